What follows belongs to an exercise in optimizing a design on an open flow for small area, a short achievable clock period and few clock cycles per item; a production flow would make more cautious choices.
RTL that was checked went through simulation tests only; none was proved equivalent to the original.
Order is by start time. A run may have started before the one above it ended, and the first run may already hold edits.
Some runs may be left out. An edit can pass the tests and still lose a function that they never use.
No functional check of the RTL was part of runs 1, 3 to 14, 16 to 18, 21 to 23 and 25.
Power is estimated from default activity; no workload was simulated.

--- design/flow/config.mk ---
export PLATFORM = sky130hd
export DESIGN_NAME = convert_to_10
export DESIGN_NICKNAME = convert_to_10
export VERILOG_FILES = /design/flow/design.v
export SDC_FILE = /design/flow/constraint.sdc
export NUM_CORES = 4
export LEC_CHECK = 0
export CAP_MARGIN = 20
export CORE_MARGIN = 2
export CORE_UTILIZATION = 40
export SLEW_MARGIN = 20
--- design/flow/constraint.sdc ---
create_clock -name core_clock -period 10.0 [get_ports {clk}]
set_input_delay 2.0000 -clock core_clock [delete_from_list [all_inputs] [get_ports {clk}]]
set_output_delay 2.0000 -clock core_clock [all_outputs]
set_load 0.01 [all_outputs]
--- design/flow/design.v ---
`timescale 1ns / 1ps
module convert_to_10 (
    input wire clk,
    input wire rst,
    input wire start,
    input wire [399:0] binary,
    output reg [3:0] decimal,   
    output reg valid,           
    output reg done
);
    reg [399:0] shift_reg;
    reg [7:0] count;   
    reg active;
    always @(posedge clk) begin
        if (rst) begin
            shift_reg <= 0;
            decimal <= 0;
            count <= 0;
            done <= 0;
            valid <= 0;
            active <= 0;
        end else if (start) begin
            shift_reg <= binary;
            decimal <= 0;
            count <= 0;
            done <= 0;
            valid <= 0;
            active <= 1;
        end else if (active) begin
            if (count < 150) begin
                decimal <= shift_reg[395:392];
                shift_reg[399:392] = 8'h00;
                shift_reg <= (shift_reg << 3) + (shift_reg << 1);
                count <= count + 1;
                valid <= 1;   
                done <= 0;    
            end else begin
                valid <= 0;   
                done <= 1;
                active <= 0;
            end
        end else begin
            valid <= 0;   
            done <= 0;
        end
    end
endmodule
--- design/flow/run.sh ---
#!/bin/bash
# synth_recipe.tcl (not shown) runs the flow's synth.tcl, then flattens the netlist and writes it again
# the make line also repeats each setting of config.mk as NAME=value (left out here)
make -C /OpenROAD-flow-scripts/flow DESIGN_CONFIG=/design/flow/config.mk WORK_HOME=/design/flow/orfs CLKGATE_MAP_FILE= SYNTH_SCRIPT=/design/flow/synth_recipe.tcl finish
==> results of run 1 <==
[kinds of logic after synthesis]
kind of cell / share of synthesized area
XOR/XNOR: 0.0630
adder cells (fa/ha/maj): 0.0973
multiplexers: 0.00240
AO/OA/AOI/OAI: 0.370
AND/OR/NAND/NOR: 0.256
flip-flops: 0.163
buffers and inverters: 0.0481
[synth_stat cells (118+ instances only)]
| cell | instances | area (µm²) |
|---|---|---|
| a21oi_1 | 1260 | 6310 |
| nand2_1 | 1114 | 4180 |
| nor2_1 | 830 | 3120 |
| o21ai_0 | 696 | 3480 |
| dfxtp_1 | 411 | 8230 |
| ha_1 | 391 | 4890 |
| clkbuf_1 | 367 | 1380 |
| nand4_1 | 275 | 1720 |
| xnor2_1 | 226 | 1980 |
| a21o_1 | 196 | 1470 |
| nor3_1 | 165 | 826 |
| o21bai_1 | 147 | 1100 |
| xor2_1 | 137 | 1200 |
| inv_1 | 126 | 473 |
| nand3_1 | 118 | 591 |
[routing by layer]
layer | up-vias | global-route usage
met4 | 10 | 0.145
met3 | 426 | 0.0651
met5 | - | 0
met1 | 28800 | 0.530
met2 | 2618 | 0.579
li1 | 28400 | -
[power groups by stage]
| stage | clock, mW | combinational (mW) | sequential, mW |
|---|---|---|---|
| CTS | 2.11 | 2.37 | 1.90 |
| finish | 2.08 | 2.43 | 1.90 |
| detailed placement | 0 | 2.36 | 1.94 |
| global placement | 0 | 2.35 | 1.93 |
| floorplan | 0 | 1.59 | 1.88 |
| global route | 2.16 | 2.62 | 1.92 |
[path summary, 6_finish.rpt]
path | endpoint | cells past startpoint
setup / recovery | shift_reg[355] | 16
hold / removal | decimal[1] | 2
setup reg to reg | shift_reg[355] | 16
hold reg to reg | decimal[1] | 2
[final cells by class]
cell class                      instances  area [µm²]  share of cell area
Inverter                              128         490             0.00862
Timing Repair Buffer                  454        4450              0.0782
Multi-Input combinational cell       6678       39800               0.700
Antenna cell                            8        20.0            0.000352
Sequential cell                       411        8230               0.145
Clock inverter                         25         302             0.00530
Clock buffer                           72        1520              0.0267
Tap cell                             1650        2060              0.0363
[worst max-delay path, cell delays in order, from the launching register on]
cell      delay [ps]
dfxtp_1          340
ha_1             420
a21o_1           170
a21oi_1           60
nor4_1           450
a21oi_1          270
o41ai_2          710
nand4_1          480
a21oi_1          430
a21oi_1          110
buf_4            200
o41ai_4          760
a41oi_1          630
o21ai_1          580
xor2_1           130
a221oi_1         280
nor2_1            60
==> results by group, run 1 <==
Global route
  • Number of global-route vias before repair: 56,100
  • Largest net degree at the start of global routing: 184
  • Antenna violations before repair: 16
  • Remaining Overflow, GRT: 0
  • Total GRT Usage: 0.380
  • First-pass GRT wire length: around 370,000 µm

Finish
  • Area Growth Syn to Fin: 12.8%
  • Fraction of layout cells with a size suffix above 1: 0.0337
  • Non-filler instance count after layout: around 9,400
  • Commonest non-fill, non-tap cell in the layout: a21oi_1
  • Most frequent cells in the layout: a21oi_1 (1,260), nand2_1 (1,113), nor2_1 (826), o21ai_0 (696), dfxtp_1 (411)
  • Filler instances: 13,300
  • Post-Route Utilization: 0.454
  • Max reg flops: between 300 and 400
  • Post-route cell area: roughly 57,000 µm²
  • Post-layout net count: 8,522

Setup path
  • Type of element capturing the critical path: flip-flop
  • Worst EP required: roughly 11,000 ps
  • Crit path arrival time: 6790 ps
  • Reg2Reg Setup Slack: 3760 ps
  • Critical setup path kind: reg -> reg
  • RR Startpoint: shift_reg[11]
  • Worst Path Max Fanout: 8
  • Startpoint types: flip-flop
  • Crit path from: shift_reg[11]

Clock tree
  • Sink Count: 411
  • Post-CTS Setup Repair Bufs: 0
  • Worst-case clock buffer depth: 3
  • Hold buffer count at CTS: 0
  • Root Driver: clkbuf_16
  • Post-CTS Resized: 0
  • CTS tree: built
  • H-tree Lvls: 2
  • Clock slew at reported path FFs: 60 ps
  • Clk latency of the worst-skew pair: 710 ps
  • Total CTS buffers: 54

Floorplanning
  • Die Ht: 359 µm
  • Die width: 359 µm
  • Top-Level Pins: 409
  • Placeable core area: roughly 130,000 µm²
  • Site row count: 130
  • Initial Util: 0.402
  • Die area: 129,000 µm²

Yosys
  • Sequential-to-total area share from yosys stat: 0.163
  • Top_reg_cell synth: dfxtp_1
  • Ys Warns: 1
  • Cells after Synth: between 7,000 and 8,000
  • Ys async rst share: 0
  • Syn nets: approximately 8,500
  • Synth Area per Inst: 6.55 µm²
  • Post-synth cell types: about 110
  • EDFF count, synth: 0
  • #FFs+latches synth: 411
  • Mapped Area: between 50,000 and 60,000 µm²

Detailed routing
  • Highest Signal Layer: met5
  • DR pass1 iterations: 6
  • Vias per cell: around 6.4
  • DRC: 0
  • Drt total wl: 258,000 µm
  • Met1 Routed Length: 116,000 µm
  • Vias: 60,300
  • Met2 WL: 109,000 µm
  • WL per Instance: 27.4 µm
  • Starting DRC count in detailed routing: 6,689
  • Met3 Routed Length: 22,100 µm
  • Antenna-violating nets left: 0

STA
  • Setup TNS: 0 ps
  • Worst setup margin: 3760 ps
  • RSZ-0062 raised after global routing: false
  • Hold_ws: 460 ps
  • Worst Max-Slew Pin Slew: 1230 ps
  • Final Skew: 38.0 ps
  • Crit share post-route: 0.624
  • Min cycle time layout: about 6200 ps
  • FMAX: 0.160 GHz
  • Final Hold Viols: 0
  • Final setup viols: 0
  • Slew Limit Fails: 0
  • Max_slew headroom: 0.173

Place
  • Worst slack at placement: 4100 ps
  • Final HPWL DP: 213,000 µm
  • RD Place Congestion: around 1.1
  • Dpl cell area: 55,100 µm²
  • DP Cell Count: 9,320
  • Port-buffer cells: approximately 400

Outcome
  • Status: no timing/DRC/antenna violations

Power
  • Net Sw Frac: 0.404
  • Switch Pwr: 2.59 mW
  • Pwr Total: 6.41 mW
  • Peak supply drop: 0.000179 V
  • Power share of the clock group: 0.325
  • Sequential group share of total power: 0.297
  • Power per cell area: 113 nW/µm²
  • Leak pwr: 21.5 nW
  • Power share of the combinational group: 0.378
  • P_int: 3.82 mW

Worst hold path
  • Hold Path Class: reg -> reg
  • HP Start: decimal[1]

Job
  • Max-cap violations: 0
==> run 2: changes to the inputs <==
==> design/flow/design.v (replaced) <==
`timescale 1ns / 1ps
module convert_to_10 (
    input wire clk,
    input wire rst,
    input wire start,
    input wire [399:0] binary,
    output reg [3:0] decimal,
    output reg valid,
    output reg done
);
    localparam integer W  = 16;                
    localparam integer NB = (392 + W - 1) / W;  
    localparam integer WT = 392 - (NB - 1) * W;  
    reg  [391:0] v;                  
    reg  [2*NB-1:0] p;               
    reg  [3:0] jreg;                 
    reg        ereg;                 
    reg        run;
    reg  [7:0] cnt;
    wire [395:0] a = {1'b0, v, 3'b000};
    wire [395:0] b = {3'b000, v, 1'b0};
    wire [391:0] v_nx;
    wire [2*NB-1:0] p_nx;
    wire [3:0]   j_nx;
    genvar gi;
    generate
        for (gi = 0; gi < NB; gi = gi + 1) begin : blk
            localparam integer LO = gi * W;
            if (gi < NB - 1) begin : mid
                wire [1:0] pp = (gi == 0) ? 2'b00 : p[2*gi +: 2];
                wire [W+1:0] q = {{(W-3){1'b0}}, pp[1], pp[0], pp[1], pp[0], 1'b0};
                wire [W+1:0] s = {2'b00, a[LO +: W]} + {2'b00, b[LO +: W]} + q;
                assign v_nx[LO +: W] = s[W-1:0];
                assign p_nx[2*(gi+1) +: 2] = s[W+1:W];
            end else begin : top
                wire [1:0] pp = p[2*gi +: 2];
                wire [WT+3:0] q = {{(WT-1){1'b0}}, pp[1], pp[0], pp[1], pp[0], 1'b0};
                wire [WT+3:0] s = a[395:LO] + b[395:LO] + q;
                assign v_nx[391:LO] = s[WT-1:0];
                assign j_nx = s[WT+3:WT];
            end
        end
    endgenerate
    assign p_nx[1:0] = 2'b00;
    wire [NB-1:0] g0, pr0;
    generate
        for (gi = 0; gi < NB; gi = gi + 1) begin : gp
            localparam integer LO = gi * W;
            localparam integer HI = (gi < NB - 1) ? LO + W - 1 : 391;
            wire hi1 = &v[HI:LO+2];
            wire v1 = v[LO + 1];
            wire v0 = v[LO];
            wire p1 = (gi == 0) ? 1'b0 : p[2*gi + 1];
            wire p0 = (gi == 0) ? 1'b0 : p[2*gi];
            assign g0[gi]  = hi1 & v1 & (p1 | (p0 & v0));
            assign pr0[gi] = hi1 & ((~p1 & ~p0 & v1 & v0) | (p0 & v1 & ~v0) | (p1 & ~v1 & v0));
        end
    endgenerate
    localparam integer LV = 5;    
    wire [NB-1:0] gl [0:LV];
    wire [NB-1:0] pl [0:LV];
    assign gl[0] = g0;
    assign pl[0] = pr0;
    genvar gl_i, gl_l;
    generate
        for (gl_l = 0; gl_l < LV; gl_l = gl_l + 1) begin : lv
            for (gl_i = 0; gl_i < NB; gl_i = gl_i + 1) begin : el
                if ((gl_i % (2 << gl_l)) == 0 && gl_i + (1 << gl_l) < NB) begin : cmb
                    assign gl[gl_l+1][gl_i] = gl[gl_l][gl_i + (1 << gl_l)] |
                                              (pl[gl_l][gl_i + (1 << gl_l)] & gl[gl_l][gl_i]);
                    assign pl[gl_l+1][gl_i] = pl[gl_l][gl_i + (1 << gl_l)] & pl[gl_l][gl_i];
                end else begin : pass
                    assign gl[gl_l+1][gl_i] = gl[gl_l][gl_i];
                    assign pl[gl_l+1][gl_i] = pl[gl_l][gl_i];
                end
            end
        end
    endgenerate
    wire e = gl[LV][0];
    wire [3:0] digit = jreg + {3'b000, e} + {1'b0, ereg, ereg, 1'b0};
    always @(posedge clk) begin
        if (run) begin
            v <= v_nx;
            p <= p_nx;
        end else begin
            v <= binary[391:0];
            p <= 0;
        end
        jreg <= j_nx;
        ereg <= e;
        decimal <= run ? digit : binary[395:392];
    end
    always @(posedge clk) begin
        if (rst) begin
            run   <= 1'b0;
            cnt   <= 8'd0;
            valid <= 1'b0;
            done  <= 1'b0;
        end else begin
            valid <= start | (run & (cnt >= 8'd2));
            done  <= run & (cnt == 8'd150);
            if (run) begin
                cnt <= cnt + 8'd1;
                if (cnt == 8'd150) run <= 1'b0;
            end else if (start) begin
                run <= 1'b1;
                cnt <= 8'd1;
            end
        end
    end
endmodule
==> run 2 against run 1 <==
- still clean on timing, DRC and antenna
- final cell count down 39%
- wire length down 62%
- register-to-register slack better by 1600 ps
- die area down 24%
- non-clock buffer count down 43
- clock skew down 20 ps
- largest cell class unchanged
- fmax up 34%
==> results by group, run 2 <==
Outcome
  • Status: no timing/DRC/antenna violations

STA
  • Worst Max-Slew Pin Slew: a little over 1000 ps
  • Worst setup margin: 5360 ps
  • Max_slew headroom: 0.311
  • FMAX: 0.215 GHz
  • Crit share post-route: 0.464
  • Min cycle time layout: 4640 ps
  • Slew Limit Fails: 0
  • Final Hold Viols: 0
  • Final setup viols: 0
  • RSZ-0062 raised after global routing: false
  • Setup TNS: 0 ps
  • Final Skew: roughly 18 ps

Floorplanning
  • Die width: 314 µm
  • Site row count: 113
  • Die Ht: ~310 µm
  • Initial Util: 0.404
  • Placeable core area: around 95,000 µm²
  • Die area: 98,500 µm²
  • Top-Level Pins: 409

Yosys
  • Top cells by area, synth: dfxtp_1 (24%), ha_1 (21%), mux2_2 (8.8%)
  • Ys async rst share: 0
  • Area share of the largest cell type after synthesis: 0.239
  • Syn nets: 5,202
  • EDFF count, synth: 0
  • Cells after Synth: 4,024
  • Post-synth top cells: ha_1 (655), dfxtp_1 (459), nor2_1 (375)
  • Post-synth cell types: 68
  • Most frequent cell after synthesis: ha_1
  • #FFs+latches synth: 459
  • Top_reg_cell synth: dfxtp_1
  • Sequential-to-total area share from yosys stat: 0.239
  • Mapped Area: roughly 38,000 µm²
  • Ys Warns: 1
  • Leading area contributor after synthesis: dfxtp_1
  • Synth Area per Inst: 9.54 µm²

Setup path
  • CP most frequent cell: a21oi_1
  • Critical setup path kind: reg -> reg
  • Slowest-stage cell, CP: nor4_1
  • Worst Path Max Fanout: 5
  • CP max stage delay: 860 ps
  • Type of element capturing the critical path: flip-flop
  • Crit path arrival time: 5180 ps
  • Startpoint types: flip-flop
  • Worst EP required: 10,540 ps
  • CP cell instances: a21oi_1, or3_1, a2111o_1, o41ai_2, nor2_1, nor4_1, a21oi_1, o32ai_1, ha_1, inv_1, fa_1, xnor2_1, mux2_2

Clock tree
  • Clk latency of the worst-skew pair: 650 ps
  • H-tree Lvls: 2
  • Total CTS buffers: 60
  • Sink Count: approximately 460
  • Worst-case clock buffer depth: 3
  • Clock slew at reported path FFs: roughly 60 ps
  • Post-CTS Setup Repair Bufs: 0
  • Post-CTS Resized: 0
  • CTS tree: built
  • Hold buffer count at CTS: 0
  • Root Driver: clkbuf_16

Detailed routing
  • Vias per cell: 5.33
  • Antenna-violating nets left: 0
  • Met1 Routed Length: 46,000 µm
  • Starting DRC count in detailed routing: 1,406
  • Vias: 30,600
  • Highest Signal Layer: met5
  • Met3 Routed Length: 3850 µm
  • DR pass1 iterations: 7
  • DRC: 0
  • Drt total wl: 99,100 µm
  • WL per Instance: 17.3 µm
  • Met2 WL: 47,400 µm

Finish
  • Fraction of layout cells with a size suffix above 1: 0.108
  • Area Growth Syn to Fin: 19.8%
  • Max reg flops: 392
  • Non-filler instance count after layout: 5,746
  • Post-layout net count: 5,606
  • Most frequent cells in the layout: ha_1 (655), dfxtp_1 (458), clkdlybuf4s50_1 (404), nor2_1 (375), mux2_2 (300)
  • Commonest non-fill, non-tap cell in the layout: ha_1

Global route
  • Number of global-route vias before repair: 30,600
  • Total GRT Usage: 0.200
  • Largest net degree at the start of global routing: 169
  • First-pass GRT wire length: around 160,000 µm
  • Antenna violations before repair: 17
  • Remaining Overflow, GRT: 0

Place
  • DP Cell Count: 5,631
  • Port-buffer cells: 404
  • Final HPWL DP: a little under 80,000 µm
  • Worst slack at placement: 5330 ps
  • RD Place Congestion: 0.875

Job
  • Max-cap violations: 0

Worst hold path
  • Hold Path Class: reg -> reg
run 2: cell count changes after synthesis, sizes merged, moves of 116 or more:
cell,previous run,this run
o21ai,738,190
nor2,832,375
fa,1,120
a21oi,1265,127
mux2,1,301
nand4,275,110
nand2,1118,222
a21o,196,80
clkbuf,367,64
ha,391,655
run 2: through the flow:
step / instance area [µm²] / hold slack, ps / util
final: 46000 / 504 / 0.484
after global routing: 46000 / 527 / 0.484
after CTS: 46000 / 503 / 0.484
after detailed placement: 43800 / 493 / 0.461
after global placement: 43800 / 487 / 0.461
after floorplan: 38400 / 461 / -
run 2: worst max-delay path, delay by kind of cell (launching register included):
family	cells	cell delay [ps]
simple gates	3	1450
compound gates	5	1430
fa+ha+maj	2	640
flops	1	450
mux	1	290
xor+xnor	1	190
buf+inv	1	60
run 2: cell type report:
type / instances / area [µm²]
clock buffers: 79 / 1670
repair buffers: 411 / 4110
clock inverters: 32 / 467
diodes: 4 / 10.0
flip-flops and latches: 459 / 9190
well taps: 1265 / 1580
inverters: 157 / 597
multi-input cells: 3339 / 28300
fillers: 8971 / 49000
run 2: logic make-up after synthesis:
| kind of cell | count (synthesis) | synth area share |
|---|---|---|
| xor+xnor | 253 | 0.0577 |
| mux | 327 | 0.0952 |
| compound gates | 770 | 0.146 |
| flops | 459 | 0.239 |
| simple gates | 1213 | 0.163 |
| buf+inv | 226 | 0.0221 |
| fa+ha+maj | 776 | 0.276 |
run 2: final timing paths:
check,start,to,slack [ps],cells past startpoint
setup / recovery,v[208],decimal[2],5360,13
hold / removal,cnt[3],cnt[3],500,2
setup reg to reg,v[208],decimal[2],5360,13
hold reg to reg,cnt[3],cnt[3],500,2
run 2: per-layer routing:
metal / vias up / GRT usage
met4: 24 / 0.0461
met1: 14300 / 0.262
met5: - / 0
met2: 463 / 0.345
li1: 15800 / -
met3: 111 / 0.0321
Testbench counts for the RTL of run 2, summed over its fixed seeds: cycles 19,328, items 128.
Power of run 2 is not shown: the default activity estimate is doubtful for this run.
==> run 3: changes to the inputs <==
--- a/design/flow/design.v
+++ b/design/flow/design.v
@@ -15,4 +15,4 @@
     reg  [2*NB-1:0] p;               
-    reg  [3:0] jreg;                 
-    reg        ereg;                 
+    reg  [3:0] jreg, jreg2;          
+    reg        ereg, ereg2;          
     reg        run;
@@ -58,3 +58,3 @@
     endgenerate
-    localparam integer LV = 5;    
+    localparam integer LV = (NB > 32) ? 6 : (NB > 16) ? 5 : (NB > 8) ? 4 : 3;   
     wire [NB-1:0] gl [0:LV];
@@ -79,3 +79,3 @@
     wire e = gl[LV][0];
-    wire [3:0] digit = jreg + {3'b000, e} + {1'b0, ereg, ereg, 1'b0};
+    wire [3:0] digit = jreg2 + {3'b000, ereg} + {1'b0, ereg2, ereg2, 1'b0};
     always @(posedge clk) begin
@@ -88,4 +88,6 @@
         end
-        jreg <= j_nx;
-        ereg <= e;
+        jreg  <= j_nx;
+        jreg2 <= jreg;
+        ereg  <= e;
+        ereg2 <= ereg;
         decimal <= run ? digit : binary[395:392];
@@ -99,7 +101,7 @@
         end else begin
-            valid <= start | (run & (cnt >= 8'd2));
-            done  <= run & (cnt == 8'd150);
+            valid <= start | (run & (cnt >= 8'd3));
+            done  <= run & (cnt == 8'd151);
             if (run) begin
                 cnt <= cnt + 8'd1;
-                if (cnt == 8'd150) run <= 1'b0;
+                if (cnt == 8'd151) run <= 1'b0;
             end else if (start) begin
==> run 3 against run 2 <==
- still clean on timing, DRC and antenna
- worst setup slack improved by 1100 ps
- core utilization about the same
- register-to-register slack improved by 1100 ps
- clock skew decreased by 7.6 ps
- die area decreased by 2.4%
- via count decreased by 0.39%
- critical path depth unchanged
- sequential cell count increased by 5
- first-iteration DRC count increased by 4.3%
- final area decreased by 2.1%
- critical endpoint is now v[335]
==> results by group, run 3 <==
Clock tree
  • Total CTS buffers: 59
  • Hold buffer count at CTS: 0
  • Root Driver: clkbuf_16
  • Worst-case clock buffer depth: 3
  • H-tree Lvls: 2
  • Clock slew at reported path FFs: 60 ps
  • CTS tree: built
  • Post-CTS Setup Repair Bufs: 0
  • Post-CTS Resized: 0
  • Sink Count: 464
  • Clk latency of the worst-skew pair: between 600 and 700 ps

Yosys
  • Ys Warns: 1
  • #FFs+latches synth: between 400 and 500
  • Ys async rst share: 0
  • Top cells by area, synth: dfxtp_1 (25%), ha_1 (22%), mux2_2 (7.7%)
  • Cells after Synth: 4,005
  • Top_reg_cell synth: dfxtp_1
  • Mapped Area: 37,500 µm²
  • Area share of the largest cell type after synthesis: 0.248
  • Syn nets: ~5,200
  • Sequential-to-total area share from yosys stat: 0.248
  • Post-synth top cells: ha_1 (654), dfxtp_1 (464), nand2_1 (294)
  • EDFF count, synth: 0
  • Synth Area per Inst: slightly above 9 µm²
  • Most frequent cell after synthesis: ha_1
  • Post-synth cell types: 75
  • Leading area contributor after synthesis: dfxtp_1

Setup path
  • Type of element capturing the critical path: flip-flop
  • Crit path arrival time: 4080 ps
  • CP delay by family, top: adder cells
  • CP max stage delay: 530 ps
  • Slowest-stage cell, CP: fa_1
  • Buf/Inv on CP: 2
  • Worst EP required: 10,560 ps
  • Startpoint types: flip-flop
  • Reg2Reg Setup Slack: between 6000 and 7000 ps
  • Worst Path Max Fanout: 6
  • Critical setup path kind: reg -> reg
  • Cell count of the worst reg-to-reg path: 13
  • CP cell instances: fa_1, ha_1, inv_1, fa_1, inv_1, a21o_1, a21oi_1, o211a_1, or3_4, a311oi_2, o21ai_1, and3_1, o31ai_2
  • RR Endpoint: v[335]
  • RR Startpoint: v[320]

Floorplanning
  • Initial Util: 0.403
  • Site row count: 112
  • Die area: 96,100 µm²
  • Die width: around 310 µm
  • Die Ht: 310 µm
  • Placeable core area: 93,000 µm²
  • Top-Level Pins: between 400 and 500

STA
  • Final Hold Viols: 0
  • RSZ-0062 raised after global routing: false
  • Crit share post-route: 0.352
  • Final Skew: 10.0 ps
  • FMAX: between 0.2 and 0.3 GHz
  • Setup TNS: 0 ps
  • Max_slew headroom: 0.339
  • Worst Max-Slew Pin Slew: 992 ps
  • Min cycle time layout: about 3500 ps
  • Slew Limit Fails: 0
  • Final setup viols: 0
  • Hold_ws: 326 ps

Place
  • RD Place Congestion: 0.876
  • Final HPWL DP: 76,200 µm
  • DP Cell Count: 5,599
  • Port-buffer cells: roughly 400

Global route
  • Total GRT Usage: 0.200
  • First-pass GRT wire length: 156,000 µm
  • Number of global-route vias before repair: 30,400
  • Remaining Overflow, GRT: 0
  • Largest net degree at the start of global routing: approximately 150
  • Antenna violations before repair: 22

Finish
  • Commonest non-fill, non-tap cell in the layout: ha_1
  • Fraction of layout cells with a size suffix above 1: 0.101
  • Most frequent cells in the layout: ha_1 (654), dfxtp_1 (463), clkdlybuf4s50_1 (404), nand2_1 (294), mux2_2 (257)
  • Area Growth Syn to Fin: 20.1%
  • Non-filler instance count after layout: 5,718
  • Post-layout net count: ~5,600
  • Max reg flops: slightly below 400

Detailed routing
  • DRC: 0
  • Vias: 30,500
  • Antenna-violating nets left: 0
  • Drt total wl: 97,300 µm
  • Starting DRC count in detailed routing: 1,467
  • WL per Instance: 17.0 µm
  • Vias per cell: between 5 and 6
  • DR pass1 iterations: 6

Worst hold path
  • Worst Hold End: jreg2[0]
  • Worst Hold Depth: 0
  • Hold Path Class: reg -> reg
  • HP Start: jreg[0]

Outcome
  • Status: no timing/DRC/antenna violations

Job
  • Max-cap violations: 0
## run 3: cell count changes after synthesis, sizes merged, moves of 53 or more
cell / change
a21oi: +103
nand3: +62
nor2: -173
nand2: +72
a211oi: -72
xnor2: -53
## run 3: routing by layer
metal | routed length (µm) | part of all wire | up-vias | global-route usage
met1 | 44600 | 0.46 | 14300 | 0.256
met4 | 2060 | 0.021 | 26 | 0.0554
met2 | 45200 | 0.46 | 437 | 0.336
met3 | 5240 | 0.054 | 133 | 0.0452
met5 | 172 | 0.0018 | - | 0
li1 | - | - | 15700 | -
## run 3: worst max path at each step
stage / cells after the start / slack [ps] / to / start
after CTS: 1 / 6420 / done / done
after global routing: 13 / 6210 / v[287] / v[272]
final: 13 / 6480 / v[335] / v[320]
after global placement: 13 / 6510 / v[287] / v[272]
after detailed placement: 13 / 6500 / v[271] / v[254]
after floorplan: 13 / 6820 / v[367] / v[352]
## run 3: area by class of cell
type	count	area (µm²)
Sequential cell	464	9290
Clock inverter	22	273
Timing Repair Buffer	411	4110
Clock buffer	89	1820
Antenna cell	8	20.0
Multi-Input combinational cell	3280	27200
Inverter	190	721
Tap cell	1254	1570
Fill cell	8951	48000
## run 3: cells by family after synthesis
family                   synth area share
AO/OA/AOI/OAI                       0.166
XOR/XNOR                           0.0493
adder cells (fa/ha/maj)             0.283
buffers and inverters              0.0261
flip-flops                          0.248
multiplexers                       0.0804
AND/OR/NAND/NOR                     0.148
## run 3: per-stage QoR
| step | util | area, µm² | setup WS [ps] |
|---|---|---|---|
| finish | 0.484 | 45000 | 6480 |
| global route | 0.484 | 45000 | 6210 |
| CTS | 0.483 | 45000 | 6420 |
| detailed placement | 0.461 | 42900 | 6500 |
| global placement | 0.461 | 42900 | 6510 |
| floorplan | - | 37500 | 6820 |
Power of run 3 is not shown: the default activity estimate is doubtful for this run.
==> run 4: changes to the inputs <==
--- a/design/flow/design.v
+++ b/design/flow/design.v
@@ -10,3 +10,3 @@
 );
-    localparam integer W  = 16;                
+    localparam integer W  = 8;                
     localparam integer NB = (392 + W - 1) / W;  
==> run 4 against run 3 <==
- still clean
- global-route usage shrank 1.6 points
- synthesized cell count fell by 8.3%
- hold slack lost 1.9 ps
- register-to-register slack got worse by 60 ps
- wire length decreased by 9.7%
- via count is 12% lower
- first-iteration DRC count down 31%
- core utilization grew 0.50 points
- clock skew increased by 8.0 ps
- non-clock buffer count shrank 2
- synthesized area up 0.91%
==> results by group, run 4 <==
Outcome
  • Status: no timing/DRC/antenna violations

Clock tree
  • Worst-case clock buffer depth: 3
  • H-tree Lvls: 3
  • Hold buffer count at CTS: 0
  • Clock slew at reported path FFs: 50 ps
  • Clk latency of the worst-skew pair: 630 ps
  • Root Driver: clkbuf_16
  • Post-CTS Resized: 0
  • Sink Count: 512
  • Post-CTS Setup Repair Bufs: 0
  • Total CTS buffers: 69
  • CTS tree: built

Yosys
  • Post-synth top cells: ha_1 (542), dfxtp_1 (512), a21oi_1 (384)
  • #FFs+latches synth: 512
  • Syn nets: 4,857
  • Ys Warns: 1
  • Cells after Synth: 3,672
  • Most frequent cell after synthesis: ha_1
  • Simple-gate portion of the synthesized area: 0.0719
  • Area share of the largest cell type after synthesis: 0.271
  • Post-synth cell types: 61
  • Mux share of post-synthesis cell area: 0.122
  • Largest family of logic cells by synthesized area: adder cells
  • Ys async rst share: 0
  • EDFF count, synth: 0
  • Leading area contributor after synthesis: dfxtp_1
  • Top cells by area, synth: dfxtp_1 (27%), ha_1 (18%), fa_1 (13%)
  • Top_reg_cell synth: dfxtp_1
  • Synth Area per Inst: 10.3 µm²
  • Mapped Area: 37,800 µm²
  • Synth Area in Adders: 0.306
  • Sequential-to-total area share from yosys stat: 0.271
  • Synth Area in XOR/XNOR: 0.0683
  • Complex-gate fraction of the synthesized area: 0.119

Global route
  • Total GRT Usage: 0.184
  • First-pass GRT wire length: approximately 140,000 µm
  • Number of global-route vias before repair: about 28,000
  • Remaining Overflow, GRT: 0
  • Antenna violations before repair: 31
  • Largest net degree at the start of global routing: 176

Worst hold path
  • Hold Path Class: reg -> reg

Place
  • Final HPWL DP: 69,900 µm
  • Port-buffer cells: 404
  • DP Cell Count: 5,278
  • Worst slack at placement: 6320 ps
  • RD Place Congestion: between 0.8 and 0.9

Floorplanning
  • Die Ht: slightly above 300 µm
  • Top-Level Pins: 409
  • Initial Util: 0.405
  • Die width: 311 µm
  • Die area: 97,000 µm²
  • Site row count: 112
  • Placeable core area: 93,500 µm²

Setup path
  • Worst Path Max Fanout: 6
  • Startpoint types: flip-flop
  • Setup crit end: ereg
  • Type of element capturing the critical path: flip-flop
  • RR Endpoint: ereg
  • Reg2Reg Setup Slack: 6420 ps
  • Crit path from: v[216]
  • Cell count of the worst reg-to-reg path: 9
  • Worst EP required: 10,560 ps
  • Crit path arrival time: 4140 ps
  • Critical setup path kind: reg -> reg
  • RR Startpoint: v[216]

STA
  • FMAX: 0.279 GHz
  • Final setup viols: 0
  • Setup TNS: 0 ps
  • Final Skew: 18.0 ps
  • Worst setup margin: 6420 ps
  • Min cycle time layout: 3580 ps
  • Worst Max-Slew Pin Slew: 1110 ps
  • Final Hold Viols: 0
  • RSZ-0062 raised after global routing: false
  • Crit share post-route: 0.358
  • Max_slew headroom: 0.258
  • Slew Limit Fails: 0

Detailed routing
  • Starting DRC count in detailed routing: ~1,000
  • DR pass1 iterations: 5
  • WL per Instance: ~16 µm
  • Antenna-violating nets left: 0
  • Drt total wl: 87,900 µm
  • Vias per cell: 4.96
  • Vias: 26,900
  • DRC: 0

Finish
  • Post-layout net count: 5,280
  • Max reg flops: between 300 and 400
  • Non-filler instance count after layout: 5,422
  • Most frequent cells in the layout: ha_1 (542), dfxtp_1 (511), clkdlybuf4s50_1 (404), a21oi_1 (384), inv_1 (359)
  • Area Growth Syn to Fin: 20.8%
  • Fraction of layout cells with a size suffix above 1: 0.115
  • Commonest non-fill, non-tap cell in the layout: ha_1

Job
  • Max-cap violations: 0
-- run 4: cell count changes after synthesis, moves of 57 or more --
cell	delta
a21oi_1	+158
fa_1	+120
ha_1	-112
inv_1	+170
mux2_2	+98
mux2i_1	+57
nand2_1	-163
nand3_1	-95
nor2_1	-96
nor3_1	-99
o21ai_0	-173
o21bai_1	+157
xor2_1	+61
-- run 4: worst min-delay path by stage --
stage	end	slack, ps	from	depth (start not counted)
after floorplan	jreg2[0]	310	jreg[0]	0
after global placement	jreg2[2]	310	jreg[2]	0
after detailed placement	jreg2[2]	310	jreg[2]	0
after CTS	jreg2[2]	330	jreg[2]	0
after global routing	jreg2[0]	340	jreg[0]	0
final	jreg2[2]	320	jreg[2]	0
-- run 4: worst max-delay path: stages, from the launching register on --
cell,delay (ps)
dfxtp_1,460
or3b_1,390
a311oi_2,330
nand4_1,170
nor4_1,510
nand4_1,390
a221oi_2,510
nor3_1,190
o211ai_1,370
a22o_1,190
-- run 4: logic make-up after synthesis --
family                   after synthesis
AO/OA/AOI/OAI                        728
XOR/XNOR                             295
adder cells (fa/ha/maj)              782
buffers and inverters                416
flip-flops                           512
multiplexers                         418
AND/OR/NAND/NOR                      521
-- run 4: per-stage QoR --
| stage | instance area, µm² | utilization | hold slack [ps] |
|---|---|---|---|
| after global placement | 43300 | 0.463 | 311 |
| after global routing | 45700 | 0.489 | 341 |
| after floorplan | 37800 | - | 310 |
| final | 45700 | 0.489 | 324 |
| after detailed placement | 43300 | 0.463 | 312 |
| after CTS | 45600 | 0.488 | 325 |
-- run 4: final cells by class --
| class | instances | area, µm² |
|---|---|---|
| Tap cell | 1254 | 1570 |
| Antenna cell | 18 | 45.0 |
| Sequential cell | 512 | 10300 |
| Inverter | 359 | 1350 |
| Fill cell | 8732 | 47800 |
| Clock buffer | 105 | 2110 |
| Multi-Input combinational cell | 2744 | 26000 |
| Clock inverter | 21 | 259 |
| Timing Repair Buffer | 409 | 4090 |
-- run 4: layer usage --
layer  vias to the layer above  GRT usage  part of all wire  routed length [µm]
met1                     12600      0.236              0.46               40200
met3                       150     0.0422             0.048                4180
li1                      13800          -                 -                   -
met4                        26     0.0606             0.027                2390
met2                       392      0.304              0.47               41000
met5                         -          0            0.0018                 156
Power of run 4 is not shown: the default activity estimate is doubtful for this run.
==> run 5: changes to the inputs <==
--- a/design/flow/design.v
+++ b/design/flow/design.v
@@ -10,3 +10,3 @@
 );
-    localparam integer W  = 8;                
+    localparam integer W  = 32;                
     localparam integer NB = (392 + W - 1) / W;  
==> run 5 against run 4 <==
- critical endpoint is now v[283]
- via count grew 19%
- non-clock buffer count grew 2
- still clean
- count of clock-buffer cells in the layout shrank 21
==> results by group, run 5 <==
Setup path
  • Slowest-stage cell, CP: o41ai_2
  • CP cell instances: inv_1, fa_1, inv_1, ha_1, fa_1, a21o_1, a21oi_1, nor2b_1, o211a_1, o21ai_0, a21oi_1, o41ai_2, o21ai_0, xor2_1, mux2_2
  • Startpoint types: flip-flop
  • Cell count of the worst reg-to-reg path: 15
  • Buf/Inv on CP: 2
  • Reg2Reg Setup Slack: ~5600 ps
  • CP max stage delay: between 600 and 700 ps
  • Crit path from: v[254]
  • Worst Path Max Fanout: 6
  • CP delay by family, top: compound AO/OA/AOI/OAI gates
  • Type of element capturing the critical path: flip-flop
  • RR Endpoint: v[283]
  • RR Startpoint: v[254]
  • Critical setup path kind: reg -> reg
  • Worst EP required: 10,540 ps
  • CP Depth: 15
  • Crit path arrival time: 4930 ps

Yosys
  • Post-synth cell types: 85
  • Ys async rst share: 0
  • Cells after Synth: 4,183
  • Area share of the largest cell type after synthesis: 0.231
  • Mapped Area: 38,200 µm²
  • Top cells by area, synth: dfxtp_1 (23%), ha_1 (23%), mux2_2 (8.7%)
  • Sequential-to-total area share from yosys stat: 0.231
  • Synth Area per Inst: 9.13 µm²
  • Post-synth top cells: ha_1 (698), dfxtp_1 (440), a21oi_1 (375)
  • Leading area contributor after synthesis: dfxtp_1
  • Ys Warns: 1
  • Syn nets: 5,344
  • Top_reg_cell synth: dfxtp_1
  • Most frequent cell after synthesis: ha_1
  • #FFs+latches synth: 440
  • EDFF count, synth: 0

Detailed routing
  • Antenna-violating nets left: 0
  • Starting DRC count in detailed routing: 1,468
  • DRC: 0
  • WL per Instance: 17.5 µm
  • Drt total wl: 103,000 µm
  • Vias per cell: approximately 5.4
  • DR pass1 iterations: 5
  • Vias: 32,000

Worst hold path
  • HP Start: jreg[1]
  • Worst Hold Depth: 0
  • Hold Path Class: reg -> reg
  • Worst Hold End: jreg2[1]

Outcome
  • Status: no timing/DRC/antenna violations

Global route
  • Total GRT Usage: 0.205
  • Remaining Overflow, GRT: 0
  • Number of global-route vias before repair: 31,600
  • Largest net degree at the start of global routing: 76
  • First-pass GRT wire length: around 160,000 µm
  • Antenna violations before repair: 18

STA
  • RSZ-0062 raised after global routing: false
  • Min cycle time layout: 4390 ps
  • Final setup viols: 0
  • Setup TNS: 0 ps
  • Final Hold Viols: 0
  • Max_slew headroom: 0.225
  • Worst Max-Slew Pin Slew: 1150 ps
  • Hold_ws: 323 ps
  • Slew Limit Fails: 0
  • Worst setup margin: roughly 5600 ps
  • Crit share post-route: 0.439
  • Final Skew: around 14 ps
  • FMAX: 0.228 GHz

Finish
  • Commonest non-fill, non-tap cell in the layout: ha_1
  • Post-layout net count: around 5,700
  • Area Growth Syn to Fin: 19.6%
  • Filler instances: 9,142
  • Most frequent cells in the layout: ha_1 (698), dfxtp_1 (439), clkdlybuf4s50_1 (404), a21oi_1 (375), mux2_2 (296)
  • Max reg flops: 392
  • Fraction of layout cells with a size suffix above 1: 0.0988
  • Post-route cell area: 45,700 µm²

Clock tree
  • Total CTS buffers: 59
  • H-tree Lvls: 2
  • CTS tree: built
  • Post-CTS Resized: 0
  • Post-CTS Setup Repair Bufs: 0
  • Clk latency of the worst-skew pair: 660 ps
  • Root Driver: clkbuf_16
  • Sink Count: 440
  • Hold buffer count at CTS: 0
  • Clock slew at reported path FFs: 60 ps
  • Worst-case clock buffer depth: 3

Place
  • Worst slack at placement: around 5600 ps
  • Dpl cell area: 43,600 µm²
  • Final HPWL DP: approximately 80,000 µm
  • RD Place Congestion: ~0.9
  • Port-buffer cells: 404

Floorplanning
  • Die Ht: 313 µm
  • Placeable core area: 94,900 µm²
  • Die area: 98,000 µm²
  • Die width: 313 µm
  • Site row count: 113
  • Top-Level Pins: 409
  • Initial Util: 0.403

Job
  • Max-cap violations: 0
==> run 5: cell count changes in the layout (fill, tap and decap cells not counted), moves of 133 or more <==
cell	before	now
inv_1	359	178
fa_1	240	60
ha_1	542	698
o21ai_0	20	175
a21o_1	59	201
o21bai_1	192	59
==> run 5: routing by layer <==
metal,part of all wire,routed length (µm),global-route usage
met1,0.47,48300,0.273
met2,0.46,47300,0.342
met3,0.047,4850,0.0325
met4,0.022,2270,0.0598
met5,0.0011,108,0
==> run 5: cell type report <==
| type | instances | area [µm²] | share of cell area |
|---|---|---|---|
| Multi-Input combinational cell | 3474 | 28400 | 0.621 |
| Tap cell | 1265 | 1580 | 0.0346 |
| Inverter | 179 | 677 | 0.0148 |
| Timing Repair Buffer | 411 | 4100 | 0.0896 |
| Clock buffer | 84 | 1760 | 0.0385 |
| Clock inverter | 28 | 367 | 0.00802 |
| Antenna cell | 9 | 22.5 | 0.000493 |
| Sequential cell | 440 | 8810 | 0.193 |
==> run 5: logic make-up after synthesis <==
kind of cell / share of synthesized area
flops: 0.231
simple gates: 0.126
mux: 0.0899
compound gates: 0.197
buf+inv: 0.0264
xor+xnor: 0.0708
fa+ha+maj: 0.260
==> run 5: worst max path at each step <==
stage | to | slack, ps
5_1_grt | v[223] | 5230
2_1_floorplan | v[381] | 6290
4_1_cts | v[223] | 5600
3_3_place_gp | v[281] | 5580
3_5_place_dp | v[281] | 5630
6_report | v[283] | 5610
==> run 5: stage by stage <==
stage,utilization,cells
final,0.482,5890
after floorplan,-,4183
after global routing,0.482,5887
after detailed placement,0.459,5769
after global placement,0.459,5769
after CTS,0.482,5881
Power of run 5 is left out: the tool's default activity adds up to more than one toggle a clock period on the data nets, which glitch-free logic cannot reach.
==> run 6: changes to the inputs <==
--- a/design/flow/design.v
+++ b/design/flow/design.v
@@ -10,3 +10,3 @@
 );
-    localparam integer W  = 32;                
+    localparam integer W  = 16;                
     localparam integer NB = (392 + W - 1) / W;  
==> design/flow/flow/run.sh (new file) <==
#!/bin/bash
# Standard layout, with the port buffers made of the smallest buffer cell.
set -euo pipefail
export BUFFER_PORTS_ARGS="-buffer_cell sky130_fd_sc_hd__buf_1"
bash standard.sh > standard_flow.log 2>&1
==> design/flow/standard.sh (new file) <==
#!/bin/bash
# synth_recipe.tcl (not shown) runs the flow's synth.tcl, then flattens the netlist and writes it again
# the make line also repeats each setting of config.mk as NAME=value (left out here)
make -C /OpenROAD-flow-scripts/flow DESIGN_CONFIG=/design/flow/config.mk WORK_HOME=/design/flow/orfs CLKGATE_MAP_FILE= SYNTH_SCRIPT=/design/flow/synth_recipe.tcl "${@:-finish}"
removed: design/flow/run.sh
==> run 6 against run 5 <==
- clock skew grew 21 ps
- count of clock-buffer cells in the layout grew 3
- synthesized cell count shrank 4.3%
- worst setup slack gained 850 ps
==> results by group, run 6 <==
Yosys
  • Area share of the largest cell type after synthesis: 0.248
  • EDFF count, synth: 0
  • Cells after Synth: 4,005
  • Top cells by area, synth: dfxtp_1 (25%), ha_1 (22%), mux2_2 (7.7%)
  • Mapped Area: 37,500 µm²
  • Synth Area per Inst: 9.36 µm²
  • Post-synth cell types: between 70 and 80
  • Top_reg_cell synth: dfxtp_1
  • Sequential-to-total area share from yosys stat: 0.248
  • Ys Warns: 1
  • Leading area contributor after synthesis: dfxtp_1
  • Post-synth top cells: ha_1 (654), dfxtp_1 (464), nand2_1 (294)
  • Most frequent cell after synthesis: ha_1
  • Syn nets: 5,182
  • #FFs+latches synth: 464
  • Ys async rst share: 0

Worst hold path
  • HP Start: jreg[1]
  • Worst Hold End: jreg2[1]
  • Hold Path Class: reg -> reg
  • Worst Hold Depth: 0

Outcome
  • Status: no timing/DRC/antenna violations

Finish
  • Max reg flops: 392
  • Commonest non-fill, non-tap cell in the layout: ha_1
  • Post-layout net count: 5,579
  • Post-route cell area: 42,400 µm²
  • Most frequent cells in the layout: ha_1 (654), dfxtp_1 (463), buf_1 (404), nand2_1 (294), mux2_2 (257)
  • Fraction of layout cells with a size suffix above 1: 0.0984
  • Area Growth Syn to Fin: 13.2%

Clock tree
  • Post-CTS Resized: 0
  • CTS tree: built
  • Clock slew at reported path FFs: 60 ps
  • Post-CTS Setup Repair Bufs: 0
  • Total CTS buffers: 58
  • Clk latency of the worst-skew pair: 660 ps
  • H-tree Lvls: 2
  • Hold buffer count at CTS: 0
  • Sink Count: 464
  • Worst-case clock buffer depth: 3
  • Root Driver: clkbuf_16

Floorplanning
  • Die width: 310 µm
  • Site row count: 112
  • Die area: ~96,000 µm²
  • Top-Level Pins: 409
  • Initial Util: 0.403
  • Placeable core area: 93,000 µm²
  • Die Ht: 310 µm

Global route
  • Antenna violations before repair: 27
  • Total GRT Usage: 0.196
  • Number of global-route vias before repair: 30,400
  • First-pass GRT wire length: 154,000 µm
  • Largest net degree at the start of global routing: approximately 180
  • Remaining Overflow, GRT: 0

Setup path
  • RR Startpoint: v[80]
  • Critical setup path kind: reg -> reg
  • Crit path arrival time: 4070 ps
  • Reg2Reg Setup Slack: 6460 ps
  • RR Endpoint: v[95]
  • Worst Path Max Fanout: 6
  • Type of element capturing the critical path: flip-flop
  • Startpoint types: flip-flop
  • Cell count of the worst reg-to-reg path: 13
  • Worst EP required: 10,530 ps

Detailed routing
  • Starting DRC count in detailed routing: 1,430
  • Vias per cell: around 5.4
  • Drt total wl: 95,400 µm
  • DR pass1 iterations: 5
  • WL per Instance: 16.7 µm
  • Vias: ~30,000
  • DRC: 0
  • Antenna-violating nets left: 0

STA
  • Final Hold Viols: 0
  • Setup TNS: 0 ps
  • Min cycle time layout: 3540 ps
  • Hold_ws: 337 ps
  • Slew Limit Fails: 0
  • Worst setup margin: 6460 ps
  • Crit share post-route: 0.354
  • Worst Max-Slew Pin Slew: 999 ps
  • FMAX: around 0.28 GHz
  • Final Skew: between 30 and 40 ps
  • RSZ-0062 raised after global routing: false
  • Max_slew headroom: 0.334
  • Final setup viols: 0

Place
  • Port-buffer cells: 404
  • Worst slack at placement: 6500 ps
  • Dpl cell area: around 40,000 µm²
  • Final HPWL DP: 74,900 µm
  • RD Place Congestion: 0.875

Job
  • Max-cap violations: 0
==> run 6: cell count changes after synthesis, moves of 28 or more <==
cell      before  now
xor2_1        81   36
fa_1          60  120
nand3_1       88  130
and2_1        12   48
a21oi_1      375  226
ha_1         698  654
nand2_1      205  294
a41oi_1       12   41
xnor2_1      228  175
nor3_1        54  116
a21o_1       201   61
nand2b_1      41   13
mux2_2       296  257
==> run 6: kinds of logic (layout without fill, tap and decap cells) <==
kind of cell,Yosys count,in the layout,share of synthesized area
AOI/OAI and AO/OA,912,912,0.166
xor gates and xnor gates,211,211,0.0493
adders and majority gates,775,775,0.283
buffers and inverters,261,705,0.0261
DFF,464,464,0.248
muxes,267,267,0.0804
other,0,10,0
and+or+nand+nor,1115,1115,0.148
==> run 6: area by class of cell <==
class                   count  area, µm²
diodes                     10       25.0
inverters                 190        721
clock inverters            20        328
multi-input cells        3280      27200
fillers                  9211      50600
clock buffers              87       1710
flip-flops and latches    464       9290
well taps                1254       1570
repair buffers            408       1570
==> run 6: worst max-delay path, cell delays in order (launching register included) <==
cell and delay, ps:
dfxtp_1 380, fa_1 530, ha_1 180, inv_1 80, fa_1 470, inv_1 80
a21o_1 100, a21oi_1 100, o211a_1 270, or3_4 410, a311oi_2 270, o21ai_1 120
and3_1 200, o31ai_2 250
==> run 6: worst max path at each step <==
stage | startpoint | endpoint | slack [ps]
floorplan | v[352] | v[367] | 6820
global placement | v[352] | v[367] | 6540
detailed placement | v[80] | v[95] | 6500
CTS | v[334] | v[351] | 6480
global route | v[254] | v[271] | 6200
finish | v[80] | v[95] | 6460
==> run 6: routing by layer <==
metal  track usage  routed length (µm)  up-vias
met5             0                 192        -
met3        0.0382                4490      149
li1              -                   -    15700
met2         0.330               44000      459
met1         0.252               44300    14400
met4        0.0615                2440       28
==> run 6: stage by stage <==
stage	util	instances
2_1_floorplan	-	4005
3_3_place_gp	0.434	5596
3_5_place_dp	0.434	5596
4_1_cts	0.456	5703
5_1_grt	0.456	5712
6_report	0.456	5713
Power of run 6 is left out for the same reason.
==> run 7: changes to the inputs <==
==> design/flow/run.sh (new file) <==
#!/bin/bash
# synth_recipe.tcl (not shown) runs the flow's synth.tcl, then flattens the netlist and writes it again
# the make line also repeats each setting of config.mk as NAME=value (left out here)
make -C /OpenROAD-flow-scripts/flow DESIGN_CONFIG=/design/flow/config.mk WORK_HOME=/design/flow/orfs CLKGATE_MAP_FILE= SYNTH_SCRIPT=/design/flow/synth_recipe.tcl finish
--- a/design/flow/config.mk
+++ b/design/flow/config.mk
@@ -7,2 +7,3 @@
 export LEC_CHECK = 0
+export ABC_AREA = 1
 export CAP_MARGIN = 20
removed: design/flow/flow/run.sh
removed: design/flow/standard.sh
==> run 7 against run 6 <==
- clock skew decreased by 13 ps
- final cell count up 25%
- sequential cell count unchanged
- first-iteration DRC count is 2.2% higher
==> results by group, run 7 <==
Setup path
  • Worst Path Max Fanout: 1
  • Buf/Inv on CP: 1
  • Worst EP required: 8000 ps
  • CP cell instances: clkdlybuf4s50_1
  • Critical setup path kind: reg -> out
  • CP max stage delay: 620 ps
  • Type of element capturing the critical path: primary output
  • CP delay by family, top: buffers and inverters
  • Crit path arrival time: 1580 ps
  • Startpoint types: flip-flop
  • Slowest-stage cell, CP: clkdlybuf4s50_1

Yosys
  • Top cells by area, synth: dfxtp_1 (23%), ha_1 (20%), nand2_1 (14%)
  • Top_reg_cell synth: dfxtp_1
  • EDFF count, synth: 0
  • Syn nets: roughly 6,600
  • Area share of the largest cell type after synthesis: 0.230
  • Most frequent cell after synthesis: nand2_1
  • Leading area contributor after synthesis: dfxtp_1
  • Synth Area per Inst: about 7.4 µm²
  • Post-synth top cells: nand2_1 (1,491), ha_1 (654), inv_1 (559)
  • Sequential-to-total area share from yosys stat: 0.230
  • #FFs+latches synth: 464
  • Ys Warns: 1
  • Post-synth cell types: around 50
  • Cells after Synth: around 5,400
  • Mapped Area: 40,400 µm²
  • Ys async rst share: 0

Floorplanning
  • Die width: 322 µm
  • Die area: approximately 100,000 µm²
  • Initial Util: 0.404
  • Placeable core area: 100,000 µm²
  • Die Ht: 322 µm
  • Site row count: 116
  • Top-Level Pins: between 400 and 500

STA
  • FMAX: 0.279 GHz
  • Slew Limit Fails: 0
  • Worst Max-Slew Pin Slew: slightly below 1000 ps
  • Setup TNS: 0 ps
  • RSZ-0062 raised after global routing: false
  • Max_slew headroom: 0.346
  • Final Hold Viols: 0
  • Final setup viols: 0
  • Final Skew: 21.6 ps
  • Hold_ws: 327 ps
  • Crit share post-route: 0.358
  • Min cycle time layout: between 3000 and 4000 ps

Global route
  • Total GRT Usage: 0.205
  • Antenna violations before repair: 8
  • Largest net degree at the start of global routing: 125
  • Number of global-route vias before repair: between 30,000 and 40,000
  • First-pass GRT wire length: roughly 170,000 µm
  • Remaining Overflow, GRT: 0

Detailed routing
  • DRC: 0
  • Vias per cell: 4.98
  • Vias: 35,700
  • Drt total wl: 107,000 µm
  • WL per Instance: between 10 and 15 µm
  • DR pass1 iterations: 5
  • Starting DRC count in detailed routing: 1,462
  • Antenna-violating nets left: 0

Clock tree
  • Clock slew at reported path FFs: 60 ps
  • Sink Count: roughly 460
  • Post-CTS Resized: 0
  • Post-CTS Setup Repair Bufs: 0
  • Root Driver: clkbuf_16
  • Worst-case clock buffer depth: 3
  • CTS tree: built
  • Hold buffer count at CTS: 0
  • H-tree Lvls: 2
  • Total CTS buffers: 59
  • Clk latency of the worst-skew pair: 660 ps

Worst hold path
  • Hold Path Class: reg -> reg

Finish
  • Non-filler instance count after layout: 7,165
  • Filler instances: 9,959
  • Area Growth Syn to Fin: 18.5%
  • Fraction of layout cells with a size suffix above 1: 0.0691
  • Post-layout net count: 6,992
  • Commonest non-fill, non-tap cell in the layout: nand2_1
  • Max reg flops: 392
  • Post-route cell area: 47,800 µm²
  • Most frequent cells in the layout: nand2_1 (1,491), ha_1 (654), inv_1 (559), dfxtp_1 (463), clkdlybuf4s50_1 (404)

Outcome
  • Status: no timing/DRC/antenna violations

Place
  • Dpl cell area: around 46,000 µm²
  • Final HPWL DP: slightly below 90,000 µm
  • DP Cell Count: 7,052
  • Port-buffer cells: 404
  • RD Place Congestion: 0.889

Job
  • Max-cap violations: 0
-- run 7: changes by cell type after synthesis, sizes merged, moves of 61 or more --
| cell | previous run | this run |
|---|---|---|
| a21oi | 230 | 318 |
| inv | 190 | 601 |
| mux2 | 261 | 0 |
| nand2 | 294 | 1520 |
| nand3 | 130 | 262 |
| nor2 | 202 | 364 |
| nor3 | 116 | 37 |
| o21ai | 215 | 508 |
| o31ai | 66 | 0 |
| or3 | 61 | 0 |
-- run 7: cell families after synthesis --
group                      count (synthesis)  share of synthesized area
buffers and inverters                    696                     0.0676
AOI/OAI and AO/OA                       1057                      0.165
adders and majority gates                774                      0.262
and+or+nand+nor                         2261                      0.235
xor gates and xnor gates                 183                     0.0397
DFF                                      464                      0.230
-- run 7: cell type report --
cell class	count	area [µm²]	share of cell area
multi-input combinational	4275	28300	0.593
sequential	464	9290	0.194
timing repair buffer	414	4120	0.0861
inverter	601	2260	0.0473
clock buffer	84	1770	0.0371
tap	1298	1620	0.0340
clock inverter	26	398	0.00832
antenna	3	7.51	0.000157
-- run 7: worst register-to-register path, delay by kind of cell (launching register included) --
family | cells | cell delay, ps
AOI/OAI and AO/OA | 1 | 120
buffers and inverters | 3 | 1950
and+or+nand+nor | 1 | 270
DFF | 1 | 400
-- run 7: through the flow --
stage	worst slack [ps]	utilization
6_report	6420	0.478
5_1_grt	6340	0.478
4_1_cts	6350	0.478
3_5_place_dp	6710	0.456
3_3_place_gp	6750	0.456
2_1_floorplan	7330	-
-- run 7: path summary, 6_finish.rpt --
path / cells past startpoint / endpoint / slack (ps) / from
worst min register to register: 0 / jreg2[1] / 330 / jreg[1]
worst max-delay path: 1 / valid / 6420 / valid
worst min-delay path: 0 / jreg2[1] / 330 / jreg[1]
worst max register to register: 5 / v[228] / 7190 / run
-- run 7: routing by layer --
layer,vias up,global-route usage,share of wire
met3,135,0.0325,0.039
met2,467,0.361,0.47
met4,8,0.0507,0.023
met5,-,0,0.00038
li1,18900,-,-
met1,16200,0.261,0.47
Power of run 7 is not shown: the default activity estimate is doubtful for this run.
==> run 8: changes to the inputs <==
==> design/flow/flow/run.sh (new file) <==
#!/bin/bash
# Standard layout, repair_timing aiming at 6.5 ns of setup slack, with the port buffers made of the smallest buffer cell.
set -euo pipefail
export BUFFER_PORTS_ARGS="-buffer_cell sky130_fd_sc_hd__buf_1"
export SETUP_SLACK_MARGIN=6.5
bash standard.sh > standard_flow.log 2>&1
==> design/flow/standard.sh (new file) <==
#!/bin/bash
# synth_recipe.tcl (not shown) runs the flow's synth.tcl, then flattens the netlist and writes it again
# the make line also repeats each setting of config.mk as NAME=value (left out here)
make -C /OpenROAD-flow-scripts/flow DESIGN_CONFIG=/design/flow/config.mk WORK_HOME=/design/flow/orfs CLKGATE_MAP_FILE= SYNTH_SCRIPT=/design/flow/synth_recipe.tcl "${@:-finish}"
--- a/design/flow/config.mk
+++ b/design/flow/config.mk
@@ -7,3 +7,2 @@
 export LEC_CHECK = 0
-export ABC_AREA = 1
 export CAP_MARGIN = 20
removed: design/flow/run.sh
==> run 8 against run 7 <==
- core utilization is 1.6 points lower
- sequential cell count unchanged
- non-clock buffer count up 19
- first-iteration DRC count shrank 5.2%
- clock skew rose by 12 ps
- final area is 10% lower
- critical path type is now reg -> reg
- largest cell class unchanged
==> results by group, run 8 <==
Detailed routing
  • Met3 Routed Length: 4470 µm
  • Highest Signal Layer: met5
  • Met1 Routed Length: 44,500 µm
  • WL per Instance: between 15 and 20 µm
  • Vias: slightly above 30,000
  • Drt total wl: 96,400 µm
  • Starting DRC count in detailed routing: between 1,000 and 1,500
  • DRC: 0
  • Vias per cell: 5.36
  • Met2 WL: approximately 45,000 µm
  • DR pass1 iterations: 7
  • Antenna-violating nets left: 0

Yosys
  • #FFs+latches synth: 464
  • Syn nets: 5,182
  • Most frequent cell after synthesis: ha_1
  • Top cells by area, synth: dfxtp_1 (25%), ha_1 (22%), mux2_2 (7.7%)
  • Ys Warns: 1
  • Mapped Area: 37,500 µm²
  • Area share of the largest cell type after synthesis: 0.248
  • Post-synth cell types: 75
  • Ys async rst share: 0
  • Post-synth top cells: ha_1 (654), dfxtp_1 (464), nand2_1 (294)
  • Leading area contributor after synthesis: dfxtp_1
  • Cells after Synth: 4,005
  • Synth Area per Inst: 9.36 µm²
  • Top_reg_cell synth: dfxtp_1
  • Sequential-to-total area share from yosys stat: 0.248
  • EDFF count, synth: 0

STA
  • Final Skew: 33.6 ps
  • Crit share post-route: 0.342
  • Min cycle time layout: 3420 ps
  • FMAX: 0.292 GHz
  • Setup TNS: 0 ps
  • Max_slew headroom: 0.329
  • Final Hold Viols: 0
  • RSZ-0062 raised after global routing: true
  • Worst setup margin: 6580 ps
  • Worst Max-Slew Pin Slew: 1010 ps
  • Final setup viols: 0
  • Slew Limit Fails: 0

Place
  • Final HPWL DP: 74,900 µm
  • Worst slack at placement: 6500 ps
  • Port-buffer cells: 404
  • RD Place Congestion: between 0.8 and 0.9
  • Dpl cell area: 40,400 µm²

Setup path
  • Crit path arrival time: 3950 ps
  • Worst Path Max Fanout: 3
  • Cell count of the worst reg-to-reg path: 13
  • RR Startpoint: v[78]
  • Critical setup path kind: reg -> reg
  • Startpoint types: flip-flop
  • Type of element capturing the critical path: flip-flop
  • Worst EP required: ~11,000 ps
  • Reg2Reg Setup Slack: about 6600 ps
  • RR Endpoint: v[95]

Global route
  • Largest net degree at the start of global routing: ~180
  • Antenna violations before repair: 28
  • First-pass GRT wire length: 154,000 µm
  • Remaining Overflow, GRT: 0
  • Total GRT Usage: 0.196
  • Number of global-route vias before repair: 30,500

Job
  • Max-cap violations: 0

Floorplanning
  • Top-Level Pins: between 400 and 500
  • Placeable core area: 93,000 µm²
  • Die Ht: between 300 and 400 µm
  • Die width: 310 µm
  • Site row count: 112
  • Die area: just under 100,000 µm²
  • Initial Util: 0.403

Clock tree
  • Worst-case clock buffer depth: 3
  • CTS tree: built
  • Root Driver: clkbuf_16
  • Total CTS buffers: 58
  • Sink Count: 464
  • Hold buffer count at CTS: 0
  • Clk latency of the worst-skew pair: 660 ps
  • Clock slew at reported path FFs: 60 ps
  • H-tree Lvls: 2

Finish
  • Area Growth Syn to Fin: 14.7%
  • Max reg flops: 392
  • Post-route cell area: between 40,000 and 50,000 µm²
  • Commonest non-fill, non-tap cell in the layout: ha_1
  • Most frequent cells in the layout: ha_1 (643), dfxtp_1 (432), buf_1 (404), nand2_1 (294), mux2_2 (257)
  • Fraction of layout cells with a size suffix above 1: 0.122
  • Post-layout net count: between 5,000 and 6,000

Worst hold path
  • Worst Hold Depth: 0
  • HP Start: jreg[1]
  • Worst Hold End: jreg2[1]
  • Hold Path Class: reg -> reg

Outcome
  • Status: no timing/DRC/antenna violations
[run 8: repair_timing]
action,CTS,global route
setup endpoints to repair,6,42
gates resized for setup,6,92
gates cloned,0,0
buffers inserted,2,23
pin swaps,3,46
[run 8: cells by family (layout without fill, tap and decap cells)]
| kind of cell | Yosys count | in the layout | synth area share |
|---|---|---|---|
| simple gates | 1115 | 1115 | 0.148 |
| xor+xnor | 211 | 211 | 0.0493 |
| other cells | 0 | 11 | 0 |
| buf+inv | 261 | 730 | 0.0261 |
| compound gates | 912 | 912 | 0.166 |
| flops | 464 | 464 | 0.248 |
| fa+ha+maj | 775 | 775 | 0.283 |
| mux | 267 | 267 | 0.0804 |
[run 8: critical path: stages, from the launching register on]
cell      delay (ps)
dfxtp_1          340
fa_1             550
ha_2             190
inv_1             70
fa_2             410
inv_1             70
a21o_1           100
a21oi_1          100
o211a_1          260
or3_4            430
a311oi_4         240
o21ai_1          120
and3_1           200
o31ai_2          250
[run 8: how the worst max path moves through the flow]
stage	startpoint	endpoint
2_1_floorplan	v[352]	v[367]
5_1_grt	v[272]	v[287]
6_report	v[78]	v[95]
4_1_cts	v[126]	p[19]
3_3_place_gp	v[352]	v[367]
3_5_place_dp	v[80]	v[95]
[run 8: metrics by stage]
step / instances / util / hold WS (ps)
2_1_floorplan: 4005 / - / 310
3_3_place_gp: 5596 / 0.434 / 316
3_5_place_dp: 5596 / 0.434 / 312
4_1_cts: 5705 / 0.456 / 339
5_1_grt: 5738 / 0.462 / 344
6_report: 5739 / 0.462 / 337
[run 8: area by class of cell]
class                      instances  area, µm²
tap                             1254       1570
timing repair buffer             433       1760
fill                            9177      50100
antenna                           11       27.5
clock buffer                      87       1710
clock inverter                    20        328
multi-input combinational       3280      27500
inverter                         190        721
sequential                       464       9340
[run 8: per-layer routing]
| layer | GRT usage | vias to the layer above |
|---|---|---|
| li1 | - | 15700 |
| met1 | 0.253 | 14400 |
| met2 | 0.330 | 445 |
| met3 | 0.0381 | 148 |
| met4 | 0.0621 | 28 |
| met5 | 0 | - |
Power of run 8 is left out: the tool's default activity adds up to more than one toggle a clock period on the data nets, which glitch-free logic cannot reach.
==> run 9: changes to the inputs <==
--- a/design/flow/design.v
+++ b/design/flow/design.v
@@ -24,3 +24,3 @@
     wire [3:0]   j_nx;
-    genvar gi;
+    genvar gi, gj, gk;
     generate
@@ -28,6 +28,27 @@
             localparam integer LO = gi * W;
+            localparam integer N  = (gi < NB - 1) ? W : WT + 4;    
+            wire [1:0]   pp = (gi == 0) ? 2'b00 : p[2*gi +: 2];
+            wire [N-1:0] ab = a[LO +: N];
+            wire [N-1:0] bb = b[LO +: N];
+            wire [N-1:0] qb = {{(N-5){1'b0}}, pp[1], pp[0], pp[1], pp[0], 1'b0};
+            wire [N:0]   x  = {1'b0, ab ^ bb ^ qb};
+            wire [N:0]   y  = {(ab & bb) | (ab & qb) | (bb & qb), 1'b0};
+            wire [N:0]   G [0:5];
+            wire [N:0]   P [0:5];
+            assign G[0] = x & y;
+            assign P[0] = x ^ y;
+            for (gj = 0; gj < 5; gj = gj + 1) begin : lv
+                for (gk = 0; gk <= N; gk = gk + 1) begin : el
+                    if ((gk >> gj) & 1) begin : c
+                        localparam integer J = ((gk >> gj) << gj) - 1;
+                        assign G[gj+1][gk] = G[gj][gk] | (P[gj][gk] & G[gj][J]);
+                        assign P[gj+1][gk] = P[gj][gk] & P[gj][J];
+                    end else begin : n
+                        assign G[gj+1][gk] = G[gj][gk];
+                        assign P[gj+1][gk] = P[gj][gk];
+                    end
+                end
+            end
+            wire [N+1:0] s = {G[5][N], P[0] ^ {G[5][N-1:0], 1'b0}};
             if (gi < NB - 1) begin : mid
-                wire [1:0] pp = (gi == 0) ? 2'b00 : p[2*gi +: 2];
-                wire [W+1:0] q = {{(W-3){1'b0}}, pp[1], pp[0], pp[1], pp[0], 1'b0};
-                wire [W+1:0] s = {2'b00, a[LO +: W]} + {2'b00, b[LO +: W]} + q;
                 assign v_nx[LO +: W] = s[W-1:0];
@@ -35,5 +56,2 @@
             end else begin : top
-                wire [1:0] pp = p[2*gi +: 2];
-                wire [WT+3:0] q = {{(WT-1){1'b0}}, pp[1], pp[0], pp[1], pp[0], 1'b0};
-                wire [WT+3:0] s = a[395:LO] + b[395:LO] + q;
                 assign v_nx[391:LO] = s[WT-1:0];
==> design/flow/flow/run.sh (replaced) <==
#!/bin/bash
# Standard layout, with the port buffers made of the smallest buffer cell.
set -euo pipefail
export BUFFER_PORTS_ARGS="-buffer_cell sky130_fd_sc_hd__buf_1"
bash standard.sh > standard_flow.log 2>&1
==> run 9 against run 8 <==
- critical path depth decreased by 1
- global-route usage decreased by 0.65 points
- worst setup slack got worse by 96 ps
- sequential share of layout area increased by 1.2 points
- non-clock buffer count decreased by 22
- die area decreased by 4.3%
- synthesized cell count decreased by 10%
- critical path type unchanged
- core utilization decreased by 0.41 points
- count of clock-buffer cells in the layout increased by 2
- final cell count decreased by 8.8%
- clock skew decreased by 7.1 ps
==> results by group, run 9 <==
Job
  • Max-cap violations: 0

Finish
  • Area of the multi-input gates: roughly 25,000 µm²
  • Post-route cell area: 40,600 µm²
  • Commonest non-fill, non-tap cell in the layout: ha_1
  • Fraction of layout cells with a size suffix above 1: 0.0999
  • Area Growth Syn to Fin: 13.2%
  • Filler instances: 8,656
  • Post-layout net count: ~5,300
  • Most frequent cells in the layout: ha_1 (687), dfxtp_1 (464), buf_1 (404), inv_1 (293), mux2_2 (269)
  • Max reg flops: 392
  • Register area: 9310 µm²

Floorplanning
  • Die width: between 300 and 400 µm
  • Placeable core area: 88,600 µm²
  • Die area: approximately 92,000 µm²
  • Top-Level Pins: 409
  • Site row count: 109
  • Die Ht: 303 µm
  • Initial Util: 0.404

Setup path
  • Setup crit end: p[8]
  • Critical setup path kind: reg -> reg
  • RR Endpoint: p[8]
  • Startpoint types: flip-flop
  • Crit path arrival time: about 4100 ps
  • Cell count of the worst reg-to-reg path: 12
  • Reg2Reg Setup Slack: 6480 ps
  • Crit path from: v[49]
  • Worst EP required: 10,530 ps
  • Worst Path Max Fanout: 5
  • RR Startpoint: v[49]
  • Type of element capturing the critical path: flip-flop

Place
  • Dpl cell area: 38,600 µm²
  • RD Place Congestion: slightly below 0.9
  • Final HPWL DP: 70,400 µm
  • Port-buffer cells: 404

Yosys
  • Syn nets: 4,867
  • Sequential-to-total area share from yosys stat: 0.260
  • Cells after Synth: around 3,600
  • Ys async rst share: 0
  • Area share of the largest cell type after synthesis: 0.260
  • Post-synth top cells: ha_1 (687), dfxtp_1 (465), inv_1 (294)
  • Post-synth cell types: 70
  • EDFF count, synth: 0
  • Ys Warns: 1
  • Leading area contributor after synthesis: dfxtp_1
  • Top_reg_cell synth: dfxtp_1
  • Top cells by area, synth: dfxtp_1 (26%), ha_1 (24%), fa_1 (9.6%)
  • Synth Area per Inst: 9.94 µm²
  • #FFs+latches synth: 465
  • Mapped Area: 35,800 µm²
  • Most frequent cell after synthesis: ha_1

Outcome
  • Status: no timing/DRC/antenna violations

STA
  • Slew Limit Fails: 0
  • Setup TNS: 0 ps
  • Min cycle time layout: 3520 ps
  • Crit share post-route: 0.352
  • RSZ-0062 raised after global routing: false
  • Final Skew: 26.5 ps
  • Worst Max-Slew Pin Slew: between 1000 and 1500 ps
  • Final Hold Viols: 0
  • Max_slew headroom: 0.234
  • FMAX: ~0.28 GHz
  • Final setup viols: 0

Clock tree
  • Worst-case clock buffer depth: 3
  • Post-CTS Resized: 0
  • H-tree Lvls: 2
  • Post-CTS Setup Repair Bufs: 0
  • Total CTS buffers: 58
  • CTS tree: built
  • Clk latency of the worst-skew pair: between 600 and 700 ps
  • Root Driver: clkbuf_16
  • Sink Count: about 470
  • Hold buffer count at CTS: 0
  • Clock slew at reported path FFs: 60 ps

Detailed routing
  • Vias per cell: 5.17
  • Vias: ~27,000
  • Starting DRC count in detailed routing: 959
  • Drt total wl: 87,400 µm
  • DR pass1 iterations: 4
  • WL per Instance: 16.7 µm
  • Antenna-violating nets left: 0
  • DRC: 0

Global route
  • Antenna violations before repair: 30
  • Total GRT Usage: 0.190
  • Remaining Overflow, GRT: 0
  • Largest net degree at the start of global routing: 92
  • First-pass GRT wire length: 140,000 µm
  • Number of global-route vias before repair: about 28,000

Worst hold path
  • Hold Path Class: reg -> reg
  • Worst Hold Depth: 0
-- run 9: worst min-delay path by stage --
stage / startpoint / endpoint / slack, ps
6_report: jreg[3] / jreg2[3] / 320
5_1_grt: jreg[3] / jreg2[3] / 330
4_1_cts: jreg[2] / jreg2[2] / 330
3_5_place_dp: jreg[2] / jreg2[2] / 310
3_3_place_gp: jreg[3] / jreg2[3] / 310
2_1_floorplan: jreg[0] / jreg2[0] / 310
-- run 9: worst max-delay path, stage by stage, from the launching register on --
cell and delay, ps:
dfxtp_1 450, fa_1 490, ha_1 330, a211oi_1 340
o21ai_0 220, a31o_2 270, o41a_1 370, nand4_1 110
nand3_1 110, o21ai_0 230, nand2b_1 90, ha_1 260
and2_1 150
-- run 9: logic make-up (layout without fill, tap and decap cells) --
group	Yosys count	after routing	synth area share
xor+xnor	221	221	0.0540
simple gates	823	823	0.115
compound gates	598	598	0.110
other cells	0	15	0
mux	278	278	0.0872
flops	465	465	0.260
fa+ha+maj	860	860	0.336
buf+inv	360	810	0.0377
-- run 9: stage by stage --
| step | hold slack (ps) | worst slack (ps) | std cells | utilization |
|---|---|---|---|---|
| 2_1_floorplan | 310 | 6780 | 3605 | - |
| 3_3_place_gp | 313 | 6510 | 5115 | 0.436 |
| 3_5_place_dp | 312 | 6500 | 5115 | 0.436 |
| 4_1_cts | 325 | 6460 | 5220 | 0.457 |
| 5_1_grt | 331 | 6170 | 5228 | 0.458 |
| 6_report | 324 | 6480 | 5235 | 0.458 |
-- run 9: layout make-up --
type                    instances  area share
multi-input cells            2780       0.620
diodes                         15    0.000925
clock buffers                  89      0.0423
inverters                     294      0.0273
well taps                    1165      0.0359
flip-flops and latches        465       0.230
repair buffers                411      0.0387
clock inverters                16     0.00500
-- run 9: per-layer routing --
layer	vias to the layer above	wire (µm)	global-route usage	part of all wire
met2	411	41100	0.324	0.47
met1	12700	39500	0.241	0.45
li1	13800	-	-	-
met5	-	177	0	0.0020
met3	137	4490	0.0393	0.051
met4	28	2130	0.0573	0.024
Power of run 9 is not shown: the default activity estimate is doubtful for this run.
==> run 10: changes to the inputs <==
==> design/flow/flow/run.sh (replaced) <==
#!/bin/bash
# Standard layout, repair_timing aiming at 7.5 ns of setup slack, with the port buffers made of the smallest buffer cell.
set -euo pipefail
export BUFFER_PORTS_ARGS="-buffer_cell sky130_fd_sc_hd__buf_1"
export SETUP_SLACK_MARGIN=7.5
bash standard.sh > standard_flow.log 2>&1
==> run 10 against run 9 <==
- clock skew increased by 2.4 ps
- hold slack got worse by 6.5 ps
- first-iteration DRC count increased by 0.63%
- critical path type is now reg -> out
- highest routed layer unchanged
==> results by group, run 10 <==
Yosys
  • #FFs+latches synth: 465
  • Top cells by area, synth: dfxtp_1 (26%), ha_1 (24%), fa_1 (9.6%)
  • Mapped Area: 35,800 µm²
  • Area share of the largest cell type after synthesis: 0.260
  • Cells after Synth: 3,605
  • Leading area contributor after synthesis: dfxtp_1
  • Post-synth top cells: ha_1 (687), dfxtp_1 (465), inv_1 (294)
  • Ys Warns: 1
  • Ys async rst share: 0
  • Sequential-to-total area share from yosys stat: 0.260
  • Syn nets: a little under 5,000
  • Synth Area per Inst: 9.94 µm²
  • Most frequent cell after synthesis: ha_1
  • EDFF count, synth: 0
  • Post-synth cell types: 70
  • Top_reg_cell synth: dfxtp_1

Finish
  • Area Growth Syn to Fin: 31.9%
  • Max reg flops: 392
  • Commonest non-fill, non-tap cell in the layout: ha_1
  • Post-layout net count: between 5,000 and 6,000
  • Most frequent cells in the layout: ha_1 (613), buf_1 (398), dfxtp_1 (301), buf_4 (234), inv_1 (218)
  • Fraction of layout cells with a size suffix above 1: 0.321

Place
  • Final HPWL DP: 70,800 µm
  • RD Place Congestion: a little under 0.9
  • Port-buffer cells: 404

STA
  • Final Skew: roughly 29 ps
  • Crit share post-route: 0.310
  • Worst Max-Slew Pin Slew: about 1000 ps
  • Setup TNS: 0 ps
  • Slew Limit Fails: 0
  • FMAX: 0.322 GHz
  • Min cycle time layout: 3100 ps
  • Final setup viols: 0
  • Max_slew headroom: 0.309
  • Final Hold Viols: 0
  • RSZ-0062 raised after global routing: true

Setup path
  • Startpoint types: flip-flop
  • Crit path arrival time: 1100 ps
  • CP delay by family, top: flip-flops
  • CP Depth: 1
  • Buf/Inv on CP: 1
  • Type of element capturing the critical path: primary output
  • RR Startpoint: p[47]
  • Slowest-stage cell, CP: dfxtp_2
  • Cell count of the worst reg-to-reg path: 11
  • RR Endpoint: p[48]
  • CP max stage delay: approximately 350 ps
  • CP cell instances: buf_6
  • Reg2Reg Setup Slack: about 6900 ps
  • Worst Path Max Fanout: 1
  • Critical setup path kind: reg -> out
  • Worst EP required: roughly 8000 ps

Global route
  • Largest net degree at the start of global routing: 85
  • Total GRT Usage: 0.207
  • First-pass GRT wire length: 153,000 µm
  • Antenna violations before repair: 38
  • Number of global-route vias before repair: 30,000
  • Remaining Overflow, GRT: 0

Worst hold path
  • Worst Hold End: jreg2[2]
  • Hold Path Class: reg -> reg
  • HP Start: jreg[2]
  • Worst Hold Depth: 0

Floorplanning
  • Top-Level Pins: 409
  • Die Ht: 303 µm
  • Die width: 303 µm
  • Site row count: 109
  • Die area: 92,000 µm²
  • Initial Util: 0.404
  • Placeable core area: 88,600 µm²

Detailed routing
  • Starting DRC count in detailed routing: 965
  • Vias: 29,100
  • Vias per cell: ~5.2
  • Drt total wl: 98,600 µm
  • Antenna-violating nets left: 0
  • DR pass1 iterations: 5
  • DRC: 0
  • WL per Instance: between 15 and 20 µm

Clock tree
  • CTS tree: built
  • Hold buffer count at CTS: 0
  • H-tree Lvls: 2
  • Sink Count: 465
  • Root Driver: clkbuf_16
  • Worst-case clock buffer depth: 3
  • Clk latency of the worst-skew pair: roughly 700 ps
  • Clock slew at reported path FFs: around 60 ps
  • Total CTS buffers: 58

Job
  • Max-cap violations: 0

Outcome
  • Status: no timing/DRC/antenna violations
-- run 10: worst register-to-register path, cell delays in order, from the launching register on --
cell,delay [ps]
dfxtp_4,360
fa_1,610
ha_4,230
a211oi_4,270
o21a_1,220
o31ai_4,80
o41a_1,360
a41o_1,220
o21ai_2,140
nand2b_1,80
ha_2,240
and2_1,150
-- run 10: what timing repair did --
item / 4_1_cts / 5_1_grt
pin swaps: 265 / 205
resized for setup: 471 / 377
buffers inserted: 209 / 103
setup endpoints to repair: 311 / 254
hold endpoints to repair: 0 / 0
-- run 10: through the flow --
stage	hold slack [ps]	cells	instance area, µm²	worst slack, ps	util
after global routing	335	5547	47200	6750	0.533
after floorplan	310	3605	36300	7040	-
after detailed placement	317	5117	39100	6560	0.441
final	318	5548	47200	6900	0.533
after CTS	326	5432	44700	6840	0.504
after global placement	314	5117	39100	6560	0.441
-- run 10: kinds of logic (layout without fill, tap and decap cells) --
group	count (synthesis)	in the layout	synth area share
mux	278	278	0.0872
compound gates	598	598	0.110
buf+inv	360	1125	0.0377
flops	465	465	0.260
other cells	0	13	0
fa+ha+maj	860	860	0.336
simple gates	823	823	0.115
xor+xnor	221	221	0.0540
-- run 10: how the worst max path moves through the flow --
stage           start  endpoint  slack, ps
6_report         done      done       6900
5_1_grt         p[27]     p[28]       6750
4_1_cts          done      done       6840
3_5_place_dp      run    v[383]       6560
3_3_place_gp      run    v[383]       6560
2_1_floorplan  v[207]     p[28]       7040
-- run 10: metal layers --
| metal | vias up | global-route usage | wire (µm) |
|---|---|---|---|
| met5 | - | 0 | 275 |
| met4 | 48 | 0.0740 | 3140 |
| met3 | 206 | 0.0456 | 5030 |
| met2 | 481 | 0.355 | 47800 |
| met1 | 13900 | 0.254 | 42400 |
| li1 | 14400 | - | - |
-- run 10: cell type report --
type / instances / area, µm²
Antenna cell: 13 / 32.5
Clock buffer: 76 / 1620
Clock inverter: 30 / 458
Fill cell: 7905 / 41400
Inverter: 294 / 1120
Multi-Input combinational cell: 2780 / 28600
Sequential cell: 465 / 9650
Tap cell: 1165 / 1460
Timing Repair Buffer: 725 / 4310
Power of run 10 is left out: the tool's default activity adds up to more than one toggle a clock period on the data nets, which glitch-free logic cannot reach.
==> run 11: changes to the inputs <==
==> design/flow/flow/run.sh (replaced) <==
#!/bin/bash
# Standard layout, repair_timing aiming at 6.5 ns of setup slack, with the port buffers made of the smallest buffer cell.
set -euo pipefail
export BUFFER_PORTS_ARGS="-buffer_cell sky130_fd_sc_hd__buf_1"
export SETUP_SLACK_MARGIN=6.5
bash standard.sh > standard_flow.log 2>&1
--- a/design/flow/config.mk
+++ b/design/flow/config.mk
@@ -9,3 +9,5 @@
 export CORE_MARGIN = 2
-export CORE_UTILIZATION = 40
+export CORE_UTILIZATION = 55
+export CTS_BUF_LIST = sky130_fd_sc_hd__clkbuf_4 sky130_fd_sc_hd__clkbuf_8
+export PLACE_DENSITY = 0.7
 export SLEW_MARGIN = 20
==> run 11 against run 10 <==
- still clean
- critical path depth up 13
- count of clock-buffer cells in the layout up 79
- hold slack worse by 10 ps
- sequential cell count unchanged
- first-iteration DRC count up 23%
- non-clock buffer count down 312
- fmax down 8.7%
- final cell count down 10%
- clock skew up 8.7 ps
- synthesized area unchanged
- die area down 27%
- highest routed layer unchanged
==> results by group, run 11 <==
Outcome
  • Status: no timing/DRC/antenna violations

Setup path
  • Critical setup path kind: reg -> reg
  • Type of element capturing the critical path: flip-flop
  • CP delay by family, top: adder cells
  • Buf/Inv on CP: 4
  • CP cell instances: inv_1, fa_1, inv_1, ha_1, o21a_1, a2111oi_4, nor4_2, nor3_2, buf_4, buf_4, o31ai_1, a21oi_1, xnor2_1, mux2_2
  • CP max stage delay: ~590 ps
  • Slowest-stage cell, CP: fa_1
  • Worst Path Max Fanout: 3
  • Crit path arrival time: 3970 ps
  • Worst EP required: 10,570 ps
  • Startpoint types: flip-flop

STA
  • RSZ-0062 raised after global routing: true
  • Max_slew headroom: 0.258
  • Final Hold Viols: 0
  • Slew Limit Fails: 0
  • Final Skew: about 38 ps
  • FMAX: 0.294 GHz
  • Setup TNS: 0 ps
  • Worst Max-Slew Pin Slew: between 1000 and 1500 ps
  • Min cycle time layout: 3400 ps
  • Crit share post-route: 0.340
  • Hold_ws: 308 ps
  • Final setup viols: 0

Floorplanning
  • Top-Level Pins: 409
  • Die width: ~260 µm
  • Die area: 67,200 µm²
  • Die Ht: 259 µm
  • Site row count: 93
  • Placeable core area: 64,500 µm²
  • Initial Util: 0.556

Finish
  • Max reg flops: 392
  • Commonest non-fill, non-tap cell in the layout: ha_1
  • Most frequent cells in the layout: ha_1 (687), dfxtp_1 (458), buf_1 (404), inv_1 (293), mux2_2 (269)
  • Non-filler instance count after layout: 4,986
  • Post-Route Utilization: 0.627
  • Post-layout net count: between 5,000 and 6,000
  • Area Growth Syn to Fin: 12.8%
  • Fraction of layout cells with a size suffix above 1: 0.121

Yosys
  • #FFs+latches synth: about 470
  • Ys Warns: 1
  • Top_reg_cell synth: dfxtp_1
  • Post-synth top cells: ha_1 (687), dfxtp_1 (465), inv_1 (294)
  • Post-synth cell types: 70
  • Mapped Area: 35,800 µm²
  • Ys async rst share: 0
  • Sequential-to-total area share from yosys stat: 0.260
  • Syn nets: 4,867
  • EDFF count, synth: 0
  • Cells after Synth: 3,605
  • Top cells by area, synth: dfxtp_1 (26%), ha_1 (24%), fa_1 (9.6%)
  • Area share of the largest cell type after synthesis: 0.260
  • Leading area contributor after synthesis: dfxtp_1
  • Synth Area per Inst: 9.94 µm²
  • Most frequent cell after synthesis: ha_1

Clock tree
  • CTS tree: built
  • Sink Count: 465
  • Clk latency of the worst-skew pair: approximately 700 ps
  • Clock slew at reported path FFs: about 60 ps
  • Root Driver: clkbuf_8
  • Total CTS buffers: 90
  • H-tree Lvls: 3
  • Worst-case clock buffer depth: 3

Detailed routing
  • Vias per cell: 5.51
  • Drt total wl: 83,100 µm
  • WL per Instance: 16.7 µm
  • Starting DRC count in detailed routing: 1,188
  • DR pass1 iterations: 5
  • Vias: 27,500
  • DRC: 0
  • Antenna-violating nets left: 0

Global route
  • Antenna violations before repair: 37
  • First-pass GRT wire length: between 100,000 and 150,000 µm
  • Total GRT Usage: 0.248
  • Remaining Overflow, GRT: 0
  • Largest net degree at the start of global routing: between 200 and 250
  • Number of global-route vias before repair: around 28,000

Place
  • RD Place Congestion: ~0.87
  • Port-buffer cells: around 400
  • DP Cell Count: 4,803
  • Final HPWL DP: ~65,000 µm

Job
  • Max-cap violations: 0

Worst hold path
  • Hold Path Class: reg -> reg
## run 11: cell counts after synthesis
No cell type changed its count.
## run 11: path summary, 6_finish.rpt
kind	from	end	slack, ps	cells after the start
worst max register to register	v[83]	v[94]	6600	14
worst min-delay path	jreg[2]	jreg2[2]	310	0
worst max-delay path	v[83]	v[94]	6600	14
worst min register to register	jreg[2]	jreg2[2]	310	0
## run 11: metal layers
layer  vias to the layer above  GRT usage  wire [µm]
met5                         -          0        267
met4                        42     0.0781       2330
met3                       186     0.0682       4980
met2                       474      0.416      38700
met1                     12900      0.308      36800
li1                      13900          -          -
## run 11: kinds of logic (layout without fill, tap and decap cells)
kind of cell,Yosys count,after routing,synth area share
adders and majority gates,860,860,0.336
and+or+nand+nor,823,823,0.115
AOI/OAI and AO/OA,598,598,0.110
DFF,465,465,0.260
buffers and inverters,360,872,0.0377
muxes,278,278,0.0872
xor gates and xnor gates,221,221,0.0540
other,0,14,0
## run 11: repair_timing
item	CTS	global route
gates cloned	0	0
resized for setup	4	34
setup buffers	0	4
pin swaps	1	5
hold buffers	0	0
endpoints found under the setup margin	54	81
## run 11: stage by stage
stage,instance area [µm²],setup WS [ps]
after floorplan,35800,6780
after global placement,38200,6380
after detailed placement,38200,6340
after CTS,40300,6500
after global routing,40400,6420
final,40400,6600
## run 11: area by class of cell
cell class / instances / area, µm²
flip-flops and latches: 465 / 9320
clock buffers: 155 / 1960
well taps: 855 / 1070
clock inverters: 10 / 92.6
diodes: 14 / 35.0
fillers: 5463 / 24000
repair buffers: 413 / 1600
inverters: 294 / 1110
multi-input cells: 2780 / 25200
Power of run 11 is not shown: the default activity estimate is doubtful for this run.
==> run 12: changes to the inputs <==
--- a/design/flow/design.v
+++ b/design/flow/design.v
@@ -18,2 +18,3 @@
     reg        run;
+    reg        first;                
     reg  [7:0] cnt;
@@ -29,3 +30,3 @@
             localparam integer N  = (gi < NB - 1) ? W : WT + 4;    
-            wire [1:0]   pp = (gi == 0) ? 2'b00 : p[2*gi +: 2];
+            wire [1:0]   pp = (gi == 0) ? 2'b00 : p[2*gi +: 2] & {2{~first}};
             wire [N-1:0] ab = a[LO +: N];
@@ -70,4 +71,4 @@
             wire v0 = v[LO];
-            wire p1 = (gi == 0) ? 1'b0 : p[2*gi + 1];
-            wire p0 = (gi == 0) ? 1'b0 : p[2*gi];
+            wire p1 = (gi == 0) ? 1'b0 : p[2*gi + 1] & ~first;
+            wire p0 = (gi == 0) ? 1'b0 : p[2*gi] & ~first;
             assign g0[gi]  = hi1 & v1 & (p1 | (p0 & v0));
@@ -99,9 +100,4 @@
     always @(posedge clk) begin
-        if (run) begin
-            v <= v_nx;
-            p <= p_nx;
-        end else begin
-            v <= binary[391:0];
-            p <= 0;
-        end
+        v <= run ? v_nx : binary[391:0];
+        p <= p_nx;
         jreg  <= j_nx;
@@ -111,2 +107,4 @@
         decimal <= run ? digit : binary[395:392];
+        first <= ~run;
+        cnt <= run ? cnt + 8'd1 : 8'd1;
     end
@@ -115,3 +113,2 @@
             run   <= 1'b0;
-            cnt   <= 8'd0;
             valid <= 1'b0;
@@ -121,9 +118,3 @@
             done  <= run & (cnt == 8'd151);
-            if (run) begin
-                cnt <= cnt + 8'd1;
-                if (cnt == 8'd151) run <= 1'b0;
-            end else if (start) begin
-                run <= 1'b1;
-                cnt <= 8'd1;
-            end
+            run   <= start | (run & (cnt != 8'd151));
         end
--- a/design/flow/config.mk
+++ b/design/flow/config.mk
@@ -9,5 +9,3 @@
 export CORE_MARGIN = 2
-export CORE_UTILIZATION = 55
-export CTS_BUF_LIST = sky130_fd_sc_hd__clkbuf_4 sky130_fd_sc_hd__clkbuf_8
-export PLACE_DENSITY = 0.7
+export CORE_UTILIZATION = 40
 export SLEW_MARGIN = 20
==> run 12 against run 11 <==
- via count increased by 5.2%
- final cell count up 12%
- sequential cell count increased by 1
- non-clock buffer count grew 175
- synthesized cell count is 4.6% higher
- wire length is 16% higher
- hold slack gained 18 ps
- first-iteration DRC count down 5.9%
- critical path type unchanged
- critical path depth grew 2
- clock skew down 19 ps
- still clean
- die area is 40% higher
==> results by group, run 12 <==
STA
  • Worst Max-Slew Pin Slew: 1050 ps
  • Slew Limit Fails: 0
  • Final Skew: 18.8 ps
  • Final setup viols: 0
  • Crit share post-route: 0.370
  • Min cycle time layout: 3700 ps
  • RSZ-0062 raised after global routing: true
  • Max_slew headroom: 0.291
  • Final Hold Viols: 0
  • Setup TNS: 0 ps
  • FMAX: 0.270 GHz
  • Hold_ws: between 300 and 400 ps

Detailed routing
  • Vias per cell: 5.17
  • Starting DRC count in detailed routing: 1,118
  • Drt total wl: 96,200 µm
  • Vias: 28,900
  • DR pass1 iterations: 7
  • WL per Instance: 17.2 µm
  • DRC: 0
  • Antenna-violating nets left: 0

Setup path
  • Crit path arrival time: 4170 ps
  • Reg2Reg Setup Slack: 6300 ps
  • Worst Path Max Fanout: 5
  • CP cell instances: buf_12, buf_8, nor2b_4, inv_2, fa_1, inv_1, ha_1, a21o_1, a21o_1, a2111oi_4, o21ai_2, o41ai_4, buf_4, o21bai_4, a2111oi_4, a211oi_2
  • Slowest-stage cell, CP: fa_1
  • Crit path from: first
  • Cell count of the worst reg-to-reg path: 16
  • RR Startpoint: first
  • Buf/Inv on CP: 5
  • Startpoint types: flip-flop
  • CP max stage delay: 550 ps
  • Type of element capturing the critical path: flip-flop
  • Worst EP required: approximately 10,000 ps
  • Critical setup path kind: reg -> reg
  • CP Depth: 16
  • RR Endpoint: v[382]
  • CP delay by family, top: compound AO/OA/AOI/OAI gates

Yosys
  • Post-synth top cells: ha_1 (729), dfxtp_1 (466), inv_1 (329)
  • Most frequent cell after synthesis: ha_1
  • Syn nets: slightly above 5,000
  • Leading area contributor after synthesis: dfxtp_1
  • Largest family of logic cells by synthesized area: adder cells
  • EDFF count, synth: 0
  • Complex-gate fraction of the synthesized area: 0.126
  • Mapped Area: 36,800 µm²
  • Area share of the largest cell type after synthesis: 0.254
  • Top_reg_cell synth: dfxtp_1
  • Top cells by area, synth: dfxtp_1 (25%), ha_1 (25%), mux2_2 (8.5%)
  • Ys async rst share: 0
  • Sequential-to-total area share from yosys stat: 0.254
  • Ys Warns: 1
  • Simple-gate portion of the synthesized area: 0.110
  • Post-synth cell types: 79
  • Mux share of post-synthesis cell area: 0.0848
  • Cells after Synth: between 3,000 and 4,000
  • Synth Area per Inst: about 10 µm²
  • Synth Area in Adders: 0.319
  • #FFs+latches synth: about 470
  • Synth Area in XOR/XNOR: 0.0655

Floorplanning
  • Site row count: 111
  • Initial Util: 0.402
  • Die area: 94,400 µm²
  • Die Ht: slightly above 300 µm
  • Placeable core area: 91,400 µm²
  • Die width: 307 µm
  • Top-Level Pins: 409

Finish
  • Area Growth Syn to Fin: 22.0%
  • Non-filler instance count after layout: 5,588
  • Fraction of layout cells with a size suffix above 1: 0.186
  • Commonest non-fill, non-tap cell in the layout: ha_1
  • Post-layout net count: 5,608
  • Max reg flops: 392
  • Most frequent cells in the layout: ha_1 (711), dfxtp_1 (464), buf_1 (404), inv_1 (314), mux2_2 (272)

Worst hold path
  • Hold Path Class: reg -> reg
  • Worst Hold Depth: 0
  • HP Start: jreg[2]
  • Worst Hold End: jreg2[2]

Global route
  • Largest net degree at the start of global routing: 152
  • Number of global-route vias before repair: 28,700
  • Remaining Overflow, GRT: 0
  • Antenna violations before repair: 36
  • First-pass GRT wire length: 148,000 µm
  • Total GRT Usage: 0.196

Clock tree
  • Sink Count: roughly 470
  • Clock slew at reported path FFs: 60 ps
  • H-tree Lvls: 2
  • Root Driver: clkbuf_16
  • CTS tree: built
  • Total CTS buffers: 58
  • Clk latency of the worst-skew pair: 650 ps
  • Worst-case clock buffer depth: 3

Job
  • Max-cap violations: 0

Place
  • Port-buffer cells: 404
  • DP Cell Count: about 5,300
  • RD Place Congestion: 0.865
  • Final HPWL DP: approximately 71,000 µm

Outcome
  • Status: no timing/DRC/antenna violations
-- run 12: changes by cell type in the layout (fill, tap and decap cells not counted), moves of 34 or more --
cell / change
nand3_1: -52
a21o_1: +42
clkbuf_8: -112
buf_4: +138
nand2_1: +50
fa_1: -52
and2_1: -34
xnor2_1: +47
clkbuf_16: +63
-- run 12: stage by stage --
step | utilization | setup slack [ps] | area (µm²)
after floorplan | - | 6330 | 37000
after CTS | 0.466 | 6290 | 42600
after global placement | 0.434 | 5200 | 39700
after detailed placement | 0.434 | 5160 | 39700
final | 0.491 | 6300 | 44900
after global routing | 0.491 | 6200 | 44800
-- run 12: cell families (layout without fill, tap and decap cells) --
kind of cell,Yosys count,in the layout
other,0,11
AND/OR/NAND/NOR,810,810
adder cells (fa/ha/maj),860,860
AO/OA/AOI/OAI,679,679
multiplexers,277,277
flip-flops,466,466
XOR/XNOR,275,275
buffers and inverters,403,1024
-- run 12: final cells by class --
class	count	area, µm²
well taps	1186	1480
diodes	11	27.5
fillers	8558	46500
clock buffers	87	1770
inverters	329	1270
clock inverters	18	293
flip-flops and latches	466	9340
multi-input cells	2901	27400
repair inverters	2	60.1
repair buffers	588	3250
-- run 12: routing by layer --
metal	up-vias	track usage	part of all wire
li1	14600	-	-
met1	13600	0.243	0.44
met2	435	0.336	0.47
met3	169	0.0489	0.055
met4	48	0.0546	0.023
met5	-	0	0.0034
-- run 12: repair_timing --
item / CTS / global route
setup buffers: 41 / 134
cloned: 0 / 4
hold buffers: 0 / 0
resized for setup: 93 / 236
pin swaps: 41 / 154
setup endpoints to repair: 312 / 186
-- run 12: how the worst max path moves through the flow --
stage,end,slack [ps]
2_1_floorplan,p[4],6330
5_1_grt,p[48],6200
3_3_place_gp,p[6],5200
6_report,v[382],6300
3_5_place_dp,p[10],5160
4_1_cts,v[222],6290
Power of run 12 is left out: the tool's default activity adds up to more than one toggle a clock period on the data nets, which glitch-free logic cannot reach.
==> run 13: changes to the inputs <==
--- a/design/flow/design.v
+++ b/design/flow/design.v
@@ -18,3 +18,2 @@
     reg        run;
-    reg        first;                
     reg  [7:0] cnt;
@@ -30,3 +29,3 @@
             localparam integer N  = (gi < NB - 1) ? W : WT + 4;    
-            wire [1:0]   pp = (gi == 0) ? 2'b00 : p[2*gi +: 2] & {2{~first}};
+            wire [1:0]   pp = (gi == 0) ? 2'b00 : p[2*gi +: 2];
             wire [N-1:0] ab = a[LO +: N];
@@ -71,4 +70,4 @@
             wire v0 = v[LO];
-            wire p1 = (gi == 0) ? 1'b0 : p[2*gi + 1] & ~first;
-            wire p0 = (gi == 0) ? 1'b0 : p[2*gi] & ~first;
+            wire p1 = (gi == 0) ? 1'b0 : p[2*gi + 1];
+            wire p0 = (gi == 0) ? 1'b0 : p[2*gi];
             assign g0[gi]  = hi1 & v1 & (p1 | (p0 & v0));
@@ -100,4 +99,9 @@
     always @(posedge clk) begin
-        v <= run ? v_nx : binary[391:0];
-        p <= p_nx;
+        if (run) begin
+            v <= v_nx;
+            p <= p_nx;
+        end else begin
+            v <= binary[391:0];
+            p <= 0;
+        end
         jreg  <= j_nx;
@@ -107,4 +111,2 @@
         decimal <= run ? digit : binary[395:392];
-        first <= ~run;
-        cnt <= run ? cnt + 8'd1 : 8'd1;
     end
@@ -113,2 +115,3 @@
             run   <= 1'b0;
+            cnt   <= 8'd0;
             valid <= 1'b0;
@@ -118,3 +121,9 @@
             done  <= run & (cnt == 8'd151);
-            run   <= start | (run & (cnt != 8'd151));
+            if (run) begin
+                cnt <= cnt + 8'd1;
+                if (cnt == 8'd151) run <= 1'b0;
+            end else if (start) begin
+                run <= 1'b1;
+                cnt <= 8'd1;
+            end
         end
==> design/flow/flow/run.sh (replaced) <==
#!/bin/bash
# Standard layout, repair_timing aiming at 6.8 ns of setup slack, with the port buffers made of the smallest buffer cell.
set -euo pipefail
export BUFFER_PORTS_ARGS="-buffer_cell sky130_fd_sc_hd__buf_1"
export SETUP_SLACK_MARGIN=6.8
bash standard.sh > standard_flow.log 2>&1
--- a/design/flow/config.mk
+++ b/design/flow/config.mk
@@ -9,3 +9,5 @@
 export CORE_MARGIN = 2
-export CORE_UTILIZATION = 40
+export CORE_UTILIZATION = 55
+export CTS_BUF_LIST = sky130_fd_sc_hd__clkbuf_4 sky130_fd_sc_hd__clkbuf_8
+export PLACE_DENSITY = 0.7
 export SLEW_MARGIN = 20
==> run 13 against run 12 <==
- still clean on timing, DRC and antenna
- sequential cell count shrank 1
- die area shrank 29%
- via count fell by 4.0%
- synthesized area down 2.6%
- fmax is 17% higher
- global-route usage is 5.4 points higher
==> results by group, run 13 <==
Floorplanning
  • Die Ht: 259 µm
  • Top-Level Pins: 409
  • Site row count: 93
  • Die width: about 260 µm
  • Initial Util: 0.556
  • Die area: 67,200 µm²
  • Placeable core area: 64,500 µm²

Setup path
  • CP cell instances: inv_1, fa_1, inv_1, ha_1, nor3_2, o21ai_2, a31o_2, o41a_1, nand4_1, nand3_1, o21ai_2, nand2b_1, ha_1, and2_1
  • Crit path arrival time: 3730 ps
  • CP max stage delay: a little under 600 ps
  • Startpoint types: flip-flop
  • Buf/Inv on CP: 2
  • Worst Path Max Fanout: 3
  • Critical setup path kind: reg -> reg
  • Type of element capturing the critical path: flip-flop
  • CP delay by family, top: adder cells
  • Slowest-stage cell, CP: fa_1
  • Worst EP required: 10,550 ps

Finish
  • Post-route cell area: 41,200 µm²
  • Post-layout net count: 5,354
  • Most frequent cells in the layout: ha_1 (680), buf_1 (400), dfxtp_1 (398), inv_1 (291), mux2_2 (269)
  • Area Growth Syn to Fin: 15.0%
  • Commonest non-fill, non-tap cell in the layout: ha_1
  • Max reg flops: approximately 390
  • Post-Route Utilization: 0.639
  • Fraction of layout cells with a size suffix above 1: 0.163

Yosys
  • Area share of the largest cell type after synthesis: 0.260
  • Sequential-to-total area share from yosys stat: 0.260
  • Mapped Area: 35,800 µm²
  • EDFF count, synth: 0
  • Ys Warns: 1
  • Ys async rst share: 0
  • Synth Area per Inst: 9.94 µm²
  • Post-synth cell types: 70
  • Cells after Synth: 3,605
  • Top cells by area, synth: dfxtp_1 (26%), ha_1 (24%), fa_1 (9.6%)
  • Syn nets: 4,867
  • Top_reg_cell synth: dfxtp_1
  • #FFs+latches synth: 465
  • Leading area contributor after synthesis: dfxtp_1
  • Most frequent cell after synthesis: ha_1
  • Post-synth top cells: ha_1 (687), dfxtp_1 (465), inv_1 (294)

Clock tree
  • Worst-case clock buffer depth: 3
  • Root Driver: clkbuf_8
  • Total CTS buffers: 90
  • Clk latency of the worst-skew pair: ~690 ps
  • CTS tree: built
  • Clock slew at reported path FFs: 60 ps
  • Sink Count: 465
  • H-tree Lvls: 3
  • Hold buffer count at CTS: 0

Place
  • Worst slack at placement: ~6500 ps
  • Port-buffer cells: 404
  • Dpl cell area: between 30,000 and 40,000 µm²
  • Final HPWL DP: about 66,000 µm
  • RD Place Congestion: about 0.88

STA
  • Final Hold Viols: 0
  • Worst Max-Slew Pin Slew: 1140 ps
  • Worst setup margin: 6820 ps
  • Setup TNS: 0 ps
  • Min cycle time layout: 3180 ps
  • Final setup viols: 0
  • Final Skew: 31.4 ps
  • Max_slew headroom: 0.239
  • FMAX: roughly 0.31 GHz
  • Slew Limit Fails: 0
  • RSZ-0062 raised after global routing: true
  • Crit share post-route: 0.318

Worst hold path
  • Hold Path Class: reg -> reg

Detailed routing
  • Drt total wl: roughly 84,000 µm
  • DRC: 0
  • Vias per cell: 5.52
  • WL per Instance: about 17 µm
  • DR pass1 iterations: 5
  • Vias: between 20,000 and 30,000
  • Starting DRC count in detailed routing: 1,278
  • Antenna-violating nets left: 0

Global route
  • Total GRT Usage: 0.250
  • First-pass GRT wire length: between 100,000 and 150,000 µm
  • Antenna violations before repair: 36
  • Number of global-route vias before repair: 28,000
  • Largest net degree at the start of global routing: 207
  • Remaining Overflow, GRT: 0

Outcome
  • Status: no timing/DRC/antenna violations

Job
  • Max-cap violations: 0
==> run 13: changes by cell type in the layout (fill, tap and decap cells not counted), moves of 31 or more <==
cell / before / now
a21o_1: 98 / 56
and2_1: 18 / 51
buf_4: 144 / 56
clkbuf_16: 63 / 0
clkbuf_8: 15 / 113
dfxtp_1: 464 / 398
dfxtp_2: 0 / 58
fa_1: 120 / 167
ha_1: 711 / 680
nand2_1: 231 / 181
nand3_1: 31 / 78
xnor2_1: 223 / 176
==> run 13: path summary, 6_finish.rpt <==
path              end  startpoint  slack [ps]  depth (start not counted)
max              p[8]        p[7]        6820                         14
min reg2reg  jreg2[0]     jreg[0]         330                          0
max reg2reg      p[8]        p[7]        6820                         14
min          jreg2[0]     jreg[0]         330                          0
==> run 13: kinds of logic (layout without fill, tap and decap cells) <==
logic type,Yosys count,count (layout),synth area share
XOR/XNOR,221,221,0.0540
buffers and inverters,360,911,0.0377
multiplexers,278,278,0.0872
other,0,18,0
AO/OA/AOI/OAI,598,598,0.110
flip-flops,465,465,0.260
adder cells (fa/ha/maj),860,860,0.336
AND/OR/NAND/NOR,823,823,0.115
==> run 13: routing by layer <==
metal  GRT usage  wire length, µm
met1       0.315            37300
met2       0.423            40300
met3      0.0594             4610
met4      0.0785             2030
met5           0              222
==> run 13: cell type report <==
class | count | area [µm²]
Fill cell | 5458 | 23300
Clock inverter | 14 | 136
Timing Repair Buffer | 461 | 1960
Antenna cell | 18 | 45.0
Clock buffer | 142 | 1770
Sequential cell | 465 | 9420
Tap cell | 855 | 1070
Multi-Input combinational cell | 2780 | 25700
Inverter | 294 | 1110
==> run 13: repair_timing <==
item | CTS | global route
gates cloned | 0 | 0
setup buffers | 8 | 44
setup endpoints to repair | 49 | 87
resized for setup | 67 | 150
pin swaps | 20 | 84
==> run 13: worst reg2reg max path: cells and delay by family (launching register included) <==
kind	cells	cell delay, ps
compound gates	4	840
fa+ha+maj	3	1060
buf+inv	2	130
flops	1	370
simple gates	5	660
==> run 13: per-stage QoR <==
| step | std cells | hold WS, ps |
|---|---|---|
| global route | 5021 | 334 |
| floorplan | 3605 | 310 |
| CTS | 4967 | 327 |
| finish | 5029 | 326 |
| detailed placement | 4803 | 312 |
| global placement | 4803 | 312 |
Power of run 13 is left out for the same reason.
==> run 14: changes to the inputs <==
==> design/flow/flow/run.sh (replaced) <==
#!/bin/bash
# Standard layout, repair_timing aiming at 7.0 ns of setup slack, with the port buffers made of the smallest buffer cell.
set -euo pipefail
export BUFFER_PORTS_ARGS="-buffer_cell sky130_fd_sc_hd__buf_1"
export SETUP_SLACK_MARGIN=7.0
bash standard.sh > standard_flow.log 2>&1
==> run 14 against run 13 <==
- register-to-register slack about the same
- sequential cell count is the same
- non-clock buffer count increased by 111
- core utilization rose by 2.7 points
- die area did not move
- synthesized cell count is the same
- sequential share of layout area decreased by 0.64 points
- largest cell class unchanged
- global-route usage increased by 0.57 points
- critical path depth down 1
- still clean on timing, DRC and antenna
- final cell count up 2.2%
==> results by group, run 14 <==
Outcome
  • Status: no timing/DRC/antenna violations

STA
  • Worst Max-Slew Pin Slew: about 1100 ps
  • Final Hold Viols: 0
  • Crit share post-route: 0.317
  • Setup TNS: 0 ps
  • RSZ-0062 raised after global routing: true
  • Max_slew headroom: 0.280
  • Slew Limit Fails: 0
  • Final Skew: ~35 ps
  • Final setup viols: 0
  • FMAX: 0.316 GHz
  • Min cycle time layout: ~3200 ps

Detailed routing
  • Antenna-violating nets left: 0
  • Drt total wl: 88,900 µm
  • Starting DRC count in detailed routing: 1,236
  • Vias per cell: 5.53
  • DRC: 0
  • DR pass1 iterations: 7
  • WL per Instance: 17.3 µm
  • Vias: 28,500

Setup path
  • Startpoint types: flip-flop
  • Crit path arrival time: 3730 ps
  • Worst Path Max Fanout: 3
  • Worst EP required: 10,570 ps
  • Critical setup path kind: reg -> reg
  • Type of element capturing the critical path: flip-flop
  • Cell count of the worst reg-to-reg path: 13

Place
  • Port-buffer cells: about 400
  • DP Cell Count: 4,803
  • Final HPWL DP: roughly 66,000 µm
  • RD Place Congestion: around 0.9

Finish
  • Post-layout net count: 5,463
  • Filler instances: 5,129
  • Commonest non-fill, non-tap cell in the layout: ha_1
  • Max reg flops: 392
  • Most frequent cells in the layout: ha_1 (658), buf_1 (398), dfxtp_1 (351), inv_1 (264), mux2_2 (262)
  • Fraction of layout cells with a size suffix above 1: 0.226
  • Register area: 9540 µm²
  • Non-filler instance count after layout: 5,141
  • Area of the multi-input gates: about 26,000 µm²
  • Area Growth Syn to Fin: 19.9%

Yosys
  • Most frequent cell after synthesis: ha_1
  • Top cells by area, synth: dfxtp_1 (26%), ha_1 (24%), fa_1 (9.6%)
  • Post-synth top cells: ha_1 (687), dfxtp_1 (465), inv_1 (294)
  • Ys Warns: 1
  • Top_reg_cell synth: dfxtp_1
  • Mapped Area: around 36,000 µm²
  • Syn nets: 4,867
  • Ys async rst share: 0
  • EDFF count, synth: 0
  • Synth Area per Inst: 9.94 µm²
  • Area share of the largest cell type after synthesis: 0.260
  • Post-synth cell types: 70
  • Sequential-to-total area share from yosys stat: 0.260
  • Leading area contributor after synthesis: dfxtp_1
  • #FFs+latches synth: 465
  • Cells after Synth: 3,605

Floorplanning
  • Top-Level Pins: approximately 400
  • Site row count: 93
  • Die area: 67,200 µm²
  • Die Ht: 259 µm
  • Placeable core area: 64,500 µm²
  • Die width: approximately 260 µm
  • Initial Util: 0.556

Global route
  • Largest net degree at the start of global routing: around 190
  • Antenna violations before repair: 34
  • Total GRT Usage: 0.256
  • Remaining Overflow, GRT: 0
  • First-pass GRT wire length: 141,000 µm
  • Number of global-route vias before repair: ~29,000

Worst hold path
  • Hold Path Class: reg -> reg
  • Worst Hold Depth: 0

Clock tree
  • Root Driver: clkbuf_8
  • Clk latency of the worst-skew pair: 690 ps
  • Sink Count: about 470
  • CTS tree: built
  • Clock slew at reported path FFs: 60 ps
  • Worst-case clock buffer depth: 3
  • H-tree Lvls: 3
  • Total CTS buffers: 88

Job
  • Max-cap violations: 0
==> run 14: area by class of cell <==
| type | instances | area share |
|---|---|---|
| inverters | 294 | 0.0259 |
| clock inverters | 21 | 0.00344 |
| flip-flops and latches | 465 | 0.222 |
| clock buffers | 138 | 0.0406 |
| repair buffers | 572 | 0.0673 |
| diodes | 16 | 0.000932 |
| multi-input cells | 2780 | 0.615 |
| well taps | 855 | 0.0249 |
==> run 14: path summary, 6_finish.rpt <==
path | startpoint | endpoint | slack, ps
worst max-delay path | v[209] | v[217] | 6830
worst min-delay path | jreg[2] | jreg2[2] | 330
worst max register to register | v[209] | v[217] | 6830
worst min register to register | jreg[2] | jreg2[2] | 330
==> run 14: what timing repair did <==
item                       in CTS  in global routing
gates resized for setup       223                243
setup endpoints to repair     171                183
hold buffers                    0                  0
buffers inserted               90                 72
pin swaps                     113                165
cloned                          0                  1
==> run 14: worst max-delay path, stage by stage (launching register included) <==
cell       delay [ps]
dfxtp_4           360
inv_2              60
fa_1              580
inv_1              60
ha_1              270
o21a_1            170
a2111oi_4         100
buf_4             150
or3_4             380
inv_2              90
a21oi_4            60
fa_2              380
xnor2_1           140
mux2_2            260
==> run 14: metrics by stage <==
stage | utilization | setup slack, ps | instance area, µm² | hold slack [ps]
after detailed placement | 0.593 | 6220 | 38300 | 312
after global placement | 0.593 | 6200 | 38300 | 313
after floorplan | - | 6980 | 35900 | 310
after CTS | 0.645 | 6760 | 41600 | 325
final | 0.666 | 6830 | 42900 | 325
after global routing | 0.666 | 6730 | 42900 | 331
==> run 14: cells by family after synthesis <==
logic type               after synthesis  synth area share
AND/OR/NAND/NOR                      823             0.115
multiplexers                         278            0.0872
buffers and inverters                360            0.0377
XOR/XNOR                             221            0.0540
flip-flops                           465             0.260
AO/OA/AOI/OAI                        598             0.110
adder cells (fa/ha/maj)              860             0.336
==> run 14: per-layer routing <==
metal,routed length (µm),track usage,share of wire,vias to the layer above
met5,243,0,0.0027,-
met4,2610,0.0910,0.029,38
met3,5080,0.0582,0.057,196
met2,42500,0.433,0.48,558
met1,38400,0.320,0.43,13500
li1,-,-,-,14200
Power of run 14 is left out for the same reason.
==> run 15: changes to the inputs <==
--- a/design/flow/design.v
+++ b/design/flow/design.v
@@ -10,3 +10,3 @@
 );
-    localparam integer W  = 16;                
+    localparam integer W  = 12;                
     localparam integer NB = (392 + W - 1) / W;  
==> design/flow/flow/run.sh (replaced) <==
#!/bin/bash
# Standard layout, repair_timing aiming at 6.8 ns of setup slack, with the port buffers made of the smallest buffer cell.
set -euo pipefail
export BUFFER_PORTS_ARGS="-buffer_cell sky130_fd_sc_hd__buf_1"
export SETUP_SLACK_MARGIN=6.8
bash standard.sh > standard_flow.log 2>&1
==> run 15 against run 14 <==
- wire length is 9.6% lower
- highest routed layer unchanged
- core utilization fell by 3.5 points
- final cell count shrank 6.8%
- critical path depth down 12
- non-clock buffer count fell by 157
- hold slack gained 0.85 ps
- sequential share of layout area increased by 1.8 points
- largest cell class unchanged
- via count fell by 8.5%
==> results by group, run 15 <==
Setup path
  • Buf/Inv on CP: 1
  • Cell count of the worst reg-to-reg path: 11
  • CP max stage delay: 310 ps
  • RR Endpoint: v[35]
  • Startpoint types: flip-flop
  • CP cell instances: buf_2
  • CP delay by family, top: flip-flops
  • Critical setup path kind: reg -> out
  • Type of element capturing the critical path: primary output
  • Crit path arrival time: 1130 ps
  • Slowest-stage cell, CP: dfxtp_1
  • RR Startpoint: p[5]
  • Worst Path Max Fanout: 1
  • Reg2Reg Setup Slack: 6880 ps
  • Worst EP required: 8000 ps

Clock tree
  • Total CTS buffers: 90
  • Clock slew at reported path FFs: approximately 60 ps
  • Root Driver: clkbuf_8
  • Clk latency of the worst-skew pair: a little under 700 ps
  • CTS tree: built
  • Worst-case clock buffer depth: 3
  • H-tree Lvls: 3
  • Sink Count: around 480

Global route
  • Total GRT Usage: 0.245
  • Largest net degree at the start of global routing: 180
  • First-pass GRT wire length: 133,000 µm
  • Remaining Overflow, GRT: 0
  • Antenna violations before repair: 29
  • Number of global-route vias before repair: 26,900

Finish
  • Area Growth Syn to Fin: 14.3%
  • Post-layout net count: 5,106
  • Max reg flops: 392
  • Commonest non-fill, non-tap cell in the layout: ha_1
  • Fraction of layout cells with a size suffix above 1: 0.164
  • Most frequent cells in the layout: ha_1 (623), dfxtp_1 (419), buf_1 (398), mux2_2 (268), inv_1 (245)
  • Non-filler instance count after layout: about 4,800
  • Filler instances: ~5,400

Yosys
  • Mapped Area: 35,400 µm²
  • EDFF count, synth: 0
  • Post-synth cell types: 70
  • #FFs+latches synth: 481
  • Post-synth top cells: ha_1 (623), dfxtp_1 (481), mux2_2 (268)
  • Area share of the largest cell type after synthesis: 0.272
  • Leading area contributor after synthesis: dfxtp_1
  • Sequential-to-total area share from yosys stat: 0.272
  • Cells after Synth: 3,414
  • Top_reg_cell synth: dfxtp_1
  • Most frequent cell after synthesis: ha_1
  • Synth Area per Inst: approximately 10 µm²
  • Syn nets: 4,668
  • Ys Warns: 1
  • Ys async rst share: 0
  • Top cells by area, synth: dfxtp_1 (27%), ha_1 (22%), fa_1 (13%)

Detailed routing
  • WL per Instance: 16.8 µm
  • Vias per cell: 5.44
  • Drt total wl: 80,400 µm
  • DR pass1 iterations: 5
  • Antenna-violating nets left: 0
  • Vias: 26,000
  • DRC: 0
  • Starting DRC count in detailed routing: 966

Place
  • Port-buffer cells: 404
  • Final HPWL DP: 62,100 µm
  • RD Place Congestion: ~0.85
  • DP Cell Count: 4,610

Floorplanning
  • Site row count: just over 90
  • Placeable core area: about 64,000 µm²
  • Top-Level Pins: just over 400
  • Die area: 66,400 µm²
  • Initial Util: 0.552
  • Die width: 258 µm
  • Die Ht: between 200 and 300 µm

STA
  • Crit share post-route: 0.313
  • Worst Max-Slew Pin Slew: 967 ps
  • Final setup viols: 0
  • Final Hold Viols: 0
  • FMAX: 0.319 GHz
  • Min cycle time layout: about 3100 ps
  • RSZ-0062 raised after global routing: true
  • Hold_ws: 326 ps
  • Max_slew headroom: 0.355
  • Final Skew: 27.4 ps
  • Slew Limit Fails: 0
  • Setup TNS: 0 ps

Worst hold path
  • Worst Hold End: jreg2[0]
  • Hold Path Class: reg -> reg
  • Worst Hold Depth: 0
  • HP Start: jreg[0]

Job
  • Max-cap violations: 0

Outcome
  • Status: no timing/DRC/antenna violations
run 15: cell types whose count changed in the layout (fill, tap and decap cells not counted), sizes merged, moves of 27 or more:
cell    before  now
a31oi       36    4
o21bai      33   62
inv        299  250
nand2      181  208
and3        34    3
nor3        93   38
o21ai      139  112
and2        52    9
buf        571  415
nor2       164  124
ha         687  623
fa         172  228
a21oi      142  236
run 15: metal layers:
layer | up-vias | share of wire | global-route usage | routed length [µm]
li1 | 13000 | - | - | -
met1 | 12300 | 0.44 | 0.310 | 35700
met2 | 487 | 0.47 | 0.405 | 37700
met3 | 182 | 0.053 | 0.0580 | 4270
met4 | 30 | 0.031 | 0.0925 | 2520
met5 | - | 0.0024 | 0 | 189
run 15: worst max path at each step:
stage               depth (start not counted)  startpoint  endpoint  slack (ps)
floorplan                                  11      v[325]    v[335]        6960
global placement                            9      v[349]      ereg        6250
detailed placement                          9      v[349]      ereg        6250
CTS                                        11       p[61]    v[371]        6800
global route                               11        p[5]     v[35]        6760
finish                                      1        done      done        6870
run 15: what timing repair did:
item	in CTS	in global routing
setup buffers	1	4
hold endpoints to repair	0	0
resized for setup	57	142
hold buffers	0	0
setup endpoints to repair	132	171
pin swaps	2	22
run 15: final cells by class:
class / count / area (µm²) / share of cell area
Antenna cell: 16 / 40.0 / 0.000989
Clock buffer: 136 / 1740 / 0.0430
Clock inverter: 23 / 206 / 0.00510
Inverter: 246 / 926 / 0.0229
Multi-Input combinational cell: 2618 / 25100 / 0.621
Sequential cell: 481 / 9720 / 0.240
Tap cell: 855 / 1070 / 0.0264
Timing Repair Buffer: 415 / 1650 / 0.0407
run 15: through the flow:
step | area (µm²) | util | worst slack [ps]
floorplan | 35400 | - | 6960
global placement | 37800 | 0.590 | 6250
detailed placement | 37800 | 0.590 | 6250
CTS | 39900 | 0.623 | 6800
global route | 40500 | 0.631 | 6760
finish | 40500 | 0.632 | 6870
run 15: cells by family after synthesis:
family	count (synthesis)	synth area share
AOI/OAI and AO/OA	582	0.104
xor gates and xnor gates	225	0.0556
adders and majority gates	852	0.349
buffers and inverters	315	0.0334
DFF	481	0.272
muxes	298	0.0937
and+or+nand+nor	661	0.0926
Testbench counts for the RTL of run 15, summed over its fixed seeds: cycles 19,456, items 128.
Power of run 15 is not shown: the default activity estimate is doubtful for this run.
==> run 16: changes to the inputs <==
--- a/design/flow/design.v
+++ b/design/flow/design.v
@@ -10,3 +10,3 @@
 );
-    localparam integer W  = 12;                
+    localparam integer W  = 8;                
     localparam integer NB = (392 + W - 1) / W;  
==> run 16 against run 15 <==
- register-to-register slack better by 120 ps
- sequential cell count rose by 32
- count of clock-buffer cells in the layout increased by 16
- final cell count fell by 0.94%
- synthesized area is 3.6% higher
- final area grew 1.7%
- global-route usage is 1.4 points lower
- fmax is 0.32% higher
- critical path depth unchanged
==> results by group, run 16 <==
Floorplanning
  • Die width: 262 µm
  • Top-Level Pins: 409
  • Initial Util: 0.557
  • Site row count: 94
  • Placeable core area: about 66,000 µm²
  • Die area: around 70,000 µm²
  • Die Ht: roughly 260 µm

Setup path
  • Worst Path Max Fanout: 1
  • CP delay by family, top: flip-flops
  • Type of element capturing the critical path: primary output
  • Slowest-stage cell, CP: dfxtp_2
  • CP max stage delay: 340 ps
  • Startpoint types: flip-flop
  • Crit path arrival time: 1120 ps
  • Worst EP required: ~8000 ps
  • Buf/Inv on CP: 1
  • CP cell instances: buf_2
  • Critical setup path kind: reg -> out

Clock tree
  • Total CTS buffers: 95
  • Sink Count: 513
  • Hold buffer count at CTS: 0
  • Clock slew at reported path FFs: 60 ps
  • CTS tree: built
  • Root Driver: clkbuf_8
  • H-tree Lvls: 3
  • Clk latency of the worst-skew pair: between 600 and 700 ps
  • Worst-case clock buffer depth: 3

Yosys
  • Post-synth cell types: 73
  • Synth Area per Inst: approximately 11 µm²
  • Most frequent cell after synthesis: ha_1
  • Leading area contributor after synthesis: dfxtp_1
  • Post-synth top cells: ha_1 (591), dfxtp_1 (513), fa_1 (292)
  • Sequential-to-total area share from yosys stat: 0.280
  • Mapped Area: 36,700 µm²
  • Top_reg_cell synth: dfxtp_1
  • Cells after Synth: 3,365
  • Ys async rst share: 0
  • Area share of the largest cell type after synthesis: 0.280
  • #FFs+latches synth: 513
  • EDFF count, synth: 0
  • Syn nets: 4,651
  • Ys Warns: 1
  • Top cells by area, synth: dfxtp_1 (28%), ha_1 (20%), fa_1 (16%)

Finish
  • Commonest non-fill, non-tap cell in the layout: ha_1
  • Most frequent cells in the layout: ha_1 (591), dfxtp_1 (491), buf_1 (399), fa_1 (292), mux2_2 (251)
  • Post-layout net count: 5,084
  • Fraction of layout cells with a size suffix above 1: 0.133
  • Area Growth Syn to Fin: 12.3%
  • Post-Route Utilization: 0.625
  • Non-filler instance count after layout: 4,745
  • Max reg flops: 392

STA
  • FMAX: 0.320 GHz
  • Setup TNS: 0 ps
  • Crit share post-route: 0.312
  • Final setup viols: 0
  • RSZ-0062 raised after global routing: true
  • Final Hold Viols: 0
  • Max_slew headroom: 0.240
  • Worst Max-Slew Pin Slew: 1140 ps
  • Min cycle time layout: approximately 3100 ps
  • Slew Limit Fails: 0
  • Final Skew: 31.9 ps

Detailed routing
  • Starting DRC count in detailed routing: 889
  • DR pass1 iterations: 5
  • Drt total wl: 77,700 µm
  • DRC: 0
  • Vias: 25,600
  • Antenna-violating nets left: 0
  • Vias per cell: 5.39
  • WL per Instance: 16.4 µm

Worst hold path
  • Hold Path Class: reg -> reg

Place
  • Final HPWL DP: approximately 62,000 µm
  • RD Place Congestion: 0.843
  • DP Cell Count: 4,565
  • Port-buffer cells: about 400

Global route
  • Number of global-route vias before repair: 26,600
  • First-pass GRT wire length: 131,000 µm
  • Total GRT Usage: 0.231
  • Remaining Overflow, GRT: 0
  • Largest net degree at the start of global routing: 215
  • Antenna violations before repair: 30

Job
  • Max-cap violations: 0

Outcome
  • Status: no timing/DRC/antenna violations
[run 16: cell count changes after synthesis, moves of 50 or more]
cell and change:
and2_1 +88, o21bai_1 -58, nand3_1 -50, inv_1 -69, xor2_1 -61, a21o_1 +93, nor2b_1 +91, nand2_1 -124
fa_1 +64
[run 16: timing repair]
item,in CTS,in global routing
resized for setup,8,31
buffers inserted,0,0
gates cloned,0,0
pin swaps,0,0
setup endpoints to repair,6,106
[run 16: per-stage QoR]
stage | area (µm²) | hold WS, ps | worst slack [ps]
floorplan | 36700 | 310 | 7190
global placement | 39100 | 311 | 6790
detailed placement | 39100 | 313 | 6750
CTS | 41100 | 332 | 6800
global route | 41200 | 337 | 6780
finish | 41200 | 330 | 6880
[run 16: area by class of cell]
| type | instances | area, µm² |
|---|---|---|
| sequential | 513 | 10300 |
| timing repair buffer | 408 | 1590 |
| multi-input combinational | 2603 | 25500 |
| inverter | 177 | 664 |
| clock buffer | 152 | 1940 |
| clock inverter | 15 | 85.1 |
| fill | 5474 | 24700 |
| antenna | 13 | 32.5 |
| tap | 864 | 1080 |
[run 16: worst paths after layout]
kind | cells past startpoint | end | slack [ps] | from
hold / removal | 0 | jreg2[1] | 330 | jreg[1]
setup / recovery | 1 | done | 6880 | done
setup reg to reg | 11 | p[72] | 7000 | v[281]
hold reg to reg | 0 | jreg2[1] | 330 | jreg[1]
[run 16: logic make-up after synthesis]
family | count (synthesis) | share of synthesized area
XOR/XNOR | 151 | 0.0361
AND/OR/NAND/NOR | 719 | 0.114
multiplexers | 269 | 0.0820
buffers and inverters | 249 | 0.0255
flip-flops | 513 | 0.280
AO/OA/AOI/OAI | 579 | 0.101
adder cells (fa/ha/maj) | 885 | 0.362
[run 16: metal layers]
layer | GRT usage | share of wire | routed length, µm | vias to the layer above
li1 | - | - | - | 12800
met1 | 0.295 | 0.44 | 34200 | 12200
met2 | 0.390 | 0.48 | 37500 | 401
met3 | 0.0469 | 0.049 | 3820 | 149
met4 | 0.0762 | 0.026 | 2030 | 26
met5 | 0 | 0.0020 | 154 | -
Power of run 16 is not shown: the default activity estimate is doubtful for this run.
==> run 17: changes to the inputs <==
--- a/design/flow/config.mk
+++ b/design/flow/config.mk
@@ -10,3 +10,5 @@
 export CORE_UTILIZATION = 55
-export CTS_BUF_LIST = sky130_fd_sc_hd__clkbuf_4 sky130_fd_sc_hd__clkbuf_8
+export CTS_BUF_LIST = sky130_fd_sc_hd__clkbuf_8 sky130_fd_sc_hd__clkbuf_16
+export CTS_CLUSTER_DIAMETER = 100
+export CTS_CLUSTER_SIZE = 30
 export PLACE_DENSITY = 0.7
==> run 17 against run 16 <==
- still clean
- sequential cell count is the same
- final cell count shrank 2.6%
- hold slack got worse by 7.3 ps
- final area is 2.5% lower
- register-to-register slack worse by 30 ps
- critical path type unchanged
- critical endpoint unchanged
- highest routed layer unchanged
==> results by group, run 17 <==
Global route
  • First-pass GRT wire length: 129,000 µm
  • Number of global-route vias before repair: about 26,000
  • Largest net degree at the start of global routing: 215
  • Remaining Overflow, GRT: 0
  • Antenna violations before repair: 29
  • Total GRT Usage: 0.226

Worst hold path
  • Worst Hold End: jreg2[3]
  • HP Start: jreg[3]
  • Hold Path Class: reg -> reg
  • Worst Hold Depth: 0

STA
  • Final Skew: 25.5 ps
  • Final setup viols: 0
  • Final Hold Viols: 0
  • Max_slew headroom: 0.348
  • Hold_ws: roughly 320 ps
  • Slew Limit Fails: 0
  • RSZ-0062 raised after global routing: false
  • Worst setup margin: 6860 ps
  • Crit share post-route: 0.314
  • Setup TNS: 0 ps
  • Worst Max-Slew Pin Slew: roughly 980 ps
  • Min cycle time layout: between 3000 and 4000 ps
  • FMAX: between 0.3 and 0.4 GHz

Setup path
  • CP delay by family, top: flip-flops
  • RR Startpoint: v[281]
  • CP cell instances: buf_1
  • Worst EP required: 8000 ps
  • Cell count of the worst reg-to-reg path: 11
  • Worst Path Max Fanout: 1
  • Type of element capturing the critical path: primary output
  • Reg2Reg Setup Slack: 6970 ps
  • RR Endpoint: p[72]
  • Slowest-stage cell, CP: dfxtp_1
  • Critical setup path kind: reg -> out
  • Startpoint types: flip-flop
  • Buf/Inv on CP: 1
  • CP max stage delay: between 300 and 400 ps
  • Crit path arrival time: 1140 ps

Finish
  • Commonest non-fill, non-tap cell in the layout: ha_1
  • Most frequent cells in the layout: ha_1 (591), dfxtp_1 (486), buf_1 (403), fa_1 (292), mux2_2 (251)
  • Max reg flops: 392
  • Area Growth Syn to Fin: 9.44%
  • Post-layout net count: about 5,000
  • Fraction of layout cells with a size suffix above 1: 0.106

Yosys
  • Cells after Synth: 3,365
  • Sequential-to-total area share from yosys stat: 0.280
  • EDFF count, synth: 0
  • Top cells by area, synth: dfxtp_1 (28%), ha_1 (20%), fa_1 (16%)
  • Ys Warns: 1
  • Post-synth cell types: 73
  • #FFs+latches synth: slightly above 500
  • Synth Area per Inst: 10.9 µm²
  • Top_reg_cell synth: dfxtp_1
  • Post-synth top cells: ha_1 (591), dfxtp_1 (513), fa_1 (292)
  • Mapped Area: ~37,000 µm²
  • Ys async rst share: 0
  • Leading area contributor after synthesis: dfxtp_1
  • Area share of the largest cell type after synthesis: 0.280
  • Most frequent cell after synthesis: ha_1
  • Syn nets: 4,651

Floorplanning
  • Site row count: 94
  • Placeable core area: 65,900 µm²
  • Die area: 68,800 µm²
  • Initial Util: 0.557
  • Die width: approximately 260 µm
  • Die Ht: 262 µm
  • Top-Level Pins: 409

Place
  • RD Place Congestion: 0.843
  • Final HPWL DP: roughly 62,000 µm
  • Worst slack at placement: 6750 ps
  • Port-buffer cells: 404

Detailed routing
  • Antenna-violating nets left: 0
  • WL per Instance: around 17 µm
  • Starting DRC count in detailed routing: 922
  • Vias per cell: 5.43
  • DR pass1 iterations: 7
  • Drt total wl: 76,600 µm
  • Vias: roughly 25,000
  • DRC: 0

Clock tree
  • Clk latency of the worst-skew pair: 630 ps
  • Total CTS buffers: 27
  • Clock slew at reported path FFs: 110 ps
  • Worst-case clock buffer depth: 3
  • Root Driver: clkbuf_16
  • Post-CTS Setup Repair Bufs: 0
  • Post-CTS Resized: 2
  • Hold buffer count at CTS: 0
  • H-tree Lvls: 1
  • Sink Count: 513
  • CTS tree: built

Job
  • Max-cap violations: 0

Outcome
  • Status: no timing/DRC/antenna violations
[run 17: cell families (layout without fill, tap and decap cells)]
family	Yosys count	count (layout)	synth area share
fa+ha+maj	885	885	0.362
simple gates	719	719	0.114
compound gates	579	579	0.101
flops	513	513	0.280
mux	269	269	0.0820
buf+inv	249	632	0.0255
xor+xnor	151	151	0.0361
other cells	0	11	0
[run 17: layout make-up]
type,count,area (µm²)
Timing Repair Buffer,408,1590
Inverter,177,664
Fill cell,5581,25700
Antenna cell,11,27.5
Multi-Input combinational cell,2603,25500
Sequential cell,513,10300
Clock buffer,28,689
Clock inverter,19,279
Tap cell,864,1080
[run 17: per-layer routing]
metal / share of wire / routed length [µm] / global-route usage
met1: 0.44 / 33900 / 0.294
met2: 0.48 / 37100 / 0.390
met3: 0.049 / 3750 / 0.0413
met4: 0.022 / 1670 / 0.0485
met5: 0.0025 / 191 / 0
[run 17: worst max-delay path by stage]
stage | slack (ps) | to | startpoint | cells after the start
finish | 6860 | done | done | 1
global route | 6800 | p[72] | v[281] | 11
CTS | 6790 | ereg | v[136] | 9
detailed placement | 6750 | ereg | v[121] | 9
global placement | 6790 | ereg | v[121] | 9
floorplan | 7190 | jreg[1] | v[385] | 10
[run 17: through the flow]
| stage | util | instances | instance area [µm²] |
|---|---|---|---|
| final | 0.609 | 4623 | 40100 |
| after global routing | 0.609 | 4620 | 40100 |
| after CTS | 0.608 | 4612 | 40000 |
| after detailed placement | 0.593 | 4565 | 39100 |
| after global placement | 0.593 | 4565 | 39100 |
| after floorplan | - | 3365 | 36700 |
Power of run 17 is not shown: the default activity estimate is doubtful for this run.
==> run 18: changes to the inputs <==
==> design/flow/flow/run.sh (replaced) <==
#!/bin/bash
# Standard layout with: repair_timing aiming at 6.8 ns of setup slack, port buffers made of
# the smallest buffer cell, and clock tree synthesis without dummy loads.
set -euo pipefail
export BUFFER_PORTS_ARGS="-buffer_cell sky130_fd_sc_hd__buf_1"
export SETUP_SLACK_MARGIN=6.8
export CTS_ARGS="-sink_clustering_enable -repair_clock_nets -dont_use_dummy_load -buf_list {sky130_fd_sc_hd__clkbuf_8 sky130_fd_sc_hd__clkbuf_16}"
bash standard.sh > standard_flow.log 2>&1
--- a/design/flow/config.mk
+++ b/design/flow/config.mk
@@ -10,5 +10,2 @@
 export CORE_UTILIZATION = 55
-export CTS_BUF_LIST = sky130_fd_sc_hd__clkbuf_8 sky130_fd_sc_hd__clkbuf_16
-export CTS_CLUSTER_DIAMETER = 100
-export CTS_CLUSTER_SIZE = 30
 export PLACE_DENSITY = 0.7
==> run 18 against run 17 <==
- still clean on timing, DRC and antenna
- die area unchanged
- final area up 1.4%
- hold slack lost 4.6 ps
- sequential share of layout area fell by 0.38 points
- via count is 0.66% higher
- global-route usage is 0.49 points higher
- register-to-register slack hardly changed
- largest cell class unchanged
==> results by group, run 18 <==
Outcome
  • Status: no timing/DRC/antenna violations

Clock tree
  • Hold buffer count at CTS: 0
  • CTS tree: built
  • Post-CTS Resized: 2
  • H-tree Lvls: 2
  • Root Driver: clkbuf_16
  • Sink Count: 513
  • Total CTS buffers: 61
  • Clk latency of the worst-skew pair: 620 ps
  • Worst-case clock buffer depth: 3
  • Post-CTS Setup Repair Bufs: 0
  • Clock slew at reported path FFs: ~60 ps

Finish
  • Area Growth Syn to Fin: 11.0%
  • Register area: between 10,000 and 15,000 µm²
  • Fraction of layout cells with a size suffix above 1: 0.107
  • Filler instances: roughly 5,500
  • Post-layout net count: 5,050
  • Max reg flops: 392
  • Commonest non-fill, non-tap cell in the layout: ha_1
  • Most frequent cells in the layout: ha_1 (591), dfxtp_1 (495), buf_1 (403), fa_1 (292), mux2_2 (251)
  • Post-route cell area: around 41,000 µm²
  • Area of the multi-input gates: 25,500 µm²

Setup path
  • Type of element capturing the critical path: primary output
  • Critical setup path kind: reg -> out
  • Startpoint types: flip-flop
  • Crit path arrival time: 1110 ps
  • Slowest-stage cell, CP: dfxtp_1
  • Buf/Inv on CP: 1
  • CP delay by family, top: flip-flops
  • Worst EP required: 8000 ps
  • Worst Path Max Fanout: 1
  • CP cell instances: buf_1
  • CP max stage delay: 340 ps

Floorplanning
  • Die width: 262 µm
  • Die area: 68,800 µm²
  • Die Ht: 262 µm
  • Placeable core area: roughly 66,000 µm²
  • Top-Level Pins: 409
  • Initial Util: 0.557
  • Site row count: 94

Detailed routing
  • Drt total wl: 77,700 µm
  • Vias: 25,300
  • Antenna-violating nets left: 0
  • DRC: 0
  • DR pass1 iterations: 5
  • Vias per cell: approximately 5.4
  • WL per Instance: between 15 and 20 µm
  • Starting DRC count in detailed routing: a little under 1,000

Yosys
  • Sequential-to-total area share from yosys stat: 0.280
  • Ys Warns: 1
  • Synth Area per Inst: 10.9 µm²
  • Largest family of logic cells by synthesized area: adder cells
  • Mux share of post-synthesis cell area: 0.0820
  • Simple-gate portion of the synthesized area: 0.114
  • Top_reg_cell synth: dfxtp_1
  • Syn nets: 4,651
  • EDFF count, synth: 0
  • Most frequent cell after synthesis: ha_1
  • #FFs+latches synth: about 510
  • Ys async rst share: 0
  • Leading area contributor after synthesis: dfxtp_1
  • Synth Area in Adders: 0.362
  • Top cells by area, synth: dfxtp_1 (28%), ha_1 (20%), fa_1 (16%)
  • Mapped Area: 36,700 µm²
  • Post-synth cell types: 73
  • Cells after Synth: about 3,400
  • Complex-gate fraction of the synthesized area: 0.101
  • Synth Area in XOR/XNOR: 0.0361
  • Post-synth top cells: ha_1 (591), dfxtp_1 (513), fa_1 (292)
  • Area share of the largest cell type after synthesis: 0.280

STA
  • Worst Max-Slew Pin Slew: 1020 ps
  • FMAX: about 0.32 GHz
  • Final Skew: 27.5 ps
  • Max_slew headroom: 0.323
  • Crit share post-route: 0.311
  • Setup TNS: 0 ps
  • Min cycle time layout: 3110 ps
  • Worst setup margin: 6890 ps
  • Final setup viols: 0
  • Hold_ws: ~320 ps
  • RSZ-0062 raised after global routing: false
  • Slew Limit Fails: 0
  • Final Hold Viols: 0

Global route
  • Number of global-route vias before repair: ~26,000
  • Largest net degree at the start of global routing: 215
  • First-pass GRT wire length: 131,000 µm
  • Remaining Overflow, GRT: 0
  • Antenna violations before repair: 31
  • Total GRT Usage: 0.231

Place
  • Dpl cell area: 39,100 µm²
  • Port-buffer cells: 404
  • Final HPWL DP: around 60,000 µm
  • Worst slack at placement: 6750 ps
  • RD Place Congestion: 0.843

Job
  • Max-cap violations: 0

Worst hold path
  • Hold Path Class: reg -> reg
-- run 18: cell counts after synthesis --
No cell type changed its count.
-- run 18: logic make-up (layout without fill, tap and decap cells) --
| logic type | count (synthesis) | after routing |
|---|---|---|
| mux | 269 | 269 |
| flops | 513 | 513 |
| other cells | 0 | 17 |
| compound gates | 579 | 579 |
| xor+xnor | 151 | 151 |
| simple gates | 719 | 719 |
| fa+ha+maj | 885 | 885 |
| buf+inv | 249 | 646 |
-- run 18: metrics by stage --
stage / utilization / cells
6_report: 0.618 / 4643
5_1_grt: 0.618 / 4637
4_1_cts: 0.616 / 4626
3_5_place_dp: 0.593 / 4565
3_3_place_gp: 0.593 / 4565
2_1_floorplan: - / 3365
-- run 18: metal layers --
metal	track usage	vias up	part of all wire
met5	0	-	0.0021
met4	0.0637	26	0.024
met3	0.0459	126	0.051
met2	0.394	372	0.48
met1	0.297	12000	0.44
li1	-	12700	-
-- run 18: path summary, 6_finish.rpt --
| path | endpoint | start | cells past startpoint | slack [ps] |
|---|---|---|---|---|
| min | jreg2[3] | jreg[3] | 0 | 320 |
| max reg2reg | p[46] | v[177] | 11 | 6970 |
| max | done | done | 1 | 6890 |
| min reg2reg | jreg2[3] | jreg[3] | 0 | 320 |
-- run 18: layout make-up --
| class | instances | area share |
|---|---|---|
| multi-input cells | 2603 | 0.627 |
| flip-flops and latches | 513 | 0.253 |
| repair buffers | 408 | 0.0390 |
| clock buffers | 61 | 0.0375 |
| diodes | 17 | 0.00105 |
| inverters | 177 | 0.0163 |
| well taps | 864 | 0.0266 |
Power of run 18 is not shown: the default activity estimate is doubtful for this run.
==> run 19: changes to the inputs <==
--- a/design/flow/design.v
+++ b/design/flow/design.v
@@ -10,3 +10,3 @@
 );
-    localparam integer W  = 8;                
+    localparam integer W  = 12;                
     localparam integer NB = (392 + W - 1) / W;  
==> run 19 against run 18 <==
- sequential cell count down 32
- highest routed layer unchanged
- sequential share of layout area down 0.97 points
- wire length up 2.9%
- global-route usage up 1.2 points
- count of clock-buffer cells in the layout is 5 lower
- final area shrank 1.8%
- fmax about the same
- non-clock buffer count grew 10
- synthesized area shrank 3.4%
==> results by group, run 19 <==
STA
  • Worst Max-Slew Pin Slew: roughly 990 ps
  • Final Hold Viols: 0
  • RSZ-0062 raised after global routing: true
  • Setup TNS: 0 ps
  • Min cycle time layout: 3110 ps
  • Slew Limit Fails: 0
  • Final setup viols: 0
  • Max_slew headroom: 0.341
  • Final Skew: 18.4 ps
  • FMAX: ~0.32 GHz
  • Crit share post-route: 0.311

Yosys
  • Syn nets: ~4,700
  • Mapped Area: 35,400 µm²
  • Area share of the largest cell type after synthesis: 0.272
  • Ys async rst share: 0
  • #FFs+latches synth: 481
  • Post-synth cell types: 70
  • Ys Warns: 1
  • Top cells by area, synth: dfxtp_1 (27%), ha_1 (22%), fa_1 (13%)
  • Synth Area per Inst: 10.4 µm²
  • Leading area contributor after synthesis: dfxtp_1
  • Sequential-to-total area share from yosys stat: 0.272
  • Cells after Synth: 3,414
  • Top_reg_cell synth: dfxtp_1
  • Most frequent cell after synthesis: ha_1
  • Post-synth top cells: ha_1 (623), dfxtp_1 (481), mux2_2 (268)
  • EDFF count, synth: 0

Setup path
  • Slowest-stage cell, CP: dfxtp_1
  • Crit path arrival time: 1110 ps
  • CP delay by family, top: flip-flops
  • CP max stage delay: between 300 and 400 ps
  • Worst Path Max Fanout: 1
  • Critical setup path kind: reg -> out
  • Worst EP required: 8000 ps
  • CP cell instances: buf_1
  • Type of element capturing the critical path: primary output
  • Startpoint types: flip-flop
  • Buf/Inv on CP: 1

Detailed routing
  • Antenna-violating nets left: 0
  • Vias per cell: 5.49
  • WL per Instance: 17.0 µm
  • DR pass1 iterations: 6
  • Drt total wl: about 80,000 µm
  • Vias: 25,800
  • Starting DRC count in detailed routing: about 1,200
  • DRC: 0

Global route
  • First-pass GRT wire length: 133,000 µm
  • Largest net degree at the start of global routing: 180
  • Antenna violations before repair: 24
  • Remaining Overflow, GRT: 0
  • Number of global-route vias before repair: 26,700
  • Total GRT Usage: 0.243

Floorplanning
  • Top-Level Pins: 409
  • Initial Util: 0.552
  • Die Ht: 258 µm
  • Die width: 258 µm
  • Die area: between 60,000 and 70,000 µm²
  • Placeable core area: ~64,000 µm²
  • Site row count: 93

Finish
  • Register area: 9720 µm²
  • Most frequent cells in the layout: ha_1 (623), dfxtp_1 (420), buf_1 (404), mux2_2 (268), inv_1 (245)
  • Commonest non-fill, non-tap cell in the layout: ha_1
  • Filler instances: 5,397
  • Max reg flops: 392
  • Non-filler instance count after layout: 4,693
  • Area Growth Syn to Fin: 12.8%
  • Post-layout net count: 5,075
  • Area of the multi-input gates: 25,100 µm²
  • Fraction of layout cells with a size suffix above 1: 0.140

Clock tree
  • H-tree Lvls: 2
  • Sink Count: 481
  • Hold buffer count at CTS: 0
  • Worst-case clock buffer depth: 3
  • Clock slew at reported path FFs: 60 ps
  • Total CTS buffers: 56
  • CTS tree: built
  • Clk latency of the worst-skew pair: 600 ps
  • Root Driver: clkbuf_16

Place
  • Final HPWL DP: ~62,000 µm
  • Port-buffer cells: 404
  • DP Cell Count: between 4,000 and 5,000
  • RD Place Congestion: around 0.85

Job
  • Max-cap violations: 0

Worst hold path
  • Hold Path Class: reg -> reg

Outcome
  • Status: no timing/DRC/antenna violations
## run 19: layout make-up
cell class	instances	area share
multi-input cells	2618	0.629
inverters	246	0.0232
well taps	855	0.0268
repair buffers	418	0.0416
diodes	19	0.00119
clock buffers	56	0.0351
flip-flops and latches	481	0.243
## run 19: cell families (layout without fill, tap and decap cells)
group	after synthesis	after routing	synth area share
adder cells (fa/ha/maj)	852	852	0.349
AND/OR/NAND/NOR	661	661	0.0926
AO/OA/AOI/OAI	582	582	0.104
flip-flops	481	481	0.272
buffers and inverters	315	720	0.0334
multiplexers	298	298	0.0937
XOR/XNOR	225	225	0.0556
other	0	19	0
## run 19: repair_timing
item                       in CTS  in global routing
resized for setup              46                144
pin swaps                       3                 27
setup endpoints to repair     155                181
setup buffers                   1                  7
hold endpoints to repair        0                  0
## run 19: path summary, 6_finish.rpt
check	slack, ps	depth (start not counted)	from	end
setup / recovery	6890	1	done	done
hold / removal	330	0	jreg[2]	jreg2[2]
setup reg to reg	6910	11	p[5]	v[35]
hold reg to reg	330	0	jreg[2]	jreg2[2]
## run 19: per-layer routing
metal,wire length (µm),global-route usage
met1,35900,0.316
met4,2020,0.0740
met3,3920,0.0442
met2,38000,0.412
met5,126,0
## run 19: through the flow
step / area [µm²] / utilization / hold WS (ps) / setup slack (ps)
6_report: 39900 / 0.623 / 326 / 6890
5_1_grt: 39900 / 0.623 / 331 / 6740
4_1_cts: 39400 / 0.614 / 327 / 6800
3_5_place_dp: 37800 / 0.590 / 312 / 6250
3_3_place_gp: 37800 / 0.590 / 311 / 6250
2_1_floorplan: 35400 / - / 310 / 6960
Testbench counts for the RTL of run 19, summed over its fixed seeds: cycles 19,456, items 128.
Power of run 19 is not shown: the default activity estimate is doubtful for this run.
==> run 20: changes to the inputs <==
==> design/flow/flow/run.sh (replaced) <==
#!/bin/bash
# Standard layout with: repair_timing aiming at 6.9 ns of setup slack, port buffers made of
# the smallest buffer cell, and clock tree synthesis without dummy loads.
set -euo pipefail
export BUFFER_PORTS_ARGS="-buffer_cell sky130_fd_sc_hd__buf_1"
export SETUP_SLACK_MARGIN=6.9
export CTS_ARGS="-sink_clustering_enable -repair_clock_nets -dont_use_dummy_load -buf_list {sky130_fd_sc_hd__clkbuf_8 sky130_fd_sc_hd__clkbuf_16}"
bash standard.sh > standard_flow.log 2>&1
--- a/design/flow/config.mk
+++ b/design/flow/config.mk
@@ -9,4 +9,4 @@
 export CORE_MARGIN = 2
-export CORE_UTILIZATION = 55
-export PLACE_DENSITY = 0.7
+export CORE_UTILIZATION = 70
+export PLACE_DENSITY = 0.8
 export SLEW_MARGIN = 20
==> run 20 against run 19 <==
- first-iteration DRC count increased by 4.9%
- critical endpoint is now v[334]
- critical path type is now reg -> reg
- worst setup slack improved by 43 ps
- wire length increased by 8.4%
==> results by group, run 20 <==
Outcome
  • Status: no timing/DRC/antenna violations

Setup path
  • Reg2Reg Setup Slack: 6930 ps
  • Type of element capturing the critical path: flip-flop
  • CP max stage delay: 560 ps
  • Critical setup path kind: reg -> reg
  • Crit path from: v[325]
  • Startpoint types: flip-flop
  • CP cell instances: fa_1, ha_1, a21o_1, a21o_1, a21o_1, a21o_1, a21oi_2, o21bai_2, a311oi_2, buf_4, xnor2_1, mux2_4
  • Cell count of the worst reg-to-reg path: 12
  • RR Endpoint: v[334]
  • CP most frequent cell: a21o_1
  • Worst Path Max Fanout: 3
  • CP Depth: 12
  • RR Startpoint: v[325]
  • CP delay by family, top: compound AO/OA/AOI/OAI gates
  • Slowest-stage cell, CP: fa_1
  • Buf/Inv on CP: 1
  • Worst EP required: between 10,000 and 15,000 ps
  • Setup crit end: v[334]
  • Crit path arrival time: 3570 ps

Finish
  • Area of the multi-input gates: 25,300 µm²
  • Register area: 9790 µm²
  • Filler instances: 3,213
  • Post-route cell area: between 40,000 and 50,000 µm²
  • Fraction of layout cells with a size suffix above 1: 0.164
  • Area Growth Syn to Fin: 13.3%
  • Max reg flops: around 390
  • Commonest non-fill, non-tap cell in the layout: ha_1
  • Most frequent cells in the layout: ha_1 (623), buf_1 (399), dfxtp_1 (397), mux2_2 (267), inv_1 (245)
  • Post-layout net count: 5,103

Yosys
  • Cells after Synth: 3,414
  • Top_reg_cell synth: dfxtp_1
  • Ys Warns: 1
  • EDFF count, synth: 0
  • Synth Area in Adders: 0.349
  • Largest family of logic cells by synthesized area: adder cells
  • Ys async rst share: 0
  • Post-synth top cells: ha_1 (623), dfxtp_1 (481), mux2_2 (268)
  • Synth Area per Inst: about 10 µm²
  • Leading area contributor after synthesis: dfxtp_1
  • Post-synth cell types: 70
  • Sequential-to-total area share from yosys stat: 0.272
  • Most frequent cell after synthesis: ha_1
  • #FFs+latches synth: 481
  • Mapped Area: 35,400 µm²
  • Top cells by area, synth: dfxtp_1 (27%), ha_1 (22%), fa_1 (13%)
  • Synth Area in XOR/XNOR: 0.0556
  • Simple-gate portion of the synthesized area: 0.0926
  • Mux share of post-synthesis cell area: 0.0937
  • Area share of the largest cell type after synthesis: 0.272
  • Syn nets: 4,668
  • Complex-gate fraction of the synthesized area: 0.104

Detailed routing
  • Vias per cell: between 5 and 6
  • WL per Instance: 19.0 µm
  • DR pass1 iterations: 7
  • Antenna-violating nets left: 0
  • Vias: 27,000
  • Starting DRC count in detailed routing: 1,244
  • Drt total wl: around 87,000 µm
  • DRC: 0

STA
  • Worst Max-Slew Pin Slew: 1030 ps
  • Final Skew: 37.6 ps
  • RSZ-0062 raised after global routing: true
  • Slew Limit Fails: 0
  • Max_slew headroom: 0.310
  • Final Hold Viols: 0
  • FMAX: 0.326 GHz
  • Setup TNS: 0 ps
  • Crit share post-route: 0.307
  • Final setup viols: 0
  • Min cycle time layout: 3070 ps

Clock tree
  • Hold buffer count at CTS: 0
  • H-tree Lvls: 2
  • Clk latency of the worst-skew pair: 610 ps
  • Clock slew at reported path FFs: 60 ps
  • Total CTS buffers: 54
  • Worst-case clock buffer depth: 3
  • Sink Count: 481
  • CTS tree: built
  • Root Driver: clkbuf_16

Floorplanning
  • Die area: 52,400 µm²
  • Die Ht: 229 µm
  • Site row count: slightly above 80
  • Die width: 229 µm
  • Placeable core area: 50,100 µm²
  • Initial Util: 0.707
  • Top-Level Pins: 409

Worst hold path
  • Hold Path Class: reg -> reg
  • Worst Hold Depth: 0

Global route
  • Number of global-route vias before repair: 29,200
  • First-pass GRT wire length: 141,000 µm
  • Remaining Overflow, GRT: 0
  • Total GRT Usage: 0.328
  • Largest net degree at the start of global routing: between 80 and 90
  • Antenna violations before repair: 43

Place
  • RD Place Congestion: 0.899
  • Port-buffer cells: 404
  • Dpl cell area: 37,600 µm²
  • Final HPWL DP: 65,600 µm

Job
  • Max-cap violations: 0
[run 20: cell counts after synthesis]
Identical to the previous run, type by type.
[run 20: area by class of cell]
cell class,count,share of cell area
Tap cell,672,0.0210
Clock buffer,54,0.0337
Inverter,246,0.0231
Timing Repair Buffer,448,0.0464
Antenna cell,29,0.00181
Sequential cell,481,0.244
Multi-Input combinational cell,2618,0.630
[run 20: how the worst min path moves through the flow]
stage / startpoint / to / slack [ps]
after floorplan: jreg[0] / jreg2[0] / 310
after global placement: jreg[0] / jreg2[0] / 320
after detailed placement: jreg[2] / jreg2[2] / 310
after CTS: jreg[2] / jreg2[2] / 330
after global routing: jreg[3] / jreg2[3] / 350
final: jreg[2] / jreg2[2] / 330
[run 20: metal layers]
metal  share of wire  vias up  global-route usage  wire (µm)
met3           0.057      269              0.0686       4960
li1                -    13000                   -          -
met1            0.39    13100               0.378      33800
met4           0.049       30               0.156       4220
met5          0.0023        -                   0        195
met2            0.50      671               0.580      43500
[run 20: worst register-to-register path, cell delays in order, from the launching register on]
cell and delay (ps):
dfxtp_4 350, fa_1 560, ha_1 240, a21o_1 150, a21o_1 160, a21o_1 150
a21o_1 170, a21oi_2 190, o21bai_2 120, a311oi_2 360, buf_4 180, xnor2_1 60
mux2_4 260
[run 20: per-stage QoR]
stage | setup slack [ps] | hold WS (ps) | cells | utilization
final | 6930 | 329 | 4548 | 0.801
after global routing | 6830 | 347 | 4544 | 0.801
after detailed placement | 6610 | 315 | 4428 | 0.750
after global placement | 6610 | 315 | 4428 | 0.750
after floorplan | 6960 | 310 | 3414 | -
after CTS | 6900 | 329 | 4485 | 0.785
[run 20: cell families after synthesis]
group                    count (synthesis)
adder cells (fa/ha/maj)                852
flip-flops                             481
AO/OA/AOI/OAI                          582
AND/OR/NAND/NOR                        661
XOR/XNOR                               225
buffers and inverters                  315
multiplexers                           298
[run 20: what timing repair did]
item	in CTS	in global routing
hold endpoints to repair	0	0
pin swaps	9	94
endpoints found under the setup margin	176	171
resized for setup	129	147
setup buffers	3	34
Power of run 20 is not shown: default switching activity piles up to over one toggle a cycle in this logic, so the estimate is an artifact.
==> run 21: changes to the inputs <==
--- a/design/flow/design.v
+++ b/design/flow/design.v
@@ -10,3 +10,3 @@
 );
-    localparam integer W  = 12;                
+    localparam integer W  = 8;                
     localparam integer NB = (392 + W - 1) / W;  
==> run 21 against run 20 <==
- still clean
- final cell count is 1.9% lower
- wire length is 4.9% lower
- count of clock-buffer cells in the layout is 3 higher
- first-iteration DRC count is 20% lower
- fmax hardly changed
- highest routed layer unchanged
==> results by group, run 21 <==
STA
  • Worst Max-Slew Pin Slew: 1100 ps
  • Final Hold Viols: 0
  • Final Skew: 30.6 ps
  • FMAX: between 0.3 and 0.4 GHz
  • Max_slew headroom: 0.267
  • Final setup viols: 0
  • Crit share post-route: 0.307
  • Setup TNS: 0 ps
  • Slew Limit Fails: 0
  • Min cycle time layout: 3070 ps
  • RSZ-0062 raised after global routing: false

Finish
  • Fraction of layout cells with a size suffix above 1: 0.123
  • Commonest non-fill, non-tap cell in the layout: ha_1
  • Max reg flops: 392
  • Filler instances: 3,374
  • Register area: 10,400 µm²
  • Area Growth Syn to Fin: 10.3%
  • Post-layout net count: 5,047
  • Area of the multi-input gates: 25,500 µm²
  • Most frequent cells in the layout: ha_1 (591), dfxtp_1 (439), buf_1 (398), fa_1 (292), mux2_2 (251)

Yosys
  • Synth Area per Inst: 10.9 µm²
  • Sequential-to-total area share from yosys stat: 0.280
  • Post-synth cell types: 73
  • #FFs+latches synth: 513
  • Top cells by area, synth: dfxtp_1 (28%), ha_1 (20%), fa_1 (16%)
  • Post-synth top cells: ha_1 (591), dfxtp_1 (513), fa_1 (292)
  • Top_reg_cell synth: dfxtp_1
  • Mapped Area: 36,700 µm²
  • Ys Warns: 1
  • Most frequent cell after synthesis: ha_1
  • Ys async rst share: 0
  • Leading area contributor after synthesis: dfxtp_1
  • Area share of the largest cell type after synthesis: 0.280
  • Cells after Synth: 3,365
  • EDFF count, synth: 0
  • Syn nets: 4,651

Detailed routing
  • Drt total wl: 82,400 µm
  • Starting DRC count in detailed routing: about 990
  • DR pass1 iterations: 5
  • Vias per cell: 5.90
  • Vias: approximately 26,000
  • Antenna-violating nets left: 0
  • DRC: 0
  • WL per Instance: 18.5 µm

Floorplanning
  • Placeable core area: about 52,000 µm²
  • Top-Level Pins: 409
  • Die width: 233 µm
  • Die area: around 54,000 µm²
  • Die Ht: approximately 230 µm
  • Site row count: between 80 and 90
  • Initial Util: 0.712

Clock tree
  • CTS tree: built
  • Clock slew at reported path FFs: 60 ps
  • Clk latency of the worst-skew pair: 620 ps
  • Total CTS buffers: 57
  • Hold buffer count at CTS: 0
  • Worst-case clock buffer depth: 3
  • H-tree Lvls: 2
  • Sink Count: 513
  • Root Driver: clkbuf_16
  • Post-CTS Setup Repair Bufs: 0

Setup path
  • CP cell instances: buf_6
  • Startpoint types: flip-flop
  • Worst EP required: approximately 8000 ps
  • Slowest-stage cell, CP: dfxtp_2
  • CP delay by family, top: flip-flops
  • CP max stage delay: between 300 and 400 ps
  • Crit path arrival time: 1070 ps
  • Critical setup path kind: reg -> out
  • Buf/Inv on CP: 1
  • Type of element capturing the critical path: primary output
  • Worst Path Max Fanout: 1

Global route
  • First-pass GRT wire length: ~140,000 µm
  • Largest net degree at the start of global routing: 205
  • Antenna violations before repair: 25
  • Number of global-route vias before repair: 28,400
  • Total GRT Usage: 0.309
  • Remaining Overflow, GRT: 0

Job
  • Max-cap violations: 0

Place
  • RD Place Congestion: 0.899
  • Port-buffer cells: 404
  • Final HPWL DP: 65,700 µm

Outcome
  • Status: no timing/DRC/antenna violations

Worst hold path
  • Hold Path Class: reg -> reg
## run 21: stage by stage
| step | hold slack, ps | cells | cell area (µm²) | util | worst slack [ps] |
|---|---|---|---|---|---|
| finish | 317 | 4460 | 40500 | 0.786 | 6930 |
| global route | 312 | 4452 | 40400 | 0.785 | 6900 |
| CTS | 313 | 4439 | 40300 | 0.782 | 6830 |
| detailed placement | 317 | 4382 | 38800 | 0.754 | 6770 |
| global placement | 313 | 4382 | 38800 | 0.754 | 6820 |
| floorplan | 310 | 3365 | 36700 | - | 7190 |
## run 21: area by class of cell
cell class / count / area share
multi-input cells: 2603 / 0.630
flip-flops and latches: 513 / 0.256
repair buffers: 409 / 0.0395
clock buffers: 57 / 0.0352
well taps: 680 / 0.0210
inverters: 177 / 0.0164
diodes: 21 / 0.00130
## run 21: final timing paths
kind	cells after the start	slack [ps]	end	start
worst max register to register	10	7000	jreg[1]	v[385]
worst min register to register	0	320	jreg2[2]	jreg[2]
worst min-delay path	0	320	jreg2[2]	jreg[2]
worst max-delay path	1	6930	valid	valid
## run 21: what timing repair did
action                                  in CTS  in global routing
endpoints found under the hold margin        0                  0
endpoints found under the setup margin      47                 74
gates resized for setup                     17                104
## run 21: logic make-up after synthesis
logic type      Yosys count  synth area share
buf+inv                 249            0.0255
mux                     269            0.0820
compound gates          579             0.101
flops                   513             0.280
xor+xnor                151            0.0361
simple gates            719             0.114
fa+ha+maj               885             0.362
## run 21: per-layer routing
metal | track usage | wire length (µm) | vias up
li1 | - | - | 12700
met1 | 0.365 | 33300 | 12800
met3 | 0.0558 | 4260 | 199
met4 | 0.133 | 3240 | 16
met5 | 0 | 95 | -
met2 | 0.549 | 41600 | 553
Power of run 21 is not shown: the default activity estimate is doubtful for this run.
==> run 22: changes to the inputs <==
--- a/design/flow/design.v
+++ b/design/flow/design.v
@@ -15,4 +15,4 @@
     reg  [2*NB-1:0] p;               
-    reg  [3:0] jreg, jreg2;          
-    reg        ereg, ereg2;          
+    reg  [3:0] jreg;                 
+    reg        ereg;                 
     reg        run;
@@ -97,3 +97,5 @@
     wire e = gl[LV][0];
-    wire [3:0] digit = jreg2 + {3'b000, ereg} + {1'b0, ereg2, ereg2, 1'b0};
+    wire [3:0] dig0 = jreg + {1'b0, ereg, ereg, 1'b0};
+    wire [3:0] dig1 = dig0 + 4'd1;
+    wire [3:0] digit = e ? dig1 : dig0;
     always @(posedge clk) begin
@@ -107,5 +109,3 @@
         jreg  <= j_nx;
-        jreg2 <= jreg;
         ereg  <= e;
-        ereg2 <= ereg;
         decimal <= run ? digit : binary[395:392];
@@ -119,7 +119,7 @@
         end else begin
-            valid <= start | (run & (cnt >= 8'd3));
-            done  <= run & (cnt == 8'd151);
+            valid <= start | (run & (cnt >= 8'd2));
+            done  <= run & (cnt == 8'd150);
             if (run) begin
                 cnt <= cnt + 8'd1;
-                if (cnt == 8'd151) run <= 1'b0;
+                if (cnt == 8'd150) run <= 1'b0;
             end else if (start) begin
==> run 22 against run 21 <==
- count of clock-buffer cells in the layout is the same
- wire length shrank 0.31%
- die area is essentially flat
- synthesized area is essentially flat
- highest routed layer unchanged
- synthesized cell count grew 0.53%
- critical path depth grew 11
- register-to-register slack lost 130 ps
- final cell count grew 0.96%
==> results by group, run 22 <==
Setup path
  • CP Depth: 12
  • CP cell instances: nand2_1, or4_4, a221o_1, buf_4, a311o_1, o221ai_4, a2111oi_4, o41ai_4, buf_4, nor2_2, xnor2_1, mux2_2
  • RR Startpoint: v[214]
  • Reg2Reg Setup Slack: around 6900 ps
  • RR Endpoint: decimal[0]
  • Slowest-stage cell, CP: or4_4
  • Type of element capturing the critical path: flip-flop
  • Worst Path Max Fanout: 3
  • Crit path from: v[214]
  • CP max stage delay: 530 ps
  • CP most frequent cell: buf_4
  • Critical setup path kind: reg -> reg
  • Buf/Inv on CP: 2
  • Startpoint types: flip-flop
  • Crit path arrival time: ~3600 ps
  • Cell count of the worst reg-to-reg path: 12
  • CP delay by family, top: compound AO/OA/AOI/OAI gates
  • Setup crit end: decimal[0]
  • Worst EP required: around 10,000 ps

STA
  • Worst Max-Slew Pin Slew: 1440 ps
  • Slew Limit Fails: 0
  • Final setup viols: 0
  • Final Hold Viols: 0
  • RSZ-0062 raised after global routing: true
  • Min cycle time layout: 3130 ps
  • Crit share post-route: 0.313
  • Max_slew headroom: 0.0429
  • Setup TNS: 0 ps
  • FMAX: 0.319 GHz
  • Final Skew: approximately 19 ps

Finish
  • Max reg flops: just under 400
  • Filler instances: between 3,000 and 4,000
  • Fraction of layout cells with a size suffix above 1: 0.133
  • Post-layout net count: roughly 5,100
  • Area Growth Syn to Fin: 11.2%
  • Post-Route Utilization: 0.790
  • Commonest non-fill, non-tap cell in the layout: ha_1
  • Most frequent cells in the layout: ha_1 (591), dfxtp_1 (418), buf_1 (401), fa_1 (292), mux2_2 (250)
  • Post-route cell area: 40,800 µm²

Global route
  • Total GRT Usage: 0.305
  • Number of global-route vias before repair: 28,400
  • Largest net degree at the start of global routing: 235
  • First-pass GRT wire length: 134,000 µm
  • Antenna violations before repair: 43
  • Remaining Overflow, GRT: 0

Yosys
  • Mux share of post-synthesis cell area: 0.0808
  • Synth Area per Inst: 10.8 µm²
  • Leading area contributor after synthesis: dfxtp_1
  • Area share of the largest cell type after synthesis: 0.277
  • Ys Warns: 1
  • EDFF count, synth: 0
  • Largest family of logic cells by synthesized area: adder cells
  • Top_reg_cell synth: dfxtp_1
  • Cells after Synth: 3,383
  • Post-synth cell types: just under 70
  • Ys async rst share: 0
  • Top cells by area, synth: dfxtp_1 (28%), ha_1 (20%), fa_1 (16%)
  • Sequential-to-total area share from yosys stat: 0.277
  • Simple-gate portion of the synthesized area: 0.117
  • Synth Area in XOR/XNOR: 0.0365
  • Syn nets: 4,669
  • Synth Area in Adders: 0.361
  • Post-synth top cells: ha_1 (591), dfxtp_1 (508), fa_1 (292)
  • Complex-gate fraction of the synthesized area: 0.102
  • #FFs+latches synth: between 500 and 600
  • Most frequent cell after synthesis: ha_1
  • Mapped Area: 36,700 µm²

Floorplanning
  • Die width: 233 µm
  • Site row count: 83
  • Placeable core area: about 52,000 µm²
  • Initial Util: 0.711
  • Top-Level Pins: about 400
  • Die area: between 50,000 and 60,000 µm²
  • Die Ht: 233 µm

Clock tree
  • H-tree Lvls: 2
  • Clock slew at reported path FFs: 60 ps
  • Hold buffer count at CTS: 0
  • Sink Count: around 510
  • Worst-case clock buffer depth: 3
  • Root Driver: clkbuf_16
  • Clk latency of the worst-skew pair: 610 ps
  • Total CTS buffers: between 50 and 60
  • CTS tree: built

Outcome
  • Status: no timing/DRC/antenna violations

Place
  • RD Place Congestion: 0.906
  • Dpl cell area: slightly below 40,000 µm²
  • Port-buffer cells: 404
  • Final HPWL DP: around 65,000 µm

Worst hold path
  • Hold Path Class: reg -> reg

Detailed routing
  • DR pass1 iterations: 5
  • WL per Instance: between 15 and 20 µm
  • Starting DRC count in detailed routing: 1,049
  • DRC: 0
  • Vias per cell: 5.88
  • Antenna-violating nets left: 0
  • Vias: 26,500
  • Drt total wl: about 82,000 µm

Job
  • Max-cap violations: 0
-- run 22: layout make-up --
cell class | count | area [µm²] | area share
Inverter | 181 | 679 | 0.0167
Clock buffer | 57 | 1430 | 0.0350
Antenna cell | 32 | 80.1 | 0.00196
Multi-Input combinational cell | 2622 | 25800 | 0.631
Sequential cell | 508 | 10300 | 0.252
Tap cell | 680 | 851 | 0.0209
Timing Repair Buffer | 423 | 1700 | 0.0417
-- run 22: cell families after synthesis --
family          Yosys count
flops                   508
xor+xnor                153
compound gates          579
mux                     265
buf+inv                 253
fa+ha+maj               884
simple gates            741
-- run 22: stage by stage --
stage | hold WS (ps) | std cells | worst slack, ps
after global placement | 478 | 4398 | 6510
after CTS | 503 | 4459 | 6900
final | 509 | 4503 | 6870
after floorplan | 461 | 3383 | 7210
after detailed placement | 482 | 4398 | 6330
after global routing | 534 | 4499 | 6780
-- run 22: worst register-to-register path: stages, from the launching register on --
cell and delay [ps]:
dfxtp_4 360, nand2_1 80, or4_4 530, a221o_1 330, buf_4 150, a311o_1 330
o221ai_4 310, a2111oi_4 140, o41ai_4 80, buf_4 200, nor2_2 70, xnor2_1 160
mux2_2 270
-- run 22: timing repair --
item,in CTS,in global routing
setup buffers,4,11
endpoints found under the setup margin,11,79
resized for setup,28,133
pin swaps,6,15
-- run 22: worst min-delay path by stage --
stage                start       to  cells after the start
floorplan             v[0]     v[1]                      1
detailed placement    v[1]     v[2]                      1
global placement      v[1]     v[2]                      1
CTS                   v[1]     v[2]                      1
global route        v[391]  jreg[2]                      1
finish                v[1]     v[2]                      1
-- run 22: layer usage --
layer | GRT usage | up-vias | routed length [µm]
li1 | - | 12800 | -
met5 | 0 | - | 161
met4 | 0.148 | 26 | 3580
met1 | 0.359 | 12900 | 33200
met3 | 0.0585 | 222 | 4360
met2 | 0.533 | 551 | 40800
Power of run 22 is not shown: the default activity estimate is doubtful for this run.
==> run 23: changes to the inputs <==
--- a/design/flow/design.v
+++ b/design/flow/design.v
@@ -15,4 +15,4 @@
     reg  [2*NB-1:0] p;               
-    reg  [3:0] jreg;                 
-    reg        ereg;                 
+    reg  [3:0] jreg, jreg2;          
+    reg        ereg, ereg2;          
     reg        run;
@@ -97,5 +97,3 @@
     wire e = gl[LV][0];
-    wire [3:0] dig0 = jreg + {1'b0, ereg, ereg, 1'b0};
-    wire [3:0] dig1 = dig0 + 4'd1;
-    wire [3:0] digit = e ? dig1 : dig0;
+    wire [3:0] digit = jreg2 + {3'b000, ereg} + {1'b0, ereg2, ereg2, 1'b0};
     always @(posedge clk) begin
@@ -109,3 +107,5 @@
         jreg  <= j_nx;
+        jreg2 <= jreg;
         ereg  <= e;
+        ereg2 <= ereg;
         decimal <= run ? digit : binary[395:392];
@@ -119,7 +119,7 @@
         end else begin
-            valid <= start | (run & (cnt >= 8'd2));
-            done  <= run & (cnt == 8'd150);
+            valid <= start | (run & (cnt >= 8'd3));
+            done  <= run & (cnt == 8'd151);
             if (run) begin
                 cnt <= cnt + 8'd1;
-                if (cnt == 8'd150) run <= 1'b0;
+                if (cnt == 8'd151) run <= 1'b0;
             end else if (start) begin
--- a/design/flow/flow/run.sh
+++ b/design/flow/flow/run.sh
@@ -6,3 +6,3 @@
 export SETUP_SLACK_MARGIN=6.9
-export CTS_ARGS="-sink_clustering_enable -repair_clock_nets -dont_use_dummy_load -buf_list {sky130_fd_sc_hd__clkbuf_8 sky130_fd_sc_hd__clkbuf_16}"
+export CTS_ARGS="-sink_clustering_enable -repair_clock_nets -dont_use_dummy_load -buf_list {sky130_fd_sc_hd__clkbuf_16} -sink_clustering_size 24 -sink_clustering_max_diameter 70"
 bash standard.sh > standard_flow.log 2>&1
==> run 23 against run 22 <==
- via count decreased by 1.3%
- wire length shrank 0.99%
- final area shrank 2.1%
- critical endpoint is now done
- count of clock-buffer cells in the layout down 20
- critical path depth fell by 11
- sequential cell count grew 5
==> results by group, run 23 <==
Finish
  • Area Growth Syn to Fin: 8.90%
  • Max reg flops: a little under 400
  • Most frequent cells in the layout: ha_1 (591), dfxtp_1 (440), buf_1 (400), fa_1 (292), mux2_2 (251)
  • Post-layout net count: 5,027
  • Post-route cell area: 39,900 µm²
  • Filler instances: around 3,500
  • Commonest non-fill, non-tap cell in the layout: ha_1
  • Post-Route Utilization: 0.775
  • Fraction of layout cells with a size suffix above 1: 0.117

Yosys
  • Most frequent cell after synthesis: ha_1
  • Leading area contributor after synthesis: dfxtp_1
  • Post-synth top cells: ha_1 (591), dfxtp_1 (513), fa_1 (292)
  • Cells after Synth: approximately 3,400
  • Ys async rst share: 0
  • Top_reg_cell synth: dfxtp_1
  • Mapped Area: 36,700 µm²
  • Ys Warns: 1
  • #FFs+latches synth: 513
  • EDFF count, synth: 0
  • Post-synth cell types: 73
  • Area share of the largest cell type after synthesis: 0.280
  • Top cells by area, synth: dfxtp_1 (28%), ha_1 (20%), fa_1 (16%)
  • Synth Area per Inst: 10.9 µm²
  • Sequential-to-total area share from yosys stat: 0.280
  • Syn nets: 4,651

Detailed routing
  • Drt total wl: 81,300 µm
  • DR pass1 iterations: 7
  • Vias per cell: 5.88
  • Antenna-violating nets left: 0
  • Starting DRC count in detailed routing: 1,006
  • DRC: 0
  • WL per Instance: 18.3 µm
  • Vias: around 26,000

STA
  • Final setup viols: 0
  • Max_slew headroom: 0.260
  • Final Hold Viols: 0
  • Setup TNS: 0 ps
  • Crit share post-route: 0.306
  • RSZ-0062 raised after global routing: true
  • Hold_ws: 330 ps
  • Min cycle time layout: between 3000 and 4000 ps
  • Final Skew: 34.7 ps
  • FMAX: approximately 0.33 GHz
  • Worst Max-Slew Pin Slew: 1110 ps
  • Slew Limit Fails: 0

Clock tree
  • Clock slew at reported path FFs: 80 ps
  • H-tree Lvls: 2
  • Sink Count: 513
  • Worst-case clock buffer depth: 3
  • Root Driver: clkbuf_16
  • Total CTS buffers: 37
  • Clk latency of the worst-skew pair: about 570 ps
  • Post-CTS Setup Repair Bufs: 0
  • CTS tree: built

Floorplanning
  • Placeable core area: 51,500 µm²
  • Die width: between 200 and 250 µm
  • Die Ht: between 200 and 250 µm
  • Die area: 54,200 µm²
  • Initial Util: 0.712
  • Site row count: 83
  • Top-Level Pins: 409

Setup path
  • Buf/Inv on CP: 1
  • Crit path from: done
  • Crit path arrival time: 1060 ps
  • CP cell instances: buf_2
  • RR Startpoint: v[207]
  • Slowest-stage cell, CP: dfxtp_2
  • Worst EP required: 8000 ps
  • Worst Path Max Fanout: 1
  • CP delay by family, top: flip-flops
  • Startpoint types: flip-flop
  • Type of element capturing the critical path: primary output
  • Critical setup path kind: reg -> out
  • CP max stage delay: 350 ps

Global route
  • Remaining Overflow, GRT: 0
  • Largest net degree at the start of global routing: between 200 and 250
  • Total GRT Usage: 0.304
  • First-pass GRT wire length: 134,000 µm
  • Number of global-route vias before repair: 28,100
  • Antenna violations before repair: 23

Job
  • Max-cap violations: 0

Place
  • RD Place Congestion: ~0.9
  • Port-buffer cells: 404
  • Final HPWL DP: 65,700 µm
  • Dpl cell area: 38,800 µm²

Worst hold path
  • HP Start: jreg[0]
  • Hold Path Class: reg -> reg

Outcome
  • Status: no timing/DRC/antenna violations
[run 23: timing repair]
action,in CTS,in global routing
gates resized for setup,13,101
hold buffers,0,0
setup endpoints to repair,33,74
hold endpoints to repair,0,0
[run 23: worst paths after layout]
check	slack (ps)	to	cells past startpoint
worst max-delay path	6940	done	1
worst min-delay path	330	jreg2[0]	0
worst max register to register	7020	p[54]	11
worst min register to register	330	jreg2[0]	0
[run 23: logic make-up (layout without fill, tap and decap cells)]
group,count (synthesis),count (layout),synth area share
xor+xnor,151,151,0.0361
fa+ha+maj,885,885,0.362
simple gates,719,719,0.114
buf+inv,249,623,0.0255
flops,513,513,0.280
compound gates,579,579,0.101
other cells,0,23,0
mux,269,269,0.0820
[run 23: stage by stage]
step | cells | setup slack, ps
3_3_place_gp | 4382 | 6820
4_1_cts | 4419 | 6860
3_5_place_dp | 4382 | 6770
2_1_floorplan | 3365 | 7190
6_report | 4442 | 6940
5_1_grt | 4431 | 6870
[run 23: area by class of cell]
type	instances	area (µm²)	area share
multi-input cells	2603	25500	0.639
flip-flops and latches	513	10400	0.259
diodes	23	57.6	0.00144
repair buffers	409	1580	0.0394
clock buffers	37	926	0.0232
well taps	680	851	0.0213
inverters	177	664	0.0166
[run 23: metal layers]
| metal | up-vias | routed length [µm] | part of all wire | GRT usage |
|---|---|---|---|---|
| met2 | 511 | 41100 | 0.50 | 0.543 |
| met5 | - | 77 | 0.00095 | 0 |
| met1 | 12700 | 33200 | 0.41 | 0.364 |
| met3 | 182 | 4080 | 0.050 | 0.0490 |
| met4 | 14 | 2930 | 0.036 | 0.125 |
| li1 | 12700 | - | - | - |
Power of run 23 is not shown: the default activity estimate is doubtful for this run.
==> run 24: changes to the inputs <==
--- a/design/flow/design.v
+++ b/design/flow/design.v
@@ -10,3 +10,3 @@
 );
-    localparam integer W  = 8;                
+    localparam integer W  = 12;                
     localparam integer NB = (392 + W - 1) / W;  
==> run 24 against run 23 <==
- sequential cell count is 32 lower
- hold slack gained 4.3 ps
- global-route usage is 1.7 points higher
- wire length is 4.9% higher
- core utilization up 1.8 points
- final cell count rose by 2.2%
- first-iteration DRC count grew 23%
- die area down 3.4%
- count of clock-buffer cells in the layout is the same
- via count grew 3.2%
- critical path type is now reg -> reg
- critical endpoint is now v[297]
==> results by group, run 24 <==
Outcome
  • Status: no timing/DRC/antenna violations

Yosys
  • Area share of the largest cell type after synthesis: 0.272
  • Sequential-to-total area share from yosys stat: 0.272
  • Syn nets: 4,668
  • Synth Area per Inst: 10.4 µm²
  • Leading area contributor after synthesis: dfxtp_1
  • Top cells by area, synth: dfxtp_1 (27%), ha_1 (22%), fa_1 (13%)
  • #FFs+latches synth: a little under 500
  • Ys async rst share: 0
  • Top_reg_cell synth: dfxtp_1
  • Most frequent cell after synthesis: ha_1
  • EDFF count, synth: 0
  • Cells after Synth: 3,414
  • Ys Warns: 1
  • Post-synth cell types: 70
  • Mapped Area: around 35,000 µm²
  • Post-synth top cells: ha_1 (623), dfxtp_1 (481), mux2_2 (268)

Setup path
  • Startpoint types: flip-flop
  • CP cell instances: fa_1, ha_1, a21o_1, a21oi_2, o21bai_1, a21o_1, a21oi_2, o21bai_2, inv_2, fa_2, xnor2_2, mux2_2
  • Crit path from: v[289]
  • Buf/Inv on CP: 1
  • Worst Path Max Fanout: 6
  • Worst EP required: around 10,000 ps
  • Crit path arrival time: 3590 ps
  • RR Startpoint: v[289]
  • CP max stage delay: around 530 ps
  • Critical setup path kind: reg -> reg
  • CP delay by family, top: adder cells
  • Type of element capturing the critical path: flip-flop
  • Slowest-stage cell, CP: fa_1

Clock tree
  • Total CTS buffers: 37
  • Root Driver: clkbuf_16
  • Sink Count: 481
  • H-tree Lvls: 2
  • Worst-case clock buffer depth: 3
  • CTS tree: built
  • Clk latency of the worst-skew pair: about 600 ps
  • Clock slew at reported path FFs: around 80 ps
  • Hold buffer count at CTS: 0

STA
  • Slew Limit Fails: 0
  • Final setup viols: 0
  • Final Skew: 45.3 ps
  • RSZ-0062 raised after global routing: true
  • Final Hold Viols: 0
  • Max_slew headroom: 0.316
  • Hold_ws: roughly 330 ps
  • Worst Max-Slew Pin Slew: 1030 ps
  • Setup TNS: 0 ps
  • Min cycle time layout: approximately 3100 ps
  • Crit share post-route: 0.313
  • FMAX: 0.320 GHz

Detailed routing
  • Starting DRC count in detailed routing: 1,239
  • Drt total wl: 85,300 µm
  • WL per Instance: 18.8 µm
  • Vias: 26,900
  • DRC: 0
  • DR pass1 iterations: 8
  • Vias per cell: around 5.9
  • Met3 Routed Length: 4560 µm
  • Met1 Routed Length: between 30,000 and 40,000 µm
  • Highest Signal Layer: met5
  • Met2 WL: about 43,000 µm
  • Antenna-violating nets left: 0

Place
  • DP Cell Count: 4,428
  • RD Place Congestion: 0.899
  • Port-buffer cells: just over 400
  • Final HPWL DP: 65,600 µm

Floorplanning
  • Placeable core area: 50,100 µm²
  • Top-Level Pins: 409
  • Die Ht: roughly 230 µm
  • Site row count: 82
  • Die area: 52,400 µm²
  • Initial Util: 0.707
  • Die width: 229 µm

Global route
  • Total GRT Usage: 0.321
  • Number of global-route vias before repair: 28,900
  • Antenna violations before repair: 42
  • First-pass GRT wire length: around 140,000 µm
  • Largest net degree at the start of global routing: 88
  • Remaining Overflow, GRT: 0

Finish
  • Most frequent cells in the layout: ha_1 (623), buf_1 (401), dfxtp_1 (399), mux2_2 (267), inv_1 (244)
  • Area Growth Syn to Fin: 12.2%
  • Non-filler instance count after layout: roughly 4,500
  • Max reg flops: slightly below 400
  • Commonest non-fill, non-tap cell in the layout: ha_1
  • Post-layout net count: 5,095
  • Fraction of layout cells with a size suffix above 1: 0.160
  • Post-Route Utilization: 0.793
  • Filler instances: about 3,300

Job
  • Max-cap violations: 0

Worst hold path
  • Hold Path Class: reg -> reg
  • HP Start: jreg[2]
-- run 24: changes by cell type after synthesis, sizes merged, moves of 64 or more --
cell   delta
nor2b    -91
inv      +69
nand2   +122
and2     -88
a21o     -93
fa       -64
-- run 24: stage by stage --
step | area, µm² | setup WS (ps)
global placement | 37600 | 6610
global route | 39700 | 6810
detailed placement | 37600 | 6610
CTS | 38800 | 6900
finish | 39700 | 6870
floorplan | 35400 | 6960
-- run 24: cell type report --
| type | instances | area (µm²) | area share |
|---|---|---|---|
| timing repair buffer | 457 | 1920 | 0.0484 |
| clock buffer | 37 | 926 | 0.0233 |
| tap | 672 | 841 | 0.0212 |
| sequential | 481 | 9800 | 0.247 |
| antenna | 27 | 67.6 | 0.00170 |
| inverter | 246 | 926 | 0.0233 |
| multi-input combinational | 2618 | 25200 | 0.636 |
-- run 24: metal layers --
layer | GRT usage | vias to the layer above
met4 | 0.144 | 28
li1 | - | 13000
met1 | 0.375 | 13100
met3 | 0.0603 | 250
met5 | 0 | -
met2 | 0.571 | 641
-- run 24: cells by family after synthesis --
family / after synthesis / synth area share
simple gates: 661 / 0.0926
flops: 481 / 0.272
fa+ha+maj: 852 / 0.349
xor+xnor: 225 / 0.0556
buf+inv: 315 / 0.0334
compound gates: 582 / 0.104
mux: 298 / 0.0937
-- run 24: worst paths after layout --
kind / depth (start not counted) / end / slack, ps
worst max-delay path: 12 / v[297] / 6870
worst min-delay path: 0 / jreg2[2] / 330
worst max register to register: 12 / v[297] / 6870
worst min register to register: 0 / jreg2[2] / 330
-- run 24: timing repair --
action | CTS | global route
resized for setup | 113 | 156
gates cloned | 0 | 0
buffers inserted | 3 | 43
setup endpoints to repair | 171 | 171
pin swaps | 9 | 111
Testbench counts for the RTL of run 24, summed over its fixed seeds: cycles 19,456, items 128.
Power of run 24 is left out: the tool's default activity adds up to more than one toggle a clock period on the data nets, which glitch-free logic cannot reach.
==> run 25: changes to the inputs <==
--- a/design/flow/design.v
+++ b/design/flow/design.v
@@ -10,3 +10,3 @@
 );
-    localparam integer W  = 12;                
+    localparam integer W  = 8;                
     localparam integer NB = (392 + W - 1) / W;  
--- a/design/flow/config.mk
+++ b/design/flow/config.mk
@@ -7,2 +7,3 @@
 export LEC_CHECK = 0
+export ABC_AREA = 1
 export CAP_MARGIN = 20
==> run 25 against run 24 <==
- global-route usage is 1.4 points lower
- synthesized area increased by 4.3%
- final cell count rose by 18%
- wire length shrank 4.1%
- critical path type is now reg -> out
==> results by group, run 25 <==
Place
  • DP Cell Count: between 5,000 and 6,000
  • RD Place Congestion: between 0.8 and 0.9
  • Final HPWL DP: 64,000 µm
  • Port-buffer cells: just over 400

STA
  • Final Hold Viols: 0
  • Crit share post-route: 0.304
  • RSZ-0062 raised after global routing: false
  • Final setup viols: 0
  • Max_slew headroom: 0.311
  • Worst Max-Slew Pin Slew: 1030 ps
  • Slew Limit Fails: 0
  • FMAX: around 0.33 GHz
  • Setup TNS: 0 ps
  • Min cycle time layout: slightly above 3000 ps
  • Final Skew: 41.1 ps

Yosys
  • Mapped Area: 36,900 µm²
  • Area share of the largest cell type after synthesis: 0.278
  • Top_reg_cell synth: dfxtp_1
  • EDFF count, synth: 0
  • #FFs+latches synth: 513
  • Syn nets: 5,587
  • Synth Area per Inst: 8.59 µm²
  • Ys async rst share: 0
  • Post-synth top cells: nand2_1 (1,307), ha_1 (591), dfxtp_1 (513)
  • Top cells by area, synth: dfxtp_1 (28%), ha_1 (20%), fa_1 (16%)
  • Sequential-to-total area share from yosys stat: 0.278
  • Most frequent cell after synthesis: nand2_1
  • Post-synth cell types: 37
  • Ys Warns: 1
  • Leading area contributor after synthesis: dfxtp_1
  • Cells after Synth: roughly 4,300

Global route
  • First-pass GRT wire length: 136,000 µm
  • Largest net degree at the start of global routing: 184
  • Remaining Overflow, GRT: 0
  • Total GRT Usage: 0.307
  • Number of global-route vias before repair: 29,000
  • Antenna violations before repair: 20

Detailed routing
  • Starting DRC count in detailed routing: 1,273
  • DRC: 0
  • DR pass1 iterations: 5
  • WL per Instance: 15.3 µm
  • Drt total wl: 81,800 µm
  • Vias per cell: 5.42
  • Vias: around 29,000
  • Antenna-violating nets left: 0

Floorplanning
  • Placeable core area: roughly 52,000 µm²
  • Initial Util: 0.706
  • Site row count: 84
  • Die area: ~55,000 µm²
  • Top-Level Pins: 409
  • Die width: 234 µm
  • Die Ht: about 230 µm

Finish
  • Commonest non-fill, non-tap cell in the layout: nand2_1
  • Max reg flops: just under 400
  • Most frequent cells in the layout: nand2_1 (1,307), ha_1 (591), dfxtp_1 (511), buf_1 (402), inv_1 (335)
  • Post-layout net count: 5,937
  • Filler instances: 3,949
  • Non-filler instance count after layout: 5,360
  • Fraction of layout cells with a size suffix above 1: 0.0118
  • Area Growth Syn to Fin: 8.21%

Setup path
  • CP cell instances: buf_2
  • Startpoint types: flip-flop
  • Critical setup path kind: reg -> out
  • Worst Path Max Fanout: 1
  • Buf/Inv on CP: 1
  • CP max stage delay: 350 ps
  • Type of element capturing the critical path: primary output
  • Crit path arrival time: 1040 ps
  • CP delay by family, top: flip-flops
  • Slowest-stage cell, CP: dfxtp_2
  • Worst EP required: 8000 ps

Clock tree
  • Clock slew at reported path FFs: 80 ps
  • CTS tree: built
  • Sink Count: 513
  • Total CTS buffers: 38
  • H-tree Lvls: 2
  • Hold buffer count at CTS: 0
  • Worst-case clock buffer depth: 3
  • Clk latency of the worst-skew pair: roughly 600 ps
  • Post-CTS Setup Repair Bufs: 0
  • Root Driver: clkbuf_16

Outcome
  • Status: no timing/DRC/antenna violations

Job
  • Max-cap violations: 0

Worst hold path
  • Hold Path Class: reg -> reg
-- run 25: changes by cell type after synthesis, moves of 36 or more --
cell / before / now
nand2_1: 208 / 1307
buf_2: 0 / 56
a21o_1: 65 / 103
mux2_2: 268 / 0
nor2b_1: 36 / 0
a21oi_1: 234 / 148
nand4_1: 72 / 32
inv_1: 246 / 335
nand3_1: 65 / 210
fa_1: 228 / 292
o21bai_1: 60 / 1
o21ai_0: 108 / 258
-- run 25: worst paths after layout --
check             slack, ps    start        to  cells past startpoint
setup / recovery       6960    valid     valid                      1
hold / removal          330  jreg[1]  jreg2[1]                      0
hold reg to reg         330  jreg[1]  jreg2[1]                      0
setup reg to reg       7320      run    v[135]                      5
-- run 25: layout make-up --
class | count | area (µm²) | area share
Timing Repair Buffer | 410 | 1590 | 0.0397
Multi-Input combinational cell | 3352 | 25000 | 0.625
Tap cell | 688 | 861 | 0.0215
Antenna cell | 23 | 57.6 | 0.00144
Clock buffer | 38 | 951 | 0.0238
Sequential cell | 513 | 10300 | 0.257
Inverter | 336 | 1280 | 0.0320
-- run 25: cells by family after synthesis --
| family | after synthesis | synth area share |
|---|---|---|
| flops | 513 | 0.278 |
| simple gates | 1722 | 0.187 |
| fa+ha+maj | 883 | 0.358 |
| xor+xnor | 203 | 0.0481 |
| buf+inv | 436 | 0.0462 |
| compound gates | 544 | 0.0829 |
-- run 25: per-stage QoR --
stage	hold slack, ps	setup WS (ps)	util	area [µm²]
6_report	328	6960	0.764	40000
5_1_grt	338	6920	0.764	40000
4_1_cts	327	6900	0.763	39900
3_5_place_dp	312	6650	0.744	38900
3_3_place_gp	311	6690	0.744	38900
2_1_floorplan	310	7330	-	36900
-- run 25: timing repair --
item                                    in CTS  in global routing
endpoints found under the setup margin      45                 29
resized for setup                            4                  3
endpoints found under the hold margin        0                  0
-- run 25: routing by layer --
metal  share of wire  vias to the layer above  global-route usage  routed length (µm)
met5         0.00056                        -                   0                  46
met1            0.43                    13500               0.390               35400
met2            0.48                      586               0.529               39200
met4           0.040                        8               0.125                3260
met3           0.048                      172              0.0389                3920
li1                -                    14800                   -                   -
Power of run 25 is not shown: the default activity estimate is doubtful for this run.
==> run 26: changes to the inputs <==
--- a/design/flow/design.v
+++ b/design/flow/design.v
@@ -10,3 +10,3 @@
 );
-    localparam integer W  = 8;                
+    localparam integer W  = 12;                
     localparam integer NB = (392 + W - 1) / W;  
==> run 26 against run 25 <==
- synthesized cell count up 7.9%
- first-iteration DRC count is 15% higher
- synthesized area rose by 0.45%
- non-clock buffer count increased by 2
- highest routed layer unchanged
==> results by group, run 26 <==
Outcome
  • Status: no timing/DRC/antenna violations

Place
  • Worst slack at placement: 6520 ps
  • Final HPWL DP: ~66,000 µm
  • RD Place Congestion: roughly 0.90
  • Port-buffer cells: 404

Finish
  • Commonest non-fill, non-tap cell in the layout: nand2_1
  • Max reg flops: 392
  • Filler instances: between 4,000 and 5,000
  • Area Growth Syn to Fin: 8.24%
  • Post-layout net count: 6,249
  • Fraction of layout cells with a size suffix above 1: 0.0367
  • Most frequent cells in the layout: nand2_1 (1,452), ha_1 (623), dfxtp_1 (478), buf_1 (402), inv_1 (374)

Yosys
  • Area share of the largest cell type after synthesis: 0.259
  • Post-synth top cells: nand2_1 (1,452), ha_1 (623), dfxtp_1 (481)
  • Synth Area in Adders: 0.333
  • Mux share of post-synthesis cell area: 0
  • Syn nets: 5,893
  • Cells after Synth: 4,639
  • Ys async rst share: 0
  • Most frequent cell after synthesis: nand2_1
  • Synth Area in XOR/XNOR: 0.0345
  • Top cells by area, synth: dfxtp_1 (26%), ha_1 (21%), nand2_1 (15%)
  • EDFF count, synth: 0
  • Leading area contributor after synthesis: dfxtp_1
  • Mapped Area: 37,100 µm²
  • Post-synth cell types: 48
  • Top_reg_cell synth: dfxtp_1
  • #FFs+latches synth: 481
  • Ys Warns: 1
  • Largest family of logic cells by synthesized area: adder cells
  • Sequential-to-total area share from yosys stat: 0.259
  • Synth Area per Inst: 8.00 µm²
  • Complex-gate fraction of the synthesized area: 0.0841
  • Simple-gate portion of the synthesized area: 0.236

Detailed routing
  • Vias: 30,700
  • DR pass1 iterations: 6
  • Vias per cell: approximately 5.4
  • Drt total wl: ~83,000 µm
  • DRC: 0
  • Antenna-violating nets left: 0
  • Starting DRC count in detailed routing: 1,459
  • WL per Instance: 14.6 µm

STA
  • Slew Limit Fails: 0
  • Final Hold Viols: 0
  • Setup TNS: 0 ps
  • Final Skew: between 30 and 40 ps
  • RSZ-0062 raised after global routing: false
  • Final setup viols: 0
  • Max_slew headroom: 0.342
  • Crit share post-route: 0.305
  • Worst setup margin: 6950 ps
  • Worst Max-Slew Pin Slew: 986 ps
  • Min cycle time layout: slightly above 3000 ps
  • FMAX: 0.328 GHz

Job
  • Max-cap violations: 0

Clock tree
  • CTS tree: built
  • H-tree Lvls: 2
  • Root Driver: clkbuf_16
  • Worst-case clock buffer depth: 3
  • Clk latency of the worst-skew pair: 590 ps
  • Clock slew at reported path FFs: 80 ps
  • Post-CTS Setup Repair Bufs: 0
  • Sink Count: 481
  • Total CTS buffers: 37
  • Hold buffer count at CTS: 0

Floorplanning
  • Die Ht: 234 µm
  • Placeable core area: 52,400 µm²
  • Die width: 234 µm
  • Site row count: 84
  • Die area: between 50,000 and 60,000 µm²
  • Initial Util: 0.708
  • Top-Level Pins: 409

Setup path
  • Critical setup path kind: reg -> out
  • Slowest-stage cell, CP: dfxtp_2
  • Worst Path Max Fanout: 1
  • CP max stage delay: 340 ps
  • CP delay by family, top: flip-flops
  • Cell count of the worst reg-to-reg path: 5
  • CP cell instances: buf_2
  • Buf/Inv on CP: 1
  • Type of element capturing the critical path: primary output
  • CP Depth: 1
  • Worst EP required: 8000 ps
  • Crit path arrival time: 1050 ps
  • Startpoint types: flip-flop

Global route
  • Remaining Overflow, GRT: 0
  • Antenna violations before repair: 29
  • Number of global-route vias before repair: approximately 30,000
  • Met2 Track Usage GR: 0.516
  • Largest net degree at the start of global routing: ~220
  • Met3 GRT Util: 0.0591
  • Total GRT Usage: 0.308
  • Top Usage Layer GRT: met2
  • Routing usage on met1: 0.388
  • First-pass GRT wire length: about 140,000 µm

Worst hold path
  • Worst Hold Depth: 0
  • Hold Path Class: reg -> reg
==> run 26: kinds of logic (layout without fill, tap and decap cells) <==
logic type      count (synthesis)  count (layout)
other cells                     0              17
buf+inv                       509             863
compound gates                524             524
fa+ha+maj                     851             851
simple gates                 2128            2128
flops                         481             481
xor+xnor                      146             146
==> run 26: what timing repair did <==
item,in CTS,in global routing
hold endpoints to repair,0,0
setup endpoints to repair,59,1
pin swaps,0,0
resized for setup,5,1
==> run 26: path summary, 6_finish.rpt <==
path / from / slack [ps] / endpoint
hold reg to reg: jreg[2] / 330 / jreg2[2]
setup reg to reg: run / 7050 / decimal[0]
hold / removal: jreg[2] / 330 / jreg2[2]
setup / recovery: done / 6950 / done
==> run 26: metal layers <==
metal | routed length [µm] | vias up
li1 | - | 15800
met1 | 36300 | 14000
met2 | 38700 | 614
met3 | 4940 | 200
met4 | 3270 | 28
met5 | 181 | -
==> run 26: layout make-up <==
cell class / count / area, µm² / area share
inverters: 414 / 1560 / 0.0389
repair buffers: 412 / 1610 / 0.0400
multi-input cells: 3649 / 25500 / 0.636
clock buffers: 37 / 926 / 0.0230
diodes: 17 / 42.5 / 0.00106
flip-flops and latches: 481 / 9640 / 0.240
well taps: 688 / 861 / 0.0214
==> run 26: metrics by stage <==
step | std cells | util | cell area (µm²) | hold slack (ps)
after global placement | 5643 | 0.747 | 39200 | 312
after detailed placement | 5643 | 0.747 | 39200 | 314
final | 5698 | 0.766 | 40200 | 332
after global routing | 5693 | 0.766 | 40200 | 339
after CTS | 5680 | 0.765 | 40100 | 334
after floorplan | 4639 | - | 37100 | 310
Testbench counts for the RTL of run 26, summed over its fixed seeds: cycles 19,456, items 128.
Power of run 26 is not shown: the default activity estimate is doubtful for this run.
==> run 27: changes to the inputs <==
--- a/design/flow/design.v
+++ b/design/flow/design.v
@@ -10,4 +10,4 @@
 );
-    localparam integer W  = 12;                
-    localparam integer NB = (392 + W - 1) / W;  
+    localparam integer W  = 10;                
+    localparam integer NB = 392 / W;              
     localparam integer WT = 392 - (NB - 1) * W;  
--- a/design/flow/config.mk
+++ b/design/flow/config.mk
@@ -7,3 +7,2 @@
 export LEC_CHECK = 0
-export ABC_AREA = 1
 export CAP_MARGIN = 20
==> run 27 against run 26 <==
- clock skew fell by 7.0 ps
- still clean
- critical path depth rose by 10
- global-route usage rose by 0.96 points
- critical endpoint is now v[88]
==> results by group, run 27 <==
Yosys
  • #FFs+latches synth: 493
  • Mux share of post-synthesis cell area: 0.0985
  • Synth Area in Adders: 0.361
  • Largest family of logic cells by synthesized area: adder cells
  • EDFF count, synth: 0
  • Syn nets: 4,511
  • Mapped Area: 35,500 µm²
  • Synth Area in XOR/XNOR: 0.0454
  • Simple-gate portion of the synthesized area: 0.112
  • Top cells by area, synth: dfxtp_1 (28%), ha_1 (21%), fa_1 (15%)
  • Area share of the largest cell type after synthesis: 0.278
  • Leading area contributor after synthesis: dfxtp_1
  • Post-synth top cells: ha_1 (593), dfxtp_1 (493), fa_1 (270)
  • Ys Warns: 1
  • Synth Area per Inst: 10.9 µm²
  • Top_reg_cell synth: dfxtp_1
  • Post-synth cell types: 63
  • Sequential-to-total area share from yosys stat: 0.278
  • Cells after Synth: around 3,200
  • Most frequent cell after synthesis: ha_1
  • Ys async rst share: 0
  • Complex-gate fraction of the synthesized area: 0.0912

STA
  • Setup TNS: 0 ps
  • Max_slew headroom: 0.209
  • Slew Limit Fails: 0
  • RSZ-0062 raised after global routing: true
  • Crit share post-route: 0.312
  • Min cycle time layout: approximately 3100 ps
  • Final setup viols: 0
  • Worst Max-Slew Pin Slew: between 1000 and 1500 ps
  • FMAX: 0.321 GHz
  • Final Hold Viols: 0
  • Final Skew: 28.3 ps

Finish
  • Filler instances: 3,062
  • Area of the multi-input gates: 25,800 µm²
  • Most frequent cells in the layout: ha_1 (589), buf_1 (402), dfxtp_1 (328), mux2_2 (259), fa_1 (221)
  • Max reg flops: 392
  • Non-filler instance count after layout: 4,517
  • Register area: just over 10,000 µm²
  • Fraction of layout cells with a size suffix above 1: 0.226
  • Commonest non-fill, non-tap cell in the layout: ha_1
  • Post-layout net count: 5,084
  • Area Growth Syn to Fin: 16.0%

Setup path
  • Worst EP required: around 10,000 ps
  • RR Startpoint: v[79]
  • Crit path arrival time: 3570 ps
  • Type of element capturing the critical path: flip-flop
  • Crit path from: v[79]
  • Critical setup path kind: reg -> reg
  • Startpoint types: flip-flop
  • Reg2Reg Setup Slack: 6880 ps
  • Worst Path Max Fanout: 2

Detailed routing
  • Drt total wl: 87,300 µm
  • DR pass1 iterations: 5
  • WL per Instance: 19.3 µm
  • Starting DRC count in detailed routing: 1,463
  • Antenna-violating nets left: 0
  • DRC: 0
  • Vias: approximately 27,000
  • Vias per cell: 5.99

Outcome
  • Status: no timing/DRC/antenna violations

Clock tree
  • Total CTS buffers: 37
  • Worst-case clock buffer depth: 3
  • Clock slew at reported path FFs: 80 ps
  • CTS tree: built
  • Root Driver: clkbuf_16
  • Sink Count: 493
  • Clk latency of the worst-skew pair: 570 ps
  • H-tree Lvls: 2

Global route
  • Largest net degree at the start of global routing: 218
  • Remaining Overflow, GRT: 0
  • Antenna violations before repair: 34
  • Number of global-route vias before repair: 28,400
  • Total GRT Usage: 0.317
  • First-pass GRT wire length: about 140,000 µm

Floorplanning
  • Die Ht: 229 µm
  • Initial Util: 0.709
  • Site row count: 82
  • Placeable core area: 50,100 µm²
  • Die area: 52,500 µm²
  • Top-Level Pins: 409
  • Die width: between 200 and 250 µm

Place
  • Port-buffer cells: 404
  • Final HPWL DP: approximately 64,000 µm
  • DP Cell Count: 4,257
  • RD Place Congestion: a little under 0.9

Worst hold path
  • Hold Path Class: reg -> reg
  • HP Start: jreg[1]

Job
  • Max-cap violations: 0
## run 27: cell types whose count changed after synthesis, sizes merged, moves of 125 or more
cell	delta
a21o	+125
inv	-352
mux2	+266
nand2	-1396
nand3	-197
nor2	-147
o21ai	-185
## run 27: area by class of cell
| type | count | area share |
|---|---|---|
| flip-flops and latches | 493 | 0.248 |
| repair buffers | 602 | 0.0741 |
| multi-input cells | 2623 | 0.627 |
| well taps | 672 | 0.0204 |
| clock buffers | 37 | 0.0225 |
| diodes | 29 | 0.00176 |
| inverters | 61 | 0.00556 |
## run 27: metal layers
metal  up-vias  share of wire  GRT usage
met1     13200           0.40      0.382
met4        28          0.040      0.130
met5         -         0.0019          0
li1      12900              -          -
met3       244          0.057     0.0631
met2       697           0.51      0.555
## run 27: final timing paths
| kind | to | depth (start not counted) |
|---|---|---|
| max | v[88] | 11 |
| min | jreg2[1] | 0 |
| min reg2reg | jreg2[1] | 0 |
| max reg2reg | v[88] | 11 |
## run 27: logic make-up after synthesis
logic type | Yosys count
buf+inv | 129
fa+ha+maj | 863
flops | 493
compound gates | 539
mux | 316
simple gates | 721
xor+xnor | 184
## run 27: through the flow
step                hold slack [ps]  setup WS [ps]   util  cell area (µm²)
floorplan                       310           6900      -            35500
global placement                315           6680  0.752            37700
detailed placement              315           6550  0.752            37700
CTS                             333           6850  0.788            39500
global route                    339           6780  0.822            41100
finish                          333           6880  0.822            41200
## run 27: timing repair
action / 4_1_cts / 5_1_grt
setup endpoints to repair: 77 / 187
cloned: 0 / 0
hold buffers: 0 / 0
pin swaps: 61 / 200
buffers inserted: 62 / 132
gates resized for setup: 184 / 243
## run 27: worst max-delay path, stage by stage (launching register included)
cell and delay [ps]:
dfxtp_4 360, fa_2 600, ha_4 210, a21o_1 160
a21o_1 160, a21o_1 170, a21oi_2 200, nor2b_2 90
o21ai_2 190, nand2b_1 130, fa_2 460, mux2_4 260
Testbench counts for the RTL of run 27, summed over its fixed seeds: cycles 19,456, items 128.
Power of run 27 is not shown: the default activity estimate is doubtful for this run.
==> run 28: changes to the inputs <==
--- a/design/flow/config.mk
+++ b/design/flow/config.mk
@@ -7,2 +7,3 @@
 export LEC_CHECK = 0
+export ABC_AREA = 1
 export CAP_MARGIN = 20
==> run 28 against run 27 <==
- non-clock buffer count decreased by 191
- sequential share of layout area rose by 0.81 points
- hold slack lost 5.5 ps
==> results by group, run 28 <==
Outcome
  • Status: no timing/DRC/antenna violations

Floorplanning
  • Placeable core area: 50,200 µm²
  • Die area: 52,700 µm²
  • Die Ht: 229 µm
  • Top-Level Pins: 409
  • Initial Util: 0.709
  • Site row count: 82
  • Die width: 229 µm

Place
  • DP Cell Count: 5,109
  • Port-buffer cells: 404
  • Final HPWL DP: 61,700 µm
  • RD Place Congestion: 0.886

Detailed routing
  • DR pass1 iterations: 6
  • Vias: 28,200
  • Drt total wl: 78,700 µm
  • DRC: 0
  • Vias per cell: roughly 5.5
  • Starting DRC count in detailed routing: approximately 1,600
  • WL per Instance: 15.3 µm
  • Antenna-violating nets left: 0

Yosys
  • #FFs+latches synth: 493
  • Area share of the largest cell type after synthesis: 0.277
  • Leading area contributor after synthesis: dfxtp_1
  • Largest family of logic cells by synthesized area: adder cells
  • Syn nets: 5,390
  • Top cells by area, synth: dfxtp_1 (28%), ha_1 (21%), fa_1 (15%)
  • Top_reg_cell synth: dfxtp_1
  • Mapped Area: between 30,000 and 40,000 µm²
  • Simple-gate portion of the synthesized area: 0.203
  • Synth Area in Adders: 0.360
  • Most frequent cell after synthesis: nand2_1
  • Ys async rst share: 0
  • Synth Area in XOR/XNOR: 0.0497
  • Mux share of post-synthesis cell area: 0
  • Post-synth cell types: 47
  • Sequential-to-total area share from yosys stat: 0.277
  • EDFF count, synth: 0
  • Synth Area per Inst: about 8.6 µm²
  • Ys Warns: 1
  • Cells after Synth: roughly 4,100
  • Complex-gate fraction of the synthesized area: 0.0841
  • Post-synth top cells: nand2_1 (1,347), ha_1 (593), dfxtp_1 (493)

Clock tree
  • Hold buffer count at CTS: 0
  • Clock slew at reported path FFs: 90 ps
  • Sink Count: 493
  • Clk latency of the worst-skew pair: 580 ps
  • H-tree Lvls: 2
  • Root Driver: clkbuf_16
  • Total CTS buffers: 37
  • CTS tree: built
  • Worst-case clock buffer depth: 3

Setup path
  • Reg2Reg Setup Slack: 7070 ps
  • Type of element capturing the critical path: primary output
  • CP cell instances: buf_1
  • Startpoint types: flip-flop
  • Critical setup path kind: reg -> out
  • Worst EP required: around 8000 ps
  • Worst Path Max Fanout: 1
  • CP max stage delay: about 320 ps
  • Slowest-stage cell, CP: dfxtp_1
  • Crit path arrival time: 1030 ps
  • Buf/Inv on CP: 1
  • CP delay by family, top: flip-flops

STA
  • Final setup viols: 0
  • Final Skew: 31.3 ps
  • Final Hold Viols: 0
  • Crit share post-route: 0.303
  • Slew Limit Fails: 0
  • Worst Max-Slew Pin Slew: 1030 ps
  • Min cycle time layout: between 3000 and 4000 ps
  • Max_slew headroom: 0.316
  • Setup TNS: 0 ps
  • RSZ-0062 raised after global routing: false
  • FMAX: between 0.3 and 0.4 GHz

Finish
  • Fraction of layout cells with a size suffix above 1: 0.0315
  • Most frequent cells in the layout: nand2_1 (1,347), ha_1 (592), dfxtp_1 (468), buf_1 (402), fa_1 (270)
  • Area Growth Syn to Fin: 8.47%
  • Non-filler instance count after layout: 5,151
  • Post-layout net count: 5,743
  • Post-Route Utilization: 0.769
  • Max reg flops: between 300 and 400
  • Commonest non-fill, non-tap cell in the layout: nand2_1

Global route
  • Met2 Track Usage GR: 0.512
  • Routing usage on met1: 0.407
  • Remaining Overflow, GRT: 0
  • Antenna violations before repair: 10
  • Total GRT Usage: 0.307
  • Top Usage Layer GRT: met2
  • First-pass GRT wire length: 133,000 µm
  • Largest net degree at the start of global routing: 270
  • Number of global-route vias before repair: about 28,000
  • Met3 GRT Util: 0.0479

Worst hold path
  • Hold Path Class: reg -> reg

Job
  • Max-cap violations: 0
run 28: cell types whose count changed after synthesis, sizes merged, moves of 50 or more:
| cell | change |
|---|---|
| nor3 | -52 |
| nand3 | +136 |
| nor2b | -99 |
| nand2 | +1276 |
| inv | +73 |
| mux2i | -50 |
| mux2 | -266 |
| o21ai | +159 |
| a21o | -88 |
| nor2 | +73 |
| a21oi | -51 |
| nand2b | -78 |
run 28: cell families after synthesis:
logic type,after synthesis
adders and majority gates,863
and+or+nand+nor,1811
buffers and inverters,231
DFF,493
xor gates and xnor gates,202
AOI/OAI and AO/OA,524
run 28: final cells by class:
cell class,count,area [µm²]
Tap cell,672,841
Sequential cell,493,9900
Fill cell,3833,11600
Clock buffer,37,926
Multi-Input combinational cell,3400,24800
Timing Repair Buffer,411,1590
Inverter,134,515
Antenna cell,4,10.0
run 28: worst paths after layout:
check                                start    endpoint  cells past startpoint
worst max register to register      v[291]      v[299]                     12
worst min-delay path               jreg[1]    jreg2[1]                      0
worst max-delay path            decimal[2]  decimal[2]                      1
worst min register to register     jreg[1]    jreg2[1]                      0
run 28: metrics by stage:
stage               area (µm²)  hold slack (ps)  worst slack, ps
finish                   38600              327             6970
global route             38600              338             6870
CTS                      38500              330             6900
detailed placement       37600              314             6630
global placement         37600              310             6610
floorplan                35600              310             7330
run 28: repair_timing:
item | 4_1_cts | 5_1_grt
setup endpoints to repair | 74 | 88
buffers inserted | 0 | 1
pin swaps | 0 | 1
resized for setup | 1 | 30
run 28: per-layer routing:
layer	vias to the layer above	share of wire	routed length, µm
met2	595	0.46	36600
met3	158	0.051	4030
met4	14	0.036	2840
met5	-	0.00094	74
li1	14400	-	-
met1	13100	0.45	35200
Power of run 28 is not shown: the default activity estimate is doubtful for this run.
==> run 29: changes to the inputs <==
--- a/design/flow/config.mk
+++ b/design/flow/config.mk
@@ -10,4 +10,4 @@
 export CORE_MARGIN = 2
-export CORE_UTILIZATION = 70
-export PLACE_DENSITY = 0.8
+export CORE_UTILIZATION = 80
+export PLACE_DENSITY = 0.85
 export SLEW_MARGIN = 20
==> run 29 against run 28 <==
- die area fell by 12%
- final cell count fell by 1.3%
- global-route usage rose by 6.3 points
- highest routed layer unchanged
- synthesized cell count did not move
- via count rose by 4.2%
- wire length rose by 6.5%
- hold slack improved by 1.0 ps
==> results by group, run 29 <==
Clock tree
  • H-tree Lvls: 2
  • Hold buffer count at CTS: 0
  • Clk latency of the worst-skew pair: roughly 570 ps
  • Post-CTS Setup Repair Bufs: 0
  • Total CTS buffers: 37
  • Sink Count: 493
  • Worst-case clock buffer depth: 3
  • CTS tree: built
  • Root Driver: clkbuf_16
  • Post-CTS Resized: 4
  • Clock slew at reported path FFs: 70 ps

Setup path
  • CP delay by family, top: flip-flops
  • Crit path from: decimal[1]
  • CP max stage delay: about 360 ps
  • Crit path arrival time: around 1100 ps
  • Slowest-stage cell, CP: dfxtp_1
  • Type of element capturing the critical path: primary output
  • RR Startpoint: v[161]
  • Buf/Inv on CP: 1
  • Worst EP required: about 8000 ps
  • Startpoint types: flip-flop
  • CP cell instances: buf_2
  • Critical setup path kind: reg -> out
  • Worst Path Max Fanout: 1

Finish
  • Post-layout net count: 5,741
  • Max reg flops: 392
  • Area of the multi-input gates: 24,800 µm²
  • Filler instances: 2,429
  • Post-Route Utilization: 0.875
  • Fraction of layout cells with a size suffix above 1: 0.0340
  • Commonest non-fill, non-tap cell in the layout: nand2_1
  • Post-route cell area: between 30,000 and 40,000 µm²
  • Area Growth Syn to Fin: 8.30%
  • Most frequent cells in the layout: nand2_1 (1,347), ha_1 (592), dfxtp_1 (456), buf_1 (401), fa_1 (270)
  • Register area: a little under 10,000 µm²

STA
  • Worst Max-Slew Pin Slew: 1010 ps
  • Slew Limit Fails: 0
  • Final setup viols: 0
  • FMAX: about 0.33 GHz
  • Min cycle time layout: 3060 ps
  • Final Skew: 22.7 ps
  • Setup TNS: 0 ps
  • Max_slew headroom: 0.328
  • RSZ-0062 raised after global routing: true
  • Final Hold Viols: 0
  • Crit share post-route: 0.306

Job
  • Max-cap violations: 0

Global route
  • Met2 Track Usage GR: 0.618
  • Total GRT Usage: 0.370
  • First-pass GRT wire length: 140,000 µm
  • Met3 GRT Util: 0.0651
  • Number of global-route vias before repair: between 20,000 and 30,000
  • Antenna violations before repair: 24
  • Largest net degree at the start of global routing: 193
  • Routing usage on met1: 0.457
  • Top Usage Layer GRT: met2
  • Remaining Overflow, GRT: 0

Floorplanning
  • Placeable core area: 44,000 µm²
  • Die width: approximately 210 µm
  • Initial Util: 0.808
  • Top-Level Pins: slightly above 400
  • Die Ht: between 200 and 250 µm
  • Die area: 46,200 µm²
  • Site row count: between 70 and 80

Place
  • Dpl cell area: 37,500 µm²
  • Final HPWL DP: 63,100 µm
  • Port-buffer cells: 404
  • RD Place Congestion: 0.932

Yosys
  • Most frequent cell after synthesis: nand2_1
  • Mapped Area: around 36,000 µm²
  • Syn nets: 5,390
  • #FFs+latches synth: 493
  • EDFF count, synth: 0
  • Area share of the largest cell type after synthesis: 0.277
  • Post-synth cell types: 47
  • Sequential-to-total area share from yosys stat: 0.277
  • Synth Area per Inst: 8.63 µm²
  • Top_reg_cell synth: dfxtp_1
  • Leading area contributor after synthesis: dfxtp_1
  • Cells after Synth: between 4,000 and 5,000
  • Post-synth top cells: nand2_1 (1,347), ha_1 (593), dfxtp_1 (493)
  • Ys async rst share: 0
  • Top cells by area, synth: dfxtp_1 (28%), ha_1 (21%), fa_1 (15%)
  • Ys Warns: 1

Detailed routing
  • DRC: 0
  • Starting DRC count in detailed routing: 1,945
  • Vias per cell: 5.79
  • WL per Instance: 16.5 µm
  • Antenna-violating nets left: 0
  • DR pass1 iterations: 5
  • Drt total wl: 83,800 µm
  • Vias: 29,400

Worst hold path
  • Hold Path Class: reg -> reg
  • HP Start: jreg[1]

Outcome
  • Status: no timing/DRC/antenna violations
==> run 29: cell counts after synthesis <==
No cell type changed its count.
==> run 29: layout make-up <==
class	count	share of cell area
Tap cell	592	0.0192
Timing Repair Buffer	409	0.0409
Clock buffer	37	0.0240
Multi-Input combinational cell	3400	0.644
Sequential cell	493	0.257
Antenna cell	19	0.00123
Inverter	134	0.0134
==> run 29: path summary, 6_finish.rpt <==
check / to / slack (ps) / cells after the start
setup / recovery: decimal[1] / 6940 / 1
hold / removal: jreg2[1] / 330 / 0
setup reg to reg: v[169] / 7020 / 12
hold reg to reg: jreg2[1] / 330 / 0
==> run 29: cell families after synthesis <==
group	after synthesis	synth area share
AOI/OAI and AO/OA	524	0.0841
xor gates and xnor gates	202	0.0497
adders and majority gates	863	0.360
buffers and inverters	231	0.0260
DFF	493	0.277
and+or+nand+nor	1811	0.203
==> run 29: routing by layer <==
metal	vias to the layer above	share of wire	wire (µm)
met1	13800	0.40	33700
li1	14400	-	-
met3	291	0.068	5720
met5	-	0.00095	80
met2	984	0.47	39700
met4	12	0.055	4600
==> run 29: metrics by stage <==
stage	instances	hold WS [ps]	setup WS, ps
after detailed placement	5028	315	6860
after global placement	5028	311	6900
final	5084	328	6940
after global routing	5079	335	6890
after floorplan	4124	310	7330
after CTS	5065	331	6920
Power of run 29 is not shown: the default activity estimate is doubtful for this run.
==> run 30: changes to the inputs <==
==> design/flow/flow/run.sh (replaced) <==
#!/bin/bash
# Standard layout with: repair_timing aiming at 6.9 ns of setup slack, port buffers made of
# the smallest buffer cell, and clock tree synthesis without dummy loads.
set -euo pipefail
export BUFFER_PORTS_ARGS="-buffer_cell sky130_fd_sc_hd__buf_1"
export SETUP_SLACK_MARGIN=6.9
export CTS_ARGS="-sink_clustering_enable -repair_clock_nets -dont_use_dummy_load -buf_list {sky130_fd_sc_hd__clkbuf_16} -sink_clustering_size 30 -sink_clustering_max_diameter 90"
bash standard.sh > standard_flow.log 2>&1
--- a/design/flow/config.mk
+++ b/design/flow/config.mk
@@ -10,4 +10,4 @@
 export CORE_MARGIN = 2
-export CORE_UTILIZATION = 80
-export PLACE_DENSITY = 0.85
+export CORE_UTILIZATION = 70
+export PLACE_DENSITY = 0.8
 export SLEW_MARGIN = 20
==> run 30 against run 29 <==
- synthesized cell count is the same
- register-to-register slack improved by 20 ps
- synthesized area is the same
- highest routed layer unchanged
- still clean
- final cell count rose by 1.1%
- global-route usage decreased by 6.7 points
==> results by group, run 30 <==
Outcome
  • Status: no timing/DRC/antenna violations

Floorplanning
  • Initial Util: 0.709
  • Die area: 52,700 µm²
  • Die Ht: 229 µm
  • Placeable core area: 50,200 µm²
  • Site row count: approximately 80
  • Die width: 229 µm
  • Top-Level Pins: 409

STA
  • Final Hold Viols: 0
  • Min cycle time layout: 3070 ps
  • Slew Limit Fails: 0
  • Crit share post-route: 0.307
  • Final Skew: between 70 and 80 ps
  • FMAX: about 0.33 GHz
  • RSZ-0062 raised after global routing: true
  • Worst Max-Slew Pin Slew: 1030 ps
  • Max_slew headroom: 0.310
  • Setup TNS: 0 ps
  • Final setup viols: 0

Finish
  • Area Growth Syn to Fin: 7.78%
  • Filler instances: slightly below 4,000
  • Fraction of layout cells with a size suffix above 1: 0.0300
  • Most frequent cells in the layout: nand2_1 (1,347), ha_1 (592), dfxtp_1 (467), buf_1 (400), fa_1 (270)
  • Commonest non-fill, non-tap cell in the layout: nand2_1
  • Max reg flops: 392
  • Post-route cell area: around 38,000 µm²
  • Post-layout net count: 5,733

Global route
  • Largest net degree at the start of global routing: 270
  • Antenna violations before repair: 11
  • Remaining Overflow, GRT: 0
  • First-pass GRT wire length: 132,000 µm
  • Total GRT Usage: 0.303
  • Number of global-route vias before repair: roughly 28,000

Clock tree
  • Clk latency of the worst-skew pair: approximately 620 ps
  • Worst-case clock buffer depth: 3
  • CTS tree: built
  • Sink Count: slightly below 500
  • Clock slew at reported path FFs: 110 ps
  • Hold buffer count at CTS: 0
  • Root Driver: clkbuf_16
  • Total CTS buffers: 27
  • H-tree Lvls: 1

Setup path
  • CP delay by family, top: flip-flops
  • Crit path arrival time: around 1100 ps
  • Worst EP required: 8000 ps
  • CP max stage delay: 320 ps
  • Type of element capturing the critical path: primary output
  • Worst Path Max Fanout: 1
  • Critical setup path kind: reg -> out
  • CP cell instances: buf_2
  • Buf/Inv on CP: 1
  • Slowest-stage cell, CP: dfxtp_1
  • Startpoint types: flip-flop

Yosys
  • Mapped Area: 35,600 µm²
  • Synth Area in XOR/XNOR: 0.0497
  • Synth Area per Inst: 8.63 µm²
  • Top cells by area, synth: dfxtp_1 (28%), ha_1 (21%), fa_1 (15%)
  • Syn nets: 5,390
  • Synth Area in Adders: 0.360
  • EDFF count, synth: 0
  • Complex-gate fraction of the synthesized area: 0.0841
  • #FFs+latches synth: 493
  • Leading area contributor after synthesis: dfxtp_1
  • Simple-gate portion of the synthesized area: 0.203
  • Post-synth top cells: nand2_1 (1,347), ha_1 (593), dfxtp_1 (493)
  • Area share of the largest cell type after synthesis: 0.277
  • Cells after Synth: slightly above 4,000
  • Largest family of logic cells by synthesized area: adder cells
  • Ys Warns: 1
  • Sequential-to-total area share from yosys stat: 0.277
  • Post-synth cell types: 47
  • Top_reg_cell synth: dfxtp_1
  • Most frequent cell after synthesis: nand2_1
  • Ys async rst share: 0
  • Mux share of post-synthesis cell area: 0

Detailed routing
  • Vias per cell: ~5.5
  • Starting DRC count in detailed routing: 1,506
  • Vias: around 28,000
  • DR pass1 iterations: 5
  • Drt total wl: 78,100 µm
  • WL per Instance: 15.2 µm
  • Antenna-violating nets left: 0
  • DRC: 0

Job
  • Max-cap violations: 0

Worst hold path
  • Hold Path Class: reg -> reg

Place
  • RD Place Congestion: 0.886
  • Dpl cell area: 37,600 µm²
  • Port-buffer cells: 404
  • Final HPWL DP: 61,700 µm
[run 30: cell counts after synthesis]
Identical to the previous run, type by type.
[run 30: final timing paths]
kind / from / to / slack, ps / cells after the start
max: decimal[3] / decimal[3] / 6930 / 1
min: ereg / ereg2 / 310 / 0
max reg2reg: v[80] / v[89] / 7040 / 12
min reg2reg: ereg / ereg2 / 310 / 0
[run 30: logic make-up after synthesis]
group / count (synthesis)
AO/OA/AOI/OAI: 524
XOR/XNOR: 202
buffers and inverters: 231
AND/OR/NAND/NOR: 1811
adder cells (fa/ha/maj): 863
flip-flops: 493
[run 30: metal layers]
| metal | up-vias | global-route usage | share of wire | wire length (µm) |
|---|---|---|---|---|
| li1 | 14300 | - | - | - |
| met1 | 13100 | 0.404 | 0.44 | 34700 |
| met4 | 14 | 0.0935 | 0.032 | 2490 |
| met3 | 139 | 0.0423 | 0.053 | 4160 |
| met5 | - | 0 | 0.0010 | 80 |
| met2 | 574 | 0.511 | 0.47 | 36700 |
[run 30: final cells by class]
| type | count | area [µm²] | area share |
|---|---|---|---|
| antenna | 4 | 10.0 | 0.000261 |
| timing repair buffer | 411 | 1590 | 0.0416 |
| sequential | 493 | 9900 | 0.258 |
| multi-input combinational | 3400 | 24800 | 0.647 |
| clock buffer | 27 | 676 | 0.0176 |
| tap | 672 | 841 | 0.0219 |
| inverter | 134 | 515 | 0.0134 |
[run 30: timing repair]
| action | in CTS | in global routing |
|---|---|---|
| resized for setup | 5 | 29 |
| buffers inserted | 0 | 1 |
| endpoints found under the setup margin | 78 | 92 |
| pin swaps | 0 | 1 |
[run 30: through the flow]
step / hold slack (ps) / util / cells / worst slack (ps)
CTS: 312 / 0.763 / 5136 / 6900
detailed placement: 314 / 0.749 / 5109 / 6630
global placement: 310 / 0.749 / 5109 / 6610
global route: 322 / 0.765 / 5141 / 6880
finish: 311 / 0.765 / 5141 / 6930
floorplan: 310 / - / 4124 / 7330
Power of run 30 is not shown: the default activity estimate is doubtful for this run.
==> run 31: changes to the inputs <==
==> design/flow/flow/run.sh (replaced) <==
#!/bin/bash
# Standard layout with: repair_timing aiming at 7.0 ns of setup slack, port buffers made of
# the smallest buffer cell, and clock tree synthesis without dummy loads.
set -euo pipefail
export BUFFER_PORTS_ARGS="-buffer_cell sky130_fd_sc_hd__buf_1"
export SETUP_SLACK_MARGIN=7.0
export CTS_ARGS="-sink_clustering_enable -repair_clock_nets -dont_use_dummy_load -buf_list {sky130_fd_sc_hd__clkbuf_16} -sink_clustering_size 24 -sink_clustering_max_diameter 70"
bash standard.sh > standard_flow.log 2>&1
==> run 31 against run 30 <==
- still clean on timing, DRC and antenna
- critical path depth unchanged
- sequential cell count did not move
- count of clock-buffer cells in the layout is 10 higher
- clock skew is 42 ps lower
- hold slack gained 17 ps
- via count increased by 0.63%
- core utilization grew 0.96 points
- non-clock buffer count grew 1
- first-iteration DRC count down 1.4%
- critical path type unchanged
- final cell count rose by 0.21%
- final area up 1.3%
- global-route usage rose by 0.42 points
==> results by group, run 31 <==
Yosys
  • Post-synth cell types: 47
  • Mux share of post-synthesis cell area: 0
  • Sequential-to-total area share from yosys stat: 0.277
  • Simple-gate portion of the synthesized area: 0.203
  • EDFF count, synth: 0
  • Most frequent cell after synthesis: nand2_1
  • Leading area contributor after synthesis: dfxtp_1
  • Post-synth top cells: nand2_1 (1,347), ha_1 (593), dfxtp_1 (493)
  • Mapped Area: 35,600 µm²
  • Area share of the largest cell type after synthesis: 0.277
  • Largest family of logic cells by synthesized area: adder cells
  • Top cells by area, synth: dfxtp_1 (28%), ha_1 (21%), fa_1 (15%)
  • #FFs+latches synth: 493
  • Cells after Synth: 4,124
  • Ys async rst share: 0
  • Synth Area in Adders: 0.360
  • Syn nets: 5,390
  • Synth Area in XOR/XNOR: 0.0497
  • Complex-gate fraction of the synthesized area: 0.0841
  • Synth Area per Inst: between 8 and 9 µm²
  • Ys Warns: 1
  • Top_reg_cell synth: dfxtp_1

Finish
  • Commonest non-fill, non-tap cell in the layout: nand2_1
  • Most frequent cells in the layout: nand2_1 (1,347), ha_1 (585), dfxtp_1 (401), buf_1 (398), fa_1 (270)
  • Fraction of layout cells with a size suffix above 1: 0.0494
  • Post-layout net count: 5,744
  • Area Growth Syn to Fin: 9.14%
  • Max reg flops: 392

STA
  • RSZ-0062 raised after global routing: true
  • Setup TNS: 0 ps
  • FMAX: roughly 0.33 GHz
  • Slew Limit Fails: 0
  • Final setup viols: 0
  • Hold_ws: 328 ps
  • Min cycle time layout: 3010 ps
  • Final Skew: 32.8 ps
  • Worst Max-Slew Pin Slew: 1020 ps
  • Crit share post-route: 0.301
  • Max_slew headroom: 0.317
  • Final Hold Viols: 0

Clock tree
  • CTS tree: built
  • Clock slew at reported path FFs: 90 ps
  • Sink Count: 493
  • Clk latency of the worst-skew pair: 580 ps
  • Worst-case clock buffer depth: 3
  • Hold buffer count at CTS: 0
  • Total CTS buffers: 37
  • Root Driver: clkbuf_16
  • H-tree Lvls: 2

Global route
  • Total GRT Usage: 0.307
  • First-pass GRT wire length: 133,000 µm
  • Remaining Overflow, GRT: 0
  • Antenna violations before repair: 10
  • Largest net degree at the start of global routing: 270
  • Number of global-route vias before repair: 28,500

Detailed routing
  • Vias: 28,300
  • Vias per cell: 5.49
  • WL per Instance: 15.3 µm
  • DR pass1 iterations: 5
  • Starting DRC count in detailed routing: ~1,500
  • Antenna-violating nets left: 0
  • Drt total wl: 79,000 µm
  • DRC: 0

Setup path
  • Startpoint types: flip-flop
  • Critical setup path kind: reg -> out
  • CP cell instances: buf_2
  • Slowest-stage cell, CP: dfxtp_1
  • Worst EP required: roughly 8000 ps
  • Worst Path Max Fanout: 1
  • CP delay by family, top: flip-flops
  • Crit path arrival time: 1010 ps
  • Type of element capturing the critical path: primary output
  • CP max stage delay: 320 ps
  • Buf/Inv on CP: 1

Place
  • Port-buffer cells: 404
  • Final HPWL DP: 61,700 µm
  • RD Place Congestion: 0.886

Floorplanning
  • Initial Util: 0.709
  • Placeable core area: 50,200 µm²
  • Die Ht: 229 µm
  • Site row count: 82
  • Die area: 52,700 µm²
  • Die width: 229 µm
  • Top-Level Pins: 409

Job
  • Max-cap violations: 0

Outcome
  • Status: no timing/DRC/antenna violations

Worst hold path
  • Hold Path Class: reg -> reg
run 31: cell counts after synthesis:
Identical to the previous run, type by type.
run 31: layer usage:
metal / track usage / share of wire / up-vias
met5: 0 / 0.00094 / -
met4: 0.111 / 0.036 / 14
met1: 0.407 / 0.45 / 13100
met3: 0.0479 / 0.052 / 156
li1: - / - / 14400
met2: 0.511 / 0.47 / 611
run 31: cell type report:
class                           count  area [µm²]
Antenna cell                        4        10.0
Clock buffer                       37         926
Tap cell                          672         841
Fill cell                        3786       11300
Inverter                          134         515
Sequential cell                   493       10000
Multi-Input combinational cell   3400       24900
Timing Repair Buffer              412        1620
run 31: path summary, 6_finish.rpt:
check                                 from  slack [ps]  cells after the start         end
worst min-delay path               jreg[1]         330                      0    jreg2[1]
worst min register to register     jreg[1]         330                      0    jreg2[1]
worst max register to register       v[80]        7140                     12       v[89]
worst max-delay path            decimal[3]        6990                      1  decimal[3]
run 31: logic make-up after synthesis:
logic type | Yosys count
and+or+nand+nor | 1811
adders and majority gates | 863
AOI/OAI and AO/OA | 524
DFF | 493
buffers and inverters | 231
xor gates and xnor gates | 202
run 31: timing repair:
item	in CTS	in global routing
setup buffers	0	2
resized for setup	8	116
pin swaps	0	5
setup endpoints to repair	80	69
run 31: stage by stage:
step | util | worst slack, ps | instance area (µm²) | cells
after CTS | 0.768 | 6950 | 38500 | 5146
after global placement | 0.749 | 6610 | 37600 | 5109
after detailed placement | 0.749 | 6630 | 37600 | 5109
after global routing | 0.774 | 6910 | 38800 | 5152
final | 0.774 | 6990 | 38800 | 5152
after floorplan | - | 7330 | 35600 | 4124
Power of run 31 is not shown: the default activity estimate is doubtful for this run.
==> run 32: changes to the inputs <==
==> design/flow/flow/run.sh (replaced) <==
#!/bin/bash
# Standard layout with: repair_timing aiming at 7.1 ns of setup slack, port buffers made of
# the smallest buffer cell, and clock tree synthesis without dummy loads.
set -euo pipefail
export BUFFER_PORTS_ARGS="-buffer_cell sky130_fd_sc_hd__buf_1"
export SETUP_SLACK_MARGIN=7.1
export CTS_ARGS="-sink_clustering_enable -repair_clock_nets -dont_use_dummy_load -buf_list {sky130_fd_sc_hd__clkbuf_16} -sink_clustering_size 24 -sink_clustering_max_diameter 70"
bash standard.sh > standard_flow.log 2>&1
==> run 32 against run 31 <==
- fmax hardly changed
- critical path depth stayed put
- hold slack is essentially flat
- highest routed layer unchanged
- sequential share of layout area is 0.21 points lower
- non-clock buffer count increased by 35
- count of clock-buffer cells in the layout unchanged
- worst setup slack improved by 1.1 ps
- final cell count grew 0.72%
- synthesized area stayed put
- final area grew 2.2%
- still clean
- first-iteration DRC count up 7.2%
==> results by group, run 32 <==
Setup path
  • Critical setup path kind: reg -> out
  • Worst EP required: 8000 ps
  • CP max stage delay: 320 ps
  • Worst Path Max Fanout: 1
  • Slowest-stage cell, CP: dfxtp_1
  • Buf/Inv on CP: 1
  • Reg2Reg Setup Slack: roughly 7000 ps
  • Startpoint types: flip-flop
  • CP cell instances: buf_2
  • Type of element capturing the critical path: primary output
  • CP delay by family, top: flip-flops
  • Crit path arrival time: 1010 ps

Finish
  • Post-route cell area: 39,700 µm²
  • Non-filler instance count after layout: 5,189
  • Area Growth Syn to Fin: 11.5%
  • Filler instances: 3,617
  • Register area: 10,100 µm²
  • Area of the multi-input gates: 25,400 µm²
  • Commonest non-fill, non-tap cell in the layout: nand2_1
  • Most frequent cells in the layout: nand2_1 (1,339), ha_1 (561), buf_1 (398), dfxtp_1 (339), fa_1 (249)
  • Fraction of layout cells with a size suffix above 1: 0.0856
  • Max reg flops: 392
  • Post-layout net count: slightly below 6,000

STA
  • Final Hold Viols: 0
  • Min cycle time layout: 3010 ps
  • Final Skew: 31.5 ps
  • Final setup viols: 0
  • Worst Max-Slew Pin Slew: 1070 ps
  • RSZ-0062 raised after global routing: true
  • FMAX: between 0.3 and 0.4 GHz
  • Worst setup margin: ~7000 ps
  • Max_slew headroom: 0.284
  • Setup TNS: 0 ps
  • Crit share post-route: 0.301
  • Slew Limit Fails: 0

Yosys
  • Complex-gate fraction of the synthesized area: 0.0841
  • Mapped Area: 35,600 µm²
  • Cells after Synth: just over 4,000
  • Mux share of post-synthesis cell area: 0
  • Top cells by area, synth: dfxtp_1 (28%), ha_1 (21%), fa_1 (15%)
  • Synth Area in Adders: 0.360
  • Ys Warns: 1
  • Area share of the largest cell type after synthesis: 0.277
  • Sequential-to-total area share from yosys stat: 0.277
  • Post-synth top cells: nand2_1 (1,347), ha_1 (593), dfxtp_1 (493)
  • Largest family of logic cells by synthesized area: adder cells
  • Ys async rst share: 0
  • Top_reg_cell synth: dfxtp_1
  • #FFs+latches synth: 493
  • Post-synth cell types: 47
  • Most frequent cell after synthesis: nand2_1
  • Syn nets: 5,390
  • Simple-gate portion of the synthesized area: 0.203
  • Leading area contributor after synthesis: dfxtp_1
  • EDFF count, synth: 0
  • Synth Area per Inst: between 8 and 9 µm²
  • Synth Area in XOR/XNOR: 0.0497

Detailed routing
  • Vias per cell: 5.53
  • DR pass1 iterations: 5
  • WL per Instance: 15.7 µm
  • Drt total wl: a little over 80,000 µm
  • Vias: 28,700
  • DRC: 0
  • Starting DRC count in detailed routing: approximately 1,600
  • Antenna-violating nets left: 0

Floorplanning
  • Die width: 229 µm
  • Placeable core area: 50,200 µm²
  • Top-Level Pins: 409
  • Initial Util: 0.709
  • Die Ht: around 230 µm
  • Site row count: approximately 80
  • Die area: about 53,000 µm²

Place
  • Worst slack at placement: between 6000 and 7000 ps
  • Port-buffer cells: 404
  • RD Place Congestion: 0.886
  • Final HPWL DP: slightly above 60,000 µm
  • Dpl cell area: 37,600 µm²
  • DP Cell Count: 5,109

Global route
  • Number of global-route vias before repair: 28,500
  • Total GRT Usage: 0.308
  • Remaining Overflow, GRT: 0
  • First-pass GRT wire length: approximately 130,000 µm
  • Largest net degree at the start of global routing: between 200 and 300
  • Antenna violations before repair: 8

Clock tree
  • CTS tree: built
  • Root Driver: clkbuf_16
  • Clock slew at reported path FFs: 80 ps
  • Clk latency of the worst-skew pair: 580 ps
  • Hold buffer count at CTS: 0
  • H-tree Lvls: 2
  • Total CTS buffers: 37
  • Sink Count: 493
  • Worst-case clock buffer depth: 3

Job
  • Max-cap violations: 0

Worst hold path
  • Hold Path Class: reg -> reg

Outcome
  • Status: no timing/DRC/antenna violations
## run 32: kinds of logic after synthesis
logic type / after synthesis
adders and majority gates: 863
buffers and inverters: 231
AOI/OAI and AO/OA: 524
and+or+nand+nor: 1811
xor gates and xnor gates: 202
DFF: 493
## run 32: what timing repair did
action | in CTS | in global routing
pin swaps | 0 | 104
setup buffers | 0 | 37
resized for setup | 24 | 261
endpoints found under the setup margin | 122 | 162
gates cloned | 0 | 0
## run 32: cell type report
class | count | area share
Timing Repair Buffer | 447 | 0.0474
Clock buffer | 37 | 0.0233
Sequential cell | 493 | 0.256
Inverter | 134 | 0.0130
Multi-Input combinational cell | 3400 | 0.639
Antenna cell | 6 | 0.000378
Tap cell | 672 | 0.0212
## run 32: path summary, 6_finish.rpt
path	from	endpoint	cells past startpoint
worst max-delay path	decimal[3]	decimal[3]	1
worst min-delay path	jreg[2]	jreg2[2]	0
worst max register to register	v[322]	v[329]	16
worst min register to register	jreg[2]	jreg2[2]	0
## run 32: through the flow
stage               hold WS (ps)  utilization
floorplan                    310            -
global placement             310        0.749
detailed placement           314        0.749
CTS                          330        0.769
global route                 338        0.791
finish                       328        0.791
## run 32: metal layers
layer | wire [µm] | global-route usage | part of all wire
met5 | 55 | 0 | 0.00067
met4 | 2930 | 0.104 | 0.036
met3 | 4550 | 0.0458 | 0.056
met2 | 38500 | 0.515 | 0.47
met1 | 35600 | 0.408 | 0.44
Power of run 32 is not shown: the default activity estimate is doubtful for this run.
==> run 33: changes to the inputs <==
==> design/flow/flow/run.sh (replaced) <==
#!/bin/bash
# Standard layout with: repair_timing aiming at 6.9 ns of setup slack, port buffers made of
# the smallest buffer cell, and clock tree synthesis without dummy loads.
set -euo pipefail
export BUFFER_PORTS_ARGS="-buffer_cell sky130_fd_sc_hd__buf_1"
export SETUP_SLACK_MARGIN=6.9
export CTS_ARGS="-sink_clustering_enable -repair_clock_nets -dont_use_dummy_load -buf_list {sky130_fd_sc_hd__clkbuf_16} -sink_clustering_size 24 -sink_clustering_max_diameter 70 -balance_levels"
bash standard.sh > standard_flow.log 2>&1
==> run 33 against run 32 <==
- global-route usage about the same
- wire length decreased by 3.6%
- register-to-register slack got worse by 70 ps
- count of clock-buffer cells in the layout unchanged
- hold slack got worse by 0.82 ps
- core utilization decreased by 2.2 points
- via count decreased by 1.6%
- worst setup slack got worse by 22 ps
- largest cell class unchanged
==> results by group, run 33 <==
Outcome
  • Status: no timing/DRC/antenna violations

Floorplanning
  • Die area: 52,700 µm²
  • Die Ht: 229 µm
  • Top-Level Pins: approximately 410
  • Site row count: about 80
  • Placeable core area: between 50,000 and 60,000 µm²
  • Die width: 229 µm
  • Initial Util: 0.709

Setup path
  • CP delay by family, top: flip-flops
  • Critical setup path kind: reg -> out
  • Worst EP required: around 8000 ps
  • Reg2Reg Setup Slack: 7070 ps
  • CP max stage delay: 320 ps
  • CP cell instances: buf_1
  • Slowest-stage cell, CP: dfxtp_1
  • Startpoint types: flip-flop
  • Buf/Inv on CP: 1
  • Type of element capturing the critical path: primary output
  • Worst Path Max Fanout: 1
  • Crit path arrival time: 1030 ps

Place
  • RD Place Congestion: 0.886
  • Dpl cell area: ~38,000 µm²
  • Final HPWL DP: just over 60,000 µm
  • Port-buffer cells: approximately 400

Yosys
  • Ys Warns: 1
  • Leading area contributor after synthesis: dfxtp_1
  • Mapped Area: 35,600 µm²
  • Post-synth cell types: 47
  • Most frequent cell after synthesis: nand2_1
  • Top_reg_cell synth: dfxtp_1
  • Synth Area in XOR/XNOR: 0.0497
  • Simple-gate portion of the synthesized area: 0.203
  • Complex-gate fraction of the synthesized area: 0.0841
  • Cells after Synth: 4,124
  • EDFF count, synth: 0
  • Mux share of post-synthesis cell area: 0
  • Post-synth top cells: nand2_1 (1,347), ha_1 (593), dfxtp_1 (493)
  • Largest family of logic cells by synthesized area: adder cells
  • Sequential-to-total area share from yosys stat: 0.277
  • Area share of the largest cell type after synthesis: 0.277
  • Synth Area per Inst: 8.63 µm²
  • Synth Area in Adders: 0.360
  • #FFs+latches synth: 493
  • Syn nets: 5,390
  • Ys async rst share: 0
  • Top cells by area, synth: dfxtp_1 (28%), ha_1 (21%), fa_1 (15%)

STA
  • RSZ-0062 raised after global routing: false
  • Worst Max-Slew Pin Slew: 1030 ps
  • FMAX: 0.330 GHz
  • Crit share post-route: 0.303
  • Slew Limit Fails: 0
  • Max_slew headroom: 0.316
  • Final setup viols: 0
  • Min cycle time layout: 3030 ps
  • Setup TNS: 0 ps
  • Final Hold Viols: 0
  • Final Skew: 31.3 ps

Finish
  • Fraction of layout cells with a size suffix above 1: 0.0315
  • Commonest non-fill, non-tap cell in the layout: nand2_1
  • Post-layout net count: ~5,700
  • Most frequent cells in the layout: nand2_1 (1,347), ha_1 (592), dfxtp_1 (468), buf_1 (402), fa_1 (270)
  • Register area: roughly 9900 µm²
  • Area of the multi-input gates: around 25,000 µm²
  • Area Growth Syn to Fin: 8.47%
  • Post-route cell area: 38,600 µm²
  • Max reg flops: around 390
  • Filler instances: 3,833

Detailed routing
  • DR pass1 iterations: 6
  • Antenna-violating nets left: 0
  • Drt total wl: 78,700 µm
  • DRC: 0
  • WL per Instance: 15.3 µm
  • Starting DRC count in detailed routing: 1,621
  • Vias per cell: 5.48
  • Vias: 28,200

Clock tree
  • Clock slew at reported path FFs: 90 ps
  • Root Driver: clkbuf_16
  • CTS tree: built
  • Total CTS buffers: 37
  • Sink Count: 493
  • Worst-case clock buffer depth: 3
  • H-tree Lvls: 2
  • Hold buffer count at CTS: 0
  • Clk latency of the worst-skew pair: ~580 ps

Global route
  • Number of global-route vias before repair: about 28,000
  • First-pass GRT wire length: 133,000 µm
  • Largest net degree at the start of global routing: 270
  • Total GRT Usage: 0.307
  • Remaining Overflow, GRT: 0
  • Antenna violations before repair: 10

Worst hold path
  • Hold Path Class: reg -> reg

Job
  • Max-cap violations: 0
## run 33: final timing paths
kind,start,endpoint,cells after the start
worst min-delay path,jreg[1],jreg2[1],0
worst max-delay path,decimal[2],decimal[2],1
worst max register to register,v[291],v[299],12
worst min register to register,jreg[1],jreg2[1],0
## run 33: metrics by stage
stage	setup WS, ps	instances	hold slack [ps]	utilization
floorplan	7330	4124	310	-
global placement	6610	5109	310	0.749
detailed placement	6630	5109	314	0.749
CTS	6900	5146	330	0.768
global route	6870	5151	338	0.769
finish	6970	5151	327	0.769
## run 33: cell type report
type | instances | share of cell area
multi-input cells | 3400 | 0.643
flip-flops and latches | 493 | 0.257
repair buffers | 411 | 0.0412
clock buffers | 37 | 0.0240
well taps | 672 | 0.0218
inverters | 134 | 0.0134
diodes | 4 | 0.000259
## run 33: metal layers
| metal | track usage | wire [µm] | vias to the layer above |
|---|---|---|---|
| li1 | - | - | 14400 |
| met1 | 0.407 | 35200 | 13100 |
| met2 | 0.512 | 36600 | 595 |
| met3 | 0.0479 | 4030 | 158 |
| met4 | 0.108 | 2840 | 14 |
| met5 | 0 | 74 | - |
## run 33: cells by family after synthesis
kind of cell               count (synthesis)
and+or+nand+nor                         1811
adders and majority gates                863
AOI/OAI and AO/OA                        524
DFF                                      493
buffers and inverters                    231
xor gates and xnor gates                 202
## run 33: repair_timing
item                                    4_1_cts  5_1_grt
pin swaps                                     0        1
gates resized for setup                       1       30
endpoints found under the setup margin       74       88
buffers inserted                              0        1
cloned                                        0        0
Power of run 33 is not shown: the default activity estimate is doubtful for this run.
==> run 34: changes to the inputs <==
==> design/flow/flow/run.sh (replaced) <==
#!/bin/bash
# Standard layout with: repair_timing aiming at 6.9 ns of setup slack, port buffers made of
# the smallest buffer cell, and clock tree synthesis without dummy loads.
set -euo pipefail
export BUFFER_PORTS_ARGS="-buffer_cell sky130_fd_sc_hd__buf_1"
export SETUP_SLACK_MARGIN=6.9
export CTS_ARGS="-sink_clustering_enable -repair_clock_nets -dont_use_dummy_load -buf_list {sky130_fd_sc_hd__clkbuf_16} -sink_clustering_size 24 -sink_clustering_max_diameter 70 -sink_clustering_levels 1"
bash standard.sh > standard_flow.log 2>&1
==> run 34 against run 33 <==
- still clean on timing, DRC and antenna
- via count stayed put
- non-clock buffer count stayed put
- worst setup slack stayed put
- critical endpoint unchanged
==> results by group, run 34 <==
STA
  • FMAX: 0.330 GHz
  • Worst Max-Slew Pin Slew: 1030 ps
  • Crit share post-route: 0.303
  • RSZ-0062 raised after global routing: false
  • Slew Limit Fails: 0
  • Max_slew headroom: 0.316
  • Setup TNS: 0 ps
  • Min cycle time layout: 3030 ps
  • Final setup viols: 0
  • Final Hold Viols: 0
  • Final Skew: 31.3 ps
  • Hold_ws: 327 ps

Detailed routing
  • Drt total wl: 78,700 µm
  • WL per Instance: 15.3 µm
  • Vias per cell: ~5.5
  • DRC: 0
  • Vias: roughly 28,000
  • DR pass1 iterations: 6
  • Starting DRC count in detailed routing: 1,621
  • Antenna-violating nets left: 0

Place
  • Final HPWL DP: a little over 60,000 µm
  • Port-buffer cells: 404
  • RD Place Congestion: between 0.8 and 0.9
  • Dpl cell area: roughly 38,000 µm²

Setup path
  • CP cell instances: buf_1
  • Slowest-stage cell, CP: dfxtp_1
  • Worst Path Max Fanout: 1
  • Worst EP required: 8000 ps
  • Buf/Inv on CP: 1
  • Startpoint types: flip-flop
  • CP max stage delay: 320 ps
  • Type of element capturing the critical path: primary output
  • CP delay by family, top: flip-flops
  • Critical setup path kind: reg -> out
  • Crit path arrival time: 1030 ps

Yosys
  • Top_reg_cell synth: dfxtp_1
  • Leading area contributor after synthesis: dfxtp_1
  • Synth Area in XOR/XNOR: 0.0497
  • Ys async rst share: 0
  • Top cells by area, synth: dfxtp_1 (28%), ha_1 (21%), fa_1 (15%)
  • Mux share of post-synthesis cell area: 0
  • Area share of the largest cell type after synthesis: 0.277
  • Mapped Area: 35,600 µm²
  • Post-synth cell types: 47
  • Complex-gate fraction of the synthesized area: 0.0841
  • Largest family of logic cells by synthesized area: adder cells
  • Synth Area per Inst: ~8.6 µm²
  • Syn nets: 5,390
  • Synth Area in Adders: 0.360
  • Ys Warns: 1
  • Most frequent cell after synthesis: nand2_1
  • Simple-gate portion of the synthesized area: 0.203
  • Post-synth top cells: nand2_1 (1,347), ha_1 (593), dfxtp_1 (493)
  • Sequential-to-total area share from yosys stat: 0.277
  • Cells after Synth: about 4,100
  • EDFF count, synth: 0
  • #FFs+latches synth: a little under 500

Floorplanning
  • Die area: about 53,000 µm²
  • Top-Level Pins: 409
  • Placeable core area: 50,200 µm²
  • Die width: 229 µm
  • Initial Util: 0.709
  • Die Ht: 229 µm
  • Site row count: 82

Job
  • Max-cap violations: 0

Worst hold path
  • Hold Path Class: reg -> reg

Clock tree
  • H-tree Lvls: 2
  • Total CTS buffers: 37
  • Hold buffer count at CTS: 0
  • Clk latency of the worst-skew pair: 580 ps
  • Worst-case clock buffer depth: 3
  • Sink Count: roughly 490
  • CTS tree: built
  • Root Driver: clkbuf_16
  • Clock slew at reported path FFs: 90 ps

Global route
  • Number of global-route vias before repair: 28,500
  • First-pass GRT wire length: around 130,000 µm
  • Antenna violations before repair: 10
  • Total GRT Usage: 0.307
  • Remaining Overflow, GRT: 0
  • Largest net degree at the start of global routing: 270

Finish
  • Post-layout net count: 5,743
  • Post-route cell area: approximately 39,000 µm²
  • Filler instances: 3,833
  • Fraction of layout cells with a size suffix above 1: 0.0315
  • Most frequent cells in the layout: nand2_1 (1,347), ha_1 (592), dfxtp_1 (468), buf_1 (402), fa_1 (270)
  • Max reg flops: 392
  • Commonest non-fill, non-tap cell in the layout: nand2_1
  • Area Growth Syn to Fin: 8.47%
  • Post-Route Utilization: 0.769

Outcome
  • Status: no timing/DRC/antenna violations
[run 34: cell counts after synthesis]
Identical to the previous run, type by type.
[run 34: logic make-up (layout without fill, tap and decap cells)]
family,after synthesis,count (layout)
flops,493,493
simple gates,1811,1811
buf+inv,231,582
fa+ha+maj,863,863
xor+xnor,202,202
compound gates,524,524
other cells,0,4
[run 34: repair_timing]
item	CTS	global route
setup endpoints to repair	74	88
endpoints found under the hold margin	0	0
gates resized for setup	1	30
cloned	0	0
pin swaps	0	1
buffers inserted	0	1
[run 34: metrics by stage]
stage	setup WS, ps	instances
after global placement	6610	5109
after floorplan	7330	4124
after CTS	6900	5146
after global routing	6870	5151
after detailed placement	6630	5109
final	6970	5151
[run 34: final timing paths]
check / slack [ps] / start / to / cells past startpoint
worst max-delay path: 6970 / decimal[2] / decimal[2] / 1
worst min-delay path: 330 / jreg[1] / jreg2[1] / 0
worst max register to register: 7070 / v[291] / v[299] / 12
worst min register to register: 330 / jreg[1] / jreg2[1] / 0
[run 34: per-layer routing]
metal	track usage	vias up	routed length (µm)
li1	-	14400	-
met1	0.407	13100	35200
met2	0.512	595	36600
met3	0.0479	158	4030
met4	0.108	14	2840
met5	0	-	74
[run 34: area by class of cell]
type                    instances  area (µm²)  share of cell area
inverters                     134         515              0.0134
diodes                          4        10.0            0.000259
well taps                     672         841              0.0218
repair buffers                411        1590              0.0412
flip-flops and latches        493        9900               0.257
clock buffers                  37         926              0.0240
multi-input cells            3400       24800               0.643
Power of run 34 is not shown: the default activity estimate is doubtful for this run.
==> run 35: changes to the inputs <==
==> design/flow/flow/run.sh (replaced) <==
#!/bin/bash
# Standard layout with: repair_timing aiming at 6.9 ns of setup slack, port buffers made of
# the smallest buffer cell, and clock tree synthesis without dummy loads.
set -euo pipefail
export BUFFER_PORTS_ARGS="-buffer_cell sky130_fd_sc_hd__buf_1"
export SETUP_SLACK_MARGIN=6.9
export CTS_ARGS="-sink_clustering_enable -repair_clock_nets -dont_use_dummy_load -buf_list {sky130_fd_sc_hd__clkbuf_16} -sink_clustering_size 24 -sink_clustering_max_diameter 70"
bash standard.sh > standard_flow.log 2>&1
--- a/design/flow/config.mk
+++ b/design/flow/config.mk
@@ -8,3 +8,3 @@
 export ABC_AREA = 1
-export CAP_MARGIN = 20
+export CAP_MARGIN = 5
 export CORE_MARGIN = 2
@@ -12,2 +12,2 @@
 export PLACE_DENSITY = 0.8
-export SLEW_MARGIN = 20
+export SLEW_MARGIN = 5
==> run 35 against run 34 <==
- still clean on timing, DRC and antenna
- fmax about the same
- count of clock-buffer cells in the layout did not move
- global-route usage stayed put
- sequential cell count unchanged
- first-iteration DRC count fell by 1.2%
- hold slack about the same
- critical path depth is the same
- sequential share of layout area barely moved
- register-to-register slack got worse by 40 ps
- critical endpoint unchanged
- largest cell class unchanged
==> results by group, run 35 <==
Place
  • Final HPWL DP: 61,700 µm
  • Dpl cell area: 37,600 µm²
  • Port-buffer cells: 404
  • RD Place Congestion: 0.886

Detailed routing
  • Antenna-violating nets left: 0
  • Drt total wl: 78,700 µm
  • Vias: 28,200
  • DRC: 0
  • DR pass1 iterations: 5
  • Starting DRC count in detailed routing: approximately 1,600
  • WL per Instance: ~15 µm
  • Vias per cell: ~5.5

Setup path
  • Worst EP required: ~8000 ps
  • Startpoint types: flip-flop
  • Critical setup path kind: reg -> out
  • CP cell instances: buf_1
  • Buf/Inv on CP: 1
  • Worst Path Max Fanout: 1
  • CP max stage delay: roughly 320 ps
  • CP delay by family, top: flip-flops
  • Type of element capturing the critical path: primary output
  • Crit path arrival time: 1030 ps
  • Slowest-stage cell, CP: dfxtp_1

Yosys
  • Sequential-to-total area share from yosys stat: 0.277
  • Synth Area in XOR/XNOR: 0.0497
  • Mapped Area: 35,600 µm²
  • EDFF count, synth: 0
  • Top_reg_cell synth: dfxtp_1
  • Leading area contributor after synthesis: dfxtp_1
  • Ys async rst share: 0
  • Area share of the largest cell type after synthesis: 0.277
  • Synth Area per Inst: approximately 8.6 µm²
  • Post-synth cell types: 47
  • Most frequent cell after synthesis: nand2_1
  • Post-synth top cells: nand2_1 (1,347), ha_1 (593), dfxtp_1 (493)
  • Largest family of logic cells by synthesized area: adder cells
  • #FFs+latches synth: 493
  • Syn nets: 5,390
  • Ys Warns: 1
  • Simple-gate portion of the synthesized area: 0.203
  • Synth Area in Adders: 0.360
  • Mux share of post-synthesis cell area: 0
  • Top cells by area, synth: dfxtp_1 (28%), ha_1 (21%), fa_1 (15%)
  • Complex-gate fraction of the synthesized area: 0.0841
  • Cells after Synth: 4,124

Clock tree
  • H-tree Lvls: 2
  • Worst-case clock buffer depth: 3
  • Clk latency of the worst-skew pair: 580 ps
  • Clock slew at reported path FFs: 90 ps
  • Total CTS buffers: 37
  • Sink Count: 493
  • CTS tree: built
  • Root Driver: clkbuf_16

STA
  • Setup TNS: 0 ps
  • FMAX: 0.330 GHz
  • Slew Limit Fails: 0
  • Final Skew: ~32 ps
  • Crit share post-route: 0.303
  • Final Hold Viols: 0
  • Max_slew headroom: 0.229
  • RSZ-0062 raised after global routing: false
  • Min cycle time layout: roughly 3000 ps
  • Worst Max-Slew Pin Slew: 1160 ps
  • Final setup viols: 0

Floorplanning
  • Site row count: 82
  • Die width: 229 µm
  • Die Ht: 229 µm
  • Die area: 52,700 µm²
  • Placeable core area: 50,200 µm²
  • Initial Util: 0.709
  • Top-Level Pins: approximately 400

Global route
  • Antenna violations before repair: 10
  • Remaining Overflow, GRT: 0
  • Number of global-route vias before repair: between 20,000 and 30,000
  • Total GRT Usage: 0.307
  • First-pass GRT wire length: 133,000 µm
  • Largest net degree at the start of global routing: 270

Finish
  • Most frequent cells in the layout: nand2_1 (1,347), ha_1 (592), dfxtp_1 (469), buf_1 (402), fa_1 (270)
  • Post-route cell area: 38,600 µm²
  • Max reg flops: ~390
  • Fraction of layout cells with a size suffix above 1: 0.0313
  • Filler instances: 3,835
  • Area Growth Syn to Fin: 8.47%
  • Commonest non-fill, non-tap cell in the layout: nand2_1
  • Post-layout net count: 5,743

Outcome
  • Status: no timing/DRC/antenna violations

Job
  • Max-cap violations: 0

Worst hold path
  • Hold Path Class: reg -> reg
-- run 35: cell counts after synthesis --
Identical to the previous run, type by type.
-- run 35: per-stage QoR --
step | setup WS [ps] | hold WS [ps] | std cells | util
after floorplan | 7330 | 310 | 4124 | -
after global placement | 6610 | 310 | 5109 | 0.749
after CTS | 6900 | 330 | 5146 | 0.768
after global routing | 6870 | 338 | 5151 | 0.769
final | 6970 | 327 | 5151 | 0.769
after detailed placement | 6630 | 314 | 5109 | 0.749
-- run 35: kinds of logic (layout without fill, tap and decap cells) --
logic type                 count (synthesis)  after routing
DFF                                      493            493
buffers and inverters                    231            582
and+or+nand+nor                         1811           1811
adders and majority gates                863            863
xor gates and xnor gates                 202            202
other                                      0              4
AOI/OAI and AO/OA                        524            524
-- run 35: final timing paths --
check | end | slack [ps] | start | cells after the start
max | decimal[2] | 6970 | decimal[2] | 1
min | jreg2[1] | 330 | jreg[1] | 0
max reg2reg | v[89] | 7030 | v[80] | 12
min reg2reg | jreg2[1] | 330 | jreg[1] | 0
-- run 35: cell type report --
type	count	area, µm²	area share
multi-input combinational	3400	24800	0.643
sequential	493	9900	0.257
antenna	4	10.0	0.000259
timing repair buffer	411	1600	0.0413
clock buffer	37	926	0.0240
tap	672	841	0.0218
inverter	134	510	0.0132
-- run 35: layer usage --
metal  vias up  part of all wire  track usage
met2       610              0.46        0.512
met5         -            0.0010            0
met4        14             0.036        0.108
li1      14400                 -            -
met3       158             0.055       0.0479
met1     13100              0.44        0.407
-- run 35: timing repair --
action | 4_1_cts | 5_1_grt
hold buffers | 0 | 0
pin swaps | 0 | 1
buffers inserted | 0 | 1
hold endpoints to repair | 0 | 0
setup endpoints to repair | 74 | 135
gates resized for setup | 1 | 30
Power of run 35 is not shown: the default activity estimate is doubtful for this run.
==> run 36: changes to the inputs <==
==> design/flow/flow/run.sh (replaced) <==
#!/bin/bash
# Standard layout with: repair_timing aiming at 6.9 ns of setup slack, port buffers made of
# the smallest buffer cell, and clock tree synthesis without dummy loads.
set -euo pipefail
export BUFFER_PORTS_ARGS="-buffer_cell sky130_fd_sc_hd__buf_1"
export SETUP_SLACK_MARGIN=6.9
export CTS_ARGS="-sink_clustering_enable -repair_clock_nets -dont_use_dummy_load -buf_list {sky130_fd_sc_hd__clkbuf_8 sky130_fd_sc_hd__clkbuf_16} -sink_clustering_size 24 -sink_clustering_max_diameter 70"
bash standard.sh > standard_flow.log 2>&1
--- a/design/flow/config.mk
+++ b/design/flow/config.mk
@@ -8,3 +8,3 @@
 export ABC_AREA = 1
-export CAP_MARGIN = 5
+export CAP_MARGIN = 20
 export CORE_MARGIN = 2
@@ -12,2 +12,2 @@
 export PLACE_DENSITY = 0.8
-export SLEW_MARGIN = 5
+export SLEW_MARGIN = 20
==> run 36 against run 35 <==
- critical path type unchanged
- sequential share of layout area is essentially flat
- worst setup slack lost 0.90 ps
- non-clock buffer count is the same
- sequential cell count is the same
- still clean on timing, DRC and antenna
- synthesized cell count is the same
- hold slack is essentially flat
- clock skew is essentially flat
- global-route usage is the same
- synthesized area is the same
- first-iteration DRC count grew 1.2%
- fmax is essentially flat
==> results by group, run 36 <==
Outcome
  • Status: no timing/DRC/antenna violations

Yosys
  • Most frequent cell after synthesis: nand2_1
  • Mapped Area: 35,600 µm²
  • Top cells by area, synth: dfxtp_1 (28%), ha_1 (21%), fa_1 (15%)
  • Syn nets: 5,390
  • Synth Area per Inst: 8.63 µm²
  • Sequential-to-total area share from yosys stat: 0.277
  • Post-synth cell types: 47
  • #FFs+latches synth: 493
  • Leading area contributor after synthesis: dfxtp_1
  • Area share of the largest cell type after synthesis: 0.277
  • Post-synth top cells: nand2_1 (1,347), ha_1 (593), dfxtp_1 (493)
  • EDFF count, synth: 0
  • Ys async rst share: 0
  • Ys Warns: 1
  • Cells after Synth: 4,124
  • Top_reg_cell synth: dfxtp_1

Clock tree
  • Total CTS buffers: 37
  • Clk latency of the worst-skew pair: 580 ps
  • Root Driver: clkbuf_16
  • Sink Count: 493
  • Clock slew at reported path FFs: about 90 ps
  • CTS tree: built
  • H-tree Lvls: 2
  • Worst-case clock buffer depth: 3
  • Hold buffer count at CTS: 0

Global route
  • Largest net degree at the start of global routing: between 200 and 300
  • Number of global-route vias before repair: 28,500
  • First-pass GRT wire length: 133,000 µm
  • Antenna violations before repair: 10
  • Remaining Overflow, GRT: 0
  • Total GRT Usage: 0.307

Setup path
  • Slowest-stage cell, CP: dfxtp_1
  • Setup crit end: decimal[2]
  • Reg2Reg Setup Slack: slightly above 7000 ps
  • Type of element capturing the critical path: primary output
  • CP delay by family, top: flip-flops
  • Buf/Inv on CP: 1
  • CP max stage delay: roughly 320 ps
  • Crit path arrival time: between 1000 and 1500 ps
  • Worst EP required: 8000 ps
  • RR Startpoint: v[291]
  • Crit path from: decimal[2]
  • CP cell instances: buf_1
  • RR Endpoint: v[299]
  • Startpoint types: flip-flop
  • CP Depth: 1
  • Cell count of the worst reg-to-reg path: 12
  • Worst Path Max Fanout: 1
  • Critical setup path kind: reg -> out

Floorplanning
  • Initial Util: 0.709
  • Die Ht: about 230 µm
  • Die width: 229 µm
  • Top-Level Pins: 409
  • Site row count: 82
  • Placeable core area: 50,200 µm²
  • Die area: 52,700 µm²

STA
  • Final setup viols: 0
  • Setup TNS: 0 ps
  • Final Hold Viols: 0
  • FMAX: 0.330 GHz
  • Slew Limit Fails: 0
  • RSZ-0062 raised after global routing: false
  • Hold_ws: 327 ps
  • Max_slew headroom: 0.316
  • Crit share post-route: 0.303
  • Worst Max-Slew Pin Slew: 1030 ps
  • Final Skew: 31.3 ps
  • Min cycle time layout: 3030 ps

Finish
  • Area Growth Syn to Fin: 8.47%
  • Post-layout net count: 5,743
  • Filler instances: 3,833
  • Fraction of layout cells with a size suffix above 1: 0.0315
  • Area of the multi-input gates: 24,800 µm²
  • Max reg flops: 392
  • Commonest non-fill, non-tap cell in the layout: nand2_1
  • Most frequent cells in the layout: nand2_1 (1,347), ha_1 (592), dfxtp_1 (468), buf_1 (402), fa_1 (270)
  • Register area: a little under 10,000 µm²
  • Post-route cell area: 38,600 µm²
  • Non-filler instance count after layout: between 5,000 and 6,000

Detailed routing
  • WL per Instance: 15.3 µm
  • Starting DRC count in detailed routing: 1,621
  • DR pass1 iterations: 6
  • Drt total wl: 78,700 µm
  • Vias: between 20,000 and 30,000
  • Antenna-violating nets left: 0
  • DRC: 0
  • Vias per cell: 5.48

Place
  • RD Place Congestion: 0.886
  • Port-buffer cells: 404
  • Dpl cell area: 37,600 µm²
  • DP Cell Count: 5,109
  • Final HPWL DP: just over 60,000 µm

Worst hold path
  • Hold Path Class: reg -> reg
  • HP Start: jreg[1]

Job
  • Max-cap violations: 0
[run 36: cell counts after synthesis]
No cell type changed its count.
[run 36: worst min path at each step]
stage,cells past startpoint,slack [ps],endpoint
4_1_cts,0,330,jreg2[3]
6_report,0,330,jreg2[1]
2_1_floorplan,0,310,jreg2[0]
5_1_grt,0,340,jreg2[2]
3_5_place_dp,0,310,jreg2[3]
3_3_place_gp,0,310,jreg2[3]
[run 36: per-stage QoR]
step | setup WS, ps | util
after floorplan | 7330 | -
after global placement | 6610 | 0.749
after detailed placement | 6630 | 0.749
after CTS | 6900 | 0.768
after global routing | 6870 | 0.769
final | 6970 | 0.769
[run 36: routing by layer]
| metal | track usage | wire (µm) | vias to the layer above |
|---|---|---|---|
| li1 | - | - | 14400 |
| met1 | 0.407 | 35200 | 13100 |
| met2 | 0.512 | 36600 | 595 |
| met3 | 0.0479 | 4030 | 158 |
| met4 | 0.108 | 2840 | 14 |
| met5 | 0 | 74 | - |
[run 36: final cells by class]
type | instances | area share
Clock buffer | 37 | 0.0240
Timing Repair Buffer | 411 | 0.0412
Antenna cell | 4 | 0.000259
Sequential cell | 493 | 0.257
Multi-Input combinational cell | 3400 | 0.643
Inverter | 134 | 0.0134
Tap cell | 672 | 0.0218
[run 36: cell families after synthesis]
family                   synth area share
buffers and inverters              0.0260
adder cells (fa/ha/maj)             0.360
AO/OA/AOI/OAI                      0.0841
XOR/XNOR                           0.0497
flip-flops                          0.277
AND/OR/NAND/NOR                     0.203
[run 36: repair_timing]
action                                  4_1_cts  5_1_grt
pin swaps                                     0        1
resized for setup                             1       30
endpoints found under the setup margin       74       88
setup buffers                                 0        1
Power of run 36 is not shown: the default activity estimate is doubtful for this run.

[separate check: timing with driven ports]
The results above use ideal ports. As a check the final layouts listed here were re-extracted and re-timed, cells and wires unchanged. Step 1 sets driving cells, clkbuf_16 on the clock port and buf_2 on the other inputs (assumed; they add their load-dependent delay and slew). Step 2 adds t to the input delays and takes it off the output delays; t is the mean of the earliest and latest rising clock arrival at the registers after step 1. Input paths then give back, and output paths get back, about the clock's delay inside the block. a / b / c = ideal ports / drivers / drivers and shift; a / b = the first two.
run | t, ns | setup slack, ns | worst setup path after step 2 | worst slew at a driven data input, ns
run 1 | 0.771 | 3.756 / 3.756 / 3.756 | register to register | 0.17
run 2 | 0.713 | 5.357 / 5.357 / 5.357 | register to register | 0.16
run 3 | 0.711 | 6.482 / 6.423 / 6.482 | register to register | 0.16
run 4 | 0.683 | 6.421 / 6.397 / 6.421 | register to register | 0.14
run 5 | 0.724 | 5.611 / 5.611 / 5.611 | register to register | 0.14
run 6 | 0.709 | 6.456 / 6.456 / 6.456 | register to register | 0.15
run 7 | 0.720 | 6.419 / 6.351 / 6.601 | input to register | 0.16
run 8 | 0.710 | 6.577 / 6.577 / 6.577 | register to register | 0.15
run 9 | 0.708 | 6.481 / 6.481 / 6.481 | register to register | 0.17
run 10 | 0.727 | 6.897 / 6.828 / 6.923 | register to register | 0.12
run 11 | 0.746 | 6.602 / 6.602 / 6.602 | register to register | 0.15
run 12 | 0.714 | 6.296 / 6.296 / 6.296 | register to register | 0.14
run 13 | 0.738 | 6.823 / 6.823 / 6.823 | register to register | 0.12
run 14 | 0.736 | 6.835 / 6.802 / 6.835 | register to register | 0.14
run 15 | 0.729 | 6.868 / 6.808 / 6.885 | register to register | 0.14
run 16 | 0.726 | 6.878 / 6.818 / 7.002 | register to register | 0.15
run 17 | 0.681 | 6.864 / 6.804 / 6.971 | register to register | 0.15
run 18 | 0.672 | 6.888 / 6.828 / 6.966 | register to register | 0.13
run 19 | 0.659 | 6.888 / 6.823 / 6.908 | register to register | 0.14
run 20 | 0.663 | 6.931 / 6.871 / 6.931 | register to register | 0.12
run 21 | 0.669 | 6.933 / 6.868 / 6.999 | register to register | 0.11
run 22 | 0.661 | 6.867 / 6.867 / 6.867 | register to register | 0.14
run 23 | 0.626 | 6.945 / 6.879 / 7.016 | register to register | 0.11
run 24 | 0.632 | 6.874 / 6.874 / 6.874 | register to register | 0.12
run 25 | 0.635 | 6.961 / 6.899 / 7.065 | input to register | 0.11
run 26 | 0.633 | 6.955 / 6.892 / 7.050 | register to register | 0.11
run 27 | 0.625 | 6.880 / 6.880 / 6.880 | register to register | 0.12
run 28 | 0.626 | 6.966 / 6.904 / 7.005 | input to register | 0.11
run 29 | 0.626 | 6.938 / 6.874 / 7.004 | input to register | 0.11
run 30 | 0.652 | 6.926 / 6.865 / 6.997 | input to register | 0.12
run 31 | 0.626 | 6.986 / 6.924 / 6.981 | input to register | 0.11
run 32 | 0.627 | 6.987 / 6.923 / 6.990 | input to register | 0.10
run 33 | 0.626 | 6.966 / 6.904 / 7.005 | input to register | 0.11
run 34 | 0.626 | 6.966 / 6.904 / 7.005 | input to register | 0.11
run 35 | 0.626 | 6.966 / 6.904 / 7.009 | input to register | 0.11
run 36 | 0.626 | 6.966 / 6.904 / 7.005 | input to register | 0.11
After both steps setup and hold are still met in every run listed. The setup slack of run 31, which loses most, moves by -0.062 ns with the drivers and by -0.005 ns with both steps.
